From an optimization exercise on the open Yosys and OpenROAD flow, aimed at small area, a short achievable clock period and few clock cycles; shortcuts taken in it are not production practice. At most, simulation tests tie the RTL to the original design; equivalence was not proved. The runs stand in the order in which they began. Some may have run side by side, so a run need not build on the results above it, and the first need not be the original design. Not every run is shown, and edits may drop behaviour that the tests do not exercise. Only the layout flow was run in runs 2, 3, 12 to 14, 16 and 20; the RTL was not checked for function there.

$ cat design/flow/run.sh
#!/bin/bash
# synth_recipe.tcl (not shown) runs the flow's synth.tcl, then flattens the netlist and writes it again
# the make line also repeats each setting of config.mk as NAME=value (left out here)
make -C /OpenROAD-flow-scripts/flow DESIGN_CONFIG=/design/flow/config.mk WORK_HOME=/design/flow/orfs CLKGATE_MAP_FILE= SYNTH_SCRIPT=/design/flow/synth_recipe.tcl finish
$ cat design/flow/design.v
`timescale 1ns / 1ps
`default_nettype none
module birotr(
    input wire [64-1:0] din,
    input wire [ 6-1:0] shift,
    output reg [64-1:0] out
    );
wire [32-1:0] i0 = din[0*32+:32];
wire [32-1:0] i1 = din[1*32+:32];
wire [ 6-1:0] shift2 = shift>>1;
wire [ 6-1:0] shift3 = (shift2 + 1'b1) % 6'd32;
always @* begin
    if(shift & 1'b1) begin
        out[ 0+:32] = (i1>>shift2) | (i1 << (6'd32-shift2));
        out[32+:32] = (i0>>shift3) | (i0 << (6'd32-shift3));
    end else begin
        out[ 0+:32] = (i0>>shift2) | (i0 << (6'd32-shift2));
        out[32+:32] = (i1>>shift2) | (i1 << (6'd32-shift2));
    end
end
endmodule
module gascon5_round(
    input wire [320-1:0] din,
    input wire [4-1:0] round,
    output reg [320-1:0] out
    );
wire [5*6-1:0] rot_lut0 = {6'd07,6'd10,6'd01,6'd61,6'd19};
wire [5*6-1:0] rot_lut1 = {6'd40,6'd17,6'd06,6'd38,6'd28};
reg [7:0] round_constant;
always @* round_constant = (((4'hf - round)<<4) | round);
reg [320-1:0] add_constant_out;
always @* add_constant_out = din ^ {{5*64-8-2*64{1'b0}},round_constant,{2*64{1'b0}}};
reg [320-1:0] sbox_stage0;
always @* begin
    sbox_stage0 = add_constant_out;
    sbox_stage0[0*64+:64] =  add_constant_out[0*64+:64] ^ add_constant_out[4*64+:64];
    sbox_stage0[2*64+:64] =  add_constant_out[2*64+:64] ^ add_constant_out[1*64+:64];
    sbox_stage0[4*64+:64] =  add_constant_out[4*64+:64] ^ add_constant_out[3*64+:64];
end
reg [320-1:0] t;
always @* begin
    t[0*64+:64] =  (~sbox_stage0[0*64+:64]) & sbox_stage0[1*64+:64];
    t[1*64+:64] =  (~sbox_stage0[1*64+:64]) & sbox_stage0[2*64+:64];
    t[2*64+:64] =  (~sbox_stage0[2*64+:64]) & sbox_stage0[3*64+:64];
    t[3*64+:64] =  (~sbox_stage0[3*64+:64]) & sbox_stage0[4*64+:64];
    t[4*64+:64] =  (~sbox_stage0[4*64+:64]) & sbox_stage0[0*64+:64];
end
reg [320-1:0] sbox_stage1;
always @* begin
    sbox_stage1[0*64+:64] =  sbox_stage0[0*64+:64] ^ t[1*64+:64];
    sbox_stage1[1*64+:64] =  sbox_stage0[1*64+:64] ^ t[2*64+:64];
    sbox_stage1[2*64+:64] =  sbox_stage0[2*64+:64] ^ t[3*64+:64];
    sbox_stage1[3*64+:64] =  sbox_stage0[3*64+:64] ^ t[4*64+:64];
    sbox_stage1[4*64+:64] =  sbox_stage0[4*64+:64] ^ t[0*64+:64];
end
reg [320-1:0] sbox_stage2;
always @* begin
    sbox_stage2 = sbox_stage1;
    sbox_stage2[1*64+:64] =  sbox_stage1[1*64+:64] ^ sbox_stage1[0*64+:64];
    sbox_stage2[3*64+:64] =  sbox_stage1[3*64+:64] ^ sbox_stage1[2*64+:64];
    sbox_stage2[0*64+:64] =  sbox_stage1[0*64+:64] ^ sbox_stage1[4*64+:64];
end
reg [320-1:0] sbox_stage3;
always @* begin
    sbox_stage3 = sbox_stage2;
    sbox_stage3[2*64+:64] = ~sbox_stage2[2*64+:64];
end
wire [320-1:0] lin_layer_r0;
wire [320-1:0] lin_layer_r1;
birotr u_birotr00(.out(lin_layer_r0[0*64+:64]), .din(sbox_stage3[0*64+:64]), .shift(6'd19));
birotr u_birotr10(.out(lin_layer_r1[0*64+:64]), .din(sbox_stage3[0*64+:64]), .shift(6'd28));
birotr u_birotr01(.out(lin_layer_r0[1*64+:64]), .din(sbox_stage3[1*64+:64]), .shift(6'd61));
birotr u_birotr11(.out(lin_layer_r1[1*64+:64]), .din(sbox_stage3[1*64+:64]), .shift(6'd38));
birotr u_birotr02(.out(lin_layer_r0[2*64+:64]), .din(sbox_stage3[2*64+:64]), .shift(6'd01));
birotr u_birotr12(.out(lin_layer_r1[2*64+:64]), .din(sbox_stage3[2*64+:64]), .shift(6'd06));
birotr u_birotr03(.out(lin_layer_r0[3*64+:64]), .din(sbox_stage3[3*64+:64]), .shift(6'd10));
birotr u_birotr13(.out(lin_layer_r1[3*64+:64]), .din(sbox_stage3[3*64+:64]), .shift(6'd17));
birotr u_birotr04(.out(lin_layer_r0[4*64+:64]), .din(sbox_stage3[4*64+:64]), .shift(6'd07));
birotr u_birotr14(.out(lin_layer_r1[4*64+:64]), .din(sbox_stage3[4*64+:64]), .shift(6'd40));
reg [320-1:0] lin_layer;
always @* begin
    lin_layer[0*64+:64] =  sbox_stage3[0*64+:64] ^ lin_layer_r0[0*64+:64] ^ lin_layer_r1[0*64+:64];
    lin_layer[1*64+:64] =  sbox_stage3[1*64+:64] ^ lin_layer_r0[1*64+:64] ^ lin_layer_r1[1*64+:64];
    lin_layer[2*64+:64] =  sbox_stage3[2*64+:64] ^ lin_layer_r0[2*64+:64] ^ lin_layer_r1[2*64+:64];
    lin_layer[3*64+:64] =  sbox_stage3[3*64+:64] ^ lin_layer_r0[3*64+:64] ^ lin_layer_r1[3*64+:64];
    lin_layer[4*64+:64] =  sbox_stage3[4*64+:64] ^ lin_layer_r0[4*64+:64] ^ lin_layer_r1[4*64+:64];
end
always @* out = lin_layer;
endmodule
module mixsx32(
    input wire [320-1:0] c,
    input wire [128-1:0] x,
    input wire [10-1:0] d,
    output reg [320-1:0] out
    );
reg [2-1:0] idx0;
reg [32-1:0] xw0;
always @* idx0 = d[0*2+:2];
always @* xw0 = x[idx0*32+:32];
always @* out[0*64+:64] = c[0*64+:64] ^ {{32{1'b0}},xw0};
reg [2-1:0] idx1;
reg [32-1:0] xw1;
always @* idx1 = d[1*2+:2];
always @* xw1 = x[idx1*32+:32];
always @* out[1*64+:64] = c[1*64+:64] ^ {{32{1'b0}},xw1};
reg [2-1:0] idx2;
reg [32-1:0] xw2;
always @* idx2 = d[2*2+:2];
always @* xw2 = x[idx2*32+:32];
always @* out[2*64+:64] = c[2*64+:64] ^ {{32{1'b0}},xw2};
reg [2-1:0] idx3;
reg [32-1:0] xw3;
always @* idx3 = d[3*2+:2];
always @* xw3 = x[idx3*32+:32];
always @* out[3*64+:64] = c[3*64+:64] ^ {{32{1'b0}},xw3};
reg [2-1:0] idx4;
reg [32-1:0] xw4;
always @* idx4 = d[4*2+:2];
always @* xw4 = x[idx4*32+:32];
always @* out[4*64+:64] = c[4*64+:64] ^ {{32{1'b0}},xw4};
endmodule
module accumulate(
    input wire [256-1:0] din,
    input wire [128-1:0] r,
    output reg [128-1:0] out
    );
always @* out = r ^ din[0+:128] ^ {din[128+:32],din[128+32+:96]};
endmodule
module drygascon128(
    input wire clk,
    input wire clk_en,
    input wire rst,
    input wire [31:0] din,
    input wire [3:0] ds,
    input wire wr_i,
    input wire wr_c,
    input wire wr_x,
    input wire [3:0] rounds,
    input wire start,
    input wire rd_r,
    input wire rd_c,
    output reg [31:0] dout,
    output reg idle
    );
localparam C_QWORDS = 5;
localparam X_QWORDS = 2;
localparam R_QWORDS = 2;
localparam CIDX_WIDTH = 3; 
localparam XIDX_WIDTH = 2; 
localparam C_DWORDS = C_QWORDS * 2;
localparam C_WIDTH = C_QWORDS * 64;
localparam X_DWORDS = X_QWORDS * 2;
localparam X_WIDTH = X_QWORDS * 64;
localparam R_DWORDS = R_QWORDS*2;
localparam R_WIDTH = R_QWORDS*64;
reg [C_WIDTH-1:0] c;
reg [X_WIDTH-1:0] x;
reg [R_WIDTH-1:0] r;
reg absorb;
reg [3:0] cnt;
always @(posedge clk) begin
    if(clk_en) begin
        case(1'b1)
        rd_c: dout <= c[cnt*32+:32];
        rd_r: dout <= r[cnt*32+:32];
        default: dout <= {32{1'b0}};
        endcase
    end
end
localparam D_WIDTH = C_QWORDS*XIDX_WIDTH;
localparam MIX_ROUNDS = (R_WIDTH+4+D_WIDTH-1)/D_WIDTH;
reg [D_WIDTH-1:0] d;
wire [C_WIDTH-1:0] mixsx32_out;
reg [C_WIDTH-1:0] core_in;
reg [3:0] core_round;
wire [C_WIDTH-1:0] core_out;
wire [128-1:0] accu_out;
localparam MIX_I_PAD = D_WIDTH*MIX_ROUNDS - R_WIDTH+4;
reg [D_WIDTH*MIX_ROUNDS-1:0] mix_i;
always @* mix_i = {{MIX_I_PAD{1'b0}},ds,r};
always @* d = mix_i[cnt*D_WIDTH+:D_WIDTH];
mixsx32 u_mixsx32(.out(mixsx32_out), .c(c), .x(x), .d(d));
always @* core_in = absorb ? mixsx32_out : c;
always @* core_round = absorb ? {4{1'b0}} : cnt;
gascon5_round u_gascon5_round(.out(core_out), .din(core_in), .round(core_round));
accumulate u_accumulate(.out(accu_out), .din(core_out[0+:256]), .r(r));
localparam STATE_WIDTH = 2;
localparam STATE_IDLE = 2'b00;
localparam STATE_MIX_ENTRY = 2'b01;
localparam STATE_G_ENTRY = 2'b10;
reg [STATE_WIDTH-1:0] state;
always @(posedge clk) begin
    if(clk_en) begin
        if(rst) begin
            state <= STATE_IDLE;
            absorb <= 1'b0;
            cnt <= {4{1'b0}};
            idle <= 1'b1;
        end else begin
            case(state)
            STATE_IDLE: begin
                if(wr_i) begin
                    r[cnt*32+:32] <= din;
                    absorb <= 1'b1;
                end
                if(wr_c) begin
                    c[cnt*32+:32] <= din;
                end
                if(wr_x) begin
                    x <= {din,x[32+:X_WIDTH-32]};
                end
                case(1'b1)
                wr_c,rd_c: cnt <= (cnt + 1'b1) % C_DWORDS;
                wr_x:      cnt <= (cnt + 1'b1) % X_DWORDS;
                wr_i,rd_r: cnt <= (cnt + 1'b1) % R_DWORDS;
                endcase
                if(start) begin
                    if(absorb) begin
                        state <= STATE_MIX_ENTRY;
                    end else begin
                        r <= {R_WIDTH{1'b0}};
                        state <= STATE_G_ENTRY;
                    end
                    cnt <= {4{1'b0}};
                    idle <= 1'b0;
                end
            end
            STATE_MIX_ENTRY: begin
                c <= core_out;
                if(MIX_ROUNDS-2==cnt) begin
                    r <= {R_WIDTH{1'b0}};
                    cnt <= cnt +1'b1; 
                    state <= STATE_G_ENTRY; 
                end else begin
                    cnt <= cnt +1'b1;
                end
            end
            STATE_G_ENTRY: begin
                absorb <= 1'b0;
                c <= core_out;
                r <= accu_out;
                if(rounds-1==cnt) begin
                    cnt <= {4{1'b0}};
                    state <= STATE_IDLE;
                    idle <= 1'b1;
                end else begin
                    cnt <= absorb ? {{3{1'b0}},1'b1} : cnt +1'b1;
                end
            end
            endcase
        end
    end
end
endmodule
`default_nettype wire
$ cat design/flow/constraint.sdc
create_clock -name core_clock -period 7.5 [get_ports {clk}]
set_input_delay 1.5000 -clock core_clock [delete_from_list [all_inputs] [get_ports {clk}]]
set_output_delay 1.5000 -clock core_clock [all_outputs]
set_load 0.01 [all_outputs]
$ cat design/flow/config.mk
export PLATFORM = sky130hd
export DESIGN_NAME = drygascon128
export DESIGN_NICKNAME = drygascon128
export VERILOG_FILES = /design/flow/design.v
export SDC_FILE = /design/flow/constraint.sdc
export NUM_CORES = 4
export LEC_CHECK = 0
export CAP_MARGIN = 20
export CORE_MARGIN = 2
export CORE_UTILIZATION = 40
export SLEW_MARGIN = 20
==> impl_results.md, run 1 <==
- Status: complete, no violations
- CTS tree: yes
- Max Clk Rate: 0.154 GHz
- Dpl ws: 921 ps
- RD Place Congestion: 1.08
- First DRT Iteration DRCs: 9270
- Antenna Nets Post-Route: 0
- Crit path launch: cnt[1]
- Avg Inst Size Synth: 10.6 sq um
- Post-route insts no fill: 8056
- Predominant post-synthesis flop cell: edfxtp_1
- Slew @ Worst Pin: 1390 ps
- Most frequent cells in the layout: xnor2_1 (820), edfxtp_1 (616), mux2i_1 (608)
- Vias in the first global route: 49.9k
- Via count: 54.2k
- HP Class: flip-flop to flip-flop
- Seq/Total Area, Yosys: 31.1%
- Total gr overflow: 0
- Period minus WS final: 6480 ps
- CP required: 7920 ps
- Yosys cell types: 104
- Number of synthesized flops with an enable pin: 616
- # nets final: 6237
- Slew headroom: 6.44%
- CTS clk-pin slew, worst paths: 70 ps
- CTS Sinks: 616
- Clk buf depth: 3
- H-tree levels: 3
- Worst Skew: 32.8 ps
- Via density: 6.73
- Cts hold-fix bufs: 0
- Min Hold Slack: 566 ps
- Syn Nets: 5818
- Worst-path cell chain: buf_12, mux2i_1, o211ai_1, o31ai_2, nor2_4, buf_4, buf_4, mux4_2, nand2_1, xor2_1, inv_1, ha_1, xnor2_1, buf_4, xnor2_1, xnor2_1, xor2_1, xnor2_1, o22ai_1
- Die area: 152000 sq um
- Cell Area, Synth: 59500 sq um
- Top cell family by delay on the critical path: XOR/XNOR gates
- Worst Setup End Kind: flip-flop
- CP Max Fanout: 29
- Root Driver: clkbuf_16
- Warnings, synthesis: 5
- Remaining routing DRC violations: 0
- CP endpoint: r[119]
- Final hold vios: 0
- WP depth: 19
- Largest net degree at the start of global routing: 175
- Buffers & Inverters on Critical Path: 5
- Worst skew pair latency: 740 ps
- Setup_tns: 0 ps
- R2R setup slack: 1020 ps
- Initial DRT Pass Iterations: 6
- FF-to-FF End: r[119]
- Die span in x: 390 microns
- Slowest CP cell: edfxtp_1
- Setup slack after layout: 1020 ps
- Number of synthesized register bits: 616
- Detailed Place HPWL: 279 mm
- Global-route wire length before repair: 473 mm
- Postcts setup bufs: 0
- GRT Total Usage: 46.8%
- CP arrival: 6900 ps
- Resize count post-CTS: 0
- Reg2Reg Depth: 19
- Max-slew violation count: 0
- Setup CP Type: flip-flop to flip-flop
- CP max stage delay: 940 ps
- Die H: 390 microns
- Initial core utilization: 40.3%
- Async set-or-reset flop fraction in the synthesized netlist: 0%
- Final period util: 86.4%
- Final Setup Violations: 0
- Syn Inst Count: 5629
- Total wire length: 363 mm
- Layout cell share with drive strength beyond 1: 18.6%
- Io pins: 82
- Initial antenna violation count: 36
- RR Startpoint: cnt[1]
- Cts bufs inserted: 86
- Commonest non-fill, non-tap cell in the layout: xnor2_1
- RSZ-0062 raised after global routing: no
- Crit path launch type: flip-flop
- Core area: 148000 sq um
- Row count: 141
- Port bufs: 81
- P&R area growth vs syn: 17.5%
- Post-placement cell count: 7890
- Top cell by count, worst path: xnor2_1
- Max_cap viols: 0
- Avg WL per Cell: 45.1 microns
## worst min path at each step
stage / startpoint / endpoint / depth (start not counted)
6_report: x[69] / x[37] / 0
5_1_grt: x[69] / x[37] / 0
3_3_place_gp: x[69] / x[37] / 0
2_1_floorplan: x[69] / x[37] / 0
3_5_place_dp: x[69] / x[37] / 0
4_1_cts: x[69] / x[37] / 0
## stage by stage
stage,util [%],area (sq um)
2_1_floorplan,-,59500
3_3_place_gp,45.4,67100
3_5_place_dp,45.5,67100
4_1_cts,47.3,69900
5_1_grt,47.4,69900
6_report,47.4,70000
## cell type report
| cell class | count | area [sq um] |
|---|---|---|
| repair buffers | 695 | 6370 |
| well taps | 1930 | 2410 |
| clock inverters | 46 | 495 |
| diodes | 13 | 32.5 |
| fillers | 13800 | 77700 |
| flip-flops and latches | 616 | 18500 |
| inverters | 175 | 657 |
| multi-input cells | 4474 | 39200 |
| clock buffers | 107 | 2270 |
## cells in the mapped netlist (13+ instances only)
| master | number | area (sq um) |
|---|---|---|
| xnor2_2 | 41 | 667 |
| mux2i_1 | 608 | 6090 |
| edfxtp_1 | 616 | 18500 |
| mux2_2 | 55 | 619 |
| nand2_1 | 472 | 1770 |
| mux4_2 | 120 | 2700 |
| buf_6 | 29 | 327 |
| a21oi_1 | 108 | 541 |
| xnor2_1 | 861 | 7540 |
| o22ai_2 | 13 | 163 |
| buf_4 | 15 | 113 |
| a21o_1 | 18 | 135 |
| o22a_1 | 13 | 114 |
| clkbuf_1 | 236 | 886 |
| a211oi_1 | 29 | 218 |
| nor3_1 | 28 | 140 |
| maj3_1 | 44 | 440 |
| xor2_2 | 15 | 244 |
| xor2_1 | 400 | 3500 |
| xor3_1 | 31 | 737 |
| nor2b_1 | 40 | 250 |
| nand4_1 | 38 | 238 |
| o211ai_1 | 52 | 390 |
| xnor3_1 | 114 | 2570 |
| ha_1 | 140 | 1750 |
| buf_1 | 36 | 135 |
| nor2_1 | 93 | 349 |
| o21ai_0 | 467 | 2340 |
| o22ai_1 | 198 | 1240 |
| a22oi_1 | 115 | 863 |
| buf_2 | 39 | 195 |
| nand3_1 | 77 | 385 |
| and2_1 | 21 | 131 |
| inv_1 | 171 | 642 |
| o2111ai_1 | 39 | 342 |
## logic make-up after synthesis
group,Yosys count,synth area share (%)
XOR/XNOR,1469,25.9
AO/OA/AOI/OAI,1164,12.4
AND/OR/NAND/NOR,858,6.66
multiplexers,793,16.0
flip-flops,616,31.1
buffers and inverters,539,4.13
adder cells (fa/ha/maj),190,3.80
## sequential cells by signal (all words and copies together), names as in the netlist
| name | cells |
|---|---|
| absorb | 1 |
| c | 320 |
| cnt | 4 |
| dout | 32 |
| idle | 1 |
| r | 128 |
| state | 2 |
| x | 128 |
## per-layer routing
metal | track usage (%) | up-vias | share of wire (%)
met1 | 60.5 | 27300 | 38
met5 | 0.159 | - | 0.058
met2 | 65.4 | 4439 | 40
li1 | - | 21400 | -
met3 | 14.6 | 1081 | 13
met4 | 34.1 | 24 | 9.1
Testbench counts, summed over its fixed seeds: cycles 61,606.
Power of run 1 is left out: the tool's default activity adds up to more than one toggle a clock period on the data nets, which glitch-free logic cannot reach.
==> run 2, diff against run 1 <==
==> design/flow/design.v (replaced) <==
`timescale 1ns / 1ps
`default_nettype none
module gascon5_round(
    input wire [320-1:0] din,
    input wire [4-1:0] round,
    output wire [320-1:0] out
    );
wire [63:0] a0 = din[0*64+:64] ^ din[4*64+:64];
wire [63:0] a1 = din[1*64+:64];
wire [63:0] a2 = din[2*64+:64] ^ din[1*64+:64] ^ {56'd0, ~round, round};
wire [63:0] a3 = din[3*64+:64];
wire [63:0] a4 = din[4*64+:64] ^ din[3*64+:64];
wire [63:0] b0 = a0 ^ (~a1 & a2);
wire [63:0] b1 = a1 ^ (~a2 & a3);
wire [63:0] b2 = a2 ^ (~a3 & a4);
wire [63:0] b3 = a3 ^ (~a4 & a0);
wire [63:0] b4 = a4 ^ (~a0 & a1);
wire [63:0] s0 = b0 ^ b4;
wire [63:0] s1 = b1 ^ b0;
wire [63:0] s2 = ~b2;
wire [63:0] s3 = b3 ^ b2;
wire [63:0] s4 = b4;
function [63:0] birotr;
    input [63:0] v;
    input integer s;
    reg [31:0] i0, i1;
    integer s2, s3;
    begin
        i0 = v[31:0];
        i1 = v[63:32];
        s2 = s / 2;
        s3 = (s2 + 1) % 32;
        if (s % 2 == 1)
            birotr = {(i0 >> s3) | (i0 << ((32 - s3) % 32)), (i1 >> s2) | (i1 << ((32 - s2) % 32))};
        else
            birotr = {(i1 >> s2) | (i1 << ((32 - s2) % 32)), (i0 >> s2) | (i0 << ((32 - s2) % 32))};
    end
endfunction
assign out[0*64+:64] = s0 ^ birotr(s0, 19) ^ birotr(s0, 28);
assign out[1*64+:64] = s1 ^ birotr(s1, 61) ^ birotr(s1, 38);
assign out[2*64+:64] = s2 ^ birotr(s2,  1) ^ birotr(s2,  6);
assign out[3*64+:64] = s3 ^ birotr(s3, 10) ^ birotr(s3, 17);
assign out[4*64+:64] = s4 ^ birotr(s4,  7) ^ birotr(s4, 40);
endmodule
module drygascon128(
    input wire clk,
    input wire clk_en,
    input wire rst,
    input wire [31:0] din,
    input wire [3:0] ds,
    input wire wr_i,
    input wire wr_c,
    input wire wr_x,
    input wire [3:0] rounds,
    input wire start,
    input wire rd_r,
    input wire rd_c,
    output reg [31:0] dout,
    output reg idle
    );
reg [319:0] c;
reg [127:0] x;
reg [127:0] r;
reg mx;         
reg [3:0] cnt;  
reg rsel;       
wire [9:0] d = r[9:0];
wire [319:0] core_in;
genvar k;
generate for (k = 0; k < 5; k = k + 1) begin : g_mix
    wire [31:0] xw = x[d[2*k+:2]*32+:32];
    assign core_in[64*k+:32] = c[64*k+:32] ^ (mx ? xw : 32'd0);
    assign core_in[64*k+32+:32] = c[64*k+32+:32];
end endgenerate
wire [319:0] core_out;
gascon5_round u_round(.din(core_in), .round(mx ? 4'd0 : cnt), .out(core_out));
wire [127:0] acc = core_out[127:0] ^ {core_out[159:128], core_out[255:160]};
wire go = start | ~idle;            
wire last_mix = (cnt == 4'd13);
wire shift_i = mx & ~last_mix;      
wire keep = ~idle & ~mx;            
always @(posedge clk) begin
    if (clk_en) begin
        if (go)
            c <= core_out;
        else if (wr_c | rd_c)
            c <= {wr_c ? din : c[31:0], c[319:32]};
        if (wr_x)
            x <= {din, x[127:32]};
        if (go) begin
            if (shift_i)
                r <= {idle ? {6'd0, ds} : 10'd0, r[127:10]};
            else
                r <= (keep ? r : 128'd0) ^ acc;
        end else if (wr_i | rd_r)
            r <= {wr_i ? din : r[31:0], r[127:32]};
        if (rd_c | rd_r)
            rsel <= rd_r;
    end
end
always @(posedge clk) begin
    if (clk_en) begin
        if (rst) begin
            idle <= 1'b1;
            mx <= 1'b0;
            cnt <= 4'd0;
        end else if (idle) begin
            if (wr_i)
                mx <= 1'b1;
            if (start && (mx || rounds != 4'd1)) begin
                idle <= 1'b0;
                cnt <= 4'd1;
            end
        end else if (mx) begin
            if (last_mix) begin
                mx <= 1'b0;
                cnt <= 4'd1;
            end else
                cnt <= cnt + 4'd1;
        end else if (cnt == rounds - 4'd1) begin
            idle <= 1'b1;
            cnt <= 4'd0;
        end else
            cnt <= cnt + 4'd1;
    end
end
always @* dout = rsel ? r[127:96] : c[319:288];
endmodule
`default_nettype wire
==> run 2 against run 1 <==
  * Still clean on timing, DRC and antenna
  * Highest routed layer unchanged
  * Flip-flop and latch count down 33
  * Hold slack worse by 15 ps
  * Cell count down 17%
  * Setup slack better by 890 ps
  * Sequential share of layout area up 5.0 points
  * Via count down 25%
  * Die area down 16%
  * Non-clock buffer count down 450
  * First-iteration DRC count down 29%
  * Critical path depth down 7
  * Synthesized cell count down 14%
  * Maximum frequency up 16%
==> impl_results.md, run 2 <==
- Max Clk Rate: 0.179 GHz
- Die H: 357 microns
- Number of synthesized flops with an enable pin: 583
- Cts hold-fix bufs: 0
- Yosys top cell area share: 35.2%
- Die area: 127000 sq um
- Top post-synthesis cells by count: xnor2_1 (878), edfxtp_1 (583), nand2_1 (569), nor2_1 (405), xor2_1 (403)
- First DRT Iteration DRCs: 6603
- Global-route wire length before repair: 319 mm
- CP arrival: 6070 ps
- Final period util: 74.6%
- Antenna Nets Post-Route: 0
- Period minus WS final: 5590 ps
- HP Class: flip-flop to flip-flop
- Slew headroom: 10.8%
- Count leader, synth: xnor2_1
- Async set-or-reset flop fraction in the synthesized netlist: 0%
- Remaining routing DRC violations: 0
- Max reg flops: 320
- Sequential Area: 17500 sq um
- Worst Skew: 41.4 ps
- CTS clk-pin slew, worst paths: 60 ps
- Total gr overflow: 0
- CP Max Fanout: 18
- Clk buf depth: 3
- Leading area contributor after synthesis: edfxtp_1
- Avg Inst Size Synth: 10.2 sq um
- Number of synthesized register bits: 583
- Final Setup Violations: 0
- H-tree levels: 3
- Met2 usage: 54.1%
- CP required: 7970 ps
- Worst Setup End Kind: flip-flop
- RD Place Congestion: 1.10
- Setup_tns: 0 ps
- Warnings, synthesis: 2
- Crit path launch type: flip-flop
- Via count: 40.7k
- Resize count post-CTS: 0
- Max-slew violation count: 0
- CTS tree: yes
- Regs by FF count: c (320), r (128), x (128)
- Slew @ Worst Pin: 1330 ps
- Root Driver: clkbuf_16
- # nets final: 5131
- Yosys cell types: 58
- Row count: 129
- Seq/Total Area, Yosys: 35.2%
- Layout cell share with drive strength beyond 1: 8.21%
- Port bufs: 81
- Multi-input gate area: 30800 sq um
- Top reg by flops: c
- Initial DRT Pass Iterations: 6
- Syn Nets: 5031
- CTS Sinks: 583
- Worst skew pair latency: 730 ps
- Die span in x: 357 microns
- Via density: 6.12
- Initial core utilization: 40.3%
- Core area: 123000 sq um
- Cts bufs inserted: 79
- Setup CP Type: flip-flop to flip-flop
- Final hold vios: 0
- Predominant post-synthesis flop cell: edfxtp_1
- GR peak layer: met2
- Commonest non-fill, non-tap cell in the layout: xnor2_1
- Met1 usage: 48.2%
- Postcts setup bufs: 0
- Detailed Place HPWL: 186 mm
- Layout Utilization: 45.0%
- Max_cap viols: 0
- Vias in the first global route: 38.1k
- Met3 GRT Util: 9.66%
- Synth top area cells: edfxtp_1 (35%), xnor2_1 (15%), xor2_1 (7.1%)
- RSZ-0062 raised after global routing: no
- Syn Inst Count: 4858
- Avg WL per Cell: 35.7 microns
- Most frequent cells in the layout: xnor2_1 (863), edfxtp_1 (583), nand2_1 (564)
- Cell Area, Synth: 49700 sq um
- Io pins: 82
- Total wire length: 238 mm
- Initial antenna violation count: 13
- Status: complete, no violations
- P&R area growth vs syn: 11.8%
- Fillers: 11.8k
- GRT Total Usage: 36.8%
- Largest net degree at the start of global routing: 142
run 2: cell count changes in the layout (fill, tap and decap cells not counted), sizes merged, moves of 108 or more:
cell and delta:
a21oi +146, a22oi -118, buf -452, mux2i -294
nor2 +306, o21ai -231, o22ai -108
run 2: final timing paths:
| check | endpoint | start | cells past startpoint | slack (ps) |
|---|---|---|---|---|
| max | r[88] | mx | 12 | 1910 |
| min | x[69] | x[101] | 0 | 550 |
| max reg2reg | r[88] | mx | 12 | 1910 |
| min reg2reg | x[69] | x[101] | 0 | 550 |
run 2: per-stage QoR:
step / cells / setup slack [ps] / cell area [sq um] / hold WS (ps)
CTS: 6652 / 2090 / 55600 / 539
global route: 6653 / 2010 / 55600 / 561
detailed placement: 6513 / 2090 / 53100 / 537
global placement: 6511 / 1320 / 53000 / 541
floorplan: 4858 / 0.0631 / 49700 / 502
finish: 6657 / 1910 / 55600 / 551
run 2: area by class of cell:
cell class                      count  share of cell area [%]
Sequential cell                   583                    31.5
Tap cell                         1637                    3.68
Clock buffer                      102                    3.83
Timing Repair Buffer              245                    3.84
Antenna cell                        4                  0.0180
Clock inverter                     37                   0.617
Multi-Input combinational cell   3887                    55.4
Inverter                          162                    1.09
run 2: worst max-delay path, stage by stage (launching register included):
cell and delay (ps):
edfxtp_1 810, nand2_2 750, o22ai_1 500, xnor2_1 190
inv_1 110, ha_1 210, xnor3_1 370, xor2_2 680
xnor2_2 430, xnor2_1 620, xor2_1 230, nor3_1 70
or3b_1 360
run 2: per-layer routing:
metal  wire length (microns)  vias up
li1                        -    17000
met1                   90800    20400
met2                  101000     2753
met3                   28500      611
met4                   17700       10
met5                      69        -
run 2: cells by family (layout without fill, tap and decap cells):
logic type                 Yosys count  after routing  share of synthesized area (%)
other                                0              4                              0
AOI/OAI and AO/OA                  652            652                           7.14
muxes                              402            402                           9.73
buffers and inverters              388            546                           3.27
adders and majority gates          160            160                           3.85
DFF                                583            583                           35.2
xor gates and xnor gates          1456           1456                           30.5
and+or+nand+nor                   1217           1217                           10.3
Power of run 2 is left out for the same reason.
==> run 3, diff against run 2 <==
--- a/design/flow/config.mk
+++ b/design/flow/config.mk
@@ -6,6 +6,8 @@
 export NUM_CORES = 4
 export LEC_CHECK = 0
+export ABC_CLOCK_PERIOD_IN_PS = 3500
 export CAP_MARGIN = 20
 export CORE_MARGIN = 2
 export CORE_UTILIZATION = 40
+export SETUP_SLACK_MARGIN = 4.0
 export SLEW_MARGIN = 20
==> run 3 against run 2 <==
  * Critical path depth up 3
  * Hold slack better by 16 ps
  * Synthesized cell count unchanged
  * Via count up 13%
  * Synthesized area unchanged
  * Design area up 31%
  * Largest cell class unchanged
  * Cell count up 10%
==> impl_results.md, run 3 <==
- Initial antenna violation count: 17
- Root Driver: clkbuf_16
- Row count: 129
- Leading area contributor after synthesis: edfxtp_1
- Worst skew pair latency: 750 ps
- Warnings, synthesis: 2
- Cts bufs inserted: 79
- CTS tree: yes
- Max reg flops: 320
- Post-placement cell count: 6526
- GRT Total Usage: 42.8%
- Io pins: 82
- Global-route wire length before repair: 366 mm
- Via count: 46.1k
- Status: complete, no violations
- Final Setup Violations: 0
- Core area: 123000 sq um
- Layout cell share with drive strength beyond 1: 36.7%
- Remaining routing DRC violations: 0
- # nets final: 5819
- Total gr overflow: 0
- First DRT Iteration DRCs: 7779
- Crit path launch type: flip-flop
- Period minus WS final: 3850 ps
- Setup CP Type: flip-flop to flip-flop
- Clk buf depth: 3
- Max_cap viols: 0
- Max Clk Rate: 0.260 GHz
- CP required: 7960 ps
- Number of synthesized register bits: 583
- Avg Inst Size Synth: 10.2 sq um
- Largest net degree at the start of global routing: 149
- Count leader, synth: xnor2_1
- Vias in the first global route: 42.3k
- Cell Area, Synth: 49700 sq um
- Die area: 127000 sq um
- Die H: 357 microns
- CTS Sinks: 583
- CP Max Fanout: 4
- Final period util: 51.3%
- P&R area growth vs syn: 46.5%
- Dpl ws: 1970 ps
- Yosys top cell area share: 35.2%
- RSZ-0062 raised after global routing: yes
- Most frequent cells in the layout: edfxtp_1 (583), nand2_1 (510), buf_4 (504)
- Slew @ Worst Pin: 1300 ps
- RD Place Congestion: 1.08
- Worst Skew: 61.5 ps
- Async set-or-reset flop fraction in the synthesized netlist: 0%
- Setup_tns: 0 ps
- Top reg by flops: c
- Initial core utilization: 40.3%
- Cts hold-fix bufs: 0
- Antenna Nets Post-Route: 0
- Total wire length: 284 mm
- Synth top area cells: edfxtp_1 (35%), xnor2_1 (15%), xor2_1 (7.1%)
- Post-route insts no fill: 7355
- Predominant post-synthesis flop cell: edfxtp_1
- Via density: 6.26
- CTS clk-pin slew, worst paths: 60 ps
- H-tree levels: 3
- Top post-synthesis cells by count: xnor2_1 (878), edfxtp_1 (583), nand2_1 (569), nor2_1 (405), xor2_1 (403)
- Seq/Total Area, Yosys: 35.2%
- Commonest non-fill, non-tap cell in the layout: edfxtp_1
- Detailed Place HPWL: 198 mm
- Worst Setup End Kind: flip-flop
- Regs by FF count: c (320), r (128), x (128)
- Slew headroom: 12.7%
- HP Class: flip-flop to flip-flop
- Final hold vios: 0
- Avg WL per Cell: 38.6 microns
- Max-slew violation count: 0
- CP arrival: 4310 ps
- Syn Nets: 5031
- Yosys cell types: 58
- Initial DRT Pass Iterations: 6
- Number of synthesized flops with an enable pin: 583
- Syn Inst Count: 4858
- Setup slack after layout: 3650 ps
- Port bufs: 81
- Die span in x: 357 microns
run 3: worst paths after layout:
check        start     to  slack, ps  depth (start not counted)
max           r[4]  c[22]       3650                         15
min reg2reg  x[35]   x[3]        570                          0
max reg2reg   r[4]  c[22]       3650                         15
min          x[35]   x[3]        570                          0
run 3: cell families after synthesis:
| group | after synthesis | synth area share (%) |
|---|---|---|
| buffers and inverters | 388 | 3.27 |
| adder cells (fa/ha/maj) | 160 | 3.85 |
| multiplexers | 402 | 9.73 |
| XOR/XNOR | 1456 | 30.5 |
| AO/OA/AOI/OAI | 652 | 7.14 |
| flip-flops | 583 | 35.2 |
| AND/OR/NAND/NOR | 1217 | 10.3 |
run 3: cell type report:
type                            count  area (sq um)
Fill cell                       10000         50600
Multi-Input combinational cell   3892         40000
Sequential cell                   583         17500
Timing Repair Buffer              928         10300
Clock buffer                       94          2050
Tap cell                         1637          2050
Inverter                          162           608
Clock inverter                     48           393
Antenna cell                       11          27.5
run 3: metal layers:
metal  wire, microns  GRT usage [%]
met3           39500           12.2
met5             165              0
met4           30100           33.5
met2          114000           60.8
met1          100000           54.6
run 3: per-stage QoR:
step	instance area [sq um]	hold WS (ps)	util, %
3_5_place_dp	53500	536	43.3
5_1_grt	72800	588	59.0
3_3_place_gp	53400	532	43.3
4_1_cts	67100	557	54.3
6_report	72900	566	59.0
2_1_floorplan	49800	502	-
run 3: critical path: stages, from the launching register on:
cell,delay [ps]
edfxtp_1,420
buf_12,170
buf_12,130
buf_12,130
buf_16,140
mux4_2,440
buf_4,150
buf_6,110
nor3b_4,240
or3_4,220
nor2_2,40
mux2_4,360
xnor2_4,250
xnor3_2,510
nor2_1,140
nor2_1,70
run 3: repair_timing:
item,CTS,global route
gates resized for setup,1143,654
setup buffers,444,209
pin swaps,354,392
cloned,17,6
endpoints found under the setup margin,858,405
Power of run 3 is left out for the same reason.
==> run 4, diff against run 3 <==
--- a/design/flow/design.v
+++ b/design/flow/design.v
@@ -65,29 +65,30 @@
 reg [3:0] cnt;  
 reg rsel;       
+wire last_mix = (cnt == 4'd13);
+wire mw_en = mx & ~last_mix;        
 wire [9:0] d = r[9:0];
-wire [319:0] core_in;
+wire [319:0] mw;
 genvar k;
 generate for (k = 0; k < 5; k = k + 1) begin : g_mix
-    wire [31:0] xw = x[d[2*k+:2]*32+:32];
-    assign core_in[64*k+:32] = c[64*k+:32] ^ (mx ? xw : 32'd0);
-    assign core_in[64*k+32+:32] = c[64*k+32+:32];
+    assign mw[64*k+:32] = mw_en ? x[d[2*k+:2]*32+:32] : 32'd0;
+    assign mw[64*k+32+:32] = 32'd0;
 end endgenerate
 wire [319:0] core_out;
-gascon5_round u_round(.din(core_in), .round(mx ? 4'd0 : cnt), .out(core_out));
+gascon5_round u_round(.din(c), .round(mx ? 4'd0 : cnt), .out(core_out));
 wire [127:0] acc = core_out[127:0] ^ {core_out[159:128], core_out[255:160]};
-wire go = start | ~idle;            
-wire last_mix = (cnt == 4'd13);
-wire shift_i = mx & ~last_mix;      
+wire go = ~idle | (start & ~mx);    
 wire keep = ~idle & ~mx;            
 always @(posedge clk) begin
     if (clk_en) begin
         if (go)
-            c <= core_out;
+            c <= core_out ^ mw;
         else if (wr_c | rd_c)
             c <= {wr_c ? din : c[31:0], c[319:32]};
+        else if (start)
+            c <= c ^ mw;
         if (wr_x)
             x <= {din, x[127:32]};
-        if (go) begin
-            if (shift_i)
+        if (go | start) begin
+            if (mw_en)
                 r <= {idle ? {6'd0, ds} : 10'd0, r[127:10]};
             else
@@ -110,5 +111,5 @@
             if (start && (mx || rounds != 4'd1)) begin
                 idle <= 1'b0;
-                cnt <= 4'd1;
+                cnt <= mx ? 4'd0 : 4'd1;
             end
         end else if (mx) begin
--- a/design/flow/config.mk
+++ b/design/flow/config.mk
@@ -6,8 +6,7 @@
 export NUM_CORES = 4
 export LEC_CHECK = 0
-export ABC_CLOCK_PERIOD_IN_PS = 3500
 export CAP_MARGIN = 20
 export CORE_MARGIN = 2
 export CORE_UTILIZATION = 40
-export SETUP_SLACK_MARGIN = 4.0
+export SETUP_SLACK_MARGIN = 3
 export SLEW_MARGIN = 20
==> run 4 against run 3 <==
  * Non-clock buffer count is 641 lower
  * Cell count is 6.5% lower
  * Synthesized area is 2.4% higher
  * Sequential share of layout area is 6.5 points higher
  * Count of clock-buffer cells in the layout is 7 higher
  * Utilization is 13 points lower
  * Via count is 9.6% lower
  * Maximum frequency is 14% lower
  * Setup slack worse by 610 ps
  * Register-to-register slack worse by 380 ps
  * Critical endpoint is now dout[28]
  * Largest cell class unchanged
==> impl_results.md, run 4 <==
- Status: complete, no violations
- Max Clk Rate: 0.224 GHz
- Fin area: 57300 sq um
- Max-slew violation count: 0
- Worst Setup End Kind: output port
- Port bufs: 81
- Avg Inst Size Synth: 10.0 sq um
- Top cell family by delay on the critical path: buffers and inverters
- Final Setup Violations: 0
- Mux cell area share after synthesis: 8.18%
- HP Class: flip-flop to flip-flop
- Antenna Nets Post-Route: 0
- CTS tree: yes
- Slew @ Worst Pin: 1380 ps
- Most frequent cells in the layout: xnor2_1 (1186), nand2_1 (641), edfxtp_1 (583)
- Total wire length: 252 mm
- Detailed Place HPWL: 198 mm
- Cts hold-fix bufs: 0
- Post-Synth Adder-Cell Area: 3.93%
- Syn Inst Count: 5065
- Predominant post-synthesis flop cell: edfxtp_1
- Final period util: 59.4%
- Post-Synth XOR/XNOR Area: 31.5%
- Simple-gate share of the synthesized area: 8.55%
- Top reg by flops: c
- Row count: 130
- Die span in x: 361 microns
- Count leader, synth: xnor2_1
- Max_cap viols: 0
- Leading area contributor after synthesis: edfxtp_1
- P&R area growth vs syn: 12.6%
- Final hold vios: 0
- Root Driver: clkbuf_16
- Buffers & Inverters on Critical Path: 3
- Clk buf depth: 3
- Worst Skew: 52.3 ps
- Period minus WS final: 4460 ps
- Synth top area cells: edfxtp_1 (34%), xnor2_1 (21%), mux4_2 (7.1%)
- Vias in the first global route: 38.8k
- # nets final: 5329
- CTS clk-pin slew, worst paths: 60 ps
- Remaining routing DRC violations: 0
- Die area: 130000 sq um
- RSZ-0062 raised after global routing: no
- Placed Instance Area: 54800 sq um
- Setup CP Type: flip-flop to output port
- Layout Utilization: 45.5%
- Worst skew pair latency: 730 ps
- Commonest non-fill, non-tap cell in the layout: xnor2_1
- Slew headroom: 7.51%
- CTS Sinks: 583
- Crit path launch type: flip-flop
- Initial DRT Pass Iterations: 6
- Total gr overflow: 0
- CP arrival: 2960 ps
- Number of synthesized register bits: 583
- Min Hold Slack: 533 ps
- RD Place Congestion: 1.08
- Global-route wire length before repair: 339 mm
- Worst-path cell chain: buf_4, buf_4, nand2_1, o21ai_0, clkdlybuf4s50_1
- CP Max Fanout: 26
- Cts bufs inserted: 80
- Async set-or-reset flop fraction in the synthesized netlist: 0%
- Largest family of logic cells by synthesized area: XOR/XNOR gates
- Regs by FF count: c (320), r (128), x (128)
- Slowest CP cell: clkdlybuf4s50_1
- GRT Total Usage: 38.2%
- Core area: 126000 sq um
- Compound-Gate Fraction of Synth Area: 10.0%
- Setup_tns: 0 ps
- Syn Nets: 5238
- Via density: 6.06
- CP max stage delay: 650 ps
- Initial core utilization: 40.4%
- Postcts setup bufs: 0
- Io pins: 82
- Number of synthesized flops with an enable pin: 583
- Max reg flops: 320
- Seq/Total Area, Yosys: 34.4%
- Warnings, synthesis: 2
- Resize count post-CTS: 0
- Fillers: 12.0k
- Largest net degree at the start of global routing: 191
- Cell Area, Synth: 50900 sq um
- Via count: 41.7k
- CP required: 6000 ps
- Top cell by count, worst path: buf_4
- Initial antenna violation count: 19
- Layout cell share with drive strength beyond 1: 10.9%
- Avg WL per Cell: 36.7 microns
- First DRT Iteration DRCs: 5822
- Die H: 361 microns
- Top post-synthesis cells by count: xnor2_1 (1208), nand2_1 (644), edfxtp_1 (583), a21oi_1 (370), xor2_1 (354)
- Yosys top cell area share: 34.4%
- Yosys cell types: 50
- H-tree levels: 3
==> run 4: cell types whose count changed after synthesis, sizes merged, moves of 41 or more <==
cell / change
xnor2: +325
mux2i: -277
a211oi: +139
nor2: -127
a21oi: +115
mux4: +98
o22ai: -81
clkbuf: +79
nand2: +75
xor2: -47
xnor3: -44
nor3: -41
==> run 4: final timing paths <==
check	cells after the start	slack (ps)	end	from
min reg2reg	0	530	x[42]	x[74]
max	5	3040	dout[28]	rsel
max reg2reg	8	3270	r[43]	c[75]
min	0	530	x[42]	x[74]
==> run 4: cell families (layout without fill, tap and decap cells) <==
logic type / count (synthesis) / after routing
AOI/OAI and AO/OA: 900 / 900
xor gates and xnor gates: 1668 / 1668
muxes: 214 / 214
buffers and inverters: 453 / 607
other: 0 / 9
DFF: 583 / 583
adders and majority gates: 169 / 169
and+or+nand+nor: 1078 / 1078
==> run 4: routing by layer <==
layer  vias up  global-route usage (%)  wire, microns
met5         -                       0             85
met4        12                    20.1          16000
met3       478                    8.55          24100
met2      2280                    57.1         109000
met1     21100                    51.5         103000
li1      17700                       -              -
==> run 4: through the flow <==
stage          worst slack, ps  std cells
5_1_grt                   3020       6869
6_report                  3040       6878
4_1_cts                   3030       6869
2_1_floorplan             2420       5065
3_5_place_dp              3140       6724
3_3_place_gp              3250       6722
==> run 4: area by class of cell <==
cell class | instances | area (sq um) | area share (%)
antenna | 9 | 22.5 | 0.0393
clock buffer | 101 | 2170 | 3.78
clock inverter | 44 | 345 | 0.603
inverter | 175 | 657 | 1.15
multi-input combinational | 4029 | 32000 | 55.9
sequential | 583 | 17500 | 30.6
tap | 1650 | 2060 | 3.60
timing repair buffer | 287 | 2520 | 4.39
Testbench counts for the RTL of run 4, summed over its fixed seeds: cycles 61,126.
Power of run 4 is left out for the same reason.
==> run 5, diff against run 4 <==
--- a/design/flow/config.mk
+++ b/design/flow/config.mk
@@ -8,5 +8,5 @@
 export CAP_MARGIN = 20
 export CORE_MARGIN = 2
-export CORE_UTILIZATION = 40
-export SETUP_SLACK_MARGIN = 3
+export CORE_UTILIZATION = 60
+export SETUP_SLACK_MARGIN = 4
 export SLEW_MARGIN = 20
==> run 5 against run 4 <==
  * Non-clock buffer count fell by 9
  * Register-to-register slack gained 550 ps
  * Routed wire length down 6.8%
  * Utilization is 23 points higher
  * Design area fell by 0.42%
  * Setup slack better by 670 ps
  * Hold slack better by 11 ps
  * Critical path depth shrank 1
  * Still clean on timing, DRC and antenna
  * Via count increased by 6.0%
==> impl_results.md, run 5 <==
- Status: complete, no violations
- Setup CP Type: flip-flop to output port
- Max-slew violation count: 0
- Worst Setup End Kind: output port
- Final period util: 50.5%
- Yosys top cell area share: 34.4%
- First DRT Iteration DRCs: 8480
- Uppermost routed layer: met5
- # nets final: 5325
- Synth top area cells: edfxtp_1 (34%), xnor2_1 (21%), mux4_2 (7.1%)
- Setup slack after layout: 3710 ps
- Number of synthesized register bits: 583
- Commonest non-fill, non-tap cell in the layout: xnor2_1
- Post-placement cell count: 6163
- Worst skew pair latency: 670 ps
- Vias in the first global route: 39.6k
- Layout cell share with drive strength beyond 1: 11.8%
- Fin area: 57100 sq um
- Top post-synthesis cells by count: xnor2_1 (1208), nand2_1 (644), edfxtp_1 (583), a21oi_1 (370), xor2_1 (354)
- Top reg by flops: c
- Via density: 6.95
- Setup_tns: 0 ps
- CTS tree: yes
- Via count: 44.1k
- Max_cap viols: 0
- Die span in x: 295 microns
- Total wire length: 235 mm
- CP Max Fanout: 13
- Predominant post-synthesis flop cell: edfxtp_1
- Period minus WS final: 3790 ps
- Most frequent cells in the layout: xnor2_1 (1147), nand2_1 (641), edfxtp_1 (583)
- Avg WL per Cell: 37.0 microns
- Fillers: 6528
- Largest net degree at the start of global routing: 198
- Die H: 295 microns
- Final Setup Violations: 0
- Remaining routing DRC violations: 0
- RR Startpoint: cnt[3]
- H-tree levels: 3
- Post-route insts no fill: 6350
- RD Place Congestion: 1.16
- CP arrival: 2290 ps
- Regs by FF count: c (320), r (128), x (128)
- Initial antenna violation count: 16
- Cts hold-fix bufs: 0
- Row count: 106
- Io pins: 82
- Core area: 83800 sq um
- Placed Instance Area: 53600 sq um
- Dpl ws: 2900 ps
- HP Class: flip-flop to flip-flop
- Cts bufs inserted: 75
- CP required: 6000 ps
- Leading area contributor after synthesis: edfxtp_1
- Final hold vios: 0
- Global-route wire length before repair: 312 mm
- Syn Inst Count: 5065
- Port bufs: 81
- Initial core utilization: 60.7%
- P&R area growth vs syn: 12.1%
- Clk buf depth: 3
- Slew headroom: 9.65%
- Count leader, synth: xnor2_1
- Slew @ Worst Pin: 1350 ps
- Avg Inst Size Synth: 10.0 sq um
- Antenna Nets Post-Route: 0
- Number of synthesized flops with an enable pin: 583
- Die area: 87200 sq um
- GRT Total Usage: 52.2%
- Seq/Total Area, Yosys: 34.4%
- Total gr overflow: 0
- Metal-1 WL: 79.0 mm
- Detailed Place HPWL: 172 mm
- Max reg flops: 320
- Yosys cell types: 50
- Syn Nets: 5238
- Warnings, synthesis: 2
- RSZ-0062 raised after global routing: yes
- Initial DRT Pass Iterations: 9
- Max Clk Rate: 0.264 GHz
- CTS clk-pin slew, worst paths: 60 ps
- Crit path launch type: flip-flop
- Crit path launch: rsel
- Met2 wire length: 94.0 mm
- HP Start: x[49]
- DR WL met3: 39.2 mm
- Async set-or-reset flop fraction in the synthesized netlist: 0%
- CTS Sinks: 583
- Cell Area, Synth: 50900 sq um
- Worst Skew: 35.1 ps
- Root Driver: clkbuf_16
==> run 5: worst paths after layout <==
kind         endpoint  depth (start not counted)  slack, ps
min reg2reg     x[17]                          0        540
min             x[17]                          0        540
max          dout[31]                          4       3710
max reg2reg     r[39]                          6       3820
==> run 5: metrics by stage <==
stage | utilization (%) | hold slack (ps)
after detailed placement | 63.9 | 522
after CTS | 67.0 | 537
final | 68.1 | 544
after floorplan | - | 490
after global routing | 68.0 | 564
after global placement | 63.8 | 513
==> run 5: area by class of cell <==
cell class | count | area (sq um) | share of cell area (%)
sequential | 583 | 17500 | 30.7
multi-input combinational | 4039 | 32500 | 57.0
clock inverter | 38 | 313 | 0.548
tap | 1134 | 1420 | 2.49
clock buffer | 90 | 1980 | 3.46
inverter | 175 | 661 | 1.16
timing repair buffer | 278 | 2650 | 4.64
antenna | 13 | 32.5 | 0.0570
==> run 5: timing repair <==
| item | CTS | global route |
|---|---|---|
| pin swaps | 3 | 4 |
| endpoints found under the setup margin | 433 | 422 |
| cloned | 4 | 10 |
| setup buffers | 7 | 22 |
| gates resized for setup | 48 | 96 |
==> run 5: cell families (layout without fill, tap and decap cells) <==
logic type | Yosys count | after routing | share of synthesized area [%]
DFF | 583 | 583 | 34.4
other | 0 | 13 | 0
AOI/OAI and AO/OA | 900 | 904 | 10.0
xor gates and xnor gates | 1668 | 1668 | 31.5
adders and majority gates | 169 | 169 | 3.93
buffers and inverters | 453 | 581 | 3.41
and+or+nand+nor | 1078 | 1084 | 8.55
muxes | 214 | 214 | 8.18
==> run 5: per-layer routing <==
metal  up-vias  global-route usage, %
li1      17800                      -
met1     21300                   65.8
met2      4064                   73.0
met3       979                   20.5
met4        10                   37.4
met5         -                  0.333
==> run 5: worst max-delay path, stage by stage (launching register included) <==
cell and delay (ps):
edfxtp_1 470, buf_12 190, buf_16 160, o21ai_1 210
clkdlybuf4s50_1 580
Power of run 5 is left out for the same reason.
==> run 6, diff against run 5 <==
--- a/design/flow/config.mk
+++ b/design/flow/config.mk
@@ -8,5 +8,5 @@
 export CAP_MARGIN = 20
 export CORE_MARGIN = 2
-export CORE_UTILIZATION = 60
+export CORE_UTILIZATION = 40
 export SETUP_SLACK_MARGIN = 4
 export SLEW_MARGIN = 20
==> run 6 against run 5 <==
  * Routed wire length is 7.6% higher
  * Non-clock buffer count is 40 higher
  * Sequential share of layout area is 0.90 points lower
  * Flip-flop and latch count stayed put
  * Hold slack worse by 14 ps
  * Synthesized cell count stayed put
  * Setup slack better by 160 ps
  * Design area is 3.0% higher
  * Global-route usage is 14 points lower
  * Utilization is 21 points lower
  * Maximum frequency is 4.4% higher
==> impl_results.md, run 6 <==
- Slowest CP cell: edfxtp_1
- Met1 usage: 51.7%
- Setup_tns: 0 ps
- Final Setup Violations: 0
- Via count: 42.4k
- Final period util: 48.3%
- Crit path launch type: flip-flop
- CP max stage delay: 430 ps
- Predominant post-synthesis flop cell: edfxtp_1
- Row count: 130
- Die span in x: 361 microns
- Count leader, synth: xnor2_1
- FF-to-FF End: r[63]
- HP Class: flip-flop to flip-flop
- Synth top area cells: edfxtp_1 (34%), xnor2_1 (21%), mux4_2 (7.1%)
- CP Max Fanout: 7
- CTS clk-pin slew, worst paths: 60 ps
- Met2 usage: 56.1%
- Avg Inst Size Synth: 10.0 sq um
- P&R area growth vs syn: 15.5%
- Initial core utilization: 40.4%
- RD Place Congestion: 1.08
- Layout cell share with drive strength beyond 1: 13.6%
- Core area: 126000 sq um
- Setup CP Type: flip-flop to output port
- Max-slew violation count: 0
- Slew headroom: 11.2%
- CP endpoint: dout[1]
- RR Startpoint: c[95]
- Io pins: 82
- Root Driver: clkbuf_16
- Largest net degree at the start of global routing: 204
- Crit path launch: rsel
- WP depth: 5
- GR peak layer: met2
- Worst skew pair latency: 730 ps
- Die area: 130000 sq um
- Avg WL per Cell: 36.6 microns
- Top reg by flops: c
- Top cell by count, worst path: buf_6
- RSZ-0062 raised after global routing: yes
- CP required: 6000 ps
- Buffers & Inverters on Critical Path: 4
- Async set-or-reset flop fraction in the synthesized netlist: 0%
- Syn Nets: 5238
- Commonest non-fill, non-tap cell in the layout: xnor2_1
- Max Clk Rate: 0.276 GHz
- CTS Sinks: 583
- Number of synthesized register bits: 583
- Global-route wire length before repair: 340 mm
- Most frequent cells in the layout: xnor2_1 (1145), nand2_1 (626), edfxtp_1 (583)
- Worst-path cell chain: buf_6, buf_16, buf_6, mux2_4, buf_6
- Die H: 361 microns
- Worst Setup End Kind: output port
- Antenna Nets Post-Route: 0
- Seq/Total Area, Yosys: 34.4%
- Warnings, synthesis: 2
- Port bufs: 81
- Yosys top cell area share: 34.4%
- First DRT Iteration DRCs: 6351
- Clk buf depth: 3
- # nets final: 5364
- Detailed Place HPWL: 195 mm
- GRT Total Usage: 38.2%
- Worst Skew: 42.7 ps
- H-tree levels: 3
- Cts bufs inserted: 81
- R2R setup slack: 3960 ps
- Met3 GRT Util: 7.84%
- Initial antenna violation count: 16
- Slew @ Worst Pin: 1330 ps
- Initial DRT Pass Iterations: 6
- Vias in the first global route: 39.5k
- Max reg flops: 320
- Top post-synthesis cells by count: xnor2_1 (1208), nand2_1 (644), edfxtp_1 (583), a21oi_1 (370), xor2_1 (354)
- Period minus WS final: 3630 ps
- Total gr overflow: 0
- CP arrival: 2130 ps
- Remaining routing DRC violations: 0
- Regs by FF count: c (320), r (128), x (128)
- Reg2Reg Depth: 9
- Yosys cell types: 50
- Max_cap viols: 0
- Final hold vios: 0
- Total wire length: 253 mm
- Leading area contributor after synthesis: edfxtp_1
- CTS tree: yes
- Cell Area, Synth: 50900 sq um
- Number of synthesized flops with an enable pin: 583
- Top cell family by delay on the critical path: buffers and inverters
- Status: complete, no violations
- Syn Inst Count: 5065
- Via density: 6.13
## run 6: cell type report
class / count / area (sq um)
antenna: 4 / 10.0
fill: 11900 / 67100
clock buffer: 98 / 2180
sequential: 583 / 17500
inverter: 175 / 657
clock inverter: 50 / 549
timing repair buffer: 318 / 3080
tap: 1650 / 2060
multi-input combinational: 4032 / 32700
## run 6: per-stage QoR
step | util [%] | setup slack [ps] | instances | area (sq um) | hold WS, ps
final | 46.7 | 3870 | 6910 | 58800 | 530
after global routing | 46.7 | 3860 | 6906 | 58800 | 558
after CTS | 46.4 | 3870 | 6901 | 58400 | 530
after detailed placement | 43.6 | 2870 | 6735 | 54800 | 527
after global placement | 43.5 | 2740 | 6733 | 54800 | 519
after floorplan | - | 2420 | 5065 | 51000 | 490
## run 6: timing repair
action	in CTS	in global routing
buffers inserted	9	3
pin swaps	3	3
gates resized for setup	273	47
hold buffers	0	0
endpoints found under the setup margin	199	358
cloned	9	2
## run 6: worst min path at each step
| stage | start | endpoint | slack, ps | cells past startpoint |
|---|---|---|---|---|
| after global placement | x[39] | x[7] | 520 | 0 |
| after global routing | x[107] | x[75] | 560 | 0 |
| after CTS | x[58] | x[26] | 530 | 0 |
| after detailed placement | x[104] | x[72] | 530 | 0 |
| final | x[58] | x[26] | 530 | 0 |
| after floorplan | x[64] | x[32] | 490 | 0 |
## run 6: kinds of logic (layout without fill, tap and decap cells)
| group | count (synthesis) | count (layout) | share of synthesized area (%) |
|---|---|---|---|
| DFF | 583 | 583 | 34.4 |
| muxes | 214 | 214 | 8.18 |
| buffers and inverters | 453 | 641 | 3.41 |
| xor gates and xnor gates | 1668 | 1668 | 31.5 |
| and+or+nand+nor | 1078 | 1079 | 8.55 |
| adders and majority gates | 169 | 169 | 3.93 |
| other | 0 | 4 | 0 |
| AOI/OAI and AO/OA | 900 | 902 | 10.0 |
## run 6: per-layer routing
layer / routed length (microns) / share of wire (%) / vias up
met5: 34 / 0.013 / -
met2: 107000 / 42 / 2512
met3: 25300 / 10 / 559
met4: 18600 / 7.4 / 6
li1: - / - / 17800
met1: 102000 / 40 / 21500
Power of run 6 is left out for the same reason.
==> run 7, diff against run 6 <==
--- a/design/flow/design.v
+++ b/design/flow/design.v
@@ -64,5 +64,4 @@
 reg mx;         
 reg [3:0] cnt;  
-reg rsel;       
 wire last_mix = (cnt == 4'd13);
 wire mw_en = mx & ~last_mix;        
@@ -96,6 +95,5 @@
         end else if (wr_i | rd_r)
             r <= {wr_i ? din : r[31:0], r[127:32]};
-        if (rd_c | rd_r)
-            rsel <= rd_r;
+        dout <= rd_c ? c[31:0] : r[31:0];
     end
 end
@@ -126,5 +124,4 @@
     end
 end
-always @* dout = rsel ? r[127:96] : c[319:288];
 endmodule
 `default_nettype wire
--- a/design/flow/config.mk
+++ b/design/flow/config.mk
@@ -6,7 +6,7 @@
 export NUM_CORES = 4
 export LEC_CHECK = 0
-export CAP_MARGIN = 20
+export CAP_MARGIN = 0
 export CORE_MARGIN = 2
 export CORE_UTILIZATION = 40
-export SETUP_SLACK_MARGIN = 4
-export SLEW_MARGIN = 20
+export SETUP_SLACK_MARGIN = 4.5
+export SLEW_MARGIN = 0
==> run 7 against run 6 <==
  * Setup slack better by 560 ps
  * Synthesized cell count is 0.95% higher
  * Critical endpoint is now r[76]
  * Count of clock-buffer cells in the layout is 2 higher
  * Routed wire length is 1.8% lower
  * Non-clock buffer count stayed put
  * Global-route usage is 1.3 points lower
  * Synthesized area is 1.8% higher
==> impl_results.md, run 7 <==
- Status: complete, no violations
- Warnings, synthesis: 2
- CP Max Fanout: 4
- Most frequent cells in the layout: xnor2_1 (975), nand2_1 (623), edfxtp_1 (614)
- Via density: 6.15
- Fillers: 11.8k
- Syn Inst Count: 5113
- RSZ-0062 raised after global routing: yes
- Total gr overflow: 0
- Setup_tns: 0 ps
- Max_cap viols: 0
- H-tree levels: 3
- Cell Area, Synth: 51800 sq um
- Worst Skew: 56.6 ps
- Seq/Total Area, Yosys: 35.6%
- RD Place Congestion: 1.08
- Yosys cell types: 49
- Antenna Nets Post-Route: 0
- Die span in x: 364 microns
- Worst Setup End Kind: flip-flop
- Cts hold-fix bufs: 0
- GRT Total Usage: 36.9%
- Initial DRT Pass Iterations: 8
- Final Setup Violations: 0
- HP Class: flip-flop to flip-flop
- CTS tree: yes
- Vias in the first global route: 40.3k
- Final hold vios: 0
- Max reg flops: 320
- # nets final: 5417
- Core area: 129000 sq um
- Root Driver: clkbuf_16
- Async set-or-reset flop fraction in the synthesized netlist: 0%
- Crit path launch type: flip-flop
- Avg Inst Size Synth: 10.1 sq um
- Final period util: 40.9%
- Slew @ Worst Pin: 1470 ps
- Cts bufs inserted: 81
- Yosys top cell area share: 35.6%
- Sequential Area: 18400 sq um
- Number of synthesized register bits: 614
- CP required: 8070 ps
- Avg WL per Cell: 35.2 microns
- Commonest non-fill, non-tap cell in the layout: xnor2_1
- Clk buf depth: 3
- Via count: 43.4k
- Multi-input gate area: 34400 sq um
- Io pins: 82
- Syn Nets: 5286
- Layout cell share with drive strength beyond 1: 15.3%
- Global-route wire length before repair: 334 mm
- Row count: 132
- CP arrival: 3640 ps
- Initial antenna violation count: 15
- CTS Sinks: 614
- Predominant post-synthesis flop cell: edfxtp_1
- CTS clk-pin slew, worst paths: 60 ps
- Total wire length: 248 mm
- Synth top area cells: edfxtp_1 (36%), xnor2_1 (20%), mux4_2 (7.0%)
- Detailed Place HPWL: 182 mm
- Die H: 364 microns
- Top reg by flops: c
- Remaining routing DRC violations: 0
- Leading area contributor after synthesis: edfxtp_1
- Worst skew pair latency: 750 ps
- Max-slew violation count: 0
- Die area: 132000 sq um
- Slew headroom: 1.67%
- Largest net degree at the start of global routing: 174
- Number of synthesized flops with an enable pin: 614
- First DRT Iteration DRCs: 6974
- Initial core utilization: 40.2%
- Port bufs: 81
- Count leader, synth: xnor2_1
- Regs by FF count: c (320), r (128), x (128)
- Max Clk Rate: 0.326 GHz
- Top post-synthesis cells by count: xnor2_1 (1202), nand2_1 (627), edfxtp_1 (614), xor2_1 (360), a21oi_1 (358)
- Period minus WS final: 3070 ps
- P&R area growth vs syn: 19.0%
- Setup CP Type: flip-flop to flip-flop
[run 7: cell types whose count changed after synthesis, moves of 12 or more]
cell / before / now
mux2_2: 14 / 0
edfxtp_1: 583 / 614
nor2_1: 279 / 293
a21oi_1: 370 / 358
o21ai_0: 259 / 293
o21ai_1: 25 / 5
inv_1: 174 / 207
nand2_1: 644 / 627
[run 7: area by class of cell]
cell class                 count  area share, %
tap                         1742           3.54
timing repair buffer         318           5.15
clock inverter                47          0.847
inverter                     207           1.28
clock buffer                 100           3.47
antenna                        3         0.0122
sequential                   614           29.9
multi-input combinational   4022           55.8
[run 7: per-stage QoR]
stage	cells	utilization, %	cell area, sq um	hold slack, ps	setup slack (ps)
finish	7053	47.8	61600	530	4430
global route	7051	47.8	61600	552	4480
CTS	7013	46.9	60500	538	4360
detailed placement	6823	42.9	55300	525	3260
global placement	6823	42.9	55300	518	3280
floorplan	5113	-	52000	490	2350
[run 7: final timing paths]
check                            from     to  slack, ps  cells after the start
worst min-delay path            x[79]  x[47]        530                      0
worst min register to register  x[79]  x[47]        530                      0
worst max-delay path            c[85]  r[76]       4430                      7
worst max register to register  c[85]  r[76]       4430                      7
[run 7: cells by family after synthesis]
kind of cell             share of synthesized area (%)
adder cells (fa/ha/maj)                           3.86
AND/OR/NAND/NOR                                   8.18
multiplexers                                      7.73
XOR/XNOR                                          31.0
buffers and inverters                             3.58
flip-flops                                        35.6
AO/OA/AOI/OAI                                     10.1
[run 7: worst max-delay path, stage by stage (launching register included)]
cell and delay (ps):
edfxtp_1 420, inv_1 110, ha_1 370, xnor2_4 410, xnor2_2 270, xnor2_1 650, xnor3_1 510, o21ai_0 170
[run 7: metal layers]
metal / up-vias / track usage (%) / routed length (microns)
met1: 21700 / 47.7 / 93000
met5: - / 0 / 57
met2: 2997 / 53.5 / 104000
li1: 18000 / - / -
met4: 8 / 25.2 / 20400
met3: 710 / 10.4 / 30800
[run 7: repair_timing]
item | CTS | global route
cloned | 12 | 1
gates resized for setup | 300 | 98
pin swaps | 20 | 28
setup buffers | 31 | 36
setup endpoints to repair | 730 | 336
Testbench counts for the RTL of run 7, summed over its fixed seeds: cycles 61,126.
Power of run 7 is left out for the same reason.
==> run 8, diff against run 7 <==
--- a/design/flow/config.mk
+++ b/design/flow/config.mk
@@ -6,7 +6,7 @@
 export NUM_CORES = 4
 export LEC_CHECK = 0
-export CAP_MARGIN = 0
+export CAP_MARGIN = 20
 export CORE_MARGIN = 2
 export CORE_UTILIZATION = 40
 export SETUP_SLACK_MARGIN = 4.5
-export SLEW_MARGIN = 0
+export SLEW_MARGIN = 20
==> run 8 against run 7 <==
  * Cell count about the same
  * Setup slack got worse by 30 ps
  * Still clean on timing, DRC and antenna
  * Die area unchanged
  * Routed wire length about the same
  * Critical path type is now input pin to flip-flop
  * Global-route usage fell by 0.18 points
  * Non-clock buffer count is the same
  * Synthesized cell count stayed put
  * Critical path depth fell by 1
  * Count of clock-buffer cells in the layout shrank 2
  * Design area decreased by 0.23%
  * Synthesized area is the same
==> impl_results.md, run 8 <==
- Via count: 43.6k
- Top reg by flops: c
- Io pins: 82
- Port bufs: 81
- Cell Area, Synth: 51800 sq um
- P&R area growth vs syn: 18.7%
- Cts bufs inserted: 82
- CP Max Fanout: 89
- Async set-or-reset flop fraction in the synthesized netlist: 0%
- Predominant post-synthesis flop cell: edfxtp_1
- Core area: 129000 sq um
- Synth top area cells: edfxtp_1 (36%), xnor2_1 (20%), mux4_2 (7.0%)
- Multi-input gate area: 34400 sq um
- Yosys top cell area share: 35.6%
- Cts hold-fix bufs: 0
- Vias in the first global route: 40.3k
- Warnings, synthesis: 2
- Most frequent cells in the layout: xnor2_1 (977), nand2_1 (623), edfxtp_1 (614)
- Max_cap viols: 0
- Post-placement cell count: 6823
- Fillers: 12.0k
- CP required: 7790 ps
- Top post-synthesis cells by count: xnor2_1 (1202), nand2_1 (627), edfxtp_1 (614), xor2_1 (360), a21oi_1 (358)
- Number of synthesized register bits: 614
- Sequential Area: 18400 sq um
- Avg WL per Cell: 35.2 microns
- Count leader, synth: xnor2_1
- First DRT Iteration DRCs: 6723
- Row count: 132
- CTS clk-pin slew, worst paths: 60 ps
- Die area: 132000 sq um
- Total gr overflow: 0
- H-tree levels: 3
- Yosys cell types: 49
- CTS tree: yes
- Antenna Nets Post-Route: 0
- Layout Utilization: 47.7%
- Initial DRT Pass Iterations: 8
- Die span in x: 364 microns
- Syn Inst Count: 5113
- Total wire length: 248 mm
- Setup_tns: 0 ps
- Seq/Total Area, Yosys: 35.6%
- Final Setup Violations: 0
- Final period util: 41.3%
- Max reg flops: 320
- Leading area contributor after synthesis: edfxtp_1
- Setup CP Type: input pin to flip-flop
- Root Driver: clkbuf_16
- Regs by FF count: c (320), r (128), x (128)
- Number of synthesized flops with an enable pin: 614
- Status: complete, no violations
- Avg Inst Size Synth: 10.1 sq um
- CTS Sinks: 614
- Worst Setup End Kind: flip-flop
- Commonest non-fill, non-tap cell in the layout: xnor2_1
- Max-slew violation count: 0
- Initial core utilization: 40.2%
- Via density: 6.18
- Layout cell share with drive strength beyond 1: 15.2%
- CP arrival: 3390 ps
- GRT Total Usage: 36.7%
- Final hold vios: 0
- HP Class: flip-flop to flip-flop
- Worst skew pair latency: 740 ps
- Slew @ Worst Pin: 1320 ps
- Detailed Place HPWL: 182 mm
- Global-route wire length before repair: 333 mm
- Period minus WS final: 3100 ps
- Max Clk Rate: 0.323 GHz
- # nets final: 5418
- RD Place Congestion: 1.08
- Die H: 364 microns
- Clk buf depth: 3
- Largest net degree at the start of global routing: 174
- Min Hold Slack: 540 ps
- RSZ-0062 raised after global routing: yes
- Crit path launch type: input pin
- Worst Skew: 62.7 ps
- Slew headroom: 11.0%
- Syn Nets: 5286
- Post-route insts no fill: 7059
- Remaining routing DRC violations: 0
- Initial antenna violation count: 21
-- run 8: cell types whose count changed in the layout (fill, tap and decap cells not counted), moves of 5 or more --
cell / previous run / this run
xnor2_2: 157 / 151
bufinv_16: 10 / 4
clkbuf_16: 83 / 88
clkinv_1: 16 / 25
-- run 8: worst paths after layout --
kind,to,slack (ps),start,depth (start not counted)
max,c[82],4400,start,6
min,x[31],540,x[63],0
max reg2reg,r[22],4410,c[319],7
min reg2reg,x[31],540,x[63],0
-- run 8: timing repair --
action,4_1_cts,5_1_grt
pin swaps,23,24
setup endpoints to repair,740,237
resized for setup,292,104
gates cloned,10,2
setup buffers,35,33
-- run 8: metrics by stage --
step | setup WS, ps | area, sq um
after floorplan | 2350 | 52000
after global placement | 3280 | 55300
after CTS | 4380 | 60300
final | 4400 | 61500
after global routing | 4420 | 61500
after detailed placement | 3230 | 55300
-- run 8: logic make-up (layout without fill, tap and decap cells) --
logic type / count (synthesis) / count (layout) / synth area share, %
xor+xnor: 1668 / 1668 / 31.0
simple gates: 1059 / 1065 / 8.18
compound gates: 919 / 920 / 10.1
flops: 614 / 614 / 35.6
buf+inv: 484 / 674 / 3.58
mux: 200 / 200 / 7.73
fa+ha+maj: 169 / 169 / 3.86
other cells: 0 / 7 / 0
-- run 8: worst max-delay path, stage by stage --
cell and delay, ps:
clkdlybuf4s50_1 410, buf_6 180, nor2b_4 240, buf_12 410
a21boi_4 140, clkbuf_16 280
-- run 8: area by class of cell --
class                           instances  share of cell area [%]
Antenna cell                            7                  0.0285
Clock buffer                           98                    3.54
Clock inverter                         51                   0.610
Inverter                              207                    1.28
Multi-Input combinational cell       4022                    56.0
Sequential cell                       614                    30.0
Tap cell                             1742                    3.54
Timing Repair Buffer                  318                    5.01
-- run 8: metal layers --
metal  vias up  track usage, %  share of wire, %
li1      18000               -                 -
met1     21900            48.3                38
met2      2983            53.3                42
met3       697            9.51                13
met4         8            24.1               7.9
met5         -               0             0.021
Power of run 8 is left out for the same reason.
==> run 9, diff against run 8 <==
--- a/design/flow/config.mk
+++ b/design/flow/config.mk
@@ -9,4 +9,5 @@
 export CORE_MARGIN = 2
 export CORE_UTILIZATION = 40
+export PLACE_DENSITY = 0.8
 export SETUP_SLACK_MARGIN = 4.5
 export SLEW_MARGIN = 20
==> run 9 against run 8 <==
  * Critical path depth rose by 2
  * Count of clock-buffer cells in the layout fell by 9
  * Global-route usage fell by 0.77 points
  * First-iteration DRC count rose by 13%
  * Maximum frequency fell by 4.3%
  * Die area did not move
  * Clock skew fell by 16 ps
  * Utilization fell by 0.081 points
  * Via count rose by 2.0%
  * Largest cell class unchanged
  * Highest routed layer unchanged
==> impl_results.md, run 9 <==
- Top post-synthesis cells by count: xnor2_1 (1202), nand2_1 (627), edfxtp_1 (614), xor2_1 (360), a21oi_1 (358)
- Slowest CP cell: xor3_1
- Via count: 44.5k
- First DRT Iteration DRCs: 7612
- Number of synthesized flops with an enable pin: 614
- Period minus WS final: 3240 ps
- Total wire length: 243 mm
- Most frequent cells in the layout: xnor2_1 (988), nand2_1 (624), edfxtp_1 (614)
- Top reg by flops: c
- Initial core utilization: 40.2%
- Fin area: 61400 sq um
- Antenna Nets Post-Route: 0
- Leading area contributor after synthesis: edfxtp_1
- # nets final: 5425
- CTS tree: yes
- Setup CP Type: flip-flop to flip-flop
- Global-route wire length before repair: 331 mm
- Async set-or-reset flop fraction in the synthesized netlist: 0%
- Vias in the first global route: 41.3k
- Regs by FF count: c (320), r (128), x (128)
- Yosys top cell area share: 35.6%
- Dpl ws: 2630 ps
- Commonest non-fill, non-tap cell in the layout: xnor2_1
- Yosys cell types: 49
- Setup_tns: 0 ps
- Die area: 132000 sq um
- CTS Sinks: 614
- Warnings, synthesis: 2
- Predominant post-synthesis flop cell: edfxtp_1
- Avg WL per Cell: 34.4 microns
- Initial antenna violation count: 14
- Slew headroom: 13.9%
- Core area: 129000 sq um
- Worst Setup End Kind: flip-flop
- Final period util: 43.2%
- Number of synthesized register bits: 614
- Io pins: 82
- Syn Nets: 5286
- Cell Area, Synth: 51800 sq um
- Cts hold-fix bufs: 0
- Seq/Total Area, Yosys: 35.6%
- H-tree levels: 3
- RSZ-0062 raised after global routing: yes
- Slew @ Worst Pin: 1290 ps
- Worst skew pair latency: 740 ps
- Status: complete, no violations
- Max_cap viols: 0
- Avg Inst Size Synth: 10.1 sq um
- CP max stage delay: 610 ps
- Via density: 6.30
- Max Clk Rate: 0.309 GHz
- Min Hold Slack: 535 ps
- Buffers & Inverters on Critical Path: 1
- Placed Instance Area: 55300 sq um
- Layout cell share with drive strength beyond 1: 15.2%
- Count leader, synth: xnor2_1
- Largest net degree at the start of global routing: 174
- Total gr overflow: 0
- Port bufs: 81
- Final hold vios: 0
- GRT Total Usage: 36.0%
- Root Driver: clkbuf_16
- Worst Skew: 46.7 ps
- CP arrival: 3810 ps
- Final Setup Violations: 0
- Worst-path cell chain: inv_1, ha_1, xnor2_2, xnor2_2, xnor2_1, xnor2_1, xor3_1, a21oi_1
- Syn Inst Count: 5113
- Detailed Place HPWL: 178 mm
- Max reg flops: 320
- Row count: 132
- Max-slew violation count: 0
- Clk buf depth: 3
- Die H: 364 microns
- Initial DRT Pass Iterations: 6
- Top cell family by delay on the critical path: XOR/XNOR gates
- CTS clk-pin slew, worst paths: 60 ps
- Crit path launch type: flip-flop
- Remaining routing DRC violations: 0
- Cts bufs inserted: 77
- Synth top area cells: edfxtp_1 (36%), xnor2_1 (20%), mux4_2 (7.0%)
- P&R area growth vs syn: 18.5%
- Die span in x: 364 microns
- CP Max Fanout: 4
- RD Place Congestion: 1.14
- Setup slack after layout: 4260 ps
- CP required: 8070 ps
- HP Class: flip-flop to flip-flop
## run 9: cell counts after synthesis
Identical to the previous run, type by type.
## run 9: metal layers
metal	share of wire (%)	track usage (%)	wire, microns
met5	0.022	0	53
met4	9.6	28.2	23400
met3	14	10.9	32900
met2	41	51.1	100000
met1	36	45.4	86600
## run 9: worst register-to-register path: stages, from the launching register on
cell      delay, ps
edfxtp_1        430
inv_1           140
ha_1            270
xnor2_2         490
xnor2_2         260
xnor2_1         200
xnor2_1         480
xor3_1          610
a21oi_1         190
## run 9: cell type report
cell class	instances	area, sq um
Inverter	207	790
Tap cell	1742	2180
Antenna cell	8	20.0
Clock buffer	89	1990
Timing Repair Buffer	329	3140
Clock inverter	52	618
Fill cell	11600	67600
Multi-Input combinational cell	4023	34200
Sequential cell	614	18400
## run 9: logic make-up (layout without fill, tap and decap cells)
| family | count (synthesis) | after routing | share of synthesized area [%] |
|---|---|---|---|
| xor+xnor | 1668 | 1668 | 31.0 |
| simple gates | 1059 | 1065 | 8.18 |
| compound gates | 919 | 921 | 10.1 |
| flops | 614 | 614 | 35.6 |
| buf+inv | 484 | 677 | 3.58 |
| mux | 200 | 200 | 7.73 |
| fa+ha+maj | 169 | 169 | 3.86 |
| other cells | 0 | 8 | 0 |
## run 9: final timing paths
path / depth (start not counted) / end / from / slack (ps)
worst max-delay path: 8 / r[39] / c[76] / 4260
worst min register to register: 0 / x[18] / x[50] / 530
worst min-delay path: 0 / x[18] / x[50] / 530
worst max register to register: 8 / r[39] / c[76] / 4260
## run 9: metrics by stage
step,utilization [%],cells
after floorplan,-,5113
after global placement,42.8,6821
after detailed placement,42.9,6822
after CTS,46.6,7010
after global routing,47.6,7058
final,47.6,7064
## run 9: timing repair
action                     4_1_cts  5_1_grt
resized for setup              266      104
pin swaps                       28       30
setup buffers                   38       43
setup endpoints to repair      914      370
gates cloned                     9        1
Power of run 9 is left out for the same reason.
==> run 10, diff against run 9 <==
==> design/flow/flow/run.sh (new file) <==
#!/bin/bash
# The standard layout (standard.sh: the ORFS flow with its standard synthesis), with
# plain buffers (buf_4) on the ports instead of the delay cells buffer_ports picks, and with
# the resizer free to change a cell's footprint when it sizes it.
set -euo pipefail
bash standard.sh 'BUFFER_PORTS_ARGS=-buffer_cell sky130_fd_sc_hd__buf_4' MATCH_CELL_FOOTPRINT=0 finish > make_finish.log 2>&1
==> design/flow/standard.sh (new file) <==
#!/bin/bash
# synth_recipe.tcl (not shown) runs the flow's synth.tcl, then flattens the netlist and writes it again
# the make line also repeats each setting of config.mk as NAME=value (left out here)
make -C /OpenROAD-flow-scripts/flow DESIGN_CONFIG=/design/flow/config.mk WORK_HOME=/design/flow/orfs CLKGATE_MAP_FILE= SYNTH_SCRIPT=/design/flow/synth_recipe.tcl "${@:-finish}"
--- a/design/flow/config.mk
+++ b/design/flow/config.mk
@@ -9,5 +9,4 @@
 export CORE_MARGIN = 2
 export CORE_UTILIZATION = 40
-export PLACE_DENSITY = 0.8
 export SETUP_SLACK_MARGIN = 4.5
 export SLEW_MARGIN = 20
removed: design/flow/run.sh
==> run 10 against run 9 <==
  * Routed wire length grew 1.8%
  * Flip-flop and latch count unchanged
  * Setup slack better by 95 ps
  * Largest cell class unchanged
  * Non-clock buffer count is 4 higher
  * Critical path type unchanged
  * Sequential share of layout area up 0.16 points
  * Critical path depth unchanged
  * Still clean on timing, DRC and antenna
  * Synthesized area unchanged
==> impl_results.md, run 10 <==
- Yosys top cell area share: 35.6%
- Remaining routing DRC violations: 0
- Most frequent cells in the layout: xnor2_1 (998), nand2_1 (624), edfxtp_1 (614)
- Regs by FF count: c (320), r (128), x (128)
- Async set-or-reset flop fraction in the synthesized netlist: 0%
- Die span in x: 364 microns
- Largest net degree at the start of global routing: 187
- Sequential Area: 18400 sq um
- Slew @ Worst Pin: 1340 ps
- Yosys cell types: 49
- CTS tree: yes
- Cell Area, Synth: 51800 sq um
- Cts bufs inserted: 82
- Final Setup Violations: 0
- H-tree levels: 3
- Period minus WS final: 3140 ps
- CP required: 8090 ps
- RSZ-0062 raised after global routing: yes
- Slowest CP cell: xnor2_2
- Syn Nets: 5286
- Max reg flops: 320
- GRT Total Usage: 36.6%
- Fillers: 12.0k
- Reg2Reg Depth: 8
- Top post-synthesis cells by count: xnor2_1 (1202), nand2_1 (627), edfxtp_1 (614), xor2_1 (360), a21oi_1 (358)
- Initial antenna violation count: 18
- Clk buf depth: 3
- Count leader, synth: xnor2_1
- First DRT Iteration DRCs: 6906
- Initial DRT Pass Iterations: 6
- Via density: 6.13
- CP arrival: 3730 ps
- Worst Setup End Kind: flip-flop
- CTS Sinks: 614
- Antenna Nets Post-Route: 0
- Final period util: 41.9%
- Status: complete, no violations
- Setup CP Type: flip-flop to flip-flop
- Row count: 132
- Worst Skew: 52.1 ps
- GR peak layer: met2
- P&R area growth vs syn: 17.9%
- Leading area contributor after synthesis: edfxtp_1
- Avg WL per Cell: 35.0 microns
- Max Clk Rate: 0.318 GHz
- Avg Inst Size Synth: 10.1 sq um
- Initial core utilization: 40.2%
- Seq/Total Area, Yosys: 35.6%
- Worst skew pair latency: 750 ps
- Warnings, synthesis: 2
- Met3 GRT Util: 8.60%
- Top cell family by delay on the critical path: XOR/XNOR gates
- Total gr overflow: 0
- Met1 usage: 48.3%
- Die H: 364 microns
- Multi-input gate area: 34200 sq um
- Crit path launch type: flip-flop
- Min Hold Slack: 530 ps
- Number of synthesized register bits: 614
- Max_cap viols: 0
- RD Place Congestion: 1.10
- Via count: 43.3k
- Syn Inst Count: 5113
- Vias in the first global route: 40.3k
- Slew headroom: 10.1%
- Number of synthesized flops with an enable pin: 614
- Total wire length: 247 mm
- CTS clk-pin slew, worst paths: 60 ps
- WP depth: 8
- Final hold vios: 0
- Top reg by flops: c
- Global-route wire length before repair: 333 mm
- HP Class: flip-flop to flip-flop
- Layout cell share with drive strength beyond 1: 16.6%
- Setup_tns: 0 ps
- Detailed Place HPWL: 184 mm
- Core area: 129000 sq um
- Commonest non-fill, non-tap cell in the layout: xnor2_1
- CP max stage delay: 570 ps
- Die area: 132000 sq um
- Max-slew violation count: 0
- Root Driver: clkbuf_16
- Buffers & Inverters on Critical Path: 1
- Port bufs: 81
- CP Max Fanout: 5
- Met2 usage: 52.8%
- # nets final: 5433
- Synth top area cells: edfxtp_1 (36%), xnor2_1 (20%), mux4_2 (7.0%)
- Worst-path cell chain: inv_1, ha_1, xnor2_1, xnor2_2, xnor2_1, xnor2_2, xnor3_1, o22ai_1
- Worst Hold Depth: 0
- Io pins: 82
- Predominant post-synthesis flop cell: edfxtp_1
==> run 10: cell types whose count changed in the layout (fill, tap and decap cells not counted), moves of 8 or more <==
cell and delta:
buf_4 +91, bufinv_16 -8, clkdlybuf4s50_1 -43, clkinv_2 +9
dlygate4sd2_1 -33, xnor2_1 +10, xnor2_2 -16
==> run 10: kinds of logic (layout without fill, tap and decap cells) <==
logic type                 count (synthesis)  after routing  share of synthesized area, %
adders and majority gates                169            169                          3.86
muxes                                    200            200                          7.73
other                                      0              4                             0
DFF                                      614            614                          35.6
and+or+nand+nor                         1059           1065                          8.18
xor gates and xnor gates                1668           1668                          31.0
buffers and inverters                    484            685                          3.58
AOI/OAI and AO/OA                        919            920                          10.1
==> run 10: routing by layer <==
metal	wire [microns]	vias up
li1	-	18000
met1	94600	21700
met2	104000	2887
met3	28400	627
met4	20200	14
met5	103	-
==> run 10: path summary, 6_finish.rpt <==
path	from	slack [ps]	endpoint
worst max-delay path	c[212]	4360	r[42]
worst min-delay path	x[64]	530	x[32]
worst max register to register	c[212]	4360	r[42]
worst min register to register	x[64]	530	x[32]
==> run 10: through the flow <==
stage / utilization, % / worst slack, ps / instances / cell area, sq um
floorplan: - / 2410 / 5113 / 51900
global placement: 42.8 / 3170 / 6844 / 55200
detailed placement: 42.9 / 3120 / 6846 / 55300
CTS: 46.4 / 4220 / 7016 / 59800
global route: 47.3 / 4390 / 7063 / 61100
finish: 47.3 / 4360 / 7067 / 61100
==> run 10: final cells by class <==
| class | count | share of cell area [%] |
|---|---|---|
| multi-input cells | 4022 | 55.9 |
| flip-flops and latches | 614 | 30.2 |
| repair buffers | 333 | 4.81 |
| well taps | 1742 | 3.57 |
| clock buffers | 99 | 3.50 |
| inverters | 207 | 1.28 |
| clock inverters | 46 | 0.680 |
| diodes | 4 | 0.0164 |
==> run 10: what timing repair did <==
action,4_1_cts,5_1_grt
setup buffers,21,42
pin swaps,14,26
gates cloned,4,5
resized for setup,232,104
hold buffers,0,0
setup endpoints to repair,703,363
==> run 10: worst register-to-register path, stage by stage, from the launching register on <==
cell	delay, ps
edfxtp_1	470
inv_1	110
ha_1	340
xnor2_1	170
xnor2_2	570
xnor2_1	250
xnor2_2	470
xnor3_1	480
o22ai_1	170
Power of run 10 is left out for the same reason.
==> run 11, diff against run 10 <==
==> design/flow/run.sh (new file) <==
#!/bin/bash
# synth_recipe.tcl (not shown) runs the flow's synth.tcl, then flattens the netlist and writes it again
# the make line also repeats each setting of config.mk as NAME=value (left out here)
make -C /OpenROAD-flow-scripts/flow DESIGN_CONFIG=/design/flow/config.mk WORK_HOME=/design/flow/orfs CLKGATE_MAP_FILE= SYNTH_SCRIPT=/design/flow/synth_recipe.tcl finish
--- a/design/flow/config.mk
+++ b/design/flow/config.mk
@@ -9,4 +9,6 @@
 export CORE_MARGIN = 2
 export CORE_UTILIZATION = 40
+export CTS_BUF_LIST = sky130_fd_sc_hd__clkbuf_8
+export CTS_CLUSTER_SIZE = 20
 export SETUP_SLACK_MARGIN = 4.5
 export SLEW_MARGIN = 20
removed: design/flow/flow/run.sh
removed: design/flow/standard.sh
==> run 11 against run 10 <==
  * Still clean on timing, DRC and antenna
  * Synthesized cell count did not move
  * Count of clock-buffer cells in the layout increased by 22
  * Routed wire length is 0.43% lower
  * Critical path depth down 2
  * Clock skew rose by 1.7 ps
  * First-iteration DRC count down 3.6%
  * Critical endpoint is now c[283]
==> impl_results.md, run 11 <==
- Buffers & Inverters on Critical Path: 4
- Avg WL per Cell: 34.5 microns
- Core area: 129000 sq um
- CP arrival: 3600 ps
- Global-route wire length before repair: 332 mm
- Top post-synthesis cells by count: xnor2_1 (1202), nand2_1 (627), edfxtp_1 (614), xor2_1 (360), a21oi_1 (358)
- Worst-path cell chain: clkdlybuf4s50_1, buf_4, nor2b_4, buf_12, a21boi_4, clkbuf_16
- Synth top area cells: edfxtp_1 (36%), xnor2_1 (20%), mux4_2 (7.0%)
- Count leader, synth: xnor2_1
- Avg Inst Size Synth: 10.1 sq um
- Total wire length: 246 mm
- Setup CP Type: input pin to flip-flop
- Max reg flops: 320
- Warnings, synthesis: 2
- Slowest CP cell: buf_12
- CTS clk-pin slew, worst paths: 60 ps
- Final hold vios: 0
- Die area: 132000 sq um
- Initial DRT Pass Iterations: 6
- P&R area growth vs syn: 17.4%
- Seq/Total Area, Yosys: 35.6%
- Worst Skew: 53.9 ps
- # nets final: 5449
- Detailed Place HPWL: 182 mm
- Root Driver: clkbuf_8
- Initial core utilization: 40.2%
- First DRT Iteration DRCs: 6660
- Remaining routing DRC violations: 0
- Clk buf depth: 3
- Leading area contributor after synthesis: edfxtp_1
- Antenna Nets Post-Route: 0
- Top cell family by delay on the critical path: buffers and inverters
- Final Setup Violations: 0
- GRT Total Usage: 36.6%
- Vias in the first global route: 40.3k
- Predominant post-synthesis flop cell: edfxtp_1
- Max Clk Rate: 0.313 GHz
- Crit path launch type: input pin
- Cts hold-fix bufs: 0
- RSZ-0062 raised after global routing: yes
- H-tree levels: 3
- Slew @ Worst Pin: 1390 ps
- Fillers: 12.1k
- Syn Nets: 5286
- Slew headroom: 6.35%
- Worst Setup End Kind: flip-flop
- Via count: 43.5k
- Sequential Area: 18400 sq um
- Layout cell share with drive strength beyond 1: 16.3%
- Yosys top cell area share: 35.6%
- Number of synthesized register bits: 614
- Max-slew violation count: 0
- Regs by FF count: c (320), r (128), x (128)
- Yosys cell types: 49
- Multi-input gate area: 34400 sq um
- Die span in x: 364 microns
- Setup slack after layout: 4310 ps
- Largest net degree at the start of global routing: 174
- CP Max Fanout: 90
- Io pins: 82
- Dpl ws: 3230 ps
- Setup_tns: 0 ps
- Cell Area, Synth: 51800 sq um
- Syn Inst Count: 5113
- Final period util: 42.6%
- Via density: 6.10
- Worst skew pair latency: 930 ps
- RD Place Congestion: 1.08
- CP required: 7910 ps
- Min Hold Slack: 524 ps
- Most frequent cells in the layout: xnor2_1 (970), nand2_1 (623), edfxtp_1 (614)
- Max_cap viols: 0
- HP Class: flip-flop to flip-flop
- Initial antenna violation count: 18
- Total gr overflow: 0
- Number of synthesized flops with an enable pin: 614
- CP max stage delay: 400 ps
- CTS tree: yes
- Die H: 364 microns
- CTS Sinks: 614
- Cts bufs inserted: 120
- Port bufs: 81
- Async set-or-reset flop fraction in the synthesized netlist: 0%
- Top reg by flops: c
- Row count: 132
- Status: complete, no violations
- Commonest non-fill, non-tap cell in the layout: xnor2_1
- Period minus WS final: 3190 ps
[run 11: cell counts after synthesis]
No cell type changed its count.
[run 11: kinds of logic after synthesis]
group	after synthesis	synth area share, %
buf+inv	484	3.58
flops	614	35.6
simple gates	1059	8.18
xor+xnor	1668	31.0
fa+ha+maj	169	3.86
mux	200	7.73
compound gates	919	10.1
[run 11: metrics by stage]
step                      utilization (%)  area (sq um)  cells
after floorplan                         -         52000   5113
after global placement               42.9         55300   6823
after detailed placement             42.9         55300   6823
after CTS                            46.2         59600   7083
after global routing                 47.1         60800   7126
final                                47.2         60800   7132
[run 11: worst reg2reg max path: stages, from the launching register on]
cell and delay, ps:
edfxtp_1 460, xnor2_1 320, nand2_1 120, xor2_1 930
xor2_1 700, xnor2_1 190, o21ai_0 90
[run 11: worst paths after layout]
path                from      to  slack (ps)  cells after the start
hold reg to reg   x[111]   x[79]         520                      0
setup reg to reg  c[294]  c[306]        4370                      6
hold / removal    x[111]   x[79]         520                      0
setup / recovery   start  c[283]        4310                      6
[run 11: final cells by class]
| cell class | instances | share of cell area [%] |
|---|---|---|
| Multi-Input combinational cell | 4022 | 56.5 |
| Sequential cell | 614 | 30.3 |
| Timing Repair Buffer | 311 | 4.59 |
| Tap cell | 1742 | 3.58 |
| Clock buffer | 121 | 2.74 |
| Inverter | 207 | 1.30 |
| Clock inverter | 104 | 0.889 |
| Antenna cell | 11 | 0.0453 |
[run 11: repair_timing]
action / in CTS / in global routing
gates cloned: 7 / 2
endpoints found under the setup margin: 581 / 344
gates resized for setup: 361 / 115
setup buffers: 28 / 36
endpoints found under the hold margin: 0 / 0
pin swaps: 20 / 28
[run 11: layer usage]
layer	part of all wire, %	routed length (microns)	global-route usage [%]
met1	38	92500	47.6
met4	8.1	20000	24.8
met3	13	31000	10.2
met5	0.015	38	0
met2	42	103000	52.8
Power of run 11 is left out for the same reason.
==> run 12, diff against run 11 <==
--- a/design/flow/design.v
+++ b/design/flow/design.v
@@ -4,5 +4,6 @@
     input wire [320-1:0] din,
     input wire [4-1:0] round,
-    output wire [320-1:0] out
+    output wire [320-1:0] out,
+    output wire [320-1:0] sbox
     );
 wire [63:0] a0 = din[0*64+:64] ^ din[4*64+:64];
@@ -37,4 +38,5 @@
     end
 endfunction
+assign sbox = {s4, s3, s2, s1, s0};
 assign out[0*64+:64] = s0 ^ birotr(s0, 19) ^ birotr(s0, 28);
 assign out[1*64+:64] = s1 ^ birotr(s1, 61) ^ birotr(s1, 38);
@@ -74,8 +76,32 @@
 end endgenerate
 wire [319:0] core_out;
-gascon5_round u_round(.din(c), .round(mx ? 4'd0 : cnt), .out(core_out));
-wire [127:0] acc = core_out[127:0] ^ {core_out[159:128], core_out[255:160]};
+wire [319:0] sb;
+gascon5_round u_round(.din(c), .round(mx ? 4'd0 : cnt), .out(core_out), .sbox(sb));
+function [63:0] birotr;
+    input [63:0] v;
+    input integer s;
+    reg [31:0] i0, i1;
+    integer s2, s3;
+    begin
+        i0 = v[31:0];
+        i1 = v[63:32];
+        s2 = s / 2;
+        s3 = (s2 + 1) % 32;
+        if (s % 2 == 1)
+            birotr = {(i0 >> s3) | (i0 << ((32 - s3) % 32)), (i1 >> s2) | (i1 << ((32 - s2) % 32))};
+        else
+            birotr = {(i1 >> s2) | (i1 << ((32 - s2) % 32)), (i0 >> s2) | (i0 << ((32 - s2) % 32))};
+    end
+endfunction
+wire keep = ~idle & ~mx;            
+wire [127:0] rk = keep ? r : 128'd0;
+wire [63:0] s2r1 = birotr(sb[128+:64], 1);
+wire [63:0] s2r6 = birotr(sb[128+:64], 6);
+wire [63:0] s3r10 = birotr(sb[192+:64], 10);
+wire [63:0] s3r17 = birotr(sb[192+:64], 17);
+wire [127:0] pa = {sb[128+:32] ^ s2r1[0+:32], sb[192+:64] ^ s3r10, sb[160+:32] ^ s2r1[32+:32]};
+wire [127:0] pb = {s2r6[0+:32], s3r17, s2r6[32+:32]};
+wire [127:0] acc_next = core_out[127:0] ^ (pa ^ (pb ^ rk));
 wire go = ~idle | (start & ~mx);    
-wire keep = ~idle & ~mx;            
 always @(posedge clk) begin
     if (clk_en) begin
@@ -92,5 +118,5 @@
                 r <= {idle ? {6'd0, ds} : 10'd0, r[127:10]};
             else
-                r <= (keep ? r : 128'd0) ^ acc;
+                r <= acc_next;
         end else if (wr_i | rd_r)
             r <= {wr_i ? din : r[31:0], r[127:32]};
--- a/design/flow/config.mk
+++ b/design/flow/config.mk
@@ -9,6 +9,4 @@
 export CORE_MARGIN = 2
 export CORE_UTILIZATION = 40
-export CTS_BUF_LIST = sky130_fd_sc_hd__clkbuf_8
-export CTS_CLUSTER_SIZE = 20
 export SETUP_SLACK_MARGIN = 4.5
 export SLEW_MARGIN = 20
==> run 12 against run 11 <==
  * Flip-flop and latch count unchanged
  * Critical endpoint is now r[2]
  * Cell count decreased by 1.5%
  * Highest routed layer unchanged
  * Still clean on timing, DRC and antenna
  * Hold slack lost 4.9 ps
==> impl_results.md, run 12 <==
- Root Driver: clkbuf_16
- Slew @ Worst Pin: 1380 ps
- First DRT Iteration DRCs: 6602
- Most frequent cells in the layout: xnor2_1 (950), nand2_1 (631), edfxtp_1 (614)
- Port bufs: 81
- Placed Instance Area: 55300 sq um
- Worst Skew: 53.3 ps
- Io pins: 82
- Setup CP Type: flip-flop to flip-flop
- Syn Nets: 5253
- RD Place Congestion: 1.08
- Final Setup Violations: 0
- Number of synthesized flops with an enable pin: 614
- CTS clk-pin slew, worst paths: 60 ps
- Leading area contributor after synthesis: edfxtp_1
- Cts hold-fix bufs: 0
- Remaining routing DRC violations: 0
- Status: complete, no violations
- Predominant post-synthesis flop cell: edfxtp_1
- Post-placement cell count: 6792
- CP Max Fanout: 4
- Layout cell share with drive strength beyond 1: 15.3%
- Die H: 364 microns
- Final period util: 41.1%
- CP arrival: 3550 ps
- Initial antenna violation count: 15
- Seq/Total Area, Yosys: 35.6%
- Cell Area, Synth: 51800 sq um
- Max Clk Rate: 0.324 GHz
- Syn Inst Count: 5080
- Async set-or-reset flop fraction in the synthesized netlist: 0%
- Top post-synthesis cells by count: xnor2_1 (1173), nand2_1 (634), edfxtp_1 (614), xor2_1 (387), a21oi_1 (326)
- # nets final: 5389
- Clk buf depth: 3
- Initial core utilization: 40.2%
- Die span in x: 364 microns
- Total wire length: 249 mm
- Period minus WS final: 3090 ps
- Largest net degree at the start of global routing: 157
- Post-route insts no fill: 7026
- H-tree levels: 3
- Fillers: 11.9k
- Final hold vios: 0
- Regs by FF count: c (320), r (128), x (128)
- Setup_tns: 0 ps
- Worst skew pair latency: 740 ps
- CTS tree: yes
- Synth top area cells: edfxtp_1 (36%), xnor2_1 (20%), mux4_2 (7.0%)
- Warnings, synthesis: 2
- Count leader, synth: xnor2_1
- Detailed Place HPWL: 181 mm
- Sequential Area: 18400 sq um
- Yosys top cell area share: 35.6%
- Vias in the first global route: 40.6k
- Avg WL per Cell: 35.5 microns
- HP Class: flip-flop to flip-flop
- Top reg by flops: c
- CTS Sinks: 614
- Commonest non-fill, non-tap cell in the layout: xnor2_1
- Worst Setup End Kind: flip-flop
- GRT Total Usage: 36.9%
- RSZ-0062 raised after global routing: yes
- Row count: 132
- Avg Inst Size Synth: 10.2 sq um
- CP required: 7960 ps
- Via count: 43.4k
- Antenna Nets Post-Route: 0
- Yosys cell types: 50
- P&R area growth vs syn: 18.2%
- Max reg flops: 320
- Cts bufs inserted: 79
- Number of synthesized register bits: 614
- Die area: 132000 sq um
- Max-slew violation count: 0
- Initial DRT Pass Iterations: 6
- Layout Utilization: 47.5%
- Total gr overflow: 0
- Max_cap viols: 0
- Fin area: 61200 sq um
- Via density: 6.18
- Crit path launch type: flip-flop
- Multi-input gate area: 34300 sq um
- Global-route wire length before repair: 335 mm
- Slew headroom: 7.60%
- Core area: 129000 sq um
[run 12: final cells by class]
cell class	instances	share of cell area, %
clock buffers	99	3.42
inverters	216	1.33
clock inverters	44	0.450
diodes	6	0.0245
well taps	1742	3.56
flip-flops and latches	614	30.1
multi-input cells	3987	56.1
repair buffers	318	5.04
[run 12: layer usage]
layer	GRT usage (%)	part of all wire, %	up-vias
met5	0	0.022	-
met1	46.6	36	21500
met3	11.1	13	816
met4	27.3	9.4	8
met2	53.3	41	3151
li1	-	-	17900
[run 12: logic make-up (layout without fill, tap and decap cells)]
| kind of cell | after synthesis | in the layout | share of synthesized area (%) |
|---|---|---|---|
| AND/OR/NAND/NOR | 1031 | 1039 | 8.01 |
| flip-flops | 614 | 614 | 35.6 |
| other | 0 | 6 | 0 |
| XOR/XNOR | 1667 | 1667 | 31.0 |
| AO/OA/AOI/OAI | 896 | 900 | 9.87 |
| buffers and inverters | 491 | 677 | 3.66 |
| adder cells (fa/ha/maj) | 179 | 179 | 4.06 |
| multiplexers | 202 | 202 | 7.77 |
[run 12: metrics by stage]
step,hold slack [ps],setup slack [ps]
after floorplan,490,2330
after global placement,515,2850
after detailed placement,527,2880
after CTS,526,4300
after global routing,557,4390
final,519,4410
[run 12: path summary, 6_finish.rpt]
check | startpoint | end | slack [ps] | depth (start not counted)
hold reg to reg | x[118] | x[86] | 520 | 0
hold / removal | x[118] | x[86] | 520 | 0
setup / recovery | c[2] | r[2] | 4410 | 7
setup reg to reg | c[2] | r[2] | 4410 | 7
[run 12: repair_timing]
item / in CTS / in global routing
resized for setup: 274 / 107
endpoints found under the setup margin: 880 / 538
gates cloned: 12 / 6
setup buffers: 41 / 26
pin swaps: 21 / 23
endpoints found under the hold margin: 0 / 0
[run 12: critical path: stages, from the launching register on]
cell	delay, ps
edfxtp_1	480
xnor2_1	460
xnor3_1	410
nor2_1	280
xnor2_4	230
xnor2_1	270
xnor2_1	560
a21oi_1	150
Power of run 12 is left out for the same reason.
==> run 13, diff against run 12 <==
--- a/design/flow/design.v
+++ b/design/flow/design.v
@@ -4,6 +4,5 @@
     input wire [320-1:0] din,
     input wire [4-1:0] round,
-    output wire [320-1:0] out,
-    output wire [320-1:0] sbox
+    output wire [320-1:0] out
     );
 wire [63:0] a0 = din[0*64+:64] ^ din[4*64+:64];
@@ -38,5 +37,4 @@
     end
 endfunction
-assign sbox = {s4, s3, s2, s1, s0};
 assign out[0*64+:64] = s0 ^ birotr(s0, 19) ^ birotr(s0, 28);
 assign out[1*64+:64] = s1 ^ birotr(s1, 61) ^ birotr(s1, 38);
@@ -67,5 +65,5 @@
 reg [3:0] cnt;  
 wire last_mix = (cnt == 4'd13);
-wire mw_en = mx & ~last_mix;        
+wire mw_en = mx & ~last_mix & (~idle | start);  
 wire [9:0] d = r[9:0];
 wire [319:0] mw;
@@ -76,49 +74,21 @@
 end endgenerate
 wire [319:0] core_out;
-wire [319:0] sb;
-gascon5_round u_round(.din(c), .round(mx ? 4'd0 : cnt), .out(core_out), .sbox(sb));
-function [63:0] birotr;
-    input [63:0] v;
-    input integer s;
-    reg [31:0] i0, i1;
-    integer s2, s3;
-    begin
-        i0 = v[31:0];
-        i1 = v[63:32];
-        s2 = s / 2;
-        s3 = (s2 + 1) % 32;
-        if (s % 2 == 1)
-            birotr = {(i0 >> s3) | (i0 << ((32 - s3) % 32)), (i1 >> s2) | (i1 << ((32 - s2) % 32))};
-        else
-            birotr = {(i1 >> s2) | (i1 << ((32 - s2) % 32)), (i0 >> s2) | (i0 << ((32 - s2) % 32))};
-    end
-endfunction
+gascon5_round u_round(.din(c), .round(mx ? 4'd0 : cnt), .out(core_out));
+wire [127:0] acc = core_out[127:0] ^ {core_out[159:128], core_out[255:160]};
 wire keep = ~idle & ~mx;            
-wire [127:0] rk = keep ? r : 128'd0;
-wire [63:0] s2r1 = birotr(sb[128+:64], 1);
-wire [63:0] s2r6 = birotr(sb[128+:64], 6);
-wire [63:0] s3r10 = birotr(sb[192+:64], 10);
-wire [63:0] s3r17 = birotr(sb[192+:64], 17);
-wire [127:0] pa = {sb[128+:32] ^ s2r1[0+:32], sb[192+:64] ^ s3r10, sb[160+:32] ^ s2r1[32+:32]};
-wire [127:0] pb = {s2r6[0+:32], s3r17, s2r6[32+:32]};
-wire [127:0] acc_next = core_out[127:0] ^ (pa ^ (pb ^ rk));
-wire go = ~idle | (start & ~mx);    
 always @(posedge clk) begin
     if (clk_en) begin
-        if (go)
-            c <= core_out ^ mw;
-        else if (wr_c | rd_c)
-            c <= {wr_c ? din : c[31:0], c[319:32]};
-        else if (start)
-            c <= c ^ mw;
+        if (~idle | start | wr_c | rd_c)
+            c <= ((idle & (wr_c | rd_c)) ? {wr_c ? din : c[31:0], c[319:32]} : (idle & mx) ? c : core_out) ^ mw;
         if (wr_x)
             x <= {din, x[127:32]};
-        if (go | start) begin
-            if (mw_en)
+        if (~idle | start | wr_i | rd_r) begin
+            if (idle & (wr_i | rd_r))
+                r <= {wr_i ? din : r[31:0], r[127:32]};
+            else if (mx & ~last_mix)
                 r <= {idle ? {6'd0, ds} : 10'd0, r[127:10]};
             else
-                r <= acc_next;
-        end else if (wr_i | rd_r)
-            r <= {wr_i ? din : r[31:0], r[127:32]};
+                r <= (keep ? r : 128'd0) ^ acc;
+        end
         dout <= rd_c ? c[31:0] : r[31:0];
     end
==> run 13 against run 12 <==
  * Design area fell by 2.7%
  * Clock skew fell by 11 ps
  * Hold slack improved by 16 ps
  * Via count fell by 6.4%
  * First-iteration DRC count rose by 4.8%
==> impl_results.md, run 13 <==
- Commonest non-fill, non-tap cell in the layout: xnor2_1
- Synth top area cells: edfxtp_1 (37%), xnor2_1 (19%), mux4_2 (7.3%)
- Buffers & Inverters on Critical Path: 1
- Max-slew violation count: 0
- Initial core utilization: 40.2%
- CTS tree: yes
- Syn Inst Count: 4503
- R2R setup slack: 4380 ps
- Sequential Area: 18400 sq um
- Period minus WS final: 3120 ps
- Leading area contributor after synthesis: edfxtp_1
- Regs by FF count: c (320), r (128), x (128)
- Max Clk Rate: 0.321 GHz
- FF-to-FF End: c[285]
- Layout cell share with drive strength beyond 1: 18.6%
- Worst Setup End Kind: flip-flop
- Initial antenna violation count: 10
- Top post-synthesis cells by count: xnor2_1 (1058), edfxtp_1 (614), nand2_1 (528), xor2_1 (364), o21ai_0 (200)
- GRT Total Usage: 38.3%
- HP Class: flip-flop to flip-flop
- Slowest CP cell: xor2_1
- Syn Nets: 4676
- Remaining routing DRC violations: 0
- Worst skew pair latency: 750 ps
- Count leader, synth: xnor2_1
- Crit path launch: c[224]
- Cell Area, Synth: 49600 sq um
- Yosys cell types: 51
- Detailed Place HPWL: 185 mm
- CP arrival: 3590 ps
- Die span in x: 356 microns
- Setup slack after layout: 4380 ps
- Antenna Nets Post-Route: 0
- Top cell family by delay on the critical path: XOR/XNOR gates
- Initial DRT Pass Iterations: 8
- Largest net degree at the start of global routing: 133
- H-tree levels: 3
- Cts hold-fix bufs: 0
- Slew @ Worst Pin: 1200 ps
- CP Max Fanout: 3
- Cts bufs inserted: 82
- Predominant post-synthesis flop cell: edfxtp_1
- Final Setup Violations: 0
- Dpl ws: 2570 ps
- Seq/Total Area, Yosys: 37.2%
- Status: complete, no violations
- Reg2Reg Depth: 7
- CP max stage delay: 950 ps
- Core area: 123000 sq um
- Total wire length: 250 mm
- Yosys top cell area share: 37.2%
- Via density: 6.36
- RD Place Congestion: 1.14
- Top reg by flops: c
- First DRT Iteration DRCs: 6921
- Global-route wire length before repair: 330 mm
- Max reg flops: 320
- RR Startpoint: c[224]
- Vias in the first global route: 37.6k
- Layout Utilization: 48.3%
- Final period util: 41.6%
- Async set-or-reset flop fraction in the synthesized netlist: 0%
- Warnings, synthesis: 2
- Clk buf depth: 3
- Slew headroom: 19.5%
- Die area: 127000 sq um
- CP required: 7970 ps
- Crit path launch type: flip-flop
- CTS clk-pin slew, worst paths: 60 ps
- Row count: 129
- P&R area growth vs syn: 20.1%
- Root Driver: clkbuf_16
- RSZ-0062 raised after global routing: yes
- Multi-input gate area: 32200 sq um
- Max_cap viols: 0
- Via count: 40.7k
- CP endpoint: c[285]
- Worst-path cell chain: inv_1, ha_1, xor2_1, xnor2_1, xnor2_1, a222oi_1, xor2_1
- Number of synthesized flops with an enable pin: 614
- Avg Inst Size Synth: 11.0 sq um
- Final hold vios: 0
- Fillers: 11.3k
- WP depth: 7
- # nets final: 4852
- Setup_tns: 0 ps
- Io pins: 82
- Min Hold Slack: 535 ps
- Avg WL per Cell: 39.1 microns
- Number of synthesized register bits: 614
- CTS Sinks: 614
- Worst Skew: 41.8 ps
- Setup CP Type: flip-flop to flip-flop
- Total gr overflow: 0
- Most frequent cells in the layout: xnor2_1 (853), edfxtp_1 (614), nand2_1 (522)
- Port bufs: 81
- Die H: 356 microns
[run 13: through the flow]
stage          cell area [sq um]  instances
2_1_floorplan              49700       4503
3_3_place_gp               53200       6150
3_5_place_dp               53300       6150
4_1_cts                    58300       6342
5_1_grt                    59600       6385
6_report                   59600       6390
[run 13: routing by layer]
layer | track usage, % | share of wire [%] | vias to the layer above
met1 | 51.4 | 38 | 20600
met2 | 55.3 | 42 | 2969
met3 | 9.57 | 12 | 661
li1 | - | - | 16400
met5 | 0 | 0.022 | -
met4 | 24.0 | 7.7 | 8
[run 13: logic make-up after synthesis]
family | Yosys count | synth area share [%]
AOI/OAI and AO/OA | 656 | 8.38
xor gates and xnor gates | 1527 | 29.9
adders and majority gates | 185 | 4.36
buffers and inverters | 433 | 3.32
DFF | 614 | 37.2
muxes | 315 | 10.5
and+or+nand+nor | 773 | 6.45
[run 13: repair_timing]
| item | in CTS | in global routing |
|---|---|---|
| cloned | 4 | 6 |
| pin swaps | 24 | 34 |
| setup endpoints to repair | 891 | 289 |
| gates resized for setup | 295 | 122 |
| setup buffers | 36 | 36 |
[run 13: how the worst min path moves through the flow]
stage	start	end	slack, ps	depth (start not counted)
final	x[82]	x[50]	540	0
after global routing	x[81]	x[49]	560	0
after CTS	x[69]	x[37]	540	0
after detailed placement	x[76]	x[44]	520	0
after global placement	x[68]	x[36]	510	0
after floorplan	x[64]	x[32]	490	0
[run 13: cell type report]
class | count | share of cell area [%]
antenna | 6 | 0.0252
clock buffer | 95 | 3.53
clock inverter | 57 | 1.14
inverter | 190 | 1.20
multi-input combinational | 3458 | 54.1
sequential | 614 | 30.9
tap | 1637 | 3.44
timing repair buffer | 333 | 5.64
Power of run 13 is left out for the same reason.
==> run 14, diff against run 13 <==
--- a/design/flow/design.v
+++ b/design/flow/design.v
@@ -4,5 +4,6 @@
     input wire [320-1:0] din,
     input wire [4-1:0] round,
-    output wire [320-1:0] out
+    output wire [320-1:0] out,
+    output wire [320-1:0] sbox
     );
 wire [63:0] a0 = din[0*64+:64] ^ din[4*64+:64];
@@ -37,4 +38,5 @@
     end
 endfunction
+assign sbox = {s4, s3, s2, s1, s0};
 assign out[0*64+:64] = s0 ^ birotr(s0, 19) ^ birotr(s0, 28);
 assign out[1*64+:64] = s1 ^ birotr(s1, 61) ^ birotr(s1, 38);
@@ -74,7 +76,31 @@
 end endgenerate
 wire [319:0] core_out;
-gascon5_round u_round(.din(c), .round(mx ? 4'd0 : cnt), .out(core_out));
-wire [127:0] acc = core_out[127:0] ^ {core_out[159:128], core_out[255:160]};
+wire [319:0] sb;
+gascon5_round u_round(.din(c), .round(mx ? 4'd0 : cnt), .out(core_out), .sbox(sb));
+function [63:0] birotr;
+    input [63:0] v;
+    input integer s;
+    reg [31:0] i0, i1;
+    integer s2, s3;
+    begin
+        i0 = v[31:0];
+        i1 = v[63:32];
+        s2 = s / 2;
+        s3 = (s2 + 1) % 32;
+        if (s % 2 == 1)
+            birotr = {(i0 >> s3) | (i0 << ((32 - s3) % 32)), (i1 >> s2) | (i1 << ((32 - s2) % 32))};
+        else
+            birotr = {(i1 >> s2) | (i1 << ((32 - s2) % 32)), (i0 >> s2) | (i0 << ((32 - s2) % 32))};
+    end
+endfunction
 wire keep = ~idle & ~mx;            
+wire [127:0] rk = keep ? r : 128'd0;
+wire [63:0] s2r1 = birotr(sb[128+:64], 1);
+wire [63:0] s2r6 = birotr(sb[128+:64], 6);
+wire [63:0] s3r10 = birotr(sb[192+:64], 10);
+wire [63:0] s3r17 = birotr(sb[192+:64], 17);
+wire [127:0] pa = {sb[128+:32] ^ s2r1[0+:32], sb[192+:64] ^ s3r10, sb[160+:32] ^ s2r1[32+:32]};
+wire [127:0] pb = {s2r6[0+:32], s3r17, s2r6[32+:32]};
+wire [127:0] acc_next = core_out[127:0] ^ (pa ^ (pb ^ rk));
 always @(posedge clk) begin
     if (clk_en) begin
@@ -89,5 +115,5 @@
                 r <= {idle ? {6'd0, ds} : 10'd0, r[127:10]};
             else
-                r <= (keep ? r : 128'd0) ^ acc;
+                r <= acc_next;
         end
         dout <= rd_c ? c[31:0] : r[31:0];
==> run 14 against run 13 <==
  * First-iteration DRC count is 1.9% higher
  * Setup slack got worse by 31 ps
  * Via count is 2.8% lower
  * Routed wire length fell by 4.2%
  * Critical path depth increased by 2
  * Non-clock buffer count shrank 41
  * Synthesized area fell by 0.62%
  * Critical path type unchanged
  * Critical endpoint is now r[19]
  * Highest routed layer unchanged
==> impl_results.md, run 14 <==
- Status: complete, no violations
- Detailed Place HPWL: 173 mm
- Placed Instance Area: 52700 sq um
- Io pins: 82
- First DRT Iteration DRCs: 7051
- RR Startpoint: c[115]
- CP max stage delay: 550 ps
- Remaining routing DRC violations: 0
- Cell Area, Synth: 49300 sq um
- Global-route wire length before repair: 318 mm
- Vias in the first global route: 36.9k
- Via count: 39.5k
- Final Setup Violations: 0
- Setup slack after layout: 4350 ps
- Clk buf depth: 3
- Async set-or-reset flop fraction in the synthesized netlist: 0%
- Slew headroom: 16.5%
- Worst Setup End Kind: flip-flop
- Regs by FF count: c (320), r (128), x (128)
- Warnings, synthesis: 2
- FF-to-FF End: r[19]
- Predominant post-synthesis flop cell: edfxtp_1
- Initial core utilization: 40.4%
- Top post-synthesis cells by count: xnor2_1 (1037), edfxtp_1 (614), nand2_1 (507), xor2_1 (351), o21ai_0 (256)
- Period minus WS final: 3150 ps
- Dpl ws: 3000 ps
- Post-Synth Adder-Cell Area: 4.45%
- Layout Utilization: 48.4%
- Cts bufs inserted: 80
- Worst Hold Depth: 0
- RD Place Congestion: 1.10
- Fin area: 59000 sq um
- Yosys cell types: 50
- Max-slew violation count: 0
- Syn Inst Count: 4401
- HP Class: flip-flop to flip-flop
- Worst-path cell chain: inv_1, ha_1, xnor2_1, buf_4, xor2_1, xnor2_1, xnor2_1, xnor2_1, o21ai_0
- Avg Inst Size Synth: 11.2 sq um
- CP required: 7950 ps
- RSZ-0062 raised after global routing: yes
- Leading area contributor after synthesis: edfxtp_1
- Die span in x: 355 microns
- Top cell family by delay on the critical path: XOR/XNOR gates
- Final period util: 42.0%
- Reg2Reg Depth: 9
- CP Max Fanout: 3
- Syn Nets: 4574
- Max reg flops: 320
- # nets final: 4720
- Crit path launch type: flip-flop
- Worst Skew: 44.0 ps
- Antenna Nets Post-Route: 0
- Top reg by flops: c
- Most frequent cells in the layout: xnor2_1 (824), edfxtp_1 (614), nand2_1 (502)
- Number of synthesized register bits: 614
- Row count: 128
- Number of synthesized flops with an enable pin: 614
- CTS Sinks: 614
- Simple-gate share of the synthesized area: 5.69%
- Layout cell share with drive strength beyond 1: 18.0%
- Post-Synth XOR/XNOR Area: 30.1%
- Total wire length: 239 mm
- Yosys top cell area share: 37.4%
- Mux cell area share after synthesis: 10.6%
- Die area: 126000 sq um
- R2R setup slack: 4350 ps
- H-tree levels: 3
- Crit path launch: c[115]
- Commonest non-fill, non-tap cell in the layout: xnor2_1
- Core area: 122000 sq um
- Avg WL per Cell: 38.4 microns
- HP Start: x[112]
- Count leader, synth: xnor2_1
- Hold Crit Endpoint: x[80]
- Port bufs: 81
- Die H: 355 microns
- CTS clk-pin slew, worst paths: 60 ps
- Max Clk Rate: 0.317 GHz
- P&R area growth vs syn: 19.7%
- Via density: 6.34
- Largest family of logic cells by synthesized area: XOR/XNOR gates
- Top cell by count, worst path: xnor2_1
- CTS tree: yes
- Max_cap viols: 0
- Root Driver: clkbuf_16
- Total gr overflow: 0
- Largest net degree at the start of global routing: 129
- Seq/Total Area, Yosys: 37.4%
- Setup CP Type: flip-flop to flip-flop
- CP arrival: 3600 ps
- Initial antenna violation count: 11
- Slew @ Worst Pin: 1250 ps
- Final hold vios: 0
- Initial DRT Pass Iterations: 9
- Worst skew pair latency: 720 ps
- Compound-Gate Fraction of Synth Area: 8.53%
- Buffers & Inverters on Critical Path: 2
- GRT Total Usage: 36.9%
- Synth top area cells: edfxtp_1 (37%), xnor2_1 (18%), mux4_2 (7.3%)
- Slowest CP cell: xor2_1
run 14: cell count changes in the layout (fill, tap and decap cells not counted), moves of 10 or more:
cell	before	now
buf_4	199	159
nand3_1	46	7
a21oi_1	128	91
o21ai_1	1	32
xnor2_1	853	824
o21ai_0	195	223
o22ai_1	129	104
nand2_1	522	502
a222oi_1	70	85
a22oi_1	55	70
xnor2_4	51	66
and3_1	33	20
o31ai_1	12	1
xor3_1	9	19
run 14: metal layers:
metal  up-vias  track usage, %  wire length (microns)
met3       633            9.61                  29400
met1     20000            49.2                  91100
met5         -               0                    220
met4        12            22.8                  18600
met2      2883            53.4                 100000
li1      16000               -                      -
run 14: kinds of logic after synthesis:
family,after synthesis
XOR/XNOR,1507
flip-flops,614
multiplexers,316
adder cells (fa/ha/maj),188
buffers and inverters,426
AND/OR/NAND/NOR,690
AO/OA/AOI/OAI,660
run 14: worst max path at each step:
stage / slack, ps / depth (start not counted) / to
after floorplan: -1740 / 4 / c[100]
after global placement: 2990 / 8 / c[204]
after detailed placement: 3000 / 8 / c[75]
after CTS: 4430 / 8 / c[222]
after global routing: 4350 / 9 / r[19]
final: 4350 / 9 / r[19]
run 14: cell type report:
cell class | count | area (sq um)
multi-input cells | 3363 | 32200
well taps | 1625 | 2030
clock buffers | 96 | 2150
diodes | 4 | 10.0
repair buffers | 292 | 3100
inverters | 196 | 736
fillers | 11000 | 63000
clock inverters | 50 | 417
flip-flops and latches | 614 | 18400
run 14: stage by stage:
stage,setup TNS (ps),std cells,hold slack [ps]
finish,0,6240,528
global route,0,6236,553
CTS,0,6200,531
detailed placement,0,6015,520
global placement,0,6015,520
floorplan,-277780,4401,490
run 14: worst reg2reg max path, delay by kind of cell (launching register included):
kind	cells	cell delay [ps]
adder cells (fa/ha/maj)	1	260
XOR/XNOR	5	1700
buffers and inverters	2	440
flip-flops	1	420
AO/OA/AOI/OAI	1	90
run 14: what timing repair did:
action / 4_1_cts / 5_1_grt
endpoints found under the setup margin: 802 / 169
hold endpoints to repair: 0 / 0
gates resized for setup: 303 / 116
cloned: 11 / 4
hold buffers: 0 / 0
pin swaps: 25 / 31
setup buffers: 28 / 32
Power of run 14 is left out for the same reason.
==> run 15, diff against run 14 <==
--- a/design/flow/design.v
+++ b/design/flow/design.v
@@ -4,6 +4,5 @@
     input wire [320-1:0] din,
     input wire [4-1:0] round,
-    output wire [320-1:0] out,
-    output wire [320-1:0] sbox
+    output wire [320-1:0] out
     );
 wire [63:0] a0 = din[0*64+:64] ^ din[4*64+:64];
@@ -38,5 +37,4 @@
     end
 endfunction
-assign sbox = {s4, s3, s2, s1, s0};
 assign out[0*64+:64] = s0 ^ birotr(s0, 19) ^ birotr(s0, 28);
 assign out[1*64+:64] = s1 ^ birotr(s1, 61) ^ birotr(s1, 38);
@@ -76,45 +74,21 @@
 end endgenerate
 wire [319:0] core_out;
-wire [319:0] sb;
-gascon5_round u_round(.din(c), .round(mx ? 4'd0 : cnt), .out(core_out), .sbox(sb));
-function [63:0] birotr;
-    input [63:0] v;
-    input integer s;
-    reg [31:0] i0, i1;
-    integer s2, s3;
-    begin
-        i0 = v[31:0];
-        i1 = v[63:32];
-        s2 = s / 2;
-        s3 = (s2 + 1) % 32;
-        if (s % 2 == 1)
-            birotr = {(i0 >> s3) | (i0 << ((32 - s3) % 32)), (i1 >> s2) | (i1 << ((32 - s2) % 32))};
-        else
-            birotr = {(i1 >> s2) | (i1 << ((32 - s2) % 32)), (i0 >> s2) | (i0 << ((32 - s2) % 32))};
-    end
-endfunction
+gascon5_round u_round(.din(c), .round(mx ? 4'd0 : cnt), .out(core_out));
+wire [127:0] acc = core_out[127:0] ^ {core_out[159:128], core_out[255:160]};
+wire go = ~idle | (start & ~mx);    
 wire keep = ~idle & ~mx;            
-wire [127:0] rk = keep ? r : 128'd0;
-wire [63:0] s2r1 = birotr(sb[128+:64], 1);
-wire [63:0] s2r6 = birotr(sb[128+:64], 6);
-wire [63:0] s3r10 = birotr(sb[192+:64], 10);
-wire [63:0] s3r17 = birotr(sb[192+:64], 17);
-wire [127:0] pa = {sb[128+:32] ^ s2r1[0+:32], sb[192+:64] ^ s3r10, sb[160+:32] ^ s2r1[32+:32]};
-wire [127:0] pb = {s2r6[0+:32], s3r17, s2r6[32+:32]};
-wire [127:0] acc_next = core_out[127:0] ^ (pa ^ (pb ^ rk));
 always @(posedge clk) begin
     if (clk_en) begin
-        if (~idle | start | wr_c | rd_c)
-            c <= ((idle & (wr_c | rd_c)) ? {wr_c ? din : c[31:0], c[319:32]} : (idle & mx) ? c : core_out) ^ mw;
+        if (go | wr_c | rd_c | start)
+            c <= (go ? core_out : (wr_c | rd_c) ? {wr_c ? din : c[31:0], c[319:32]} : c) ^ mw;
         if (wr_x)
             x <= {din, x[127:32]};
-        if (~idle | start | wr_i | rd_r) begin
-            if (idle & (wr_i | rd_r))
-                r <= {wr_i ? din : r[31:0], r[127:32]};
-            else if (mx & ~last_mix)
+        if (go | start) begin
+            if (mx & ~last_mix)
                 r <= {idle ? {6'd0, ds} : 10'd0, r[127:10]};
             else
-                r <= acc_next;
-        end
+                r <= (keep ? r : 128'd0) ^ acc;
+        end else if (wr_i | rd_r)
+            r <= {wr_i ? din : r[31:0], r[127:32]};
         dout <= rd_c ? c[31:0] : r[31:0];
     end
==> design/flow/flow/run.sh (new file) <==
#!/bin/bash
# The standard layout (standard.sh: the ORFS flow with its standard synthesis), with
# plain buffers (buf_4) on the ports instead of the delay cells buffer_ports picks, and with
# the resizer free to change a cell's footprint when it sizes it.
set -euo pipefail
bash standard.sh 'BUFFER_PORTS_ARGS=-buffer_cell sky130_fd_sc_hd__buf_4' MATCH_CELL_FOOTPRINT=0 finish > make_finish.log 2>&1
==> design/flow/standard.sh (new file) <==
#!/bin/bash
# synth_recipe.tcl (not shown) runs the flow's synth.tcl, then flattens the netlist and writes it again
# the make line also repeats each setting of config.mk as NAME=value (left out here)
make -C /OpenROAD-flow-scripts/flow DESIGN_CONFIG=/design/flow/config.mk WORK_HOME=/design/flow/orfs CLKGATE_MAP_FILE= SYNTH_SCRIPT=/design/flow/synth_recipe.tcl "${@:-finish}"
removed: design/flow/run.sh
==> run 15 against run 14 <==
  * Utilization is 0.60 points lower
  * Count of clock-buffer cells in the layout shrank 5
  * Cell count up 9.1%
  * Maximum frequency rose by 2.5%
  * Largest cell class unchanged
  * Synthesized area grew 2.4%
  * Global-route usage grew 0.54 points
==> impl_results.md, run 15 <==
- CTS Sinks: 614
- Yosys top cell area share: 36.5%
- Io pins: 82
- Yosys cell types: 48
- Max-slew violation count: 0
- Syn Inst Count: 4955
- GRT Total Usage: 37.4%
- Root Driver: clkbuf_16
- Initial antenna violation count: 13
- Max_cap viols: 0
- Die span in x: 359 microns
- Setup_tns: 0 ps
- Most frequent cells in the layout: xnor2_1 (860), nand2_1 (803), edfxtp_1 (614)
- CP required: 7930 ps
- Via density: 6.29
- Die area: 129000 sq um
- CTS tree: yes
- Top reg by flops: c
- Leading area contributor after synthesis: edfxtp_1
- Predominant post-synthesis flop cell: edfxtp_1
- CP max stage delay: 530 ps
- Regs by FF count: c (320), r (128), x (128)
- Crit path launch type: flip-flop
- Via count: 42.8k
- Max Clk Rate: 0.325 GHz
- Top cell family by delay on the critical path: XOR/XNOR gates
- Cts bufs inserted: 80
- Core area: 125000 sq um
- CP Max Fanout: 4
- Largest net degree at the start of global routing: 155
- Worst-path cell chain: inv_1, ha_1, xnor2_2, xnor3_2, xnor2_4, buf_4, xnor2_4, o21ai_0, xor2_1
- # nets final: 5259
- Seq/Total Area, Yosys: 36.5%
- CTS clk-pin slew, worst paths: 60 ps
- Global-route wire length before repair: 332 mm
- Count leader, synth: xnor2_1
- Final Setup Violations: 0
- Number of synthesized register bits: 614
- Period minus WS final: 3070 ps
- Cell Area, Synth: 50500 sq um
- Avg WL per Cell: 37.1 microns
- Final hold vios: 0
- Commonest non-fill, non-tap cell in the layout: xnor2_1
- Number of synthesized flops with an enable pin: 614
- Detailed Place HPWL: 182 mm
- Syn Nets: 5128
- Port bufs: 81
- CP arrival: 3500 ps
- Worst skew pair latency: 730 ps
- Worst Setup End Kind: flip-flop
- RD Place Congestion: 1.08
- Total gr overflow: 0
- First DRT Iteration DRCs: 6517
- Slew @ Worst Pin: 1200 ps
- Final period util: 41.0%
- Worst Skew: 51.1 ps
- Slowest CP cell: xnor3_2
- RSZ-0062 raised after global routing: yes
- Max reg flops: 320
- Fillers: 11.6k
- Top cell by count, worst path: xnor2_4
- Vias in the first global route: 39.3k
- Avg Inst Size Synth: 10.2 sq um
- Warnings, synthesis: 2
- Setup slack after layout: 4430 ps
- Buffers & Inverters on Critical Path: 2
- Total wire length: 253 mm
- Status: complete, no violations
- Remaining routing DRC violations: 0
- P&R area growth vs syn: 18.6%
- Top post-synthesis cells by count: xnor2_1 (1058), nand2_1 (807), edfxtp_1 (614), xor2_1 (350), o21ai_0 (315)
- Antenna Nets Post-Route: 0
- Initial core utilization: 40.3%
- Slew headroom: 19.6%
- Initial DRT Pass Iterations: 8
- Setup CP Type: flip-flop to flip-flop
- Async set-or-reset flop fraction in the synthesized netlist: 0%
- Row count: 130
- Dpl ws: 3030 ps
- Cts hold-fix bufs: 0
- Die H: 359 microns
- Layout cell share with drive strength beyond 1: 17.0%
- Synth top area cells: edfxtp_1 (37%), xnor2_1 (18%), mux4_2 (7.1%)
- HP Class: flip-flop to flip-flop
- H-tree levels: 3
- Clk buf depth: 3
==> run 15: path summary, 6_finish.rpt <==
path	from	endpoint	slack [ps]	cells after the start
max	c[196]	c[223]	4430	9
min	x[113]	x[81]	520	0
max reg2reg	c[196]	c[223]	4430	9
min reg2reg	x[113]	x[81]	520	0
==> run 15: cell families after synthesis <==
kind of cell	Yosys count	share of synthesized area (%)
adders and majority gates	184	4.26
AOI/OAI and AO/OA	810	8.87
and+or+nand+nor	1076	8.56
buffers and inverters	517	3.88
xor gates and xnor gates	1515	29.2
DFF	614	36.5
muxes	239	8.70
==> run 15: layer usage <==
| metal | wire (microns) | track usage, % | up-vias | share of wire [%] |
|---|---|---|---|---|
| met5 | 13 | 0 | - | 0.0051 |
| met4 | 23000 | 28.0 | 2 | 9.1 |
| met3 | 30800 | 9.98 | 840 | 12 |
| met2 | 107000 | 55.0 | 3108 | 42 |
| met1 | 92200 | 47.2 | 21500 | 36 |
| li1 | - | - | 17400 | - |
==> run 15: layout make-up <==
type / instances / area (sq um) / share of cell area [%]
sequential: 614 / 18400 / 30.8
timing repair buffer: 310 / 2900 / 4.84
clock inverter: 55 / 644 / 1.08
multi-input combinational: 3828 / 32800 / 54.7
clock buffer: 91 / 2110 / 3.52
inverter: 252 / 953 / 1.59
antenna: 9 / 22.5 / 0.0376
tap: 1650 / 2060 / 3.45
==> run 15: timing repair <==
item | in CTS | in global routing
cloned | 8 | 7
gates resized for setup | 229 | 92
endpoints found under the hold margin | 0 | 0
setup buffers | 24 | 42
pin swaps | 12 | 29
endpoints found under the setup margin | 585 | 314
==> run 15: metrics by stage <==
stage	hold WS, ps	area (sq um)	util (%)	std cells
after floorplan	490	50600	-	4955
after global placement	515	53700	42.8	6571
after detailed placement	526	53800	42.9	6573
after CTS	518	58700	46.8	6751
after global routing	546	59900	47.8	6800
final	521	59900	47.8	6809
Testbench counts for the RTL of run 15, summed over its fixed seeds: cycles 61,126.
Power of run 15 is left out for the same reason.
==> run 16, diff against run 15 <==
==> design/flow/design.v: back to that of run 14 <==
==> run 16 against run 15 <==
  * Flip-flop and latch count stayed put
  * Count of clock-buffer cells in the layout is 3 higher
  * Critical path depth is 2 lower
  * Design area is 2.6% lower
  * Critical path type unchanged
==> impl_results.md, run 16 <==
- Worst Hold Depth: 0
- Final period util: 41.1%
- Vias in the first global route: 36.9k
- Dpl ws: 2750 ps
- Clk buf depth: 3
- Met1 usage: 48.6%
- CP Max Fanout: 4
- Met3 GRT Util: 10.3%
- Regs by FF count: c (320), r (128), x (128)
- Top post-synthesis cells by count: xnor2_1 (1037), edfxtp_1 (614), nand2_1 (507), xor2_1 (351), o21ai_0 (256)
- HP Class: flip-flop to flip-flop
- Top reg by flops: c
- Via count: 39.5k
- Syn Nets: 4574
- Remaining routing DRC violations: 0
- Slew @ Worst Pin: 1170 ps
- Total gr overflow: 0
- Max_cap viols: 0
- Leading area contributor after synthesis: edfxtp_1
- Via density: 6.32
- P&R area growth vs syn: 18.4%
- Async set-or-reset flop fraction in the synthesized netlist: 0%
- Predominant post-synthesis flop cell: edfxtp_1
- Global-route wire length before repair: 319 mm
- Die area: 126000 sq um
- Buffers & Inverters on Critical Path: 0
- Port bufs: 81
- Largest net degree at the start of global routing: 129
- Worst Setup End Kind: flip-flop
- Warnings, synthesis: 2
- Slowest CP cell: xnor3_1
- CP required: 7950 ps
- Die H: 355 microns
- Setup slack after layout: 4410 ps
- Avg WL per Cell: 38.1 microns
- H-tree levels: 3
- Initial DRT Pass Iterations: 12
- CTS clk-pin slew, worst paths: 70 ps
- Min Hold Slack: 534 ps
- Top cell by count, worst path: xnor2_1
- Initial antenna violation count: 15
- Cell Area, Synth: 49300 sq um
- # nets final: 4729
- Setup CP Type: flip-flop to flip-flop
- Fillers: 11.2k
- CP arrival: 3540 ps
- Syn Inst Count: 4401
- Number of synthesized flops with an enable pin: 614
- Met2 usage: 54.0%
- WP depth: 7
- RSZ-0062 raised after global routing: yes
- Reg2Reg Depth: 7
- Period minus WS final: 3090 ps
- CTS Sinks: 614
- Core area: 122000 sq um
- Die span in x: 355 microns
- Io pins: 82
- CTS tree: yes
- Slew headroom: 22.0%
- Yosys cell types: 50
- Layout cell share with drive strength beyond 1: 19.4%
- Yosys top cell area share: 37.4%
- RD Place Congestion: 1.14
- Worst skew pair latency: 740 ps
- Number of synthesized register bits: 614
- Total wire length: 238 mm
- Worst-path cell chain: ha_1, xnor2_1, xnor2_2, xnor3_1, xor2_1, xnor2_1, a21oi_1
- Avg Inst Size Synth: 11.2 sq um
- Final Setup Violations: 0
- Final hold vios: 0
- Initial core utilization: 40.4%
- Synth top area cells: edfxtp_1 (37%), xnor2_1 (18%), mux4_2 (7.3%)
- GRT Total Usage: 37.1%
- Cts bufs inserted: 79
- Antenna Nets Post-Route: 0
- Status: complete, no violations
- Max reg flops: 320
- Count leader, synth: xnor2_1
- First DRT Iteration DRCs: 6307
- GR peak layer: met2
- Worst Skew: 50.1 ps
- Crit path launch type: flip-flop
- Max-slew violation count: 0
- Root Driver: clkbuf_16
- Row count: 128
- Detailed Place HPWL: 179 mm
- CP max stage delay: 700 ps
- Seq/Total Area, Yosys: 37.4%
- Top cell family by delay on the critical path: XOR/XNOR gates
- Most frequent cells in the layout: xnor2_1 (833), edfxtp_1 (614), nand2_1 (503)
- Commonest non-fill, non-tap cell in the layout: xnor2_1
- Max Clk Rate: 0.324 GHz
run 16: metal layers:
| layer | share of wire [%] | routed length, microns | up-vias |
|---|---|---|---|
| li1 | - | - | 16000 |
| met1 | 39 | 91800 | 20100 |
| met2 | 43 | 101000 | 2673 |
| met3 | 11 | 27300 | 598 |
| met4 | 7.4 | 17600 | 10 |
| met5 | 0.023 | 55 | - |
run 16: timing repair:
item | in CTS | in global routing
setup endpoints to repair | 768 | 274
setup buffers | 36 | 26
hold buffers | 0 | 0
pin swaps | 23 | 21
gates resized for setup | 258 | 106
gates cloned | 5 | 0
run 16: layout make-up:
type,count,area [sq um],area share [%]
well taps,1625,2030,3.48
repair buffers,301,2680,4.60
clock buffers,94,2100,3.59
inverters,196,739,1.27
multi-input cells,3364,32000,54.8
flip-flops and latches,614,18400,31.6
diodes,10,25.0,0.0429
clock inverters,43,363,0.622
run 16: stage by stage:
step	cells	setup TNS, ps	instance area [sq um]	util [%]
2_1_floorplan	4401	-384890	49400	-
3_3_place_gp	6032	0	52600	43.1
3_5_place_dp	6033	0	52600	43.1
4_1_cts	6211	0	57300	47.0
5_1_grt	6237	0	58300	47.8
6_report	6247	0	58400	47.8
run 16: logic make-up after synthesis:
kind of cell	count (synthesis)	share of synthesized area, %
fa+ha+maj	188	4.45
flops	614	37.4
buf+inv	426	3.26
compound gates	660	8.53
xor+xnor	1507	30.1
simple gates	690	5.69
mux	316	10.6
run 16: worst paths after layout:
path	end	slack, ps	from
setup / recovery	r[45]	4410	c[301]
hold / removal	x[91]	530	x[123]
setup reg to reg	r[45]	4410	c[301]
hold reg to reg	x[91]	530	x[123]
Power of run 16 is left out for the same reason.
==> run 17, diff against run 16 <==
==> design/flow/design.v: back to that of run 15 <==
==> design/flow/run.sh (new file) <==
#!/bin/bash
# synth_recipe.tcl (not shown) runs the flow's synth.tcl, then flattens the netlist and writes it again
# the make line also repeats each setting of config.mk as NAME=value (left out here)
make -C /OpenROAD-flow-scripts/flow DESIGN_CONFIG=/design/flow/config.mk WORK_HOME=/design/flow/orfs CLKGATE_MAP_FILE= SYNTH_SCRIPT=/design/flow/synth_recipe.tcl finish
removed: design/flow/flow/run.sh
removed: design/flow/standard.sh
==> run 17 against run 16 <==
  * Via count up 5.3%
  * Critical endpoint is now r[85]
  * Setup slack worse by 3.8 ps
  * Count of clock-buffer cells in the layout decreased by 3
  * Cell count rose by 8.3%
  * Still clean on timing, DRC and antenna
  * Design area is 1.3% higher
  * Register-to-register slack barely moved
  * Synthesized area increased by 2.4%
==> impl_results.md, run 17 <==
- Yosys cell types: 48
- Period minus WS final: 3090 ps
- Detailed Place HPWL: 177 mm
- Antenna Nets Post-Route: 0
- Total wire length: 235 mm
- Layout Utilization: 47.2%
- Max_cap viols: 0
- Remaining routing DRC violations: 0
- Cts hold-fix bufs: 0
- Vias in the first global route: 38.4k
- WP depth: 8
- Predominant post-synthesis flop cell: edfxtp_1
- Warnings, synthesis: 2
- Most frequent cells in the layout: xnor2_1 (878), nand2_1 (804), edfxtp_1 (614)
- Slowest CP cell: xnor2_1
- GRT Total Usage: 35.6%
- Worst-path cell chain: xnor2_1, xnor2_1, xnor2_1, buf_4, xnor2_2, xnor2_1, xnor3_1, a21oi_1
- Regs by FF count: c (320), r (128), x (128)
- RD Place Congestion: 1.07
- Max-slew violation count: 0
- Syn Nets: 5128
- Clk buf depth: 3
- Initial antenna violation count: 13
- Core area: 125000 sq um
- Final hold vios: 0
- Initial core utilization: 40.3%
- Number of synthesized flops with an enable pin: 614
- Top reg by flops: c
- Cts bufs inserted: 77
- Die H: 359 microns
- Initial DRT Pass Iterations: 6
- Via density: 6.14
- Setup CP Type: flip-flop to flip-flop
- Fin area: 59100 sq um
- Yosys top cell area share: 36.5%
- Synth top area cells: edfxtp_1 (37%), xnor2_1 (18%), mux4_2 (7.1%)
- Final period util: 41.2%
- RSZ-0062 raised after global routing: yes
- Worst Setup End Kind: flip-flop
- Root Driver: clkbuf_16
- Top cell family by delay on the critical path: XOR/XNOR gates
- Setup_tns: 0 ps
- Cell Area, Synth: 50500 sq um
- Number of synthesized register bits: 614
- Max Clk Rate: 0.324 GHz
- Status: complete, no violations
- Async set-or-reset flop fraction in the synthesized netlist: 0%
- Count leader, synth: xnor2_1
- Global-route wire length before repair: 318 mm
- Commonest non-fill, non-tap cell in the layout: xnor2_1
- CP required: 8080 ps
- P&R area growth vs syn: 17.1%
- Slew @ Worst Pin: 1330 ps
- CP arrival: 3670 ps
- Die span in x: 359 microns
- Worst skew pair latency: 720 ps
- CP Max Fanout: 3
- CTS Sinks: 614
- # nets final: 5224
- Final Setup Violations: 0
- Worst Hold Depth: 0
- Placed Instance Area: 53900 sq um
- First DRT Iteration DRCs: 6613
- Io pins: 82
- Syn Inst Count: 4955
- Avg Inst Size Synth: 10.2 sq um
- Slew headroom: 11.1%
- Crit path launch type: flip-flop
- Min Hold Slack: 539 ps
- Largest net degree at the start of global routing: 173
- Via count: 41.5k
- CTS clk-pin slew, worst paths: 70 ps
- Avg WL per Cell: 34.8 microns
- Top cell by count, worst path: xnor2_1
- Row count: 130
- H-tree levels: 3
- Leading area contributor after synthesis: edfxtp_1
- Total gr overflow: 0
- Seq/Total Area, Yosys: 36.5%
- HP Class: flip-flop to flip-flop
- Port bufs: 81
- CP max stage delay: 670 ps
- CTS tree: yes
- Max reg flops: 320
- Die area: 129000 sq um
- Buffers & Inverters on Critical Path: 1
- Layout cell share with drive strength beyond 1: 14.3%
- Top post-synthesis cells by count: xnor2_1 (1058), nand2_1 (807), edfxtp_1 (614), xor2_1 (350), o21ai_0 (315)
- Worst Skew: 42.1 ps
- Reg2Reg Depth: 8
==> run 17: changes by cell type after synthesis, moves of 59 or more <==
cell,before,now
nand2_1,507,807
a21oi_1,93,306
a222oi_1,85,0
nand3_1,7,87
o22ai_1,104,36
o21ai_0,256,315
==> run 17: layout make-up <==
| class | instances | area, sq um |
|---|---|---|
| Clock inverter | 50 | 499 |
| Multi-Input combinational cell | 3829 | 32500 |
| Timing Repair Buffer | 277 | 2610 |
| Fill cell | 11600 | 66300 |
| Antenna cell | 4 | 10.0 |
| Sequential cell | 614 | 18400 |
| Inverter | 252 | 958 |
| Tap cell | 1650 | 2060 |
| Clock buffer | 91 | 2060 |
==> run 17: per-stage QoR <==
| stage | instances | setup WS (ps) |
|---|---|---|
| floorplan | 4955 | 2360 |
| global placement | 6574 | 2740 |
| detailed placement | 6574 | 2730 |
| CTS | 6733 | 4380 |
| global route | 6763 | 4390 |
| finish | 6767 | 4410 |
==> run 17: logic make-up (layout without fill, tap and decap cells) <==
family                     Yosys count  count (layout)  synth area share, %
AOI/OAI and AO/OA                  810             811                 8.87
xor gates and xnor gates          1515            1515                 29.2
adders and majority gates          184             184                 4.26
buffers and inverters              517             670                 3.88
DFF                                614             614                 36.5
muxes                              239             239                 8.70
other                                0               4                    0
and+or+nand+nor                   1076            1080                 8.56
==> run 17: worst paths after layout <==
| check | startpoint | endpoint | slack [ps] |
|---|---|---|---|
| setup / recovery | c[51] | r[85] | 4410 |
| hold reg to reg | x[104] | x[72] | 540 |
| hold / removal | x[104] | x[72] | 540 |
| setup reg to reg | c[51] | r[85] | 4410 |
==> run 17: timing repair <==
item	in CTS	in global routing
gates resized for setup	223	95
endpoints found under the setup margin	839	291
endpoints found under the hold margin	0	0
setup buffers	13	29
pin swaps	14	22
cloned	5	1
==> run 17: metal layers <==
metal | part of all wire, % | vias up | GRT usage [%]
met5 | 0.030 | - | 0
met4 | 8.7 | 12 | 26.5
met2 | 42 | 2823 | 51.9
li1 | - | 17300 | -
met1 | 37 | 20700 | 45.1
met3 | 12 | 731 | 9.79
==> run 17: worst reg2reg max path: cells and delay by family, from the launching register on <==
family | cells | cell delay [ps]
xor+xnor | 6 | 2110
compound gates | 1 | 150
buf+inv | 1 | 260
flops | 1 | 440
Testbench counts for the RTL of run 17, summed over its fixed seeds: cycles 61,126.
Power of run 17 is left out for the same reason.
==> run 18, diff against run 17 <==
--- a/design/flow/config.mk
+++ b/design/flow/config.mk
@@ -9,4 +9,4 @@
 export CORE_MARGIN = 2
 export CORE_UTILIZATION = 40
-export SETUP_SLACK_MARGIN = 4.5
+export SETUP_SLACK_MARGIN = 4.75
 export SLEW_MARGIN = 20
==> run 18 against run 17 <==
  * Still clean on timing, DRC and antenna
  * Utilization grew 4.2 points
  * Clock skew shrank 1.6 ps
  * Routed wire length grew 9.2%
  * Design area grew 8.9%
  * Synthesized cell count is the same
  * Sequential share of layout area shrank 2.6 points
  * Via count grew 4.6%
==> impl_results.md, run 18 <==
- Commonest non-fill, non-tap cell in the layout: nand2_1
- Number of synthesized register bits: 614
- Total gr overflow: 0
- Max Clk Rate: 0.350 GHz
- Via count: 43.4k
- Count leader, synth: xnor2_1
- Initial antenna violation count: 16
- Syn Inst Count: 4955
- Regs by FF count: c (320), r (128), x (128)
- Crit path launch type: flip-flop
- Detailed Place HPWL: 186 mm
- Avg Inst Size Synth: 10.2 sq um
- Cell Area, Synth: 50500 sq um
- CTS tree: yes
- Predominant post-synthesis flop cell: edfxtp_1
- First DRT Iteration DRCs: 6682
- Most frequent cells in the layout: nand2_1 (804), xnor2_1 (749), edfxtp_1 (614)
- Largest net degree at the start of global routing: 128
- # nets final: 5511
- Final Setup Violations: 0
- Worst Hold Depth: 0
- H-tree levels: 3
- Slew headroom: 28.4%
- Reg2Reg Depth: 8
- Worst Skew: 40.5 ps
- Core area: 125000 sq um
- Setup CP Type: flip-flop to flip-flop
- Max reg flops: 320
- Die area: 129000 sq um
- Slew @ Worst Pin: 1070 ps
- Period minus WS final: 2850 ps
- RR Startpoint: cnt[0]
- Syn Nets: 5128
- P&R area growth vs syn: 27.6%
- CTS Sinks: 614
- Leading area contributor after synthesis: edfxtp_1
- RD Place Congestion: 1.06
- Antenna Nets Post-Route: 0
- Die H: 359 microns
- Initial core utilization: 40.3%
- Worst-path cell chain: buf_4, ha_1, nand3_1, and2_4, buf_6, and3_1, nand2_1, o221ai_1
- Warnings, synthesis: 2
- Row count: 130
- Remaining routing DRC violations: 0
- Slowest CP cell: and3_1
- GRT Total Usage: 38.3%
- HP Start: x[115]
- Status: complete, no violations
- CP arrival: 3410 ps
- Port bufs: 81
- RSZ-0062 raised after global routing: yes
- Initial DRT Pass Iterations: 6
- Die span in x: 359 microns
- Synth top area cells: edfxtp_1 (37%), xnor2_1 (18%), mux4_2 (7.1%)
- Via density: 6.15
- FF-to-FF End: r[119]
- CTS clk-pin slew, worst paths: 60 ps
- HP Class: flip-flop to flip-flop
- CP Max Fanout: 25
- Seq/Total Area, Yosys: 36.5%
- Io pins: 82
- Avg WL per Cell: 36.4 microns
- Root Driver: clkbuf_16
- Max-slew violation count: 0
- Vias in the first global route: 39.9k
- R2R setup slack: 4650 ps
- Yosys top cell area share: 36.5%
- Final hold vios: 0
- Clk buf depth: 3
- Top post-synthesis cells by count: xnor2_1 (1058), nand2_1 (807), edfxtp_1 (614), xor2_1 (350), o21ai_0 (315)
- Cts bufs inserted: 82
- CP max stage delay: 480 ps
- Yosys cell types: 48
- Layout cell share with drive strength beyond 1: 23.4%
- CP required: 8060 ps
- Worst skew pair latency: 730 ps
- Async set-or-reset flop fraction in the synthesized netlist: 0%
- Worst Setup End Kind: flip-flop
- Setup_tns: 0 ps
- Number of synthesized flops with an enable pin: 614
- Total wire length: 257 mm
- Final period util: 38.0%
- Top reg by flops: c
- Global-route wire length before repair: 339 mm
- Max_cap viols: 0
- Hold Crit Endpoint: x[83]
## run 18: changes by cell type in the layout (fill, tap and decap cells not counted), moves of 24 or more
| cell | previous run | this run |
|---|---|---|
| xnor2_1 | 878 | 749 |
| xnor2_2 | 121 | 192 |
| dlygate4sd2_1 | 33 | 1 |
| o21ai_0 | 315 | 290 |
| xnor2_4 | 65 | 123 |
| xnor3_1 | 65 | 32 |
| buf_2 | 4 | 28 |
| xnor3_2 | 19 | 52 |
| o21ai_1 | 8 | 33 |
| buf_12 | 23 | 59 |
| buf_4 | 160 | 369 |
| xor2_1 | 333 | 309 |
## run 18: worst max-delay path: cells and delay by family, from the launching register on
kind / cells / cell delay [ps]
fa+ha+maj: 1 / 200
simple gates: 4 / 1300
compound gates: 1 / 120
flops: 1 / 460
buf+inv: 2 / 580
## run 18: cell type report
| class | count | area (sq um) |
|---|---|---|
| clock inverters | 47 | 452 |
| multi-input cells | 3831 | 34700 |
| flip-flops and latches | 614 | 18400 |
| fillers | 11100 | 61000 |
| inverters | 252 | 958 |
| well taps | 1650 | 2060 |
| diodes | 8 | 20.0 |
| clock buffers | 102 | 2170 |
| repair buffers | 557 | 5660 |
## run 18: worst max-delay path by stage
| stage | from | endpoint | slack [ps] |
|---|---|---|---|
| floorplan | rd_c | c[100] | 2360 |
| global placement | start | c[25] | 2680 |
| detailed placement | start | c[276] | 2630 |
| CTS | c[83] | r[115] | 4630 |
| global route | cnt[0] | r[114] | 4650 |
| finish | cnt[0] | r[119] | 4650 |
## run 18: per-stage QoR
step                      util, %  hold WS, ps  worst slack [ps]  cell area (sq um)  cells
final                        51.4          540              4650              64400   7061
after global routing         51.4          553              4650              64400   7053
after CTS                    49.1          536              4630              61500   6881
after detailed placement     43.2          520              2630              54100   6597
after global placement       43.1          519              2680              54000   6596
after floorplan                 -          490              2360              50800   4955
## run 18: cell families (layout without fill, tap and decap cells)
kind of cell | after synthesis | count (layout) | share of synthesized area (%)
AO/OA/AOI/OAI | 810 | 813 | 8.87
buffers and inverters | 517 | 958 | 3.88
multiplexers | 239 | 239 | 8.70
XOR/XNOR | 1515 | 1515 | 29.2
adder cells (fa/ha/maj) | 184 | 184 | 4.26
other | 0 | 8 | 0
AND/OR/NAND/NOR | 1076 | 1080 | 8.56
flip-flops | 614 | 614 | 36.5
## run 18: what timing repair did
item | 4_1_cts | 5_1_grt
endpoints found under the setup margin | 1040 | 406
cloned | 16 | 7
buffers inserted | 119 | 165
resized for setup | 623 | 185
pin swaps | 102 | 113
hold buffers | 0 | 0
## run 18: per-layer routing
metal	vias up	wire length, microns	GRT usage, %
li1	17900	-	-
met1	21700	94900	49.3
met2	3077	108000	56.0
met3	764	31800	10.1
met4	8	22200	27.1
met5	-	43	0
Power of run 18 is left out for the same reason.
==> run 19, diff against run 18 <==
--- a/design/flow/config.mk
+++ b/design/flow/config.mk
@@ -9,4 +9,4 @@
 export CORE_MARGIN = 2
 export CORE_UTILIZATION = 40
-export SETUP_SLACK_MARGIN = 4.75
+export SETUP_SLACK_MARGIN = 4.25
 export SLEW_MARGIN = 20
==> run 19 against run 18 <==
  * Register-to-register slack got worse by 480 ps
  * Hold slack improved by 1.6 ps
  * Sequential share of layout area rose by 3.5 points
  * Count of clock-buffer cells in the layout did not move
  * Synthesized area did not move
  * Setup slack got worse by 490 ps
  * Utilization fell by 5.6 points
  * Cell count fell by 4.6%
  * Synthesized cell count did not move
  * Non-clock buffer count fell by 313
  * Flip-flop and latch count did not move
  * Critical endpoint is now r[120]
  * Highest routed layer unchanged
==> impl_results.md, run 19 <==
- Status: complete, no violations
- RSZ-0062 raised after global routing: yes
- Crit path launch type: input pin
- Setup_tns: 0 ps
- Final hold vios: 0
- Regs by FF count: c (320), r (128), x (128)
- Layout Utilization: 45.8%
- Async set-or-reset flop fraction in the synthesized netlist: 0%
- Cts bufs inserted: 77
- Max_cap viols: 0
- Root Driver: clkbuf_16
- Io pins: 82
- CTS clk-pin slew, worst paths: 60 ps
- Seq/Total Area, Yosys: 36.5%
- Core area: 125000 sq um
- Avg Inst Size Synth: 10.2 sq um
- Port bufs: 81
- Cts hold-fix bufs: 0
- Total wire length: 235 mm
- Worst Skew: 30.5 ps
- Worst Setup End Kind: flip-flop
- Initial antenna violation count: 10
- Slowest CP cell: buf_4
- Slew headroom: 14.6%
- Via count: 41.2k
- Yosys top cell area share: 36.5%
- R2R setup slack: 4170 ps
- Layout cell share with drive strength beyond 1: 11.7%
- Number of synthesized register bits: 614
- Worst-path cell chain: buf_2, buf_4, mux2i_1, o21ai_0, nand2_1, o21ai_0
- # nets final: 5191
- CP max stage delay: 790 ps
- CP required: 7930 ps
- Warnings, synthesis: 2
- Max Clk Rate: 0.299 GHz
- Via density: 6.12
- Cell Area, Synth: 50500 sq um
- Max-slew violation count: 0
- Initial core utilization: 40.3%
- Detailed Place HPWL: 179 mm
- Die area: 129000 sq um
- H-tree levels: 3
- HP Class: flip-flop to flip-flop
- Largest net degree at the start of global routing: 193
- Final Setup Violations: 0
- CP arrival: 3770 ps
- Max reg flops: 320
- Slew @ Worst Pin: 1280 ps
- Yosys cell types: 48
- Count leader, synth: xnor2_1
- Top post-synthesis cells by count: xnor2_1 (1058), nand2_1 (807), edfxtp_1 (614), xor2_1 (350), o21ai_0 (315)
- Most frequent cells in the layout: xnor2_1 (951), nand2_1 (803), edfxtp_1 (614)
- Setup CP Type: input pin to flip-flop
- Predominant post-synthesis flop cell: edfxtp_1
- Top cell by count, worst path: o21ai_0
- Syn Inst Count: 4955
- Initial DRT Pass Iterations: 6
- Syn Nets: 5128
- Number of synthesized flops with an enable pin: 614
- Vias in the first global route: 39.1k
- Commonest non-fill, non-tap cell in the layout: xnor2_1
- Clk buf depth: 3
- Period minus WS final: 3340 ps
- Avg WL per Cell: 34.8 microns
- Final period util: 44.6%
- CTS tree: yes
- CP Max Fanout: 44
- Die H: 359 microns
- GRT Total Usage: 35.7%
- Worst skew pair latency: 720 ps
- Top reg by flops: c
- Fillers: 11.9k
- First DRT Iteration DRCs: 5717
- RD Place Congestion: 1.08
- Remaining routing DRC violations: 0
- Row count: 130
- P&R area growth vs syn: 13.8%
- Leading area contributor after synthesis: edfxtp_1
- CTS Sinks: 614
- Global-route wire length before repair: 319 mm
- Die span in x: 359 microns
- Synth top area cells: edfxtp_1 (37%), xnor2_1 (18%), mux4_2 (7.1%)
- Total gr overflow: 0
- Antenna Nets Post-Route: 0
run 19: cell counts after synthesis:
No cell type changed its count.
run 19: what timing repair did:
item / 4_1_cts / 5_1_grt
gates cloned: 7 / 0
setup buffers: 7 / 5
setup endpoints to repair: 621 / 184
pin swaps: 6 / 5
gates resized for setup: 88 / 53
run 19: cell families (layout without fill, tap and decap cells):
| kind of cell | count (synthesis) | after routing | share of synthesized area (%) |
|---|---|---|---|
| adder cells (fa/ha/maj) | 184 | 184 | 4.26 |
| multiplexers | 239 | 239 | 8.70 |
| buffers and inverters | 517 | 636 | 3.88 |
| AO/OA/AOI/OAI | 810 | 812 | 8.87 |
| XOR/XNOR | 1515 | 1515 | 29.2 |
| other | 0 | 5 | 0 |
| AND/OR/NAND/NOR | 1076 | 1079 | 8.56 |
| flip-flops | 614 | 614 | 36.5 |
run 19: worst max-delay path, delay by kind of cell:
| kind | cells | cell delay (ps) |
|---|---|---|
| buf+inv | 2 | 990 |
| mux | 1 | 560 |
| simple gates | 1 | 330 |
| compound gates | 2 | 310 |
run 19: path summary, 6_finish.rpt:
kind / startpoint / cells after the start / to
min reg2reg: x[87] / 0 / x[55]
min: x[87] / 0 / x[55]
max: wr_i / 6 / r[120]
max reg2reg: c[310] / 7 / r[40]
run 19: metrics by stage:
step / instance area (sq um) / std cells / hold slack, ps / worst slack (ps)
after floorplan: 50600 / 4955 / 490 / 2360
after global placement: 53800 / 6569 / 514 / 2760
after detailed placement: 53900 / 6570 / 520 / 2680
after CTS: 56900 / 6724 / 531 / 4050
after global routing: 57400 / 6729 / 561 / 4220
final: 57400 / 6734 / 542 / 4160
run 19: cell type report:
cell class,instances,area [sq um],area share [%]
Clock buffer,102,2080,3.63
Sequential cell,614,18400,32.1
Timing Repair Buffer,244,2290,3.98
Inverter,252,946,1.65
Multi-Input combinational cell,3829,31400,54.6
Antenna cell,5,12.5,0.0218
Clock inverter,38,218,0.379
Tap cell,1650,2060,3.59
run 19: layer usage:
layer	GRT usage [%]	up-vias	routed length [microns]
met5	0	-	61
met4	26.2	10	20600
met3	9.36	738	27000
met2	52.5	2693	99300
met1	45.4	20600	87500
li1	-	17200	-
Power of run 19 is left out for the same reason.
==> run 20, diff against run 19 <==
==> design/flow/design.v: back to that of run 14 <==
==> design/flow/flow/run.sh (new file) <==
#!/bin/bash
# The standard layout (standard.sh: the ORFS flow with its standard synthesis), with
# plain buffers (buf_4) on the ports instead of the delay cells buffer_ports picks, and with
# the resizer free to change a cell's footprint when it sizes it.
set -euo pipefail
bash standard.sh 'BUFFER_PORTS_ARGS=-buffer_cell sky130_fd_sc_hd__buf_4' MATCH_CELL_FOOTPRINT=0 finish > make_finish.log 2>&1
==> design/flow/standard.sh (new file) <==
#!/bin/bash
# synth_recipe.tcl (not shown) runs the flow's synth.tcl, then flattens the netlist and writes it again
# the make line also repeats each setting of config.mk as NAME=value (left out here)
make -C /OpenROAD-flow-scripts/flow DESIGN_CONFIG=/design/flow/config.mk WORK_HOME=/design/flow/orfs CLKGATE_MAP_FILE= SYNTH_SCRIPT=/design/flow/synth_recipe.tcl "${@:-finish}"
removed: design/flow/run.sh
==> run 20 against run 19 <==
  * Still clean on timing, DRC and antenna
  * Die area decreased by 2.3%
  * Synthesized area decreased by 2.3%
  * Routed wire length increased by 0.67%
  * Via count decreased by 5.0%
  * Cell count decreased by 8.0%
  * Non-clock buffer count increased by 13
  * Setup slack got worse by 120 ps
  * Critical path depth increased by 1
  * Count of clock-buffer cells in the layout decreased by 8
  * Critical path type is now flip-flop to flip-flop
  * Highest routed layer unchanged
==> impl_results.md, run 20 <==
- Status: complete, no violations
- Fillers: 11.4k
- P&R area growth vs syn: 14.4%
- Detailed Place HPWL: 179 mm
- First DRT Iteration DRCs: 6028
- Seq/Total Area, Yosys: 37.4%
- Core area: 122000 sq um
- Global-route wire length before repair: 315 mm
- Predominant post-synthesis flop cell: edfxtp_1
- Max Clk Rate: 0.289 GHz
- Yosys cell types: 50
- Io pins: 82
- Setup_tns: 0 ps
- Synth top area cells: edfxtp_1 (37%), xnor2_1 (18%), mux4_2 (7.3%)
- Total wire length: 236 mm
- Cts bufs inserted: 79
- Antenna Nets Post-Route: 0
- Worst Setup End Kind: flip-flop
- Warnings, synthesis: 2
- RSZ-0062 raised after global routing: yes
- Top post-synthesis cells by count: xnor2_1 (1037), edfxtp_1 (614), nand2_1 (507), xor2_1 (351), o21ai_0 (256)
- Fin area: 56400 sq um
- CP Max Fanout: 5
- Row count: 128
- Simple-gate share of the synthesized area: 5.69%
- Worst skew pair latency: 750 ps
- Worst Skew: 46.7 ps
- HP Class: flip-flop to flip-flop
- Yosys top cell area share: 37.4%
- CP arrival: 3920 ps
- Root Driver: clkbuf_16
- Max reg flops: 320
- Placed Instance Area: 52600 sq um
- CTS tree: yes
- Largest net degree at the start of global routing: 142
- Die span in x: 355 microns
- H-tree levels: 3
- Slew @ Worst Pin: 1290 ps
- Commonest non-fill, non-tap cell in the layout: xnor2_1
- Syn Inst Count: 4401
- Max-slew violation count: 0
- Avg WL per Cell: 38.1 microns
- Number of synthesized flops with an enable pin: 614
- Mux cell area share after synthesis: 10.6%
- Leading area contributor after synthesis: edfxtp_1
- Port bufs: 81
- Post-Synth XOR/XNOR Area: 30.1%
- Total gr overflow: 0
- Number of synthesized register bits: 614
- Avg Inst Size Synth: 11.2 sq um
- CTS Sinks: 614
- Top reg by flops: c
- CTS clk-pin slew, worst paths: 60 ps
- Slew headroom: 13.9%
- Final hold vios: 0
- Most frequent cells in the layout: xnor2_1 (916), edfxtp_1 (614), nand2_1 (503)
- Regs by FF count: c (320), r (128), x (128)
- Max_cap viols: 0
- Clk buf depth: 3
- Final Setup Violations: 0
- Post-Synth Adder-Cell Area: 4.45%
- Initial antenna violation count: 19
- Async set-or-reset flop fraction in the synthesized netlist: 0%
- Layout cell share with drive strength beyond 1: 15.9%
- GRT Total Usage: 36.7%
- Period minus WS final: 3460 ps
- RD Place Congestion: 1.14
- Via density: 6.32
- Die H: 355 microns
- Vias in the first global route: 36.7k
- CP required: 7960 ps
- Initial DRT Pass Iterations: 9
- Compound-Gate Fraction of Synth Area: 8.53%
- Cell Area, Synth: 49300 sq um
- Crit path launch type: flip-flop
- Final period util: 46.1%
- Count leader, synth: xnor2_1
- Remaining routing DRC violations: 0
- # nets final: 4685
- Setup CP Type: flip-flop to flip-flop
- Sequential Area: 18400 sq um
- Initial core utilization: 40.4%
- Cts hold-fix bufs: 0
- Via count: 39.2k
- Die area: 126000 sq um
- Largest family of logic cells by synthesized area: XOR/XNOR gates
- Syn Nets: 4574
- Multi-input gate area: 30500 sq um
run 20: cell count changes after synthesis, moves of 57 or more:
cell	previous run	this run
a21oi_1	306	93
nand3_1	87	7
o21ai_0	315	256
o22ai_1	36	104
nand2_1	807	507
inv_1	252	195
a222oi_1	0	85
run 20: kinds of logic after synthesis:
family | after synthesis
flip-flops | 614
buffers and inverters | 426
multiplexers | 316
AO/OA/AOI/OAI | 660
adder cells (fa/ha/maj) | 188
AND/OR/NAND/NOR | 690
XOR/XNOR | 1507
run 20: final cells by class:
class,instances,share of cell area (%)
diodes,5,0.0222
clock buffers,94,3.72
clock inverters,43,0.643
inverters,196,1.31
multi-input cells,3364,54.1
flip-flops and latches,614,32.7
well taps,1625,3.60
repair buffers,257,3.88
run 20: timing repair:
action / CTS / global route
endpoints found under the setup margin: 519 / 102
gates resized for setup: 99 / 51
gates cloned: 3 / 1
pin swaps: 9 / 2
setup buffers: 16 / 3
run 20: through the flow:
step	cells	utilization [%]	setup WS, ps	hold WS (ps)
finish	6198	46.2	4040	544
global route	6193	46.2	4120	557
CTS	6189	45.9	4240	528
detailed placement	6033	43.1	2750	524
global placement	6032	43.1	2850	520
floorplan	4401	-	-1720	490
run 20: worst paths after layout:
check        slack (ps)  depth (start not counted)   start  endpoint
min reg2reg         540                          0  x[123]     x[91]
max                4040                          7  c[221]    c[285]
min                 540                          0  x[123]     x[91]
max reg2reg        4040                          7  c[221]    c[285]
run 20: layer usage:
layer / wire length [microns] / vias up / track usage [%]
li1: - / 16000 / -
met1: 91100 / 19900 / 48.6
met2: 99700 / 2648 / 53.5
met3: 27100 / 619 / 9.07
met4: 18200 / 12 / 23.4
met5: 77 / - / 0
run 20: critical path: stages, from the launching register on:
cell and delay, ps:
edfxtp_1 490, inv_1 100, ha_1 350, xnor2_1 870, xnor2_1 450, xnor2_1 260
a222oi_1 530, xor2_1 120
Power of run 20 is left out for the same reason.

re-timing with driven ports:
The results above use ideal ports. As a check the final layouts listed here were re-extracted and re-timed, cells and wires unchanged. Step 1 sets driving cells, clkbuf_16 on the clock port and buf_2 on the other inputs (assumed; they add their load-dependent delay and slew). Step 2 adds t to the input delays and takes it off the output delays; t is the mean of the earliest and latest rising clock arrival at the registers after step 1. Input paths then give back, and output paths get back, about the clock's delay inside the block. a / b / c = ideal / step 1 / step 2; a / b = the first two.
run | shift t [ns] | slack for setup (ns) | worst setup path at the end | slew at the worst register clock pin (ns) | pins driven straight from the clock port
run 1 | 0.811 | 1.023 / 1.023 / 0.703 | input to register | 0.07 / 0.07 | 1
run 2 | 0.784 | 1.909 / 1.909 / 1.909 | register to register | 0.07 / 0.07 | 1
run 3 | 0.797 | 3.653 / 3.653 / 3.200 | input to register | 0.07 / 0.07 | 1
run 4 | 0.781 | 3.044 / 2.964 / 3.033 | input to register | 0.07 / 0.07 | 1
run 5 | 0.724 | 3.714 / 3.641 / 3.305 | input to register | 0.07 / 0.07 | 1
run 6 | 0.789 | 3.874 / 3.795 / 3.247 | input to register | 0.07 / 0.07 | 1
run 7 | 0.799 | 4.431 / 4.431 / 3.700 | input to register | 0.07 / 0.07 | 1
run 8 | 0.789 | 4.401 / 4.410 / 3.670 | input to register | 0.07 / 0.07 | 1
run 9 | 0.799 | 4.262 / 4.262 / 3.710 | input to register | 0.07 / 0.07 | 1
run 10 | 0.807 | 4.356 / 4.356 / 3.721 | input to register | 0.07 / 0.07 | 1
run 11 | 0.987 | 4.308 / 4.328 / 3.387 | input to register | 0.07 / 0.07 | 1
run 12 | 0.790 | 4.414 / 4.414 / 3.672 | input to register | 0.07 / 0.07 | 1
run 13 | 0.812 | 4.380 / 4.380 / 3.662 | input to register | 0.07 / 0.07 | 1
run 14 | 0.766 | 4.349 / 4.349 / 3.677 | input to register | 0.07 / 0.07 | 1
run 15 | 0.787 | 4.425 / 4.425 / 3.712 | input to register | 0.07 / 0.07 | 1
run 16 | 0.789 | 4.414 / 4.414 / 3.678 | input to register | 0.07 / 0.07 | 1
run 17 | 0.780 | 4.410 / 4.410 / 3.727 | input to register | 0.07 / 0.07 | 1
run 18 | 0.788 | 4.647 / 4.630 / 3.995 | input to register | 0.07 / 0.07 | 1
run 19 | 0.776 | 4.159 / 4.168 / 3.430 | input to register | 0.07 / 0.07 | 1
run 20 | 0.802 | 4.043 / 4.043 / 3.454 | input to register | 0.08 / 0.08 | 1
After both steps every run listed still meets setup and hold. The setup slack of run 11, which loses most, moves by +0.020 ns with the drivers and by -0.921 ns with both steps.
